Context: an optimization exercise on an open-source flow, tuned for a short achievable clock period and few clock cycles. The choices shown serve that exercise and are no tape-out recipe.
At most, simulation tests tie the RTL to the original design; equivalence was not proved.
Order is by start time. A run may have started before the one above it ended, and the first run may already hold edits.
Not every run is shown, and edits may drop behaviour that the tests do not exercise.
Function not checked in runs 1 and 7: the RTL went through the layout flow alone.
Power is estimated from default activity; no workload was simulated.

<file path="flow/run.sh">
#!/bin/bash
# synth_recipe.tcl (not shown) runs the flow's synth.tcl, then flattens the netlist and writes it again
# the make line also repeats each setting of config.mk as NAME=value (left out here)
make -C /OpenROAD-flow-scripts/flow DESIGN_CONFIG=/design/flow/config.mk WORK_HOME=/design/flow/orfs CLKGATE_MAP_FILE= SYNTH_SCRIPT=/design/flow/synth_recipe.tcl finish
</file>
<file path="flow/config.mk">
export PLATFORM = sky130hd
export DESIGN_NAME = riscv_single_cycle
export DESIGN_NICKNAME = riscv_single_cycle
export VERILOG_FILES = /design/flow/design.v
export SDC_FILE = /design/flow/constraint.sdc
export NUM_CORES = 4
export LEC_CHECK = 0
export ABC_CLOCK_PERIOD_IN_PS = 5000
export CAP_MARGIN = 20
export CORE_MARGIN = 2
export CORE_UTILIZATION = 40
export PLACE_DENSITY = 0.6
export SETUP_SLACK_MARGIN = 4
export SLEW_MARGIN = 20
export TNS_END_PERCENT = 10
</file>
<file path="flow/constraint.sdc">
create_clock -name core_clock -period 10.0 [get_ports {clk}]
set_input_delay 2.0000 -clock core_clock [delete_from_list [all_inputs] [get_ports {clk}]]
set_output_delay 2.0000 -clock core_clock [all_outputs]
set_load 0.01 [all_outputs]
</file>
<file path="flow/design.v">
module Control_Unit(opcode , Branch, Jump , ImmSrc , ResultSrc , ALUOp , MemWrite , ALUSrc , RegWrite);
input [6:0] opcode;
output reg Branch , Jump , MemWrite , ALUSrc , RegWrite;
output reg [1:0] ImmSrc , ALUOp ,  ResultSrc;
always @(*) begin 
case (opcode)
7'b0110011 : {ALUSrc , ResultSrc , ImmSrc , RegWrite , MemWrite , Branch , ALUOp , Jump} = 11'b0_00_00_1_0_0_10_0;
7'b0000011 : {ALUSrc , ResultSrc , ImmSrc , RegWrite , MemWrite , Branch , ALUOp , Jump} = 11'b1_01_00_1_0_0_00_0;
7'b0100011 : {ALUSrc , ResultSrc , ImmSrc , RegWrite , MemWrite , Branch , ALUOp , Jump} = 11'b1_00_01_0_1_0_00_0;
7'b1100011 : {ALUSrc , ResultSrc , ImmSrc , RegWrite , MemWrite , Branch , ALUOp , Jump} = 11'b0_00_10_0_0_1_01_0;
7'b0010011 : {ALUSrc , ResultSrc , ImmSrc , RegWrite , MemWrite , Branch , ALUOp , Jump} = 11'b1_00_00_1_0_0_10_0;
7'b1101111 : {ALUSrc , ResultSrc , ImmSrc , RegWrite , MemWrite , Branch , ALUOp , Jump} = 11'b0_10_11_1_0_0_00_1;
default    : {ALUSrc , ResultSrc , ImmSrc , RegWrite , MemWrite , Branch , ALUOp , Jump} = 11'b0_00_00_0_0_0_00_0;
endcase
end
endmodule
module ALU_Control(ALUOp , Funct3 , Funct7 , op , Operation);
input [1:0] ALUOp;
input [2:0] Funct3;
input Funct7 , op;
output reg [2:0] Operation;
always @(*) begin
case(ALUOp)
2'b00: Operation = 3'b000;   
2'b01: Operation = 3'b001;   
2'b10: begin                
case(Funct3)
3'b000: Operation = (op && Funct7) ? 3'b001 : 3'b000;  
 3'b010: Operation = 3'b101;  
                3'b110: Operation = 3'b011;  
                3'b111: Operation = 3'b010;  
                default: Operation = 3'b000;
            endcase
        end
        default: Operation = 3'b000;
    endcase
end
endmodule
module CU(Zero , opcode , Funct3 , Funct7 , PCSrc , ResultSrc , MemWrite , ALUSrc , ImmSrc , RegWrite , Operation);
input Zero;
input [6:0] opcode ,Funct7;
input [2:0] Funct3;
output  PCSrc , MemWrite , ALUSrc , RegWrite;
output  [1:0] ImmSrc , ResultSrc;
output  [2:0] Operation;
wire Branch , Jump;
wire [1:0] ALUOp;
Control_Unit c(opcode , Branch , Jump , ImmSrc , ResultSrc , ALUOp , MemWrite , ALUSrc , RegWrite);
ALU_Control  a(ALUOp , Funct3 , Funct7[5] , opcode[5] , Operation);
assign PCSrc = Jump | (Zero & Branch);
endmodule
module registerFile (
    input wire clk,              
    input wire RegWrite,         
    input wire [4:0] RS1,        
    input wire [4:0] RS2,        
    input wire [4:0] RD,         
    input wire [31:0] WriteData,  
    output wire [31:0] ReadData1,  
    output wire [31:0] ReadData2   
);
    reg [31:0] Registers [31:0];  
    assign ReadData1 = (RS1 == 5'd0) ? 32'd0 : Registers[RS1];   
    assign ReadData2 = (RS2 == 5'd0) ? 32'd0 : Registers[RS2];   
    always @(posedge clk) begin
        if (RegWrite) begin
            Registers[RD] <= WriteData;  
        end
    end
endmodule
module alu(a, b, op, res, zero);
input [31:0] a, b; 
input [2:0] op;
output reg zero;
output reg [31:0] res;
always @(*) begin
    case(op)
        3'b000: res = a + b;     
        3'b001: res = a - b;     
        3'b101: res = {31'b0, $signed(a) < $signed(b)};     
        3'b011: res = a | b;     
        3'b010: res = a & b;     
        default: res = 32'b0;
    endcase
    zero = (res == 32'b0) ? 1'b1 : 1'b0;
end
endmodule
module imm_data_gen(instruction , ImmSrc , imm_data);
input [31:0] instruction;
input [1:0] ImmSrc;
output reg [31:0] imm_data;
always @(*) begin
    case(ImmSrc)
        2'b00: imm_data = {{20{instruction[31]}}, instruction[31:20]};
        2'b01: imm_data = {{20{instruction[31]}}, instruction[31:25], instruction[11:7]};
        2'b10: imm_data = {{20{instruction[31]}}, instruction[7], instruction[30:25], instruction[11:8], 1'b0};
        2'b11: imm_data = {{12{instruction[31]}}, instruction[19:12], instruction[20], instruction[30:21], 1'b0};
        default: imm_data = 32'b0; 
    endcase
end
endmodule
module Program_Counter (clk , rst , PC_In , PC_Out);
input clk , rst;
input [31:0] PC_In;
output reg [31:0] PC_Out;
always @(posedge clk) begin
if (rst)
PC_Out <= 0;
else
PC_Out <= PC_In;
end
endmodule 
module adder (a , b , out);
input [31:0] a , b;
output [31:0] out;
assign out = a + b ; 
endmodule
module mux32bit(a,b,c,sel,out);
input [31:0] a,b,c;
input [1:0] sel;
output reg [31:0] out; 
always @(*) begin 
case(sel)
2'b00 : out <= a;
2'b01 : out <= b;
2'b10 : out <= c;
default: out <=32'b0;
endcase
end
endmodule
module mux32bit2(a,b,sel,out);
input [31:0] a,b;
input  sel;
output reg [31:0] out; 
always @(*) begin 
case(sel)
2'b0 : out <= a;
2'b1 : out <= b;
default: out <=32'b0;
endcase
end
endmodule
module riscv_single_cycle (
    input  wire        clk,
    input  wire        rst,
    output wire [31:0] imem_addr,
    input  wire [31:0] imem_rdata,
    output wire [31:0] dmem_addr,
    output wire [31:0] dmem_wdata,
    output wire        dmem_we,
    input  wire [31:0] dmem_rdata
);
    wire [31:0] PC, PCNext, PCPlus4, PCTarget;
    wire [31:0] Instr = imem_rdata;
    wire [31:0] SrcA, RD2, SrcB, ImmExt, ALUResult, Result;
    wire        Zero, PCSrc, MemWrite, ALUSrc, RegWrite;
    wire [1:0]  ImmSrc, ResultSrc;
    wire [2:0]  Operation;
    Program_Counter pc_reg (clk, rst, PCNext, PC);
    adder           pc_inc (PC, 32'd4, PCPlus4);
    adder           pc_br  (PC, ImmExt, PCTarget);
    mux32bit2       pc_mux (PCPlus4, PCTarget, PCSrc, PCNext);
    CU cu (Zero, Instr[6:0], Instr[14:12], Instr[31:25], PCSrc, ResultSrc,
           MemWrite, ALUSrc, ImmSrc, RegWrite, Operation);
    registerFile rf (
        .clk(clk), .RegWrite(RegWrite),
        .RS1(Instr[19:15]), .RS2(Instr[24:20]), .RD(Instr[11:7]),
        .WriteData(Result), .ReadData1(SrcA), .ReadData2(RD2));
    imm_data_gen imm (Instr, ImmSrc, ImmExt);
    mux32bit2    src_mux (RD2, ImmExt, ALUSrc, SrcB);
    alu          alu0 (SrcA, SrcB, Operation, ALUResult, Zero);
    mux32bit     res_mux (ALUResult, dmem_rdata, PCPlus4, ResultSrc, Result);
    assign imem_addr  = PC;
    assign dmem_addr  = ALUResult;
    assign dmem_wdata = RD2;
    assign dmem_we    = MemWrite;
endmodule
</file>
==> results.yml, run 1 <==
timing:
  slew_headroom: 0.2286
  min_period_ps: 8553
  setup_violations: 0
  tightest_slew_ps: 1154
  fin_setup_tns_ps: 0
  fin_crit_sh: 0.8553
  hold_viol_final: 0
  clock_skew_ps: 59.35
  fmax_ghz: 0.1169
  finalMaxSlewViolations: 0
  rsz0062_at_grt: "true"
synth:
  synthArstFlopShare: 0
  ys_types: 96
  avgSynthCellArea_um2: 15.12
  syn_area_um2: 56920
  ys_seq_area_frac: 0.5514
  syn_inst: 3766
  ys.flop_type: "edfxtp_1"
  synth_edf_count: 1024
  yosys_warnings: 8
  synth-seq-cells: 1056
cts:
  ctsHoldBuffers: 0
  clk_pin_slew_ps: 60
  cts_tree: "yes"
  clock_latency_ps: 770
  numCtsBuffers: 111
  cts_sinks: 1056
  root_buffer: "clkbuf_16"
  cts_buffer_depth: 3
  htreeDepth: 3
grt:
  grt_pass1_wl_um: 300700
  antenna_found_initial: 3
  gr-total-overflow: 0
  grt_max_degree: 52
  grt_pass1_vias: 39980
  track_usage: 0.2909
power:
  switching_share: 0.3001
  seqPwrFrac: 0.416
  leakage_nw: 24.62
  power_density_nw_per_um2: 183.4
  power.share.combinational: 0.259
  p_int_mw: 9.166
  ir_worst_vdd_uv: 150.9
  power_frac_clock: 0.326
  p_switching_mw: 3.929
  total_power_mw: 13.10
placement:
  place_hpwl_um: 126400
  io_buffers: 162
  routabilityCongestion: 0.9671
  post_dp_cell_area_um2: 62510
die:
  die_h_um: 381.2
  die_x_um: 381.2
  die-area_um2: 145300
  boundaryPins: 163
  num_rows: 138
  start_util: 0.4025
  core_um2: 141400
worst_setup_path:
  cp-end-kind: "primary output"
  reg2reg_from: "rf.Registers[7][7]"
  critPathMaxFanout: 6
  rr_endpoint: "pc_reg.PC_Out[11]"
  crit_required_ps: 8000
  worstSetupPathType: "in2out"
  startpoint_type: "primary input"
  worstPathArrival_ps: 6550
  reg2reg_setup_slack_ps: 3870
  rr_worst_depth: 25
detailed_routing:
  ant_nets: 0
  viasPerCell: 6.595
  drtIter0Drc: 5818
  wire_per_inst_um: 34.58
  wl_um: 215800
  drc: 0
  vias: 41150
  first_pass_iters: 6
layout:
  areaGrowthSynthToFinish_pct: 25.41
  fin_nets: 4454
  final_layout_size_suffix_gt1_frac: 0.3778
  postLayoutCellArea_um2: 71390
job:
  timing.max_cap.violations: 0
hold_path:
  hold_class: "reg2reg"
  hp-start: "pc_reg.PC_Out[0]"
  min_path_cells: 2
  holdPathEnd: "pc_reg.PC_Out[0]"
run_status:
  status: "finished clean"
cell type report:
class                   instances  area [um^2]
inverters                     144        554.3
repair buffers                630         6935
flip-flops and latches       1056        31390
well taps                    1890         2365
clock inverters                85        905.9
clock buffers                 123         2823
fillers                     11660        70020
multi-input cells            2311        26410
diodes                          1        2.502
cell usage in the layout, fill, tap and decap left out, types with 44 or more instances in the layout:
master / instances
o21ai_0: 62
nor3_1: 64
clkdlybuf4s50_1: 116
mux4_2: 471
o221ai_1: 47
clkbuf_16: 112
buf_4: 330
edfxtp_1: 1024
buf_6: 56
mux2i_1: 204
xnor2_1: 44
nor2_1: 150
mux2_2: 48
buf_12: 44
nand2_1: 96
ha_1: 96
inv_1: 123
o22ai_1: 54
a21oi_1: 127
critical path, cell delays in order:
cell       delay (ps)
buf_16            170
buf_8             140
buf_4             110
mux4_2            490
mux4_2            530
mux2i_4           280
nor3_2             80
a21oi_2           240
ha_4              260
nor2b_4           140
a2111oi_4          90
or4b_4            550
or3_4             440
a21oi_4           160
a41oi_2           110
mux2i_1           200
nand4_1           280
buf_2             250
cell families (layout without fill, tap and decap cells):
kind of cell	Yosys count	after routing	synth area share
adder cells (fa/ha/maj)	134	134	0.02985
AND/OR/NAND/NOR	658	660	0.05805
multiplexers	726	726	0.2323
buffers and inverters	408	982	0.02868
flip-flops	1056	1056	0.5514
AO/OA/AOI/OAI	709	716	0.08816
XOR/XNOR	75	75	0.01154
other	0	1	0
worst max path at each step:
stage                         from             to  slack (ps)  depth (start not counted)
global placement    imem_rdata[20]  dmem_addr[23]         280                         18
global route        imem_rdata[20]  dmem_addr[28]        1370                         26
floorplan           imem_rdata[20]  dmem_addr[17]        2030                         18
detailed placement  imem_rdata[20]  dmem_addr[17]         300                         18
CTS                 imem_rdata[20]  dmem_addr[31]        1480                         18
finish              imem_rdata[20]  dmem_addr[31]        1450                         18
stage by stage:
stage                     std cells  setup WS, ps  hold WS [ps]  utilization
after CTS                      6192          1483         532.0       0.4979
after floorplan                3766          2035         516.6            -
after global routing           6239          1367         557.9       0.5048
after global placement         5776         282.9         502.4       0.4421
after detailed placement       5776         296.4         516.8       0.4421
final                          6240          1447         536.8       0.5048
cells in the mapped netlist (all sizes together) (25+ instances only):
| library cell | number | share of area |
|---|---|---|
| nand2b | 25 | 0.0029 |
| a21o | 42 | 0.0055 |
| ha | 131 | 0.029 |
| mux4 | 471 | 0.19 |
| dfxtp | 32 | 0.011 |
| clkbuf | 162 | 0.011 |
| o22ai | 56 | 0.0062 |
| a21oi | 170 | 0.015 |
| nor3 | 105 | 0.0094 |
| inv | 143 | 0.0094 |
| edfxtp | 1024 | 0.54 |
| a221o | 29 | 0.0051 |
| mux2 | 49 | 0.0097 |
| nor2 | 201 | 0.013 |
| o31ai | 37 | 0.0062 |
| buf | 102 | 0.0085 |
| nand2 | 113 | 0.0075 |
| o221ai | 61 | 0.0096 |
| nor2b | 29 | 0.0032 |
| xnor2 | 47 | 0.0072 |
| xor2 | 28 | 0.0043 |
| nand3 | 40 | 0.0035 |
| o21ai | 121 | 0.011 |
| mux2i | 206 | 0.036 |
| and2 | 33 | 0.0036 |
routing by layer:
metal / wire length [um] / vias up / GRT usage
li1: - / 16450 / -
met1: 82950 / 21450 / 0.3995
met2: 99790 / 2781 / 0.4599
met3: 24600 / 472 / 0.06228
met4: 8459 / 2 / 0.09742
met5: 7 / - / 0
registers in the layout, summed over array words and instances (netlist names):
| register | count |
|---|---|
| pc_reg.PC_Out | 32 |
| rf.Registers | 1024 |
power by group through the flow:
stage	registers (mW)	clock network [mW]	logic, mW
2_1_floorplan	5.55	0	1.51
3_3_place_gp	5.55	0	2.65
3_5_place_dp	5.55	0	2.67
4_1_cts	5.45	4.30	3.15
5_1_grt	5.44	4.47	3.55
6_report	5.44	4.27	3.39
repair_timing:
action                                  in CTS  in global routing
buffers inserted                           173                 43
resized for setup                          566                129
endpoints found under the setup margin    1025               1061
gates cloned                                35                  4
pin swaps                                  149                 96
==> run 2: changes to the inputs <==
==> flow/design.v (replaced) <==
module rv_alu (
    input  wire [31:0] a,
    input  wire [31:0] b,
    input  wire [31:0] pc4,
    input  wire        op_add,
    input  wire        op_sub,
    input  wire        op_slt,
    input  wire        op_or,
    input  wire        op_and,
    input  wire        op_link,
    output wire [31:0] res
);
    wire [31:0] sum  = a + b;
    wire [31:0] diff = a - b;
    wire        lt   = (a[31] ^ b[31]) ? a[31] : diff[31];
    assign res = ({32{op_add}}  & sum)
               | ({32{op_sub}}  & diff)
               | ({31'd0, op_slt & lt})
               | ({32{op_or}}   & (a | b))
               | ({32{op_and}}  & (a & b))
               | ({32{op_link}} & pc4);
endmodule
module riscv_single_cycle (
    input  wire        clk,
    input  wire        rst,
    output wire [31:0] imem_addr,
    input  wire [31:0] imem_rdata,
    output wire [31:0] dmem_addr,
    output wire [31:0] dmem_wdata,
    output wire        dmem_we,
    input  wire [31:0] dmem_rdata
);
    reg [31:0] rf [1:31];
    reg [31:0] pc;
    reg        x_wr, x_ld, x_st, x_br, x_pred;
    reg [4:0]  x_rd;
    reg [31:0] x_a, x_b, x_imm, x_pc4, x_alt;
    reg        x_useimm;
    reg        x_add, x_sub, x_slt, x_or, x_and, x_link;
    reg        x_s1M, x_s1W, x_s2M, x_s2W;
    reg        m_wr, m_ld, m_we;
    reg [4:0]  m_rd;
    reg [31:0] m_res, m_sd;
    reg        w_v;
    reg [4:0]  w_rd;
    reg [31:0] w_val;
    wire [31:0] ins = imem_rdata;
    wire [6:0]  f_op  = ins[6:0];
    wire [2:0]  f_f3  = ins[14:12];
    wire [4:0]  f_rd  = ins[11:7];
    wire [4:0]  f_rs1 = ins[19:15];
    wire [4:0]  f_rs2 = ins[24:20];
    wire f_isR = (f_op == 7'b0110011);
    wire f_isI = (f_op == 7'b0010011);
    wire f_isL = (f_op == 7'b0000011);
    wire f_isS = (f_op == 7'b0100011);
    wire f_isB = (f_op == 7'b1100011);
    wire f_isJ = (f_op == 7'b1101111);
    wire [31:0] immI = {{20{ins[31]}}, ins[31:20]};
    wire [31:0] immS = {{20{ins[31]}}, ins[31:25], ins[11:7]};
    wire [31:0] immB = {{20{ins[31]}}, ins[7], ins[30:25], ins[11:8], 1'b0};
    wire [31:0] immJ = {{12{ins[31]}}, ins[19:12], ins[20], ins[30:21], 1'b0};
    wire [31:0] pc4  = pc + 32'd4;
    wire [31:0] tgtB = pc + immB;
    wire [31:0] tgtJ = pc + immJ;
    wire f_same  = (f_rs1 == f_rs2);
    wire f_b4    = (immB == 32'd4);
    wire f_predB = f_same | ins[31];
    wire f_jump  = f_isJ | (f_isB & f_predB);
    wire [31:0] f_tgt = f_isJ ? tgtJ : tgtB;
    wire f_use1 = f_isR | f_isI | f_isL | f_isS | f_isB;
    wire f_use2 = f_isR | f_isS | f_isB;
    wire f_wr   = (f_isR | f_isI | f_isL | f_isJ) & (f_rd != 5'd0);
    wire [31:0] f_a = (f_rs1 == 5'd0) ? 32'd0 : rf[f_rs1];
    wire [31:0] f_b = (f_rs2 == 5'd0) ? 32'd0 : rf[f_rs2];
    wire f_alu   = f_isR | f_isI;
    wire f_subop = f_alu & (f_f3 == 3'b000) & f_isR & ins[30];
    wire f_sltop = f_alu & (f_f3 == 3'b010);
    wire f_orop  = f_alu & (f_f3 == 3'b110);
    wire f_andop = f_alu & (f_f3 == 3'b111);
    wire f_addop = ~(f_subop | f_sltop | f_orop | f_andop | f_isJ);
    wire [31:0] a  = x_s1M ? m_res : x_s1W ? w_val : x_a;
    wire [31:0] b2 = x_s2M ? m_res : x_s2W ? w_val : x_b;
    wire [31:0] bs = x_useimm ? x_imm : b2;
    wire [31:0] x_res;
    rv_alu alu (.a(a), .b(bs), .pc4(x_pc4),
                .op_add(x_add), .op_sub(x_sub), .op_slt(x_slt),
                .op_or(x_or), .op_and(x_and), .op_link(x_link), .res(x_res));
    wire x_eq       = (a == b2);
    wire x_redirect = x_br & (x_eq ^ x_pred);
    wire stall = x_ld & x_wr & ((f_use1 & (f_rs1 == x_rd)) | (f_use2 & (f_rs2 == x_rd)));
    wire f_go  = ~x_redirect & ~stall;
    wire       wn_v  = m_wr | w_v;
    wire [4:0] wn_rd = m_wr ? m_rd : w_rd;
    wire [31:0] m_wdata = m_ld ? dmem_rdata : m_res;
    assign imem_addr  = pc;
    assign dmem_addr  = m_res;
    assign dmem_wdata = m_sd;
    assign dmem_we    = m_we;
    always @(posedge clk) begin
        if (rst)             pc <= 32'd0;
        else if (x_redirect) pc <= x_alt;
        else if (stall)      pc <= pc;
        else if (f_jump)     pc <= f_tgt;
        else                 pc <= pc4;
        x_wr     <= ~rst & f_go & f_wr;
        x_ld     <= ~rst & f_go & f_isL;
        x_st     <= ~rst & f_go & f_isS;
        x_br     <= ~rst & f_go & f_isB & ~f_same & ~f_b4;
        x_pred   <= ins[31];
        x_rd     <= f_rd;
        x_a      <= f_a;
        x_b      <= f_b;
        x_imm    <= f_isS ? immS : immI;
        x_useimm <= ~f_isR;
        x_pc4    <= pc4;
        x_alt    <= ins[31] ? pc4 : tgtB;
        x_add    <= f_addop;
        x_sub    <= f_subop;
        x_slt    <= f_sltop;
        x_or     <= f_orop;
        x_and    <= f_andop;
        x_link   <= f_isJ;
        x_s1M    <= x_wr & ~x_ld & (x_rd == f_rs1);
        x_s2M    <= x_wr & ~x_ld & (x_rd == f_rs2);
        x_s1W    <= wn_v & (wn_rd == f_rs1);
        x_s2W    <= wn_v & (wn_rd == f_rs2);
        m_wr  <= ~rst & x_wr;
        m_ld  <= x_ld;
        m_we  <= ~rst & x_st;
        m_rd  <= x_rd;
        m_res <= x_res;
        m_sd  <= b2;
        if (m_wr) begin
            rf[m_rd] <= m_wdata;
            w_val    <= m_wdata;
            w_rd     <= m_rd;
        end
        w_v <= ~rst & wn_v;
    end
endmodule
--- a/flow/config.mk
+++ b/flow/config.mk
@@ -6,10 +6,10 @@
 export NUM_CORES = 4
 export LEC_CHECK = 0
-export ABC_CLOCK_PERIOD_IN_PS = 5000
+export ABC_CLOCK_PERIOD_IN_PS = 2500
 export CAP_MARGIN = 20
 export CORE_MARGIN = 2
 export CORE_UTILIZATION = 40
 export PLACE_DENSITY = 0.6
-export SETUP_SLACK_MARGIN = 4
+export SETUP_SLACK_MARGIN = 5
 export SLEW_MARGIN = 20
-export TNS_END_PERCENT = 10
+export TNS_END_PERCENT = 100
==> run 2 against run 1 <==
Sequential power up about 20%. Worst setup slack gained 3600 ps. Sequential share of layout area up 4.8 points. Utilization decreased by 4.8 points. Fmax up 74%. Critical path type is now reg2reg. Largest power group unchanged. Highest routed layer unchanged.
==> results.yml, run 2 <==
worst_setup_path:
  crit_chain: "buf_6 -> mux2_2 -> mux2i_1 -> xor2_1 -> nor4_1 -> nand4_1 -> o211ai_2 -> nand2_2 -> buf_4 -> or3_1 -> a21oi_1"
  cp_num_buf_inv: 2
  startpoint_type: "flop"
  cp-end-kind: "flop"
  critPathMaxStageDelay_ps: 700
  worstSetupPathType: "reg2reg"
  worstPathArrival_ps: 5630
  slowest_stage: "o211ai_2"
  reg2reg_setup_slack_ps: 5070
  critPathTopFamily: "simple AND/OR/NAND/NOR gates"
  critPathMaxFanout: 32
  crit_required_ps: 10710
timing:
  tightest_slew_ps: 1196
  slew_headroom: 0.1962
  setup_violations: 0
  rsz0062_at_grt: "true"
  min_period_ps: 4929
  clock_skew_ps: 46.22
  fin_crit_sh: 0.4929
  hold_viol_final: 0
  fmax_ghz: 0.2029
  finalMaxSlewViolations: 0
  fin_setup_tns_ps: 0
cts:
  cts_sinks: 1293
  ctsHoldBuffers: 0
  cts_tree: "yes"
  cts_buffer_depth: 3
  numCtsBuffers: 142
  htreeDepth: 4
  clk_pin_slew_ps: 60
  clock_latency_ps: 800
  root_buffer: "clkbuf_16"
grt:
  grt_pass1_vias: 41740
  grt_max_degree: 123
  gr-total-overflow: 0
  antenna_found_initial: 16
  track_usage: 0.2568
  grt_pass1_wl_um: 308500
detailed_routing:
  wire_per_inst_um: 31.72
  drc: 0
  met3_length_um: 20430
  wl_met2_um: 99930
  first_pass_iters: 5
  top_layer: "met5"
  viasPerCell: 6.263
  wl_met1_um: 86980
  vias: 42820
  wl_um: 216900
  drtIter0Drc: 5425
  ant_nets: 0
hold_path:
  hold_class: "reg2reg"
die:
  num_rows: 148
  boundaryPins: 163
  die_h_um: 407.4
  start_util: 0.4012
  core_um2: 162200
  die_x_um: 407.4
  die-area_um2: 166000
synth:
  synthSimpleGateAreaFrac: 0.05185
  synth_area_leaders: "edfxtp_1 47%, mux4_2 18%, dfxtp_1 8.3%, mux2i_1 3.1%, ha_1 2.7%"
  synth_top_area_frac: 0.4725
  avgSynthCellArea_um2: 14.65
  synth_most_common_cell: "edfxtp_1"
  synth_xor_area_frac: 0.01776
  synth_compound_area_frac: 0.08253
  synthArstFlopShare: 0
  ys.flop_type: "edfxtp_1"
  synthTopCellsByCount: "1024 x edfxtp_1, 510 x mux4_2, 269 x dfxtp_1"
  ys_types: 80
  ys_seq_area_frac: 0.5552
  synthAdderAreaFrac: 0.02903
  yosysTopAreaCell: "edfxtp_1"
  synth-seq-cells: 1293
  synth_edf_count: 1024
  syn_area_um2: 65080
  syn_inst: 4441
  synth_top_family_by_area: "multiplexers"
  yosys_warnings: 1
  synthMuxAreaShare: 0.2347
power:
  power.share.combinational: 0.152
  ir_worst_vdd_uv: 134.3
  switching_share: 0.2741
  power_density_nw_per_um2: 186.9
  total_power_mw: 13.87
  p_int_mw: 10.07
  power_frac_clock: 0.378
  leakage_nw: 25.10
  seqPwrFrac: 0.469
  p_switching_mw: 3.801
placement:
  io_buffers: 162
  routabilityCongestion: 0.9271
  place_hpwl_um: 134000
  post_dp_cell_area_um2: 69280
layout:
  areaGrowthSynthToFinish_pct: 13.98
  layout_common_cells: "1024 x edfxtp_1, 510 x mux4_2, 262 x dfxtp_1"
  largest_reg_flops: 992
  register_area_um2: 36150
  final_layout_size_suffix_gt1_frac: 0.2326
  fillCellCount: 14200
  postLayoutCellArea_um2: 74180
  multi_input_area_um2: 27510
  regMostFlops: "rf"
  layout_commonest_cell: "edfxtp_1"
  fin_nets: 4755
run_status:
  status: "finished clean"
job:
  timing.max_cap.violations: 0
==> run 2: cell types whose count changed after synthesis, moves of 27 or more <==
| cell | delta |
|---|---|
| a21oi_1 | +52 |
| o21a_1 | +33 |
| o21ai_0 | +33 |
| dfxtp_1 | +237 |
| mux4_2 | +39 |
| buf_2 | -34 |
| xor2_1 | +44 |
| nor2_1 | +44 |
| clkbuf_1 | +52 |
| o22ai_1 | -45 |
| a221oi_1 | +40 |
| mux2_2 | +92 |
| o221ai_1 | -27 |
| nand2_1 | +66 |
==> run 2: layer usage <==
metal	track usage	up-vias
li1	-	17890
met1	0.3508	22260
met2	0.4014	2242
met3	0.05331	421
met4	0.1033	6
met5	0	-
==> run 2: what timing repair did <==
action,in CTS,in global routing
buffers inserted,0,1
pin swaps,0,2
hold endpoints to repair,0,0
gates resized for setup,13,31
endpoints found under the setup margin,24,15
==> run 2: kinds of logic after synthesis <==
group | Yosys count
flip-flops | 1293
multiplexers | 864
AO/OA/AOI/OAI | 804
AND/OR/NAND/NOR | 729
buffers and inverters | 471
adder cells (fa/ha/maj) | 148
XOR/XNOR | 132
==> run 2: worst paths after layout <==
kind                             from      to  depth (start not counted)
worst min-delay path             x_ld    m_ld                          0
worst max register to register  x_s1W  pc[11]                         11
worst max-delay path            x_s1W  pc[11]                         11
worst min register to register   x_ld    m_ld                          0
==> run 2: metrics by stage <==
| stage | utilization | setup WS (ps) | std cells | hold WS (ps) |
|---|---|---|---|---|
| detailed placement | 0.4271 | 4242 | 6571 | 360.6 |
| finish | 0.4573 | 5071 | 6837 | 351.6 |
| global route | 0.4572 | 4983 | 6832 | 366.8 |
| floorplan | - | 5085 | 4441 | 342.6 |
| global placement | 0.4268 | 4299 | 6569 | 358.8 |
| CTS | 0.4563 | 4926 | 6831 | 344.3 |
==> run 2: cell type report <==
class,instances,share of cell area
antenna,5,0.0001687
sequential,1293,0.4873
clock buffer,196,0.05440
clock inverter,64,0.008906
multi-input combinational,2677,0.3708
inverter,167,0.008450
tap,2175,0.03669
timing repair buffer,260,0.03333
==> run 2: power by group through the flow <==
stage	sequential, mW	combinational (mW)	clock [mW]
2_1_floorplan	6.49	1.25	0
3_3_place_gp	6.61	2.06	0
3_5_place_dp	6.61	2.07	0
4_1_cts	6.50	2.08	5.32
5_1_grt	6.51	2.26	5.54
6_report	6.51	2.11	5.25
Testbench counts for the RTL of run 2, summed over its fixed seeds: cycles 53,980.
==> run 3: changes to the inputs <==
--- a/flow/design.v
+++ b/flow/design.v
@@ -80,6 +80,7 @@
     wire f_andop = f_alu & (f_f3 == 3'b111);
     wire f_addop = ~(f_subop | f_sltop | f_orop | f_andop | f_isJ);
-    wire [31:0] a  = x_s1M ? m_res : x_s1W ? w_val : x_a;
-    wire [31:0] b2 = x_s2M ? m_res : x_s2W ? w_val : x_b;
+    wire [31:0] m_fwd = m_ld ? dmem_rdata : m_res;
+    wire [31:0] a  = x_s1M ? m_fwd : x_s1W ? w_val : x_a;
+    wire [31:0] b2 = x_s2M ? m_fwd : x_s2W ? w_val : x_b;
     wire [31:0] bs = x_useimm ? x_imm : b2;
     wire [31:0] x_res;
@@ -89,5 +90,5 @@
     wire x_eq       = (a == b2);
     wire x_redirect = x_br & (x_eq ^ x_pred);
-    wire stall = x_ld & x_wr & ((f_use1 & (f_rs1 == x_rd)) | (f_use2 & (f_rs2 == x_rd)));
+    wire stall = 1'b0;
     wire f_go  = ~x_redirect & ~stall;
     wire       wn_v  = m_wr | w_v;
@@ -122,6 +123,6 @@
         x_and    <= f_andop;
         x_link   <= f_isJ;
-        x_s1M    <= x_wr & ~x_ld & (x_rd == f_rs1);
-        x_s2M    <= x_wr & ~x_ld & (x_rd == f_rs2);
+        x_s1M    <= x_wr & (x_rd == f_rs1);
+        x_s2M    <= x_wr & (x_rd == f_rs2);
         x_s1W    <= wn_v & (wn_rd == f_rs1);
         x_s2W    <= wn_v & (wn_rd == f_rs2);
==> flow/flow/run.sh (new file) <==
#!/bin/bash
set -euo pipefail
MARGIN=6.8
sed -E "s/SETUP_SLACK_MARGIN=[0-9.]+/SETUP_SLACK_MARGIN=${MARGIN}/" standard.sh > standard_tight.sh
grep -q "SETUP_SLACK_MARGIN=${MARGIN}" standard_tight.sh
bash standard_tight.sh > make_flow.log 2>&1
==> flow/standard.sh (new file) <==
#!/bin/bash
# synth_recipe.tcl (not shown) runs the flow's synth.tcl, then flattens the netlist and writes it again
# the make line also repeats each setting of config.mk as NAME=value (left out here)
make -C /OpenROAD-flow-scripts/flow DESIGN_CONFIG=/design/flow/config.mk WORK_HOME=/design/flow/orfs CLKGATE_MAP_FILE= SYNTH_SCRIPT=/design/flow/synth_recipe.tcl "${@:-finish}"
removed: flow/run.sh
==> run 3 against run 2 <==
Via count grew 7.3%. Combinational power grew 44%. Fmax increased by 0.53%. Clock-buffer cell count decreased by 20. Flip-flop and latch count stayed put. Power is 5.7% higher. Critical path type is now in2reg.
==> results.yml, run 3 <==
synth:
  syn_inst: 4489
  ys.flop_type: "edfxtp_1"
  syn_area_um2: 65080
  synthTopCellsByCount: "1024 x edfxtp_1, 506 x mux4_2, 269 x dfxtp_1"
  yosysTopAreaCell: "edfxtp_1"
  synth_edf_count: 1024
  yosys_warnings: 1
  synth-seq-cells: 1293
  ys_seq_area_frac: 0.5553
  synth_top_area_frac: 0.4725
  ys_types: 81
  avgSynthCellArea_um2: 14.50
  synthArstFlopShare: 0
  synth_area_leaders: "edfxtp_1 47%, mux4_2 18%, dfxtp_1 8.3%, mux2i_1 3.2%, ha_1 2.7%"
  synth_most_common_cell: "edfxtp_1"
cts:
  clk_pin_slew_ps: 70
  clock_latency_ps: 820
  numCtsBuffers: 138
  cts_tree: "yes"
  root_buffer: "clkbuf_16"
  cts_buffer_depth: 3
  htreeDepth: 4
  cts_sinks: 1293
detailed_routing:
  vias: 45960
  first_pass_iters: 7
  wire_per_inst_um: 33.24
  ant_nets: 0
  viasPerCell: 6.287
  drtIter0Drc: 6110
  wl_um: 243000
  drc: 0
timing:
  fin_crit_sh: 0.4903
  setup_violations: 0
  hold_viol_final: 0
  finalMaxSlewViolations: 0
  tightest_slew_ps: 1096
  rsz0062_at_grt: "true"
  slew_headroom: 0.2649
  min_period_ps: 4903
  fin_setup_tns_ps: 0
  clock_skew_ps: 35.33
  fmax_ghz: 0.2039
  hold_ws_ps: 324.2
power:
  power_frac_clock: 0.357
  power.share.combinational: 0.206
  power_density_nw_per_um2: 174.7
  ir_worst_vdd_uv: 191.9
  leakage_nw: 29.42
  switching_share: 0.2846
  p_switching_mw: 4.172
  seqPwrFrac: 0.437
  total_power_mw: 14.66
  p_int_mw: 10.49
placement:
  post_dp_cell_area_um2: 70430
  io_buffers: 162
  place_hpwl_um: 131000
  routabilityCongestion: 0.9462
  place_inst: 6606
die:
  start_util: 0.4012
  die-area_um2: 165900
  boundaryPins: 163
  die_x_um: 407.4
  die_h_um: 407.4
  num_rows: 148
  core_um2: 162200
grt:
  grt_pass1_wl_um: 328000
  grt_max_degree: 64
  antenna_found_initial: 9
  grt_pass1_vias: 44380
  track_usage: 0.2754
  gr-total-overflow: 0
layout:
  largest_reg_flops: 992
  layout_commonest_cell: "edfxtp_1"
  fin_cells: 7311
  areaGrowthSynthToFinish_pct: 28.94
  regMostFlops: "rf"
  fin_nets: 5228
  final_layout_size_suffix_gt1_frac: 0.4136
  postLayoutCellArea_um2: 83910
  layout_common_cells: "1024 x edfxtp_1, 506 x mux4_2, 328 x buf_4"
worst_setup_path:
  critPathMaxFanout: 4
  startpoint_type: "primary input"
  cp-end-kind: "flop"
  worstSetupPathType: "in2reg"
  worstPathArrival_ps: 5590
  crit_required_ps: 10690
job:
  timing.max_cap.violations: 0
run_status:
  status: "finished clean"
hold_path:
  hold_class: "reg2reg"
run 3: cell types whose count changed after synthesis, moves of 27 or more:
cell / previous run / this run
o21ai_0: 152 / 184
inv_1: 166 / 194
mux2_2: 141 / 104
xor2_1: 72 / 99
nor2_1: 244 / 217
a21oi_1: 220 / 248
run 3: final cells by class:
class / instances / area, um^2
Fill cell: 13250 / 78310
Sequential cell: 1293 / 36380
Multi-Input combinational cell: 2691 / 30970
Timing Repair Buffer: 693 / 8452
Clock buffer: 176 / 3687
Tap cell: 2175 / 2721
Clock inverter: 79 / 889.6
Inverter: 199 / 794.5
Timing Repair inverter: 2 / 11.26
Antenna cell: 3 / 7.507
run 3: logic make-up after synthesis:
group                      after synthesis  synth area share
adders and majority gates              144           0.02826
AOI/OAI and AO/OA                      850           0.08494
muxes                                  829            0.2277
and+or+nand+nor                        685           0.04901
xor gates and xnor gates               182           0.02449
DFF                                   1293            0.5553
buffers and inverters                  506           0.03034
run 3: critical path, stage by stage:
cell      delay (ps)
buf_6            100
mux2i_4          260
nand2_2          110
o21ai_2           80
o21a_1           220
ha_4             230
or3_4            330
a211oi_2         230
a211oi_2         100
o21a_2           260
o221a_4          270
nor2_4           100
nand3_2           90
a211oi_2         260
nor3_2            80
fa_1             480
o22ai_1           80
a221oi_1         210
o21ai_1           90
run 3: per-layer routing:
metal	wire length, um	GRT usage	vias to the layer above
met5	12	0	-
li1	-	-	18840
met3	22060	0.04953	614
met4	14240	0.1338	2
met1	90600	0.3541	23820
met2	116100	0.4510	2685
run 3: stage by stage:
step                      setup slack, ps  utilization
final                                5097       0.5173
after global routing                 4967       0.5172
after CTS                            5230       0.4940
after detailed placement             3522       0.4342
after global placement               3528       0.4342
after floorplan                      4543            -
run 3: timing repair:
item                                    in CTS  in global routing
pin swaps                                  106                116
cloned                                      43                 44
gates resized for setup                   1106                343
hold buffers                                 0                  0
endpoints found under the setup margin     567                375
setup buffers                              217                138
run 3: path summary, 6_finish.rpt:
path                      start         to  slack [ps]  cells after the start
setup reg to reg           m_ld  m_res[31]        5210                     20
hold / removal             x_ld       m_ld         320                      0
setup / recovery  dmem_rdata[6]  m_res[31]        5100                     19
hold reg to reg            x_ld       m_ld         320                      0
run 3: power by group through the flow:
stage / sequential [mW] / clock [mW] / combinational, mW
final: 6.40 / 5.23 / 3.03
after global placement: 6.50 / 0 / 2.21
after CTS: 6.40 / 5.29 / 2.63
after global routing: 6.41 / 5.49 / 3.16
after detailed placement: 6.50 / 0 / 2.22
after floorplan: 6.46 / 0 / 1.39
Testbench counts for the RTL of run 3, summed over its fixed seeds: cycles 53,178.
==> run 4: changes to the inputs <==
--- a/flow/design.v
+++ b/flow/design.v
@@ -80,7 +80,6 @@
     wire f_andop = f_alu & (f_f3 == 3'b111);
     wire f_addop = ~(f_subop | f_sltop | f_orop | f_andop | f_isJ);
-    wire [31:0] m_fwd = m_ld ? dmem_rdata : m_res;
-    wire [31:0] a  = x_s1M ? m_fwd : x_s1W ? w_val : x_a;
-    wire [31:0] b2 = x_s2M ? m_fwd : x_s2W ? w_val : x_b;
+    wire [31:0] a  = x_s1M ? m_res : x_s1W ? w_val : x_a;
+    wire [31:0] b2 = x_s2M ? m_res : x_s2W ? w_val : x_b;
     wire [31:0] bs = x_useimm ? x_imm : b2;
     wire [31:0] x_res;
@@ -90,5 +89,5 @@
     wire x_eq       = (a == b2);
     wire x_redirect = x_br & (x_eq ^ x_pred);
-    wire stall = 1'b0;
+    wire stall = x_ld & x_wr & ((f_use1 & (f_rs1 == x_rd)) | (f_use2 & (f_rs2 == x_rd)));
     wire f_go  = ~x_redirect & ~stall;
     wire       wn_v  = m_wr | w_v;
@@ -123,6 +122,6 @@
         x_and    <= f_andop;
         x_link   <= f_isJ;
-        x_s1M    <= x_wr & (x_rd == f_rs1);
-        x_s2M    <= x_wr & (x_rd == f_rs2);
+        x_s1M    <= x_wr & ~x_ld & (x_rd == f_rs1);
+        x_s2M    <= x_wr & ~x_ld & (x_rd == f_rs2);
         x_s1W    <= wn_v & (wn_rd == f_rs1);
         x_s2W    <= wn_v & (wn_rd == f_rs2);
==> run 4 against run 3 <==
Still clean. Via count up 1.5%. Final cell count down 1.2%. First-iteration DRC count is 13% higher. Cell area shrank 0.64%.
==> results.yml, run 4 <==
run_status:
  status: "finished clean"
grt:
  grt_max_degree: 59
  grt_pass1_vias: 44930
  gr-total-overflow: 0
  track_usage: 0.2873
  grt_pass1_wl_um: 340100
  antenna_found_initial: 25
synth:
  syn_area_um2: 65080
  synth_most_common_cell: "edfxtp_1"
  ys_seq_area_frac: 0.5552
  synthMuxAreaShare: 0.2347
  synthArstFlopShare: 0
  synthSimpleGateAreaFrac: 0.05185
  syn_inst: 4441
  ys.flop_type: "edfxtp_1"
  synth_xor_area_frac: 0.01776
  synth_compound_area_frac: 0.08253
  synth-seq-cells: 1293
  ys_types: 80
  synth_top_family_by_area: "multiplexers"
  yosysTopAreaCell: "edfxtp_1"
  synth_edf_count: 1024
  synthTopCellsByCount: "1024 x edfxtp_1, 510 x mux4_2, 269 x dfxtp_1"
  yosys_warnings: 1
  avgSynthCellArea_um2: 14.65
  synth_top_area_frac: 0.4725
  synth_area_leaders: "edfxtp_1 47%, mux4_2 18%, dfxtp_1 8.3%, mux2i_1 3.1%, ha_1 2.7%"
  synthAdderAreaFrac: 0.02903
timing:
  setup_violations: 0
  min_period_ps: 4036
  rsz0062_at_grt: "true"
  fmax_ghz: 0.2477
  fin_crit_sh: 0.4036
  finalMaxSlewViolations: 0
  fin_setup_tns_ps: 0
  slew_headroom: 0.1878
  tightest_slew_ps: 1210
  hold_viol_final: 0
  clock_skew_ps: 40.49
die:
  num_rows: 148
  start_util: 0.4012
  die_x_um: 407.4
  core_um2: 162200
  die-area_um2: 166000
  die_h_um: 407.4
  boundaryPins: 163
cts:
  cts_buffer_depth: 3
  cts_sinks: 1293
  htreeDepth: 4
  clock_latency_ps: 810
  root_buffer: "clkbuf_16"
  numCtsBuffers: 143
  cts_tree: "yes"
  clk_pin_slew_ps: 60
detailed_routing:
  viasPerCell: 6.456
  vias: 46640
  wire_per_inst_um: 34.64
  wl_um: 250200
  drc: 0
  drtIter0Drc: 6882
  first_pass_iters: 6
  ant_nets: 0
layout:
  largest_reg_flops: 992
  layout_common_cells: "1024 x edfxtp_1, 510 x mux4_2, 289 x buf_4"
  layout_commonest_cell: "edfxtp_1"
  fin_nets: 5132
  areaGrowthSynthToFinish_pct: 28.11
  final_layout_size_suffix_gt1_frac: 0.4132
  regMostFlops: "rf"
  fin_cells: 7224
worst_setup_path:
  crit_start: "x_s2W"
  endpoint: "m_res[31]"
  crit_chain: "buf_8 -> mux2i_4 -> o21a_1 -> o21a_2 -> ha_4 -> nor2_4 -> a211oi_4 -> o311ai_2 -> buf_4 -> a21oi_4 -> a31oi_4 -> a21o_4 -> nor2_4 -> o21ai_2 -> a221oi_2 -> fa_2 -> o21ai_2 -> nor3_2 -> nand2_1"
  worstSetupPathType: "reg2reg"
  critPathMaxStageDelay_ps: 480
  reg2reg_setup_slack_ps: 5960
  cp-end-kind: "flop"
  critPathMaxFanout: 6
  worstPathArrival_ps: 4770
  crit_required_ps: 10730
  slowest_stage: "fa_2"
  rr_worst_depth: 19
  rr_endpoint: "m_res[31]"
  reg2reg_from: "x_s2W"
  startpoint_type: "flop"
placement:
  place_hpwl_um: 135100
  place_inst: 6565
  io_buffers: 162
  routabilityCongestion: 0.9040
power:
  leakage_nw: 28.95
  ir_worst_vdd_uv: 151.6
  power_density_nw_per_um2: 176.5
hold_path:
  hold_class: "reg2reg"
job:
  timing.max_cap.violations: 0
==> run 4: cell types whose count changed after synthesis, sizes merged, moves of 22 or more <==
cell / delta
xnor2: -23
xor2: -27
nor3: +22
o21ai: -36
inv: -31
nor2: +27
mux2: +42
a21oi: -29
==> run 4: critical path: cells and delay by family (launching register included) <==
family	cells	cell delay (ps)
adders and majority gates	2	810
and+or+nand+nor	4	290
buffers and inverters	2	330
AOI/OAI and AO/OA	10	1910
DFF	1	400
muxes	1	200
==> run 4: logic make-up (layout without fill, tap and decap cells) <==
logic type               Yosys count  count (layout)
adder cells (fa/ha/maj)          148             148
other                              0              13
AO/OA/AOI/OAI                    804             804
XOR/XNOR                         132             132
flip-flops                      1293            1293
AND/OR/NAND/NOR                  729             735
multiplexers                     864             864
buffers and inverters            471            1060
==> run 4: final cells by class <==
type / instances / area, um^2
inverter: 167 / 635.6
antenna: 13 / 32.53
sequential: 1293 / 36420
clock inverter: 72 / 777.0
multi-input combinational: 2683 / 31130
tap: 2175 / 2721
fill: 13260 / 78840
timing repair buffer: 630 / 7742
clock buffer: 191 / 3923
==> run 4: worst min-delay path by stage <==
stage	from	end	slack (ps)	cells past startpoint
6_report	x_ld	m_ld	370	0
3_3_place_gp	x_ld	m_ld	360	0
5_1_grt	x_ld	m_ld	380	0
4_1_cts	x_ld	m_ld	370	0
3_5_place_dp	x_ld	m_ld	350	0
2_1_floorplan	x_ld	m_ld	340	0
==> run 4: where the power goes <==
part,leakage [nW],switching (mW),internal [mW]
registers,11.5,0.209,6.32
clock network,2.29,2.30,3.02
logic,15.2,1.70,1.17
==> run 4: timing repair <==
action	4_1_cts	5_1_grt
setup endpoints to repair	449	240
hold buffers	0	0
hold endpoints to repair	0	0
buffers inserted	238	74
pin swaps	165	181
gates resized for setup	1181	283
gates cloned	48	23
==> run 4: stage by stage <==
stage          area [um^2]  hold WS (ps)  setup WS (ps)    util  power (mW)
6_report             83380         369.9           5964  0.5140       14.72
3_5_place_dp         70370         353.7           4333  0.4338       8.787
5_1_grt              83340         384.7           5858  0.5138       15.11
2_1_floorplan        67620         342.6           5722       -       7.906
3_3_place_gp         70350         362.7           4315  0.4337       8.765
4_1_cts              80860         365.5           5953  0.4985       14.48
==> run 4: layer usage <==
metal	GRT usage	share of wire	vias up
li1	-	-	18710
met1	0.3784	0.37	24100
met2	0.4482	0.46	3116
met3	0.06576	0.12	708
met4	0.1426	0.062	10
met5	0	0.00026	-
Testbench counts for the RTL of run 4, summed over its fixed seeds: cycles 53,980.
==> run 5: changes to the inputs <==
--- a/flow/design.v
+++ b/flow/design.v
@@ -1,2 +1,54 @@
+module rv_xor32 (input wire [31:0] a, input wire [31:0] b, output wire [31:0] y);
+    assign y = a ^ b;
+endmodule
+module rv_xnor32 (input wire [31:0] a, input wire [31:0] b, output wire [31:0] y);
+    assign y = ~(a ^ b);
+endmodule
+module rv_and32 (input wire [31:0] a, input wire [31:0] b, output wire [31:0] y);
+    assign y = a & b;
+endmodule
+module rv_andn32 (input wire [31:0] a, input wire [31:0] b, output wire [31:0] y);
+    assign y = a & ~b;
+endmodule
+module rv_carry (
+    input  wire [31:0] g,
+    input  wire [31:0] p,
+    input  wire        cin,
+    output wire [31:0] c
+);
+    wire [31:0] G [0:5];
+    wire [31:0] P [0:5];
+    assign G[0] = g;
+    assign P[0] = p;
+    genvar k, i;
+    generate
+        for (k = 0; k < 5; k = k + 1) begin : lvl
+            for (i = 0; i < 32; i = i + 1) begin : bt
+                if (i >= (1 << k)) begin : comb
+                    assign G[k+1][i] = G[k][i] | (P[k][i] & G[k][i-(1<<k)]);
+                    assign P[k+1][i] = P[k][i] & P[k][i-(1<<k)];
+                end else begin : pass
+                    assign G[k+1][i] = G[k][i];
+                    assign P[k+1][i] = P[k][i];
+                end
+            end
+        end
+    endgenerate
+    assign c = {G[5][30:0] | (P[5][30:0] & {31{cin}}), cin};
+endmodule
+module rv_add (input wire [31:0] a, input wire [31:0] b, output wire [31:0] s);
+    wire [31:0] p, g, c;
+    rv_xor32 px (.a(a), .b(b), .y(p));
+    rv_and32 gx (.a(a), .b(b), .y(g));
+    rv_carry cx (.g(g), .p(p), .cin(1'b0), .c(c));
+    rv_xor32 sx (.a(p), .b(c), .y(s));
+endmodule
+module rv_sub (input wire [31:0] a, input wire [31:0] b, output wire [31:0] s);
+    wire [31:0] p, g, c;
+    rv_xnor32 px (.a(a), .b(b), .y(p));
+    rv_andn32 gx (.a(a), .b(b), .y(g));
+    rv_carry  cx (.g(g), .p(p), .cin(1'b1), .c(c));
+    rv_xor32  sx (.a(p), .b(c), .y(s));
+endmodule
 module rv_alu (
     input  wire [31:0] a,
@@ -11,7 +63,26 @@
     output wire [31:0] res
 );
-    wire [31:0] sum  = a + b;
-    wire [31:0] diff = a - b;
-    wire        lt   = (a[31] ^ b[31]) ? a[31] : diff[31];
+    wire [31:0] sum, diff;
+    rv_add add_u (.a(a), .b(b), .s(sum));
+    rv_sub sub_u (.a(a), .b(b), .s(diff));
+    rv_alu_out out_u (.a(a), .b(b), .sum(sum), .diff(diff), .pc4(pc4),
+                      .op_add(op_add), .op_sub(op_sub), .op_slt(op_slt),
+                      .op_or(op_or), .op_and(op_and), .op_link(op_link), .res(res));
+endmodule
+module rv_alu_out (
+    input  wire [31:0] a,
+    input  wire [31:0] b,
+    input  wire [31:0] sum,
+    input  wire [31:0] diff,
+    input  wire [31:0] pc4,
+    input  wire        op_add,
+    input  wire        op_sub,
+    input  wire        op_slt,
+    input  wire        op_or,
+    input  wire        op_and,
+    input  wire        op_link,
+    output wire [31:0] res
+);
+    wire lt = (a[31] ^ b[31]) ? a[31] : diff[31];
     assign res = ({32{op_add}}  & sum)
                | ({32{op_sub}}  & diff)
@@ -20,4 +91,18 @@
                | ({32{op_and}}  & (a & b))
                | ({32{op_link}} & pc4);
+endmodule
+module rv_rf_read (
+    input  wire [1023:0] regs,
+    input  wire [4:0]    ra,
+    input  wire          wen,
+    input  wire [4:0]    wa,
+    input  wire [31:0]   wd,
+    output wire [31:0]   rd
+);
+    wire [31:0] r = regs[ra*32 +: 32];
+    assign rd = (ra == 5'd0) ? 32'd0 : (wen & (wa == ra)) ? wd : r;
+endmodule
+module rv_eq32 (input wire [31:0] a, input wire [31:0] b, output wire eq);
+    assign eq = (a == b);
 endmodule
 module riscv_single_cycle (
@@ -32,17 +117,21 @@
 );
     reg [31:0] rf [1:31];
+    wire [1023:0] regs;
+    assign regs[31:0] = 32'd0;
+    genvar gi;
+    generate
+        for (gi = 1; gi < 32; gi = gi + 1) begin : rfw
+            assign regs[gi*32 +: 32] = rf[gi];
+        end
+    endgenerate
     reg [31:0] pc;
     reg        x_wr, x_ld, x_st, x_br, x_pred;
     reg [4:0]  x_rd;
-    reg [31:0] x_a, x_b, x_imm, x_pc4, x_alt;
-    reg        x_useimm;
+    reg [31:0] x_a, x_b, x_bv, x_pc4, x_alt;
     reg        x_add, x_sub, x_slt, x_or, x_and, x_link;
-    reg        x_s1M, x_s1W, x_s2M, x_s2W;
+    reg        x_s1M, x_s2M, x_s2Mv;
     reg        m_wr, m_ld, m_we;
     reg [4:0]  m_rd;
     reg [31:0] m_res, m_sd;
-    reg        w_v;
-    reg [4:0]  w_rd;
-    reg [31:0] w_val;
     wire [31:0] ins = imem_rdata;
     wire [6:0]  f_op  = ins[6:0];
@@ -61,7 +150,8 @@
     wire [31:0] immB = {{20{ins[31]}}, ins[7], ins[30:25], ins[11:8], 1'b0};
     wire [31:0] immJ = {{12{ins[31]}}, ins[19:12], ins[20], ins[30:21], 1'b0};
-    wire [31:0] pc4  = pc + 32'd4;
-    wire [31:0] tgtB = pc + immB;
-    wire [31:0] tgtJ = pc + immJ;
+    wire [31:0] pc4 = pc + 32'd4;
+    wire [31:0] tgtB, tgtJ;
+    rv_add addB (.a(pc), .b(immB), .s(tgtB));
+    rv_add addJ (.a(pc), .b(immJ), .s(tgtJ));
     wire f_same  = (f_rs1 == f_rs2);
     wire f_b4    = (immB == 32'd4);
@@ -72,6 +162,8 @@
     wire f_use2 = f_isR | f_isS | f_isB;
     wire f_wr   = (f_isR | f_isI | f_isL | f_isJ) & (f_rd != 5'd0);
-    wire [31:0] f_a = (f_rs1 == 5'd0) ? 32'd0 : rf[f_rs1];
-    wire [31:0] f_b = (f_rs2 == 5'd0) ? 32'd0 : rf[f_rs2];
+    wire [31:0] m_wdata = m_ld ? dmem_rdata : m_res;
+    wire [31:0] f_a, f_b;
+    rv_rf_read rd1 (.regs(regs), .ra(f_rs1), .wen(m_wr), .wa(m_rd), .wd(m_wdata), .rd(f_a));
+    rv_rf_read rd2 (.regs(regs), .ra(f_rs2), .wen(m_wr), .wa(m_rd), .wd(m_wdata), .rd(f_b));
     wire f_alu   = f_isR | f_isI;
     wire f_subop = f_alu & (f_f3 == 3'b000) & f_isR & ins[30];
@@ -80,18 +172,19 @@
     wire f_andop = f_alu & (f_f3 == 3'b111);
     wire f_addop = ~(f_subop | f_sltop | f_orop | f_andop | f_isJ);
-    wire [31:0] a  = x_s1M ? m_res : x_s1W ? w_val : x_a;
-    wire [31:0] b2 = x_s2M ? m_res : x_s2W ? w_val : x_b;
-    wire [31:0] bs = x_useimm ? x_imm : b2;
+    wire [31:0] a  = x_s1M  ? m_res : x_a;
+    wire [31:0] b2 = x_s2M  ? m_res : x_b;
+    wire [31:0] bs = x_s2Mv ? m_res : x_bv;
     wire [31:0] x_res;
     rv_alu alu (.a(a), .b(bs), .pc4(x_pc4),
                 .op_add(x_add), .op_sub(x_sub), .op_slt(x_slt),
                 .op_or(x_or), .op_and(x_and), .op_link(x_link), .res(x_res));
-    wire x_eq       = (a == b2);
+    wire eq_AB, eq_MB, eq_AM;
+    rv_eq32 e0 (.a(x_a),   .b(x_b), .eq(eq_AB));
+    rv_eq32 e1 (.a(m_res), .b(x_b), .eq(eq_MB));
+    rv_eq32 e2 (.a(x_a), .b(m_res), .eq(eq_AM));
+    wire x_eq = x_s1M ? (x_s2M | eq_MB) : (x_s2M ? eq_AM : eq_AB);
     wire x_redirect = x_br & (x_eq ^ x_pred);
     wire stall = x_ld & x_wr & ((f_use1 & (f_rs1 == x_rd)) | (f_use2 & (f_rs2 == x_rd)));
     wire f_go  = ~x_redirect & ~stall;
-    wire       wn_v  = m_wr | w_v;
-    wire [4:0] wn_rd = m_wr ? m_rd : w_rd;
-    wire [31:0] m_wdata = m_ld ? dmem_rdata : m_res;
     assign imem_addr  = pc;
     assign dmem_addr  = m_res;
@@ -112,6 +205,5 @@
         x_a      <= f_a;
         x_b      <= f_b;
-        x_imm    <= f_isS ? immS : immI;
-        x_useimm <= ~f_isR;
+        x_bv     <= f_isR ? f_b : f_isS ? immS : immI;
         x_pc4    <= pc4;
         x_alt    <= ins[31] ? pc4 : tgtB;
@@ -122,8 +214,7 @@
         x_and    <= f_andop;
         x_link   <= f_isJ;
-        x_s1M    <= x_wr & ~x_ld & (x_rd == f_rs1);
-        x_s2M    <= x_wr & ~x_ld & (x_rd == f_rs2);
-        x_s1W    <= wn_v & (wn_rd == f_rs1);
-        x_s2W    <= wn_v & (wn_rd == f_rs2);
+        x_s1M    <= x_wr & (x_rd == f_rs1);
+        x_s2M    <= x_wr & (x_rd == f_rs2);
+        x_s2Mv   <= x_wr & (x_rd == f_rs2) & f_isR;
         m_wr  <= ~rst & x_wr;
         m_ld  <= x_ld;
@@ -132,10 +223,5 @@
         m_res <= x_res;
         m_sd  <= b2;
-        if (m_wr) begin
-            rf[m_rd] <= m_wdata;
-            w_val    <= m_wdata;
-            w_rd     <= m_rd;
-        end
-        w_v <= ~rst & wn_v;
+        if (m_wr) rf[m_rd] <= m_wdata;
     end
 endmodule
--- a/flow/config.mk
+++ b/flow/config.mk
@@ -13,3 +13,4 @@
 export SETUP_SLACK_MARGIN = 5
 export SLEW_MARGIN = 20
+export SYNTH_HIERARCHICAL = 1
 export TNS_END_PERCENT = 100
==> run 5 against run 4 <==
Still clean. Area after synthesis grew 4.5%. Flip-flop and latch count is 18 lower. Power is 5.3% higher. Sequential share of layout area shrank 4.5 points. Sequential power is essentially flat. Critical path depth fell by 7. Largest cell class is now multi-input gates. Highest routed layer unchanged.
==> results.yml, run 5 <==
detailed_routing:
  vias: 54780
  wl_um: 295000
  drc: 0
  drtIter0Drc: 7424
  first_pass_iters: 7
  ant_nets: 0
  viasPerCell: 6.691
  wire_per_inst_um: 36.02
power:
  power_density_nw_per_um2: 170.0
  ir_worst_vdd_uv: 176.0
  total_power_mw: 15.50
  leakage_nw: 33.15
worst_setup_path:
  critPathMaxFanout: 7
  rr_endpoint: "m_res[27]"
  worstPathArrival_ps: 4370
  rr_worst_depth: 12
  reg2reg_from: "x_s2Mv"
  crit_start: "imem_rdata[20]"
  endpoint: "x_bv[6]"
  crit_required_ps: 10700
  cp-end-kind: "flop"
  worstSetupPathType: "in2reg"
  reg2reg_setup_slack_ps: 6370
  startpoint_type: "primary input"
die:
  boundaryPins: 163
  start_util: 0.4024
  num_rows: 151
  die_h_um: 416.4
  core_um2: 169100
  die-area_um2: 173400
  die_x_um: 416.4
layout:
  fin_nets: 5919
  final_layout_size_suffix_gt1_frac: 0.4075
  fin_cells: 8188
  largest_reg_flops: 992
  fillCellCount: 13560
  areaGrowthSynthToFinish_pct: 33.98
  layout_commonest_cell: "edfxtp_1"
  layout_common_cells: "992 x edfxtp_1, 442 x buf_4, 342 x mux4_2"
  regMostFlops: "rf"
hold_path:
  hold_class: "reg2reg"
  hp-start: "x_ld"
synth:
  avgSynthCellArea_um2: 13.50
  syn_area_um2: 68040
  syn_inst: 5040
  yosys_warnings: 8
grt:
  grt_busiest_layer: "met2"
  met2_usage: 0.5022
  grt_pass1_wl_um: 399100
  antenna_found_initial: 22
  track_usage: 0.3250
  use_met3: 0.08580
  grt_pass1_vias: 52480
  met1_usage: 0.3997
  gr-total-overflow: 0
  grt_max_degree: 48
timing:
  tightest_slew_ps: 1066
  setup_violations: 0
  finalWorstSetupSlack_ps: 6329
  clock_skew_ps: 53.42
  fin_crit_sh: 0.3671
  rsz0062_at_grt: "true"
  slew_headroom: 0.2896
  hold_viol_final: 0
  fmax_ghz: 0.2724
  finalMaxSlewViolations: 0
  fin_setup_tns_ps: 0
  min_period_ps: 3671
job:
  timing.max_cap.violations: 0
cts:
  cts_tree: "yes"
  root_buffer: "clkbuf_16"
  cts_sinks: 1275
  htreeDepth: 4
  clock_latency_ps: 830
  ctsHoldBuffers: 0
  numCtsBuffers: 139
  clk_pin_slew_ps: 60
  cts_buffer_depth: 3
placement:
  routabilityCongestion: 0.9499
  place_inst: 7288
  place_ws_ps: 4371
  io_buffers: 162
  place_hpwl_um: 160700
run_status:
  status: "finished clean"
## run 5: stage by stage
stage                     hold WS (ps)  cell area (um^2)  utilization
after floorplan                  356.0             69610            -
after global placement           364.5             72680       0.4298
after detailed placement         361.6             72680       0.4298
after CTS                        340.8             87620       0.5182
after global routing             346.6             91150       0.5390
final                            340.4             91160       0.5391
## run 5: worst min-delay path by stage
stage | slack, ps | end | depth (start not counted)
3_5_place_dp | 360 | m_ld | 0
6_report | 340 | m_ld | 0
4_1_cts | 340 | m_ld | 0
3_3_place_gp | 360 | m_ld | 0
5_1_grt | 350 | m_ld | 0
2_1_floorplan | 360 | m_ld | 0
## run 5: power by group
part	total, mW	switching [mW]	internal [mW]
Sequential	6.54	0.214	6.33
Combinational	3.66	2.24	1.43
Clock	5.29	2.28	3.01
Total	15.5	4.73	10.8
## run 5: worst max-delay path, stage by stage
cell and delay [ps]:
buf_16 110, buf_12 110, buf_6 90, buf_6 90, buf_12 160, buf_12 140
buf_16 130, mux4_2 560, o21ai_2 170, a211oi_2 90, a311o_1 400, mux2_2 290
## run 5: final cells by class
class	count	area (um^2)	share of cell area
multi-input combinational	3495	36450	0.3998
sequential	1275	35730	0.3919
timing repair buffer	893	11350	0.1245
clock buffer	192	3879	0.04255
tap	2218	2775	0.03044
clock inverter	64	773.2	0.008482
inverter	45	186.4	0.002045
antenna	5	12.51	0.0001373
timing repair inverter	1	7.507	0.00008235
## run 5: timing repair
item                       in CTS  in global routing
setup endpoints to repair     290                266
gates cloned                   81                 26
hold endpoints to repair        0                  0
setup buffers                 407                125
pin swaps                     261                214
resized for setup            1500                399
## run 5: layer usage
layer / vias up / routed length [um] / part of all wire
met4: 30 / 24820 / 0.084
met3: 1148 / 34900 / 0.12
li1: 21770 / - / -
met2: 4093 / 131800 / 0.45
met5: - / 253 / 0.00086
met1: 27750 / 103200 / 0.35
Testbench counts for the RTL of run 5, summed over its fixed seeds: cycles 53,980.
==> run 6: changes to the inputs <==
--- a/flow/design.v
+++ b/flow/design.v
@@ -105,4 +105,15 @@
 module rv_eq32 (input wire [31:0] a, input wire [31:0] b, output wire eq);
     assign eq = (a == b);
+endmodule
+module rv_pcsel (
+    input  wire        sel_b,
+    input  wire        sel_j,
+    input  wire        sel_o,
+    input  wire [31:0] tgt_b,
+    input  wire [31:0] tgt_j,
+    input  wire [31:0] other,
+    output wire [31:0] pc_next
+);
+    assign pc_next = ({32{sel_b}} & tgt_b) | ({32{sel_j}} & tgt_j) | ({32{sel_o}} & other);
 endmodule
 module riscv_single_cycle (
@@ -158,5 +169,4 @@
     wire f_predB = f_same | ins[31];
     wire f_jump  = f_isJ | (f_isB & f_predB);
-    wire [31:0] f_tgt = f_isJ ? tgtJ : tgtB;
     wire f_use1 = f_isR | f_isI | f_isL | f_isS | f_isB;
     wire f_use2 = f_isR | f_isS | f_isB;
@@ -187,4 +197,9 @@
     wire stall = x_ld & x_wr & ((f_use1 & (f_rs1 == x_rd)) | (f_use2 & (f_rs2 == x_rd)));
     wire f_go  = ~x_redirect & ~stall;
+    wire f_take = ~rst & ~x_redirect & ~stall & f_jump;
+    wire [31:0] pc_other = rst ? 32'd0 : x_redirect ? x_alt : stall ? pc : pc4;
+    wire [31:0] pc_next;
+    rv_pcsel pcs (.sel_b(f_take & ~f_isJ), .sel_j(f_take & f_isJ), .sel_o(~f_take),
+                  .tgt_b(tgtB), .tgt_j(tgtJ), .other(pc_other), .pc_next(pc_next));
     assign imem_addr  = pc;
     assign dmem_addr  = m_res;
@@ -192,9 +207,5 @@
     assign dmem_we    = m_we;
     always @(posedge clk) begin
-        if (rst)             pc <= 32'd0;
-        else if (x_redirect) pc <= x_alt;
-        else if (stall)      pc <= pc;
-        else if (f_jump)     pc <= f_tgt;
-        else                 pc <= pc4;
+        pc <= pc_next;
         x_wr     <= ~rst & f_go & f_wr;
         x_ld     <= ~rst & f_go & f_isL;
==> run 6 against run 5 <==
Still clean on timing, DRC and antenna. Clock-buffer cell count fell by 17. Power decreased by 0.21%. First-iteration DRC count increased by 3.0%.
==> results.yml, run 6 <==
run_status:
  status: "finished clean"
timing:
  fin_setup_tns_ps: 0
  fin_crit_sh: 0.3877
  min_period_ps: 3877
  rsz0062_at_grt: "true"
  fmax_ghz: 0.2579
  tightest_slew_ps: 959.7
  slew_headroom: 0.3602
  hold_ws_ps: 363.5
  setup_violations: 0
  clock_skew_ps: 36.54
  hold_viol_final: 0
  finalMaxSlewViolations: 0
placement:
  post_dp_cell_area_um2: 72670
  io_buffers: 162
  routabilityCongestion: 0.9720
  place_hpwl_um: 162700
detailed_routing:
  drtIter0Drc: 7646
  ant_nets: 0
  wl_um: 287600
  drc: 0
  wire_per_inst_um: 35.49
  first_pass_iters: 8
  viasPerCell: 6.641
  vias: 53830
cts:
  cts_sinks: 1275
  cts_tree: "yes"
  clk_pin_slew_ps: 60
  root_buffer: "clkbuf_16"
  numCtsBuffers: 140
  htreeDepth: 4
  clock_latency_ps: 820
  cts_buffer_depth: 3
power:
  power_density_nw_per_um2: 173.0
  ir_worst_vdd_uv: 200.1
  total_power_mw: 15.46
  leakage_nw: 32.70
layout:
  layout_common_cells: "992 x edfxtp_1, 419 x buf_4, 344 x mux4_2"
  areaGrowthSynthToFinish_pct: 31.13
  largest_reg_flops: 992
  fin_nets: 5844
  final_layout_size_suffix_gt1_frac: 0.3857
  postLayoutCellArea_um2: 89390
  regMostFlops: "rf"
  finish.utilization: 0.5280
  layout_commonest_cell: "edfxtp_1"
worst_setup_path:
  critPathMaxStageDelay_ps: 520
  worstPathArrival_ps: 4570
  crit_top_cell: "buf_16"
  worstSetupPathType: "in2reg"
  reg2reg_from: "m_res[1]"
  cp-end-kind: "flop"
  startpoint_type: "primary input"
  reg2reg_setup_slack_ps: 6460
  rr_worst_depth: 18
  critPathMaxFanout: 22
  slowest_stage: "a2111o_1"
  crit_required_ps: 10690
  crit_chain: "buf_16 -> buf_12 -> buf_16 -> and2_1 -> a221o_1 -> a2111o_1 -> o211ai_1 -> nand2_2 -> xor2_1 -> a222oi_1 -> inv_1"
  rr_endpoint: "pc[30]"
job:
  timing.max_cap.violations: 0
hold_path:
  min_path_cells: 0
  hp-start: "x_ld"
  holdPathEnd: "m_ld"
  hold_class: "reg2reg"
die:
  core_um2: 169300
  num_rows: 151
  die_x_um: 416.8
  boundaryPins: 163
  die_h_um: 416.8
  start_util: 0.4027
  die-area_um2: 173700
synth:
  syn_inst: 5026
  avgSynthCellArea_um2: 13.56
  syn_area_um2: 68170
  yosys_warnings: 8
grt:
  track_usage: 0.3194
  met2_usage: 0.4959
  grt_pass1_wl_um: 393900
  grt_pass1_vias: 51520
  gr-total-overflow: 0
  use_met3: 0.07399
  grt_busiest_layer: "met2"
  antenna_found_initial: 12
  grt_max_degree: 52
  met1_usage: 0.4046
==> run 6: area by class of cell <==
cell class,instances,area (um^2)
repair buffers,820,10060
flip-flops and latches,1275,35770
clock inverters,78,889.6
fillers,13810,79890
clock buffers,175,3737
inverters,68,271.5
diodes,1,2.502
multi-input cells,3470,35880
well taps,2218,2775
==> run 6: critical path: cells and delay by family <==
family | cells | cell delay [ps]
buf+inv | 4 | 500
compound gates | 4 | 1530
simple gates | 2 | 340
xor+xnor | 1 | 180
==> run 6: power by group <==
part | switching (mW) | total (mW) | internal (mW)
Sequential | 0.218 | 6.55 | 6.33
Clock | 2.28 | 5.27 | 2.99
Combinational | 2.23 | 3.64 | 1.41
Total | 4.73 | 15.5 | 10.7
==> run 6: worst max-delay path by stage <==
stage / start / endpoint
3_3_place_gp: imem_rdata[20] / x_bv[9]
4_1_cts: imem_rdata[31] / pc[29]
5_1_grt: imem_rdata[31] / pc[31]
3_5_place_dp: imem_rdata[20] / x_bv[9]
6_report: imem_rdata[31] / pc[31]
2_1_floorplan: imem_rdata[31] / pc[24]
==> run 6: metrics by stage <==
step | setup WS (ps) | std cells
floorplan | 5979 | 5097
global placement | 4360 | 7284
detailed placement | 4400 | 7284
CTS | 6304 | 7963
global route | 6087 | 8105
finish | 6123 | 8105
==> run 6: metal layers <==
layer  routed length [um]  part of all wire
met1               104400              0.36
met2               129900              0.45
met3                31570              0.11
met4                21690             0.075
met5                   76           0.00026
==> run 6: what timing repair did <==
item | in CTS | in global routing
setup endpoints to repair | 284 | 277
pin swaps | 233 | 192
hold buffers | 0 | 0
setup buffers | 350 | 127
cloned | 76 | 14
gates resized for setup | 1420 | 317
Testbench counts for the RTL of run 6, summed over its fixed seeds: cycles 53,980.
==> run 7: changes to the inputs <==
==> flow/design.v (replaced) <==
module rv_xorw #(parameter W = 32) (input wire [W-1:0] a, input wire [W-1:0] b, output wire [W-1:0] y);
    assign y = a ^ b;
endmodule
module rv_xnorw #(parameter W = 32) (input wire [W-1:0] a, input wire [W-1:0] b, output wire [W-1:0] y);
    assign y = ~(a ^ b);
endmodule
module rv_andw #(parameter W = 32) (input wire [W-1:0] a, input wire [W-1:0] b, output wire [W-1:0] y);
    assign y = a & b;
endmodule
module rv_andnw #(parameter W = 32) (input wire [W-1:0] a, input wire [W-1:0] b, output wire [W-1:0] y);
    assign y = a & ~b;
endmodule
module rv_carry #(parameter W = 32) (
    input  wire [W-1:0] g,
    input  wire [W-1:0] p,
    input  wire         cin,
    output wire [W-1:0] c,
    output wire         cout
);
    localparam L = $clog2(W);
    wire [W-1:0] G [0:L];
    wire [W-1:0] P [0:L];
    assign G[0] = g;
    assign P[0] = p;
    genvar k, i;
    generate
        for (k = 0; k < L; k = k + 1) begin : lvl
            for (i = 0; i < W; i = i + 1) begin : bt
                if (i >= (1 << k)) begin : comb
                    assign G[k+1][i] = G[k][i] | (P[k][i] & G[k][i-(1<<k)]);
                    assign P[k+1][i] = P[k][i] & P[k][i-(1<<k)];
                end else begin : pass
                    assign G[k+1][i] = G[k][i];
                    assign P[k+1][i] = P[k][i];
                end
            end
        end
    endgenerate
    wire [W-1:0] co = G[L] | (P[L] & {W{cin}});
    assign c    = {co[W-2:0], cin};
    assign cout = co[W-1];
endmodule
module rv_add #(parameter W = 32) (input wire [W-1:0] a, input wire [W-1:0] b,
                                   output wire [W-1:0] s, output wire cout);
    wire [W-1:0] p, g, c;
    rv_xorw  #(W) px (.a(a), .b(b), .y(p));
    rv_andw  #(W) gx (.a(a), .b(b), .y(g));
    rv_carry #(W) cx (.g(g), .p(p), .cin(1'b0), .c(c), .cout(cout));
    rv_xorw  #(W) sx (.a(p), .b(c), .y(s));
endmodule
module rv_sub (input wire [31:0] a, input wire [31:0] b, output wire [31:0] s);
    wire [31:0] p, g, c;
    wire        co;
    rv_xnorw #(32) px (.a(a), .b(b), .y(p));
    rv_andnw #(32) gx (.a(a), .b(b), .y(g));
    rv_carry #(32) cx (.g(g), .p(p), .cin(1'b1), .c(c), .cout(co));
    rv_xorw  #(32) sx (.a(p), .b(c), .y(s));
endmodule
module rv_incdec #(parameter LO = 13) (input wire [31:0] pc,
                                       output wire [31:LO] inc, output wire [31:LO] dec);
    assign inc = pc[31:LO] + 1'b1;
    assign dec = pc[31:LO] - 1'b1;
endmodule
module rv_alu (
    input  wire [31:0] a,
    input  wire [31:0] b,
    input  wire [31:0] pc4,
    input  wire        op_slt,
    input  wire        op_or,
    input  wire        op_and,
    input  wire        op_link,
    output wire [31:0] sum,
    output wire [31:0] diff,
    output wire [31:0] other
);
    wire [31:0] oth;
    wire        co;
    rv_add #(32) add_u (.a(a), .b(b), .s(sum), .cout(co));
    rv_sub       sub_u (.a(a), .b(b), .s(diff));
    rv_alu_misc  mis_u (.a(a), .b(b), .pc4(pc4), .op_or(op_or), .op_and(op_and),
                        .op_link(op_link), .other(oth));
    rv_alu_slt   slt_u (.a31(a[31]), .b31(b[31]), .d31(diff[31]), .op_slt(op_slt),
                        .oth(oth), .other(other));
endmodule
module rv_alu_misc (
    input  wire [31:0] a,
    input  wire [31:0] b,
    input  wire [31:0] pc4,
    input  wire        op_or,
    input  wire        op_and,
    input  wire        op_link,
    output wire [31:0] other
);
    assign other = ({32{op_or}} & (a | b)) | ({32{op_and}} & (a & b)) | ({32{op_link}} & pc4);
endmodule
module rv_alu_slt (
    input  wire        a31,
    input  wire        b31,
    input  wire        d31,
    input  wire        op_slt,
    input  wire [31:0] oth,
    output wire [31:0] other
);
    wire lt = (a31 ^ b31) ? a31 : d31;
    assign other = {oth[31:1], oth[0] | (op_slt & lt)};
endmodule
module rv_fwd4 (
    input  wire        s0, s1, s2, s3,
    input  wire [31:0] d0, d1, d2, d3,
    output wire [31:0] y
);
    assign y = ({32{s0}} & d0) | ({32{s1}} & d1) | ({32{s2}} & d2) | ({32{s3}} & d3);
endmodule
module rv_add20 (input wire [19:0] a, input wire [19:0] b, input wire c, output wire [19:0] s);
    assign s = a + b + c;
endmodule
module rv_rf_mux (
    input  wire [1023:0] regs,
    input  wire [4:0]    ra,
    output wire [31:0]   rd
);
    assign rd = regs[ra*32 +: 32];
endmodule
module rv_ao (input wire s, input wire [31:0] a, input wire [31:0] o, output wire [31:0] y);
    assign y = ({32{s}} & a) | o;
endmodule
module rv_eq32 (input wire [31:0] a, input wire [31:0] b, output wire eq);
    assign eq = (a == b);
endmodule
module rv_pcsel (
    input  wire        sel_b,
    input  wire        sel_j,
    input  wire        sel_h,
    input  wire        sel_o,
    input  wire [31:0] tgt_b,
    input  wire [31:0] tgt_j,
    input  wire [31:0] hold,
    input  wire [31:0] other,
    output wire [31:0] pc_next
);
    assign pc_next = ({32{sel_b}} & tgt_b) | ({32{sel_j}} & tgt_j)
                   | ({32{sel_h}} & hold)  | ({32{sel_o}} & other);
endmodule
module riscv_single_cycle (
    input  wire        clk,
    input  wire        rst,
    output wire [31:0] imem_addr,
    input  wire [31:0] imem_rdata,
    output wire [31:0] dmem_addr,
    output wire [31:0] dmem_wdata,
    output wire        dmem_we,
    input  wire [31:0] dmem_rdata
);
    reg [31:0] rf [1:31];
    wire [1023:0] regs;
    assign regs[31:0] = 32'd0;
    genvar gi;
    generate
        for (gi = 1; gi < 32; gi = gi + 1) begin : rfw
            assign regs[gi*32 +: 32] = rf[gi];
        end
    endgenerate
    reg [31:0] pc;
    reg        fx_t;                 
    wire       fx = fx_t & ~((fx_imm == 20'hFFFFF) & fx_c | (fx_imm == 20'h00000) & ~fx_c);
    reg [19:0] fx_pc, fx_imm;
    reg        fx_c;
    reg        x_wr, x_ld, x_st, x_br, x_pred;
    reg [4:0]  x_rd;
    reg [31:0] x_a, x_b, x_bv, x_pc4;
    reg [11:0] x_lo;                 
    reg        x_c;
    reg [31:12] x_pchi, x_inc;
    reg        x_add, x_sub, x_slt, x_or, x_and, x_link;
    reg        x_1s, x_1d, x_1o, x_1n;
    reg        x_2s, x_2d, x_2o, x_2n;
    reg        x_vs, x_vd, x_vo, x_vn;
    reg        m_wr, m_ld, m_we, m_add, m_sub;
    reg [4:0]  m_rd;
    reg [31:0] m_sum, m_diff, m_oth, m_sd;
    wire [31:0] ins = imem_rdata;
    wire [6:0]  f_op  = ins[6:0];
    wire [2:0]  f_f3  = ins[14:12];
    wire [4:0]  f_rd  = ins[11:7];
    wire [4:0]  f_rs1 = ins[19:15];
    wire [4:0]  f_rs2 = ins[24:20];
    wire f_isR = (f_op == 7'b0110011);
    wire f_isI = (f_op == 7'b0010011);
    wire f_isL = (f_op == 7'b0000011);
    wire f_isS = (f_op == 7'b0100011);
    wire f_isB = (f_op == 7'b1100011);
    wire f_isJ = (f_op == 7'b1101111);
    wire [31:0] immI = {{20{ins[31]}}, ins[31:20]};
    wire [31:0] immS = {{20{ins[31]}}, ins[31:25], ins[11:7]};
    wire [31:0] immB = {{20{ins[31]}}, ins[7], ins[30:25], ins[11:8], 1'b0};
    wire [31:0] immJ = {{12{ins[31]}}, ins[19:12], ins[20], ins[30:21], 1'b0};
    wire [31:0] pc4 = pc + 32'd4;
    wire [11:0] loB, loJ;
    wire        cB, cJ;
    rv_add #(12) addB (.a(pc[11:0]), .b(immB[11:0]), .s(loB), .cout(cB));
    rv_add #(12) addJ (.a(pc[11:0]), .b(immJ[11:0]), .s(loJ), .cout(cJ));
    wire [31:12] incB, decB;
    rv_incdec #(12) idB (.pc(pc), .inc(incB), .dec(decB));
    wire f_same  = (f_rs1 == f_rs2);
    wire f_b4    = (immB == 32'd4);
    wire f_predB = f_same | ins[31];
    wire f_jump  = f_isJ | (f_isB & f_predB);
    wire f_use1 = f_isR | f_isI | f_isL | f_isS | f_isB;
    wire f_use2 = f_isR | f_isS | f_isB;
    wire f_wr   = (f_isR | f_isI | f_isL | f_isJ) & (f_rd != 5'd0);
    wire [31:0] m_val;
    rv_fwd4 mv (.s0(m_add), .s1(m_sub), .s2(1'b1), .s3(1'b0),
                .d0(m_sum), .d1(m_diff), .d2(m_oth), .d3(32'd0), .y(m_val));
    wire [31:0] m_wdata = m_ld ? dmem_rdata : m_val;
    wire [31:0] r1, r2, f_a, f_b, f_bv;
    rv_rf_mux rm1 (.regs(regs), .ra(f_rs1), .rd(r1));
    rv_rf_mux rm2 (.regs(regs), .ra(f_rs2), .rd(r2));
    wire byp1 = m_wr & (m_rd == f_rs1);
    wire byp2 = m_wr & (m_rd == f_rs2);
    rv_ao ao1 (.s(~byp1), .a(r1), .o({32{byp1}} & m_wdata), .y(f_a));
    rv_ao ao2 (.s(~byp2), .a(r2), .o({32{byp2}} & m_wdata), .y(f_b));
    rv_ao ao3 (.s(f_isR & ~byp2), .a(r2),
               .o(({32{f_isR & byp2}} & m_wdata) | ({32{~f_isR}} & (f_isS ? immS : immI))),
               .y(f_bv));
    wire f_alu   = f_isR | f_isI;
    wire f_subop = f_alu & (f_f3 == 3'b000) & f_isR & ins[30];
    wire f_sltop = f_alu & (f_f3 == 3'b010);
    wire f_orop  = f_alu & (f_f3 == 3'b110);
    wire f_andop = f_alu & (f_f3 == 3'b111);
    wire f_addop = ~(f_subop | f_sltop | f_orop | f_andop | f_isJ);
    wire fw1 = x_wr & ~x_ld & (x_rd == f_rs1);
    wire fw2 = x_wr & ~x_ld & (x_rd == f_rs2);
    wire fwv = fw2 & f_isR;
    wire [31:0] a, b2, bs;
    rv_fwd4 fa (.s0(x_1s), .s1(x_1d), .s2(x_1o), .s3(x_1n),
                .d0(m_sum), .d1(m_diff), .d2(m_oth), .d3(x_a), .y(a));
    rv_fwd4 fb (.s0(x_2s), .s1(x_2d), .s2(x_2o), .s3(x_2n),
                .d0(m_sum), .d1(m_diff), .d2(m_oth), .d3(x_b), .y(b2));
    rv_fwd4 fv (.s0(x_vs), .s1(x_vd), .s2(x_vo), .s3(x_vn),
                .d0(m_sum), .d1(m_diff), .d2(m_oth), .d3(x_bv), .y(bs));
    wire [31:0] x_sum, x_diff, x_oth;
    rv_alu alu (.a(a), .b(bs), .pc4(x_pc4),
                .op_slt(x_slt), .op_or(x_or), .op_and(x_and), .op_link(x_link),
                .sum(x_sum), .diff(x_diff), .other(x_oth));
    wire x_eq;
    rv_eq32 eq (.a(a), .b(b2), .eq(x_eq));
    wire x_redirect = x_br & (x_eq ^ x_pred);
    wire [31:0] x_alt = x_pred ? x_pc4 :
                        {x_c ? x_inc : x_pchi, x_lo};    
    wire stall = x_ld & x_wr & ((f_use1 & (f_rs1 == x_rd)) | (f_use2 & (f_rs2 == x_rd)));
    wire f_go  = ~x_redirect & ~fx & ~stall;
    wire f_take = ~rst & f_go & f_jump;
    wire f_hold = ~rst & ~x_redirect & ~fx & stall;
    wire [19:0] fx_hi;
    rv_add20 fxa (.a(fx_pc), .b(fx_imm), .c(fx_c), .s(fx_hi));
    wire [31:0] pc_other = rst ? 32'd0 : x_redirect ? x_alt : fx ? {fx_hi, pc[11:0]} : pc4;
    wire [31:0] pc_next;
    rv_pcsel pcs (.sel_b(f_take & ~f_isJ), .sel_j(f_take & f_isJ), .sel_h(f_hold),
                  .sel_o(~f_take & ~f_hold),
                  .tgt_b({pc[31:12], loB}), .tgt_j({pc[31:12], loJ}), .hold(pc),
                  .other(pc_other), .pc_next(pc_next));
    assign imem_addr  = pc;
    assign dmem_addr  = m_sum;       
    assign dmem_wdata = m_sd;
    assign dmem_we    = m_we;
    always @(posedge clk) begin
        pc     <= pc_next;
        fx_t   <= f_take;
        fx_pc  <= pc[31:12];
        fx_imm <= f_isJ ? immJ[31:12] : immB[31:12];
        fx_c   <= f_isJ ? cJ : cB;
        x_wr     <= ~rst & f_go & f_wr;
        x_ld     <= ~rst & f_go & f_isL;
        x_st     <= ~rst & f_go & f_isS;
        x_br     <= ~rst & f_go & f_isB & ~f_same & ~f_b4;
        x_pred   <= ins[31];
        x_rd     <= f_rd;
        x_a      <= f_a;
        x_b      <= f_b;
        x_bv     <= f_bv;
        x_pc4    <= pc4;
        x_lo     <= loB;
        x_c      <= cB;
        x_pchi   <= pc[31:12];
        x_inc    <= incB;
        x_add    <= f_addop;
        x_sub    <= f_subop;
        x_slt    <= f_sltop;
        x_or     <= f_orop;
        x_and    <= f_andop;
        x_link   <= f_isJ;
        x_1s <= fw1 & x_add;  x_1d <= fw1 & x_sub;  x_1o <= fw1 & ~x_add & ~x_sub;  x_1n <= ~fw1;
        x_2s <= fw2 & x_add;  x_2d <= fw2 & x_sub;  x_2o <= fw2 & ~x_add & ~x_sub;  x_2n <= ~fw2;
        x_vs <= fwv & x_add;  x_vd <= fwv & x_sub;  x_vo <= fwv & ~x_add & ~x_sub;  x_vn <= ~fwv;
        m_wr   <= ~rst & x_wr;
        m_ld   <= x_ld;
        m_we   <= ~rst & x_st;
        m_rd   <= x_rd;
        m_add  <= x_add;
        m_sub  <= x_sub;
        m_sum  <= x_sum;
        m_diff <= x_diff;
        m_oth  <= x_oth;
        m_sd   <= b2;
        if (m_wr) rf[m_rd] <= m_wdata;
    end
endmodule
--- a/flow/config.mk
+++ b/flow/config.mk
@@ -10,4 +10,6 @@
 export CORE_MARGIN = 2
 export CORE_UTILIZATION = 40
+export CTS_CLUSTER_DIAMETER = 60
+export CTS_CLUSTER_SIZE = 30
 export PLACE_DENSITY = 0.6
 export SETUP_SLACK_MARGIN = 5
==> run 7 against run 6 <==
Non-clock buffer count decreased by 167. First-iteration DRC count grew 0.21%. Clock skew rose by 20 ps. Wire length shrank 1.3%. Combinational power down 18%. Power down 2.4%. Sequential power rose by 5.5%. Critical path type is now reg2reg. Via count grew 4.5%. Largest power group unchanged. Synthesized cell count is 19% higher. Sequential share of layout area increased by 3.4 points. Cell area down 2.5%. Still clean on timing, DRC and antenna.
==> results.yml, run 7 <==
cts:
  htreeDepth: 3
  clock_latency_ps: 800
  cts_tree: "yes"
  cts_sinks: 1381
  cts_buffer_depth: 3
  numCtsBuffers: 118
  root_buffer: "clkbuf_16"
  ctsHoldBuffers: 0
  clk_pin_slew_ps: 80
grt:
  grt_pass1_wl_um: 386300
  track_usage: 0.2951
  grt_pass1_vias: 53190
  grt_max_degree: 69
  antenna_found_initial: 13
  gr-total-overflow: 0
die:
  die-area_um2: 180900
  boundaryPins: 163
  num_rows: 154
  core_um2: 176300
  die_h_um: 425.3
  die_x_um: 425.3
  start_util: 0.4026
placement:
  io_buffers: 162
  place_hpwl_um: 147400
  routabilityCongestion: 0.9473
synth:
  syn_inst: 6004
  syn_area_um2: 70990
  avgSynthCellArea_um2: 11.82
  yosys_warnings: 9
layout:
  layout_commonest_cell: "mux2i_1"
  layout_common_cells: "1081 x mux2i_1, 992 x edfxtp_1, 440 x a22oi_1"
  areaGrowthSynthToFinish_pct: 22.82
  final_layout_size_suffix_gt1_frac: 0.2280
  largest_reg_flops: 992
  regMostFlops: "rf"
  fin_nets: 6575
run_status:
  status: "finished clean"
timing:
  rsz0062_at_grt: "true"
  clock_skew_ps: 56.87
  slew_headroom: 0.2598
  tightest_slew_ps: 1106
  min_period_ps: 3537
  fin_crit_sh: 0.3537
  fmax_ghz: 0.2827
  hold_ws_ps: 400.6
  hold_viol_final: 0
  setup_violations: 0
  finalMaxSlewViolations: 0
  fin_setup_tns_ps: 0
detailed_routing:
  ant_nets: 0
  drc: 0
  wire_per_inst_um: 31.78
  drtIter0Drc: 7662
  vias: 56230
  first_pass_iters: 7
  wl_um: 284000
  viasPerCell: 6.292
power:
  p_int_mw: 10.37
  leakage_nw: 34.13
  seqPwrFrac: 0.458
  p_switching_mw: 4.713
  switching_share: 0.3124
  ir_worst_vdd_uv: 155.7
  power_density_nw_per_um2: 173.0
  power_frac_clock: 0.345
  power.share.combinational: 0.197
  total_power_mw: 15.09
worst_setup_path:
  startpoint_type: "flop"
  worstSetupPathType: "reg2reg"
  cp_num_buf_inv: 3
  crit_required_ps: 10660
  slowest_stage: "dfxtp_2"
  critPathMaxStageDelay_ps: 330
  worstPathArrival_ps: 4200
  reg2reg_setup_slack_ps: 6460
  crit_chain: "buf_8 -> a22oi_1 -> nand2_2 -> xor2_4 -> nor4_2 -> nand4_1 -> nor2_4 -> xor2_4 -> nand2_8 -> o211a_4 -> o211ai_4 -> buf_12 -> nor2_4 -> buf_12 -> a22oi_1 -> nand2_1"
  cp-end-kind: "flop"
  critPathTopFamily: "simple AND/OR/NAND/NOR gates"
  critPathMaxFanout: 32
job:
  timing.max_cap.violations: 0
hold_path:
  hold_class: "reg2reg"
[run 7: path summary, 6_finish.rpt]
check / endpoint / depth (start not counted) / start
setup reg to reg: pc[26] / 16 / x_2o
hold / removal: m_ld / 0 / x_ld
setup / recovery: pc[26] / 16 / x_2o
hold reg to reg: m_ld / 0 / x_ld
[run 7: repair_timing]
item | 4_1_cts | 5_1_grt
endpoints found under the setup margin | 439 | 462
resized for setup | 1116 | 265
pin swaps | 91 | 74
setup buffers | 197 | 118
gates cloned | 62 | 18
[run 7: per-stage QoR]
stage                     instances  utilization  cell area, um^2  setup WS [ps]
after floorplan                6116            -            71800           6400
after global placement         8310       0.4240            74760           4193
after detailed placement       8310       0.4240            74760           4160
after CTS                      8794       0.4795            84550           6481
after global routing           8934       0.4945            87180           6450
final                          8937       0.4945            87180           6463
[run 7: cell type report]
class	count	area [um^2]
diodes	6	15.01
clock buffers	130	3072
clock inverters	95	1344
fillers	15350	89120
inverters	104	439.2
multi-input cells	4219	33540
flip-flops and latches	1381	37870
well taps	2340	2928
repair buffers	653	7908
repair inverters	9	67.56
[run 7: routing by layer]
metal,GRT usage,wire (um),up-vias
li1,-,-,23650
met1,0.3963,112200,28190
met2,0.4500,124100,3535
met3,0.05856,29720,842
met4,0.1546,17940,8
met5,0,57,-
[run 7: power by group through the flow]
stage / sequential [mW] / clock (mW) / combinational (mW)
after floorplan: 6.96 / 0 / 1.34
final: 6.91 / 5.21 / 2.97
after detailed placement: 7.05 / 0 / 2.22
after global placement: 7.05 / 0 / 2.20
after CTS: 6.90 / 5.23 / 2.67
after global routing: 6.93 / 5.46 / 3.09
==> run 8: changes to the inputs <==
--- a/flow/design.v
+++ b/flow/design.v
@@ -18,5 +18,5 @@
     output wire         cout
 );
-    localparam L = $clog2(W);
+    localparam L = (W > 16) ? 5 : (W > 8) ? 4 : (W > 4) ? 3 : (W > 2) ? 2 : 1;
     wire [W-1:0] G [0:L];
     wire [W-1:0] P [0:L];
--- a/flow/config.mk
+++ b/flow/config.mk
@@ -10,6 +10,4 @@
 export CORE_MARGIN = 2
 export CORE_UTILIZATION = 40
-export CTS_CLUSTER_DIAMETER = 60
-export CTS_CLUSTER_SIZE = 30
 export PLACE_DENSITY = 0.6
 export SETUP_SLACK_MARGIN = 5
==> run 8 against run 7 <==
Still clean. Clock-buffer cell count grew 85. Utilization is 0.30 points higher. Clock skew down 17 ps. Synthesized cell count unchanged. Flip-flop and latch count did not move. Wire length down 0.38%. Worst setup slack improved by 3.6 ps. Largest power group unchanged.
==> results.yml, run 8 <==
power:
  ir_worst_vdd_uv: 154.4
  leakage_nw: 34.31
  power_density_nw_per_um2: 177.9
  total_power_mw: 15.60
worst_setup_path:
  crit_start: "x_1s"
  endpoint: "pc[26]"
  crit_required_ps: 10690
  worstPathArrival_ps: 4220
  rr_worst_depth: 16
  worstSetupPathType: "reg2reg"
  crit_chain: "buf_12 -> a22oi_2 -> nand2_2 -> xor2_4 -> nor4_2 -> nand4_1 -> nor2_4 -> xor2_4 -> nand2_8 -> o211a_4 -> o211ai_4 -> buf_12 -> nor2_4 -> buf_12 -> a22oi_1 -> nand2_1"
  reg2reg_from: "x_1s"
  startpoint_type: "flop"
  cp-end-kind: "flop"
  reg2reg_setup_slack_ps: 6470
  rr_endpoint: "pc[26]"
  slowest_stage: "dfxtp_4"
  critPathMaxFanout: 16
  critPathMaxStageDelay_ps: 440
  crit_top_cell: "buf_12"
cts:
  cts_buffer_depth: 3
  numCtsBuffers: 152
  root_buffer: "clkbuf_16"
  clock_latency_ps: 820
  cts_sinks: 1381
  cts_tree: "yes"
  htreeDepth: 4
  ctsHoldBuffers: 0
  clk_pin_slew_ps: 60
detailed_routing:
  wl_um: 282900
  drtIter0Drc: 7561
  wire_per_inst_um: 31.59
  viasPerCell: 6.282
  drc: 0
  first_pass_iters: 6
  vias: 56250
  ant_nets: 0
die:
  die-area_um2: 180900
  die_h_um: 425.3
  die_x_um: 425.3
  start_util: 0.4026
  boundaryPins: 163
  num_rows: 154
  core_um2: 176300
timing:
  fmax_ghz: 0.2830
  rsz0062_at_grt: "true"
  setup_violations: 0
  finalMaxSlewViolations: 0
  fin_crit_sh: 0.3533
  min_period_ps: 3533
  fin_setup_tns_ps: 0
  clock_skew_ps: 39.77
  hold_viol_final: 0
  tightest_slew_ps: 1118
  hold_ws_ps: 397.3
  slew_headroom: 0.2518
  finalWorstSetupSlack_ps: 6467
grt:
  grt_pass1_vias: 53620
  grt_max_degree: 69
  track_usage: 0.2974
  grt_pass1_wl_um: 388400
  antenna_found_initial: 8
  gr-total-overflow: 0
job:
  timing.max_cap.violations: 0
layout:
  regMostFlops: "rf"
  largest_reg_flops: 992
  layout_commonest_cell: "mux2i_1"
  final_layout_size_suffix_gt1_frac: 0.2263
  fin_nets: 6575
  layout_common_cells: "1081 x mux2i_1, 992 x edfxtp_1, 441 x a22oi_1"
  postLayoutCellArea_um2: 87710
  fillCellCount: 15320
  areaGrowthSynthToFinish_pct: 23.55
synth:
  avgSynthCellArea_um2: 11.82
  syn_inst: 6004
  yosys_warnings: 9
  syn_area_um2: 70990
placement:
  io_buffers: 162
  place_hpwl_um: 147400
  place_ws_ps: 4160
  routabilityCongestion: 0.9473
  post_dp_cell_area_um2: 74760
hold_path:
  hp-start: "x_rd[2]"
  hold_class: "reg2reg"
run_status:
  status: "finished clean"
[run 8: how the worst min path moves through the flow]
stage	endpoint	slack (ps)	cells after the start
2_1_floorplan	m_ld	360	0
3_3_place_gp	m_ld	380	0
3_5_place_dp	m_ld	380	0
4_1_cts	m_ld	390	0
5_1_grt	m_rd[4]	400	0
6_report	m_rd[2]	400	0
[run 8: report_power, final]
| group | internal [mW] | leakage [nW] | total [mW] | switching [mW] |
|---|---|---|---|---|
| logic | 1.10 | 19.7 | 2.98 | 1.88 |
| clock network | 3.27 | 2.46 | 5.70 | 2.44 |
| registers | 6.71 | 12.1 | 6.92 | 0.206 |
| total | 11.1 | 34.3 | 15.6 | 4.52 |
[run 8: metrics by stage]
step                      std cells    util
after floorplan                6116       -
after global placement         8310  0.4240
after detailed placement       8310  0.4240
after CTS                      8860  0.4849
after global routing           8953  0.4974
final                          8954  0.4975
[run 8: final cells by class]
| type | count | area (um^2) | area share |
|---|---|---|---|
| Clock buffer | 215 | 4285 | 0.04886 |
| Timing Repair inverter | 8 | 55.05 | 0.0006277 |
| Clock inverter | 65 | 716.9 | 0.008174 |
| Inverter | 104 | 435.4 | 0.004965 |
| Antenna cell | 2 | 5.005 | 0.00005706 |
| Timing Repair Buffer | 619 | 7672 | 0.08748 |
| Sequential cell | 1381 | 37870 | 0.4318 |
| Tap cell | 2340 | 2928 | 0.03338 |
| Multi-Input combinational cell | 4220 | 33730 | 0.3846 |
[run 8: worst max-delay path: cells and delay by family (launching register included)]
family	cells	cell delay, ps
flip-flops	1	440
AND/OR/NAND/NOR	7	1050
buffers and inverters	3	550
AO/OA/AOI/OAI	4	720
XOR/XNOR	2	580
[run 8: layer usage]
| metal | vias up | share of wire | GRT usage |
|---|---|---|---|
| li1 | 23670 | - | - |
| met1 | 28250 | 0.39 | 0.4000 |
| met2 | 3544 | 0.44 | 0.4510 |
| met3 | 796 | 0.11 | 0.05849 |
| met4 | 2 | 0.062 | 0.1608 |
| met5 | - | 0.000046 | 0 |
[run 8: what timing repair did]
item                                     CTS  global route
pin swaps                                 94            94
buffers inserted                         210            79
endpoints found under the setup margin   434           486
cloned                                    60            12
resized for setup                       1158           241
Testbench counts for the RTL of run 8, summed over its fixed seeds: cycles 53,980.
==> run 9: changes to the inputs <==
--- a/flow/design.v
+++ b/flow/design.v
@@ -178,5 +178,5 @@
     reg        m_wr, m_ld, m_we, m_add, m_sub;
     reg [4:0]  m_rd;
-    reg [31:0] m_sum, m_diff, m_oth, m_sd;
+    reg [31:0] m_sum, m_diff, m_oth, m_sd, m_addr;
     wire [31:0] ins = imem_rdata;
     wire [6:0]  f_op  = ins[6:0];
@@ -243,6 +243,16 @@
                 .op_slt(x_slt), .op_or(x_or), .op_and(x_and), .op_link(x_link),
                 .sum(x_sum), .diff(x_diff), .other(x_oth));
-    wire x_eq;
-    rv_eq32 eq (.a(a), .b(b2), .eq(x_eq));
+    wire e_ab, e_sb, e_db, e_ob, e_as, e_ad, e_ao;
+    rv_eq32 eq0 (.a(x_a),    .b(x_b),    .eq(e_ab));
+    rv_eq32 eq1 (.a(m_sum),  .b(x_b),    .eq(e_sb));
+    rv_eq32 eq2 (.a(m_diff), .b(x_b),    .eq(e_db));
+    rv_eq32 eq3 (.a(m_oth),  .b(x_b),    .eq(e_ob));
+    rv_eq32 eq4 (.a(x_a),    .b(m_sum),  .eq(e_as));
+    rv_eq32 eq5 (.a(x_a),    .b(m_diff), .eq(e_ad));
+    rv_eq32 eq6 (.a(x_a),    .b(m_oth),  .eq(e_ao));
+    wire x_eq = (~x_1n & ~x_2n)
+              | (x_1n & x_2n & e_ab)
+              | (x_1s & x_2n & e_sb) | (x_1d & x_2n & e_db) | (x_1o & x_2n & e_ob)
+              | (x_1n & x_2s & e_as) | (x_1n & x_2d & e_ad) | (x_1n & x_2o & e_ao);
     wire x_redirect = x_br & (x_eq ^ x_pred);
     wire [31:0] x_alt = x_pred ? x_pc4 :
@@ -261,5 +271,5 @@
                   .other(pc_other), .pc_next(pc_next));
     assign imem_addr  = pc;
-    assign dmem_addr  = m_sum;       
+    assign dmem_addr  = m_addr;      
     assign dmem_wdata = m_sd;
     assign dmem_we    = m_we;
@@ -302,5 +312,6 @@
         m_diff <= x_diff;
         m_oth  <= x_oth;
-        m_sd   <= b2;
+        if (x_ld | x_st) m_addr <= x_sum;    
+        if (x_st) m_sd <= b2;
         if (m_wr) rf[m_rd] <= m_wdata;
     end
==> run 9 against run 8 <==
Critical path type is now reg2out. Wire length grew 10%. Clock skew grew 12 ps. Largest power group unchanged. Clock power grew 3.9%. Sequential share of layout area grew 0.14 points. Worst setup slack gained 90 ps. Still clean on timing, DRC and antenna. Highest routed layer is now met4. Via count grew 6.2%. Critical endpoint is now dmem_addr[0]. Global-route usage grew 1.4 points.
==> results.yml, run 9 <==
layout:
  final_layout_size_suffix_gt1_frac: 0.2230
  largest_reg_flops: 992
  layout_commonest_cell: "mux2i_1"
  regMostFlops: "rf"
  areaGrowthSynthToFinish_pct: 21.46
  layout_common_cells: "1068 x mux2i_1, 1056 x edfxtp_1, 415 x a22oi_1"
  fin_nets: 6847
worst_setup_path:
  cp-end-kind: "primary output"
  critPathMaxStageDelay_ps: 450
  worstPathArrival_ps: 1440
  startpoint_type: "flop"
  cp_num_buf_inv: 1
  critPathTopFamily: "flip-flops"
  crit_required_ps: 8000
  critPathMaxFanout: 1
  reg2reg_setup_slack_ps: 6590
  worstSetupPathType: "reg2out"
  slowest_stage: "edfxtp_1"
  crit_chain: "buf_6"
grt:
  grt_pass1_wl_um: 424700
  grt_pass1_vias: 56460
  gr-total-overflow: 0
  antenna_found_initial: 10
  track_usage: 0.3110
  grt_max_degree: 68
detailed_routing:
  drtIter0Drc: 8521
  viasPerCell: 6.367
  vias: 59730
  drc: 0
  ant_nets: 0
  first_pass_iters: 9
  wire_per_inst_um: 33.32
  wl_um: 312600
synth:
  syn_area_um2: 74720
  avgSynthCellArea_um2: 11.73
  yosys_warnings: 9
  syn_inst: 6373
placement:
  place_ws_ps: 4197
  place_hpwl_um: 167100
  io_buffers: 162
  routabilityCongestion: 0.9931
hold_path:
  hold_class: "reg2reg"
timing:
  setup_violations: 0
  clock_skew_ps: 51.53
  hold_viol_final: 0
  finalMaxSlewViolations: 0
  rsz0062_at_grt: "true"
  tightest_slew_ps: 1235
  fmax_ghz: 0.2904
  fin_setup_tns_ps: 0
  finalWorstSetupSlack_ps: 6557
  fin_crit_sh: 0.3443
  min_period_ps: 3443
  slew_headroom: 0.1739
cts:
  numCtsBuffers: 155
  ctsHoldBuffers: 0
  root_buffer: "clkbuf_16"
  clk_pin_slew_ps: 60
  cts_tree: "yes"
  htreeDepth: 4
  cts_buffer_depth: 3
  clock_latency_ps: 830
  cts_sinks: 1413
die:
  boundaryPins: 163
  die-area_um2: 190300
  core_um2: 185400
  die_h_um: 436.2
  start_util: 0.4030
  num_rows: 158
  die_x_um: 436.2
run_status:
  status: "finished clean"
job:
  timing.max_cap.violations: 0
power:
  power_density_nw_per_um2: 179.3
  leakage_nw: 34.96
  total_power_mw: 16.28
  ir_worst_vdd_uv: 201.1
==> run 9: area by class of cell <==
class | count | area [um^2]
fill | 16310 | 94670
sequential | 1413 | 39320
multi-input combinational | 4539 | 36190
timing repair buffer | 529 | 6291
clock buffer | 222 | 4446
tap | 2480 | 3103
clock inverter | 66 | 810.8
inverter | 104 | 454.2
timing repair inverter | 16 | 120.1
antenna | 11 | 27.53
==> run 9: where the power goes <==
| part | leakage (nW) | switching, mW | internal, mW |
|---|---|---|---|
| sequential | 12.4 | 0.589 | 6.91 |
| clock | 2.58 | 2.51 | 3.41 |
| combinational | 20.0 | 1.87 | 0.989 |
| total | 35.0 | 4.97 | 11.3 |
==> run 9: worst paths after layout <==
path              from            to  cells past startpoint
max          m_addr[0]  dmem_addr[0]                      1
min            x_rd[2]       m_rd[2]                      0
max reg2reg   m_sum[1]        pc[16]                     15
min reg2reg    x_rd[2]       m_rd[2]                      0
==> run 9: timing repair <==
action                                  in CTS  in global routing
endpoints found under the setup margin     597                669
pin swaps                                   62                 87
gates resized for setup                   1062                386
setup buffers                              126                 94
gates cloned                                56                 23
==> run 9: metrics by stage <==
stage | utilization | area (um^2) | cells | hold slack, ps
after floorplan | - | 75530 | 6485 | 359.7
after global placement | 0.4230 | 78440 | 8782 | 372.1
after detailed placement | 0.4230 | 78440 | 8782 | 375.4
after CTS | 0.4751 | 88100 | 9252 | 390.4
after global routing | 0.4894 | 90740 | 9374 | 393.9
final | 0.4894 | 90760 | 9380 | 387.9
==> run 9: per-layer routing <==
layer / GRT usage / wire, um
met5: 0 / 0
met2: 0.4668 / 134800
met3: 0.07231 / 35850
met1: 0.4137 / 121800
met4: 0.1723 / 20100
Testbench counts for the RTL of run 9, summed over its fixed seeds: cycles 53,980.
==> run 10: changes to the inputs <==
==> flow/flow/run.sh (replaced) <==
#!/bin/bash
set -euo pipefail
MARGIN=7.3
sed -E "s/SETUP_SLACK_MARGIN=[0-9.]+/SETUP_SLACK_MARGIN=${MARGIN}/" standard.sh > standard_tight.sh
grep -q "SETUP_SLACK_MARGIN=${MARGIN}" standard_tight.sh
bash standard_tight.sh > make_flow.log 2>&1
==> run 10 against run 9 <==
Via count up 6.6%. Sequential power about the same. Clock-buffer cell count down 15. Non-clock buffer count up 365. Flip-flop and latch count unchanged. Synthesized cell count unchanged.
==> results.yml, run 10 <==
timing:
  slew_headroom: 0.1642
  setup_violations: 0
  finalWorstSetupSlack_ps: 6503
  fmax_ghz: 0.2860
  fin_setup_tns_ps: 0
  fin_crit_sh: 0.3497
  rsz0062_at_grt: "true"
  tightest_slew_ps: 1254
  clock_skew_ps: 44.09
  min_period_ps: 3497
  hold_viol_final: 0
  finalMaxSlewViolations: 0
worst_setup_path:
  endpoint: "pc[3]"
  slowest_stage: "a222oi_1"
  crit_chain: "xor2_1 -> nor4_2 -> nand4_1 -> nor2_1 -> a222oi_1 -> mux2i_2 -> buf_4 -> o21ai_4 -> and2_4 -> bufbuf_16 -> a211oi_2 -> a311oi_1 -> a22oi_2 -> nand2_1"
  reg2reg_from: "m_oth[14]"
  cp-end-kind: "flop"
  rr_endpoint: "pc[3]"
  critPathMaxFanout: 13
  reg2reg_setup_slack_ps: 6500
  startpoint_type: "flop"
  worstPathArrival_ps: 4250
  worstSetupPathType: "reg2reg"
  rr_worst_depth: 14
  crit_required_ps: 10750
  crit_start: "m_oth[14]"
  critPathMaxStageDelay_ps: 590
power:
  switching_share: 0.3105
  seqPwrFrac: 0.437
  total_power_mw: 17.08
  power_density_nw_per_um2: 173.4
  p_switching_mw: 5.303
  p_int_mw: 11.78
  ir_worst_vdd_uv: 187.0
  leakage_nw: 38.49
  power.share.combinational: 0.200
  power_frac_clock: 0.362
cts:
  cts_tree: "yes"
  cts_sinks: 1413
  ctsHoldBuffers: 0
  numCtsBuffers: 158
  root_buffer: "clkbuf_16"
  cts_buffer_depth: 3
  clock_latency_ps: 840
  clk_pin_slew_ps: 60
  htreeDepth: 4
detailed_routing:
  wire_per_inst_um: 35.66
  drtIter0Drc: 9630
  drc: 0
  wl_um: 347300
  viasPerCell: 6.535
  first_pass_iters: 9
  vias: 63650
  ant_nets: 0
die:
  die_h_um: 436.2
  start_util: 0.4030
  num_rows: 158
  die-area_um2: 190300
  boundaryPins: 163
  die_x_um: 436.2
  core_um2: 185400
placement:
  io_buffers: 162
  place_hpwl_um: 170600
  place_ws_ps: 3938
  place_inst: 8790
  routabilityCongestion: 0.9722
grt:
  track_usage: 0.3499
  grt_pass1_vias: 60710
  gr-total-overflow: 0
  grt_pass1_wl_um: 471800
  antenna_found_initial: 15
  grt_max_degree: 65
layout:
  fin_cells: 9740
  regMostFlops: "rf"
  fillCellCount: 15380
  final_layout_size_suffix_gt1_frac: 0.2899
  layout_common_cells: "1056 x edfxtp_1, 1042 x mux2i_1, 428 x a22oi_1"
  largest_reg_flops: 992
  areaGrowthSynthToFinish_pct: 31.83
  layout_commonest_cell: "edfxtp_1"
  fin_nets: 7204
  register_area_um2: 39240
  multi_input_area_um2: 37960
synth:
  yosys_warnings: 9
  avgSynthCellArea_um2: 11.73
  syn_inst: 6373
  syn_area_um2: 74720
hold_path:
  hold_class: "reg2reg"
  min_path_cells: 0
job:
  timing.max_cap.violations: 0
run_status:
  status: "finished clean"
==> run 10: worst min path at each step <==
stage	start	end	slack, ps
floorplan	x_ld	m_ld	360
global placement	x_ld	m_ld	390
detailed placement	x_rd[2]	m_rd[2]	380
CTS	x_rd[2]	m_rd[2]	390
global route	x_rd[1]	m_rd[1]	400
finish	x_rd[4]	m_rd[4]	400
==> run 10: power groups by stage <==
| stage | clock [mW] | sequential [mW] | combinational (mW) |
|---|---|---|---|
| 6_report | 6.19 | 7.47 | 3.42 |
| 5_1_grt | 6.43 | 7.44 | 3.54 |
| 4_1_cts | 6.18 | 7.41 | 3.08 |
| 3_5_place_dp | 0 | 7.50 | 2.31 |
| 3_3_place_gp | 0 | 7.51 | 2.28 |
| 2_1_floorplan | 0 | 7.20 | 1.59 |
==> run 10: through the flow <==
| step | utilization | hold slack (ps) | area (um^2) |
|---|---|---|---|
| after global placement | 0.4253 | 385.3 | 78860 |
| after global routing | 0.5311 | 399.0 | 98490 |
| after floorplan | - | 359.7 | 76000 |
| after CTS | 0.5187 | 391.9 | 96180 |
| final | 0.5312 | 396.7 | 98510 |
| after detailed placement | 0.4258 | 383.3 | 78960 |
==> run 10: area by class of cell <==
cell class / count / area share
antenna: 8 / 0.0002032
clock buffer: 207 / 0.04385
clock inverter: 90 / 0.01217
inverter: 104 / 0.004763
multi-input combinational: 4544 / 0.3853
sequential: 1413 / 0.3983
tap: 2480 / 0.03150
timing repair buffer: 894 / 0.1238
==> run 10: critical path: cells and delay by family, from the launching register on <==
family                 cells  cell delay (ps)
AND/OR/NAND/NOR            5              610
flip-flops                 1              530
buffers and inverters      2              550
XOR/XNOR                   1              270
multiplexers               1              230
AO/OA/AOI/OAI              5             1260
==> run 10: what timing repair did <==
item,in CTS,in global routing
gates resized for setup,1626,330
cloned,136,4
pin swaps,330,180
setup endpoints to repair,1687,903
buffers inserted,413,92
endpoints found under the hold margin,0,0
==> run 10: per-layer routing <==
layer | up-vias | wire length (um) | GRT usage
met5 | - | 264 | 0.004284
met1 | 31710 | 127400 | 0.4447
met2 | 4918 | 142100 | 0.5010
met4 | 20 | 30300 | 0.2393
li1 | 25590 | - | -
met3 | 1413 | 47270 | 0.1172
==> run 11: changes to the inputs <==
--- a/flow/design.v
+++ b/flow/design.v
@@ -49,7 +49,8 @@
     rv_xorw  #(W) sx (.a(p), .b(c), .y(s));
 endmodule
-module rv_sub (input wire [31:0] a, input wire [31:0] b, output wire [31:0] s);
+module rv_sub (input wire [31:0] a, input wire [31:0] b, output wire [31:0] s, output wire c31);
     wire [31:0] p, g, c;
     wire        co;
+    assign c31 = c[31];
     rv_xnorw #(32) px (.a(a), .b(b), .y(p));
     rv_andnw #(32) gx (.a(a), .b(b), .y(g));
@@ -77,8 +78,9 @@
     wire        co;
     rv_add #(32) add_u (.a(a), .b(b), .s(sum), .cout(co));
-    rv_sub       sub_u (.a(a), .b(b), .s(diff));
+    wire         c31;
+    rv_sub       sub_u (.a(a), .b(b), .s(diff), .c31(c31));
     rv_alu_misc  mis_u (.a(a), .b(b), .pc4(pc4), .op_or(op_or), .op_and(op_and),
                         .op_link(op_link), .other(oth));
-    rv_alu_slt   slt_u (.a31(a[31]), .b31(b[31]), .d31(diff[31]), .op_slt(op_slt),
+    rv_alu_slt   slt_u (.a31(a[31]), .b31(b[31]), .c31(c31), .op_slt(op_slt),
                         .oth(oth), .other(other));
 endmodule
@@ -97,10 +99,10 @@
     input  wire        a31,
     input  wire        b31,
-    input  wire        d31,
+    input  wire        c31,
     input  wire        op_slt,
     input  wire [31:0] oth,
     output wire [31:0] other
 );
-    wire lt = (a31 ^ b31) ? a31 : d31;
+    wire lt = (a31 ^ b31) ? a31 : ~c31;
     assign other = {oth[31:1], oth[0] | (op_slt & lt)};
 endmodule
==> flow/flow/run.sh (replaced) <==
#!/bin/bash
set -euo pipefail
MARGIN=6.8
sed -E "s/SETUP_SLACK_MARGIN=[0-9.]+/SETUP_SLACK_MARGIN=${MARGIN}/" standard.sh > standard_tight.sh
grep -q "SETUP_SLACK_MARGIN=${MARGIN}" standard_tight.sh
bash standard_tight.sh > make_flow.log 2>&1
==> run 11 against run 10 <==
Still clean. Area after synthesis unchanged. Final cell count decreased by 3.7%. Global-route usage decreased by 3.6 points. First-iteration DRC count decreased by 12%. Die area unchanged. Synthesized cell count about the same. Hold slack got worse by 1.2 ps. Fmax decreased by 0.50%. Largest power group unchanged.
==> results.yml, run 11 <==
worst_setup_path:
  critPathMaxFanout: 1
  slowest_stage: "edfxtp_1"
  crit_required_ps: 8000
  cp_num_buf_inv: 1
  critPathTopFamily: "flip-flops"
  cp-end-kind: "primary output"
  startpoint_type: "flop"
  worstSetupPathType: "reg2out"
  critPathMaxStageDelay_ps: 490
  worstPathArrival_ps: 1510
  crit_chain: "buf_2"
cts:
  cts_tree: "yes"
  cts_sinks: 1413
  htreeDepth: 4
  clock_latency_ps: 850
  cts_buffer_depth: 3
  clk_pin_slew_ps: 60
  root_buffer: "clkbuf_16"
  numCtsBuffers: 155
detailed_routing:
  wl_um: 317200
  drc: 0
  vias: 59400
  first_pass_iters: 8
  ant_nets: 0
  drtIter0Drc: 8481
  viasPerCell: 6.333
  wire_per_inst_um: 33.82
die:
  core_um2: 185400
  start_util: 0.4030
  num_rows: 158
  die-area_um2: 190300
  boundaryPins: 163
  die_h_um: 436.2
  die_x_um: 436.2
grt:
  track_usage: 0.3140
  grt_pass1_wl_um: 428100
  antenna_found_initial: 12
  grt_pass1_vias: 56180
  grt_max_degree: 65
  gr-total-overflow: 0
layout:
  fin_nets: 6847
  layout_commonest_cell: "mux2i_1"
  final_layout_size_suffix_gt1_frac: 0.2205
  fin_cells: 9379
  largest_reg_flops: 992
  regMostFlops: "rf"
  layout_common_cells: "1066 x mux2i_1, 1056 x edfxtp_1, 438 x a22oi_1"
  postLayoutCellArea_um2: 91010
  areaGrowthSynthToFinish_pct: 21.80
placement:
  place_hpwl_um: 173600
  place_inst: 8791
  place_ws_ps: 4134
  routabilityCongestion: 0.9850
  post_dp_cell_area_um2: 78490
  io_buffers: 162
timing:
  rsz0062_at_grt: "true"
  slew_headroom: 0.2864
  finalMaxSlewViolations: 0
  setup_violations: 0
  finalWorstSetupSlack_ps: 6486
  fin_setup_tns_ps: 0
  min_period_ps: 3514
  hold_viol_final: 0
  fmax_ghz: 0.2845
  clock_skew_ps: 41.23
  fin_crit_sh: 0.3514
  tightest_slew_ps: 1061
hold_path:
  hold_class: "reg2reg"
synth:
  syn_inst: 6372
  syn_area_um2: 74720
  yosys_warnings: 9
  avgSynthCellArea_um2: 11.73
power:
  leakage_nw: 35.21
  power_density_nw_per_um2: 180.3
  ir_worst_vdd_uv: 204.6
job:
  timing.max_cap.violations: 0
run_status:
  status: "finished clean"
==> run 11: routing by layer <==
layer	wire length, um	GRT usage	up-vias
met2	138000	0.4717	3923
met4	18480	0.1565	10
met1	125000	0.4239	29790
li1	-	-	24830
met5	74	0	-
met3	35750	0.07315	847
==> run 11: final cells by class <==
type	count	area, um^2
Antenna cell	7	17.52
Timing Repair inverter	18	125.1
Multi-Input combinational cell	4540	36370
Timing Repair Buffer	527	6387
Sequential cell	1413	39240
Tap cell	2480	3103
Clock buffer	202	4327
Inverter	103	457.9
Clock inverter	89	993.5
Fill cell	16250	94420
==> run 11: path summary, 6_finish.rpt <==
path | startpoint | endpoint | slack (ps) | cells past startpoint
setup reg to reg | x_a[14] | pc[1] | 6600 | 15
setup / recovery | m_sd[30] | dmem_wdata[30] | 6490 | 1
hold / removal | x_rd[2] | m_rd[2] | 400 | 0
hold reg to reg | x_rd[2] | m_rd[2] | 400 | 0
==> run 11: through the flow <==
step | util | power [mW] | hold WS (ps)
after floorplan | - | 8.737 | 359.7
after global placement | 0.4233 | 9.777 | 381.1
after detailed placement | 0.4233 | 9.790 | 387.6
after CTS | 0.4757 | 16.07 | 397.3
after global routing | 0.4908 | 16.80 | 409.1
final | 0.4908 | 16.41 | 395.5
==> run 11: power breakdown <==
part	switching (mW)	internal [mW]
logic	1.92	1.03
registers	0.589	6.89
clock network	2.56	3.42
total	5.07	11.3
==> run 11: timing repair <==
item / CTS / global route
setup buffers: 107 / 98
gates cloned: 60 / 25
pin swaps: 68 / 100
resized for setup: 1160 / 336
setup endpoints to repair: 769 / 497
hold buffers: 0 / 0
Testbench counts for the RTL of run 11, summed over its fixed seeds: cycles 53,980.
==> run 12: changes to the inputs <==
--- a/flow/config.mk
+++ b/flow/config.mk
@@ -9,6 +9,6 @@
 export CAP_MARGIN = 20
 export CORE_MARGIN = 2
-export CORE_UTILIZATION = 40
-export PLACE_DENSITY = 0.6
+export CORE_UTILIZATION = 60
+export PLACE_DENSITY = 0.72
 export SETUP_SLACK_MARGIN = 5
 export SLEW_MARGIN = 20
==> run 12 against run 11 <==
Sequential power about the same. Non-clock buffer count increased by 56. Synthesized cell count unchanged. Via count increased by 4.4%. Clock power decreased by 3.7%. Clock-buffer cell count grew 3. Critical path depth up 14. Flip-flop and latch count stayed put. Global-route usage increased by 13 points. Wire length is 3.9% lower. Largest cell class unchanged.
==> results.yml, run 12 <==
run_status:
  status: "finished clean"
timing:
  finalMaxSlewViolations: 0
  fin_setup_tns_ps: 0
  setup_violations: 0
  fmax_ghz: 0.2646
  min_period_ps: 3779
  tightest_slew_ps: 1189
  fin_crit_sh: 0.3779
  clock_skew_ps: 44.33
  rsz0062_at_grt: "true"
  hold_viol_final: 0
  slew_headroom: 0.2000
worst_setup_path:
  critPathMaxFanout: 9
  crit_chain: "xor2_2 -> nor4_2 -> nand4_1 -> nor2_1 -> a222oi_1 -> mux2i_1 -> buf_4 -> buf_6 -> o21ai_4 -> and2_4 -> buf_16 -> nor3_1 -> a311o_1 -> a22oi_1 -> nand2_1"
  slowest_stage: "a222oi_1"
  startpoint_type: "flop"
  worstSetupPathType: "reg2reg"
  crit_required_ps: 10700
  crit_start: "x_b[11]"
  critPathMaxStageDelay_ps: 760
  worstPathArrival_ps: 4480
  cp-end-kind: "flop"
  reg2reg_from: "x_b[11]"
grt:
  antenna_found_initial: 17
  grt_pass1_wl_um: 407600
  gr-total-overflow: 0
  grt_max_degree: 76
  grt_pass1_vias: 57660
  track_usage: 0.4483
die:
  num_rows: 129
  die_x_um: 356.9
  boundaryPins: 163
  start_util: 0.6044
  die-area_um2: 127400
  core_um2: 123600
  die_h_um: 356.9
detailed_routing:
  first_pass_iters: 9
  wire_per_inst_um: 35.55
  vias: 62040
  viasPerCell: 7.234
  ant_nets: 0
  wl_um: 304900
  drtIter0Drc: 10870
  drc: 0
job:
  timing.max_cap.violations: 0
cts:
  cts_buffer_depth: 3
  clk_pin_slew_ps: 70
  htreeDepth: 4
  cts_sinks: 1413
  root_buffer: "clkbuf_16"
  clock_latency_ps: 830
  cts_tree: "yes"
  ctsHoldBuffers: 0
  numCtsBuffers: 152
power:
  leakage_nw: 35.41
  power_density_nw_per_um2: 178.3
  ir_worst_vdd_uv: 214.1
synth:
  syn_inst: 6372
  avgSynthCellArea_um2: 11.73
  yosys_warnings: 9
  syn_area_um2: 74720
placement:
  place_hpwl_um: 156500
  io_buffers: 162
  routabilityCongestion: 0.9927
  post_dp_cell_area_um2: 77380
hold_path:
  hold_class: "reg2reg"
  hp-start: "x_rd[1]"
layout:
  postLayoutCellArea_um2: 90180
  regMostFlops: "rf"
  areaGrowthSynthToFinish_pct: 20.68
  final_layout_size_suffix_gt1_frac: 0.2183
  largest_reg_flops: 992
  layout_commonest_cell: "mux2i_1"
  fin_nets: 6894
  layout_common_cells: "1071 x mux2i_1, 1056 x edfxtp_1, 425 x a22oi_1"
run 12: area by class of cell:
type / count / area (um^2)
Clock inverter: 71 / 857.1
Inverter: 103 / 431.7
Fill cell: 8249 / 33460
Sequential cell: 1413 / 39230
Timing Repair inverter: 11 / 77.57
Clock buffer: 205 / 4198
Timing Repair Buffer: 583 / 7202
Tap cell: 1637 / 2048
Antenna cell: 13 / 32.53
Multi-Input combinational cell: 4541 / 36100
run 12: power breakdown:
part           internal, mW  switching [mW]
registers              6.90           0.552
logic                  1.02            1.85
clock network          3.33            2.44
total                  11.2            4.84
run 12: path summary, 6_finish.rpt:
kind	slack, ps	cells after the start	endpoint
worst min-delay path	380	0	m_rd[1]
worst max-delay path	6220	15	pc[25]
worst min register to register	380	0	m_rd[1]
worst max register to register	6220	15	pc[25]
run 12: critical path: cells and delay by family (launching register included):
family | cells | cell delay [ps]
buffers and inverters | 3 | 510
and+or+nand+nor | 6 | 770
xor gates and xnor gates | 1 | 160
muxes | 1 | 220
DFF | 1 | 480
AOI/OAI and AO/OA | 4 | 1470
run 12: stage by stage:
| step | power, mW | hold WS, ps | utilization | setup WS, ps | instances |
|---|---|---|---|---|---|
| 2_1_floorplan | 8.737 | 359.7 | - | 6052 | 6484 |
| 3_3_place_gp | 9.662 | 394.3 | 0.6259 | 3976 | 7952 |
| 3_5_place_dp | 9.687 | 389.2 | 0.6259 | 3865 | 7952 |
| 4_1_cts | 15.63 | 393.4 | 0.7037 | 6519 | 8432 |
| 5_1_grt | 16.38 | 393.3 | 0.7291 | 6286 | 8565 |
| 6_report | 16.08 | 383.8 | 0.7294 | 6221 | 8577 |
run 12: what timing repair did:
action                                   CTS  global route
cloned                                    68            30
pin swaps                                 78           143
buffers inserted                         136           102
resized for setup                       1088           340
endpoints found under the setup margin   554           442
run 12: per-layer routing:
layer / wire length, um / GRT usage / vias to the layer above
li1: - / - / 24910
met1: 105300 / 0.5754 / 29900
met2: 125000 / 0.6343 / 5679
met3: 48080 / 0.1478 / 1539
met4: 26410 / 0.3282 / 12
met5: 80 / 0 / -
==> run 13: changes to the inputs <==
--- a/flow/design.v
+++ b/flow/design.v
@@ -144,4 +144,39 @@
                    | ({32{sel_h}} & hold)  | ({32{sel_o}} & other);
 endmodule
+module rv_fctl (
+    input  wire [6:0] op,
+    input  wire [4:0] rs1,
+    input  wire [4:0] rs2,
+    input  wire       sign,
+    input  wire       rst,
+    input  wire       redirect,
+    input  wire       fx,
+    input  wire       x_ldwr,        
+    input  wire [4:0] x_rd,
+    output wire       sel_b,
+    output wire       sel_j,
+    output wire       sel_h,
+    output wire       sel_o,
+    output wire       go,
+    output wire       take
+);
+    wire isR = (op == 7'b0110011);
+    wire isI = (op == 7'b0010011);
+    wire isL = (op == 7'b0000011);
+    wire isS = (op == 7'b0100011);
+    wire isB = (op == 7'b1100011);
+    wire isJ = (op == 7'b1101111);
+    wire use1 = isR | isI | isL | isS | isB;
+    wire use2 = isR | isS | isB;
+    wire stall = x_ldwr & ((use1 & (rs1 == x_rd)) | (use2 & (rs2 == x_rd)));
+    wire free  = ~rst & ~redirect & ~fx;
+    wire jump  = isJ | (isB & ((rs1 == rs2) | sign));
+    assign go    = ~redirect & ~fx & ~stall;
+    assign take  = free & ~stall & jump;
+    assign sel_b = take & ~isJ;
+    assign sel_j = take & isJ;
+    assign sel_h = free & stall;
+    assign sel_o = ~take & ~(free & stall);
+endmodule
 module riscv_single_cycle (
     input  wire        clk,
@@ -181,4 +216,7 @@
     reg [4:0]  m_rd;
     reg [31:0] m_sum, m_diff, m_oth, m_sd, m_addr;
+    reg        w_wr;
+    reg [4:0]  w_rd;
+    reg [31:0] w_data;
     wire [31:0] ins = imem_rdata;
     wire [6:0]  f_op  = ins[6:0];
@@ -206,8 +244,4 @@
     wire f_same  = (f_rs1 == f_rs2);
     wire f_b4    = (immB == 32'd4);
-    wire f_predB = f_same | ins[31];
-    wire f_jump  = f_isJ | (f_isB & f_predB);
-    wire f_use1 = f_isR | f_isI | f_isL | f_isS | f_isB;
-    wire f_use2 = f_isR | f_isS | f_isB;
     wire f_wr   = (f_isR | f_isI | f_isL | f_isJ) & (f_rd != 5'd0);
     wire [31:0] m_val;
@@ -218,10 +252,14 @@
     rv_rf_mux rm1 (.regs(regs), .ra(f_rs1), .rd(r1));
     rv_rf_mux rm2 (.regs(regs), .ra(f_rs2), .rd(r2));
-    wire byp1 = m_wr & (m_rd == f_rs1);
-    wire byp2 = m_wr & (m_rd == f_rs2);
-    rv_ao ao1 (.s(~byp1), .a(r1), .o({32{byp1}} & m_wdata), .y(f_a));
-    rv_ao ao2 (.s(~byp2), .a(r2), .o({32{byp2}} & m_wdata), .y(f_b));
-    rv_ao ao3 (.s(f_isR & ~byp2), .a(r2),
-               .o(({32{f_isR & byp2}} & m_wdata) | ({32{~f_isR}} & (f_isS ? immS : immI))),
+    wire bm1 = m_wr & (m_rd == f_rs1);
+    wire bm2 = m_wr & (m_rd == f_rs2);
+    wire bw1 = ~bm1 & w_wr & (w_rd == f_rs1);
+    wire bw2 = ~bm2 & w_wr & (w_rd == f_rs2);
+    wire [31:0] byv1 = ({32{bm1}} & m_wdata) | ({32{bw1}} & w_data);
+    wire [31:0] byv2 = ({32{bm2}} & m_wdata) | ({32{bw2}} & w_data);
+    rv_ao ao1 (.s(~bm1 & ~bw1), .a(r1), .o(byv1), .y(f_a));
+    rv_ao ao2 (.s(~bm2 & ~bw2), .a(r2), .o(byv2), .y(f_b));
+    rv_ao ao3 (.s(f_isR & ~bm2 & ~bw2), .a(r2),
+               .o(({32{f_isR}} & byv2) | ({32{~f_isR}} & (f_isS ? immS : immI))),
                .y(f_bv));
     wire f_alu   = f_isR | f_isI;
@@ -260,14 +298,14 @@
     wire [31:0] x_alt = x_pred ? x_pc4 :
                         {x_c ? x_inc : x_pchi, x_lo};    
-    wire stall = x_ld & x_wr & ((f_use1 & (f_rs1 == x_rd)) | (f_use2 & (f_rs2 == x_rd)));
-    wire f_go  = ~x_redirect & ~fx & ~stall;
-    wire f_take = ~rst & f_go & f_jump;
-    wire f_hold = ~rst & ~x_redirect & ~fx & stall;
+    wire f_go, f_take, sel_b, sel_j, sel_h, sel_o;
+    rv_fctl fctl (.op(f_op), .rs1(f_rs1), .rs2(f_rs2), .sign(ins[31]), .rst(rst),
+                  .redirect(x_redirect), .fx(fx), .x_ldwr(x_ld & x_wr), .x_rd(x_rd),
+                  .sel_b(sel_b), .sel_j(sel_j), .sel_h(sel_h), .sel_o(sel_o),
+                  .go(f_go), .take(f_take));
     wire [19:0] fx_hi;
     rv_add20 fxa (.a(fx_pc), .b(fx_imm), .c(fx_c), .s(fx_hi));
     wire [31:0] pc_other = rst ? 32'd0 : x_redirect ? x_alt : fx ? {fx_hi, pc[11:0]} : pc4;
     wire [31:0] pc_next;
-    rv_pcsel pcs (.sel_b(f_take & ~f_isJ), .sel_j(f_take & f_isJ), .sel_h(f_hold),
-                  .sel_o(~f_take & ~f_hold),
+    rv_pcsel pcs (.sel_b(sel_b), .sel_j(sel_j), .sel_h(sel_h), .sel_o(sel_o),
                   .tgt_b({pc[31:12], loB}), .tgt_j({pc[31:12], loJ}), .hold(pc),
                   .other(pc_other), .pc_next(pc_next));
@@ -314,7 +352,10 @@
         m_diff <= x_diff;
         m_oth  <= x_oth;
-        if (x_ld | x_st) m_addr <= x_sum;    
-        if (x_st) m_sd <= b2;
-        if (m_wr) rf[m_rd] <= m_wdata;
+        m_addr <= (x_ld | x_st) ? x_sum : 32'd0;    
+        m_sd   <= b2;
+        w_wr   <= ~rst & m_wr;
+        w_rd   <= m_rd;
+        w_data <= m_wdata;
+        if (w_wr) rf[w_rd] <= w_data;
     end
 endmodule
--- a/flow/config.mk
+++ b/flow/config.mk
@@ -9,6 +9,6 @@
 export CAP_MARGIN = 20
 export CORE_MARGIN = 2
-export CORE_UTILIZATION = 60
-export PLACE_DENSITY = 0.72
+export CORE_UTILIZATION = 40
+export PLACE_DENSITY = 0.6
 export SETUP_SLACK_MARGIN = 5
 export SLEW_MARGIN = 20
==> run 13 against run 12 <==
Still clean. Global-route usage down 13 points. Non-clock buffer count rose by 106. Cell area rose by 4.8%. Critical endpoint is now pc[15]. Largest cell class unchanged.
==> results.yml, run 13 <==
worst_setup_path:
  startpoint_type: "flop"
  rr_worst_depth: 18
  reg2reg_from: "x_a[27]"
  reg2reg_setup_slack_ps: 6160
  worstPathArrival_ps: 4590
  critPathMaxFanout: 10
  cp-end-kind: "flop"
  worstSetupPathType: "reg2reg"
  endpoint: "pc[15]"
  crit_start: "x_a[27]"
  crit_required_ps: 10740
  rr_endpoint: "pc[15]"
die:
  boundaryPins: 163
  core_um2: 189600
  num_rows: 160
  die-area_um2: 193800
  die_h_um: 440.2
  start_util: 0.4014
  die_x_um: 440.2
timing:
  finalMaxSlewViolations: 0
  fmax_ghz: 0.2604
  rsz0062_at_grt: "true"
  clock_skew_ps: 28.35
  tightest_slew_ps: 1219
  hold_viol_final: 0
  fin_setup_tns_ps: 0
  min_period_ps: 3840
  fin_crit_sh: 0.3840
  setup_violations: 0
  slew_headroom: 0.1864
layout:
  register_area_um2: 39460
  final_layout_size_suffix_gt1_frac: 0.2386
  multi_input_area_um2: 37740
  fin_nets: 7156
  layout_commonest_cell: "mux2i_1"
  largest_reg_flops: 992
  fillCellCount: 16390
  layout_common_cells: "1095 x mux2i_1, 992 x edfxtp_1, 437 x a22oi_1"
  postLayoutCellArea_um2: 94540
  areaGrowthSynthToFinish_pct: 24.23
  regMostFlops: "rf"
detailed_routing:
  wl_um: 329200
  vias: 61850
  drc: 0
  ant_nets: 0
  wire_per_inst_um: 33.87
  viasPerCell: 6.365
  first_pass_iters: 9
  drtIter0Drc: 8925
placement:
  routabilityCongestion: 0.9450
  io_buffers: 162
  place_hpwl_um: 177900
  post_dp_cell_area_um2: 80040
power:
  ir_worst_vdd_uv: 138.4
  leakage_nw: 37.04
  total_power_mw: 16.72
  power_density_nw_per_um2: 176.8
cts:
  htreeDepth: 4
  cts_sinks: 1451
  cts_buffer_depth: 3
  root_buffer: "clkbuf_16"
  cts_tree: "yes"
  clk_pin_slew_ps: 60
  clock_latency_ps: 820
  numCtsBuffers: 157
grt:
  grt_pass1_vias: 58550
  antenna_found_initial: 10
  gr-total-overflow: 0
  track_usage: 0.3218
  grt_pass1_wl_um: 443300
  grt_max_degree: 64
synth:
  syn_inst: 6559
  yosys_warnings: 9
  syn_area_um2: 76100
  avgSynthCellArea_um2: 11.60
job:
  timing.max_cap.violations: 0
run_status:
  status: "finished clean"
hold_path:
  hold_class: "reg2reg"
[run 13: worst min path at each step]
stage               endpoint  slack, ps  cells after the start    start
detailed placement   w_rd[0]        400                      0  m_rd[0]
finish               w_rd[1]        420                      0  m_rd[1]
global placement     w_rd[0]        410                      0  m_rd[0]
floorplan               m_ld        360                      0     x_ld
global route         w_rd[1]        440                      0  m_rd[1]
CTS                  w_rd[0]        410                      0  m_rd[0]
[run 13: area by class of cell]
type | instances | share of cell area
Inverter | 135 | 0.005360
Clock buffer | 222 | 0.04779
Sequential cell | 1451 | 0.4174
Clock inverter | 69 | 0.007332
Tap cell | 2511 | 0.03323
Timing Repair Buffer | 689 | 0.08949
Antenna cell | 7 | 0.0001853
Multi-Input combinational cell | 4633 | 0.3992
[run 13: routing by layer]
metal / wire [um] / share of wire / vias up / track usage
met5: 94 / 0.00029 / - / 0
li1: - / - / 25740 / -
met1: 131300 / 0.40 / 31080 / 0.4414
met2: 139400 / 0.42 / 4121 / 0.4671
met3: 40340 / 0.12 / 904 / 0.08579
met4: 18040 / 0.055 / 6 / 0.1594
[run 13: timing repair]
action | 4_1_cts | 5_1_grt
endpoints found under the setup margin | 310 | 309
endpoints found under the hold margin | 0 | 0
pin swaps | 144 | 172
buffers inserted | 211 | 144
gates resized for setup | 1222 | 330
hold buffers | 0 | 0
cloned | 60 | 16
[run 13: critical path, stage by stage (launching register included)]
cell      delay [ps]
dfxtp_1          560
xor2_1           140
nor4_1           600
nand4_1          180
nor2_1           190
a22oi_1          100
a21boi_0         260
buf_4            250
nor3_4            90
nor2_4           120
inv_2             50
nor3_4           120
nand4b_1         190
buf_6            190
a211oi_4         160
buf_6            210
buf_12           160
a22oi_1           90
nand2_1           80
[run 13: through the flow]
| stage | hold WS (ps) | util | std cells | setup WS, ps |
|---|---|---|---|---|
| 2_1_floorplan | 360.0 | - | 6671 | 6462 |
| 3_3_place_gp | 414.2 | 0.4221 | 8988 | 4337 |
| 3_5_place_dp | 403.1 | 0.4222 | 8988 | 4279 |
| 4_1_cts | 411.1 | 0.4821 | 9550 | 6266 |
| 5_1_grt | 435.6 | 0.4986 | 9714 | 6017 |
| 6_report | 419.1 | 0.4987 | 9717 | 6160 |
[run 13: power breakdown]
part	leakage [nW]	internal (mW)	switching, mW	total [mW]
logic	21.8	1.14	1.60	2.74
registers	12.7	7.07	0.979	8.05
clock network	2.55	3.34	2.59	5.93
Testbench counts for the RTL of run 13, summed over its fixed seeds: cycles 53,980.
==> run 14: changes to the inputs <==
--- a/flow/design.v
+++ b/flow/design.v
@@ -179,4 +179,18 @@
     assign sel_o = ~take & ~(free & stall);
 endmodule
+module rv_xctl (
+    input  wire x_br,
+    input  wire x_pred,
+    input  wire s1s, s1d, s1o, s1n,
+    input  wire s2s, s2d, s2o, s2n,
+    input  wire e_ab, e_sb, e_db, e_ob, e_as, e_ad, e_ao,
+    output wire redirect
+);
+    wire eq = (~s1n & ~s2n)
+            | (s1n & s2n & e_ab)
+            | (s1s & s2n & e_sb) | (s1d & s2n & e_db) | (s1o & s2n & e_ob)
+            | (s1n & s2s & e_as) | (s1n & s2d & e_ad) | (s1n & s2o & e_ao);
+    assign redirect = x_br & (eq ^ x_pred);
+endmodule
 module riscv_single_cycle (
     input  wire        clk,
@@ -291,9 +305,10 @@
     rv_eq32 eq5 (.a(x_a),    .b(m_diff), .eq(e_ad));
     rv_eq32 eq6 (.a(x_a),    .b(m_oth),  .eq(e_ao));
-    wire x_eq = (~x_1n & ~x_2n)
-              | (x_1n & x_2n & e_ab)
-              | (x_1s & x_2n & e_sb) | (x_1d & x_2n & e_db) | (x_1o & x_2n & e_ob)
-              | (x_1n & x_2s & e_as) | (x_1n & x_2d & e_ad) | (x_1n & x_2o & e_ao);
-    wire x_redirect = x_br & (x_eq ^ x_pred);
+    wire x_redirect;
+    rv_xctl xctl (.x_br(x_br), .x_pred(x_pred),
+                  .s1s(x_1s), .s1d(x_1d), .s1o(x_1o), .s1n(x_1n),
+                  .s2s(x_2s), .s2d(x_2d), .s2o(x_2o), .s2n(x_2n),
+                  .e_ab(e_ab), .e_sb(e_sb), .e_db(e_db), .e_ob(e_ob),
+                  .e_as(e_as), .e_ad(e_ad), .e_ao(e_ao), .redirect(x_redirect));
     wire [31:0] x_alt = x_pred ? x_pc4 :
                         {x_c ? x_inc : x_pchi, x_lo};    
==> run 14 against run 13 <==
Cell area fell by 2.4%. Clock-buffer cell count up 5. First-iteration DRC count up 8.3%. Wire length is 1.2% lower. Register-to-register slack gained 150 ps. Critical path type unchanged. Critical endpoint is now pc[28]. Clock skew is 9.0 ps higher. Sequential share of layout area is 0.89 points higher.
==> results.yml, run 14 <==
cts:
  clock_latency_ps: 830
  cts_tree: "yes"
  htreeDepth: 4
  ctsHoldBuffers: 0
  numCtsBuffers: 155
  root_buffer: "clkbuf_16"
  cts_buffer_depth: 3
  cts_sinks: 1451
  clk_pin_slew_ps: 60
worst_setup_path:
  startpoint_type: "flop"
  worstPathArrival_ps: 4390
  cp-end-kind: "flop"
  critPathMaxFanout: 6
  worstSetupPathType: "reg2reg"
  reg2reg_setup_slack_ps: 6310
  crit_required_ps: 10700
detailed_routing:
  wire_per_inst_um: 34.10
  first_pass_iters: 6
  ant_nets: 0
  drc: 0
  drtIter0Drc: 9667
  wl_um: 325100
  viasPerCell: 6.430
  vias: 61290
die:
  core_um2: 188200
  die_x_um: 439.5
  boundaryPins: 163
  die-area_um2: 193200
  start_util: 0.4031
  die_h_um: 439.5
  num_rows: 159
grt:
  antenna_found_initial: 16
  track_usage: 0.3191
  grt_pass1_vias: 57970
  gr-total-overflow: 0
  grt_max_degree: 69
  grt_pass1_wl_um: 438600
power:
  leakage_nw: 36.48
  power_frac_clock: 0.358
  p_int_mw: 11.44
  p_switching_mw: 4.929
  power_density_nw_per_um2: 177.4
  seqPwrFrac: 0.488
  ir_worst_vdd_uv: 137.0
  switching_share: 0.3011
  power.share.combinational: 0.154
timing:
  rsz0062_at_grt: "true"
  hold_ws_ps: 403.3
  slew_headroom: 0.1359
  fin_setup_tns_ps: 0
  clock_skew_ps: 37.36
  fin_crit_sh: 0.3690
  hold_viol_final: 0
  fmax_ghz: 0.2710
  tightest_slew_ps: 1296
  min_period_ps: 3690
  setup_violations: 0
  finalMaxSlewViolations: 0
layout:
  fin_nets: 6993
  layout_common_cells: "1086 x mux2i_1, 992 x edfxtp_1, 448 x a22oi_1"
  largest_reg_flops: 992
  layout_commonest_cell: "mux2i_1"
  regMostFlops: "rf"
  areaGrowthSynthToFinish_pct: 21.66
  final_layout_size_suffix_gt1_frac: 0.2184
synth:
  yosys_warnings: 9
  syn_inst: 6490
  syn_area_um2: 75870
  avgSynthCellArea_um2: 11.69
placement:
  routabilityCongestion: 0.9737
  place_hpwl_um: 166900
  io_buffers: 162
run_status:
  status: "finished clean"
job:
  timing.max_cap.violations: 0
hold_path:
  hold_class: "reg2reg"
## run 14: cell types whose count changed in the layout (fill, tap and decap cells not counted), sizes merged, moves of 33 or more
cell,before,now
inv,146,110
a31oi,104,71
a21oi,329,294
buf,595,494
and3,13,53
## run 14: final timing paths
path                 from      end  cells after the start
setup / recovery   x_a[5]   pc[28]                     16
hold / removal    m_rd[4]  w_rd[4]                      0
setup reg to reg   x_a[5]   pc[28]                     16
hold reg to reg   m_rd[4]  w_rd[4]                      0
## run 14: layer usage
layer,up-vias,global-route usage,share of wire
li1,25300,-,-
met1,30690,0.4385,0.39
met2,4370,0.4516,0.41
met3,917,0.09216,0.13
met4,14,0.1701,0.063
met5,-,0,0.00049
## run 14: per-stage QoR
stage | cell area [um^2] | std cells | util | setup slack (ps) | power, mW
5_1_grt | 92280 | 9527 | 0.4903 | 6261 | 16.74
3_5_place_dp | 79610 | 8902 | 0.4230 | 4269 | 10.01
6_report | 92290 | 9532 | 0.4904 | 6310 | 16.37
3_3_place_gp | 79590 | 8901 | 0.4229 | 3840 | 9.984
4_1_cts | 90340 | 9444 | 0.4800 | 6473 | 16.11
2_1_floorplan | 76470 | 6602 | - | 6325 | 8.960
## run 14: critical path, cell delays in order (launching register included)
cell      delay [ps]
dfxtp_2          580
xor2_1           120
nor4_1           410
nand4_1          290
nor2_1           160
a22oi_1          110
a21boi_2         170
buf_4            180
nor3_2            50
and3b_4          360
buf_6            150
nor2_2            90
buf_6            170
and3_1           190
a221o_1          290
a22oi_2          160
nand2_1           70
## run 14: power by group through the flow
stage / logic (mW) / registers [mW] / clock network (mW)
after floorplan: 1.37 / 7.59 / 0
after global placement: 1.98 / 8.01 / 0
after global routing: 2.64 / 8.00 / 6.10
after CTS: 2.32 / 7.92 / 5.87
final: 2.52 / 8.00 / 5.85
after detailed placement: 1.99 / 8.02 / 0
## run 14: area by class of cell
| type | count | area [um^2] |
|---|---|---|
| diodes | 9 | 22.52 |
| clock buffers | 227 | 4519 |
| clock inverters | 54 | 546.8 |
| fillers | 16560 | 95900 |
| inverters | 107 | 416.7 |
| multi-input cells | 4607 | 36970 |
| flip-flops and latches | 1451 | 39350 |
| well taps | 2495 | 3122 |
| repair buffers | 582 | 7348 |
## run 14: repair_timing
| item | 4_1_cts | 5_1_grt |
|---|---|---|
| resized for setup | 1133 | 235 |
| setup buffers | 203 | 65 |
| cloned | 58 | 14 |
| pin swaps | 143 | 76 |
| endpoints found under the setup margin | 313 | 276 |
Testbench counts for the RTL of run 14, summed over its fixed seeds: cycles 53,980.
==> run 15: changes to the inputs <==
--- a/flow/design.v
+++ b/flow/design.v
@@ -49,8 +49,7 @@
     rv_xorw  #(W) sx (.a(p), .b(c), .y(s));
 endmodule
-module rv_sub (input wire [31:0] a, input wire [31:0] b, output wire [31:0] s, output wire c31);
+module rv_sub (input wire [31:0] a, input wire [31:0] b, output wire [31:0] s);
     wire [31:0] p, g, c;
     wire        co;
-    assign c31 = c[31];
     rv_xnorw #(32) px (.a(a), .b(b), .y(p));
     rv_andnw #(32) gx (.a(a), .b(b), .y(g));
@@ -78,9 +77,8 @@
     wire        co;
     rv_add #(32) add_u (.a(a), .b(b), .s(sum), .cout(co));
-    wire         c31;
-    rv_sub       sub_u (.a(a), .b(b), .s(diff), .c31(c31));
+    rv_sub       sub_u (.a(a), .b(b), .s(diff));
     rv_alu_misc  mis_u (.a(a), .b(b), .pc4(pc4), .op_or(op_or), .op_and(op_and),
                         .op_link(op_link), .other(oth));
-    rv_alu_slt   slt_u (.a31(a[31]), .b31(b[31]), .c31(c31), .op_slt(op_slt),
+    rv_alu_slt   slt_u (.a31(a[31]), .b31(b[31]), .d31(diff[31]), .op_slt(op_slt),
                         .oth(oth), .other(other));
 endmodule
@@ -99,10 +97,10 @@
     input  wire        a31,
     input  wire        b31,
-    input  wire        c31,
+    input  wire        d31,
     input  wire        op_slt,
     input  wire [31:0] oth,
     output wire [31:0] other
 );
-    wire lt = (a31 ^ b31) ? a31 : ~c31;
+    wire lt = (a31 ^ b31) ? a31 : d31;
     assign other = {oth[31:1], oth[0] | (op_slt & lt)};
 endmodule
@@ -144,52 +142,6 @@
                    | ({32{sel_h}} & hold)  | ({32{sel_o}} & other);
 endmodule
-module rv_fctl (
-    input  wire [6:0] op,
-    input  wire [4:0] rs1,
-    input  wire [4:0] rs2,
-    input  wire       sign,
-    input  wire       rst,
-    input  wire       redirect,
-    input  wire       fx,
-    input  wire       x_ldwr,        
-    input  wire [4:0] x_rd,
-    output wire       sel_b,
-    output wire       sel_j,
-    output wire       sel_h,
-    output wire       sel_o,
-    output wire       go,
-    output wire       take
-);
-    wire isR = (op == 7'b0110011);
-    wire isI = (op == 7'b0010011);
-    wire isL = (op == 7'b0000011);
-    wire isS = (op == 7'b0100011);
-    wire isB = (op == 7'b1100011);
-    wire isJ = (op == 7'b1101111);
-    wire use1 = isR | isI | isL | isS | isB;
-    wire use2 = isR | isS | isB;
-    wire stall = x_ldwr & ((use1 & (rs1 == x_rd)) | (use2 & (rs2 == x_rd)));
-    wire free  = ~rst & ~redirect & ~fx;
-    wire jump  = isJ | (isB & ((rs1 == rs2) | sign));
-    assign go    = ~redirect & ~fx & ~stall;
-    assign take  = free & ~stall & jump;
-    assign sel_b = take & ~isJ;
-    assign sel_j = take & isJ;
-    assign sel_h = free & stall;
-    assign sel_o = ~take & ~(free & stall);
-endmodule
-module rv_xctl (
-    input  wire x_br,
-    input  wire x_pred,
-    input  wire s1s, s1d, s1o, s1n,
-    input  wire s2s, s2d, s2o, s2n,
-    input  wire e_ab, e_sb, e_db, e_ob, e_as, e_ad, e_ao,
-    output wire redirect
-);
-    wire eq = (~s1n & ~s2n)
-            | (s1n & s2n & e_ab)
-            | (s1s & s2n & e_sb) | (s1d & s2n & e_db) | (s1o & s2n & e_ob)
-            | (s1n & s2s & e_as) | (s1n & s2d & e_ad) | (s1n & s2o & e_ao);
-    assign redirect = x_br & (eq ^ x_pred);
+module rv_mux32 (input wire s, input wire [31:0] a, input wire [31:0] b, output wire [31:0] y);
+    assign y = s ? a : b;
 endmodule
 module riscv_single_cycle (
@@ -230,7 +182,4 @@
     reg [4:0]  m_rd;
     reg [31:0] m_sum, m_diff, m_oth, m_sd, m_addr;
-    reg        w_wr;
-    reg [4:0]  w_rd;
-    reg [31:0] w_data;
     wire [31:0] ins = imem_rdata;
     wire [6:0]  f_op  = ins[6:0];
@@ -258,4 +207,8 @@
     wire f_same  = (f_rs1 == f_rs2);
     wire f_b4    = (immB == 32'd4);
+    wire f_predB = f_same | ins[31];
+    wire f_jump  = f_isJ | (f_isB & f_predB);
+    wire f_use1 = f_isR | f_isI | f_isL | f_isS | f_isB;
+    wire f_use2 = f_isR | f_isS | f_isB;
     wire f_wr   = (f_isR | f_isI | f_isL | f_isJ) & (f_rd != 5'd0);
     wire [31:0] m_val;
@@ -266,14 +219,10 @@
     rv_rf_mux rm1 (.regs(regs), .ra(f_rs1), .rd(r1));
     rv_rf_mux rm2 (.regs(regs), .ra(f_rs2), .rd(r2));
-    wire bm1 = m_wr & (m_rd == f_rs1);
-    wire bm2 = m_wr & (m_rd == f_rs2);
-    wire bw1 = ~bm1 & w_wr & (w_rd == f_rs1);
-    wire bw2 = ~bm2 & w_wr & (w_rd == f_rs2);
-    wire [31:0] byv1 = ({32{bm1}} & m_wdata) | ({32{bw1}} & w_data);
-    wire [31:0] byv2 = ({32{bm2}} & m_wdata) | ({32{bw2}} & w_data);
-    rv_ao ao1 (.s(~bm1 & ~bw1), .a(r1), .o(byv1), .y(f_a));
-    rv_ao ao2 (.s(~bm2 & ~bw2), .a(r2), .o(byv2), .y(f_b));
-    rv_ao ao3 (.s(f_isR & ~bm2 & ~bw2), .a(r2),
-               .o(({32{f_isR}} & byv2) | ({32{~f_isR}} & (f_isS ? immS : immI))),
+    wire byp1 = m_wr & (m_rd == f_rs1);
+    wire byp2 = m_wr & (m_rd == f_rs2);
+    rv_ao ao1 (.s(~byp1), .a(r1), .o({32{byp1}} & m_wdata), .y(f_a));
+    rv_ao ao2 (.s(~byp2), .a(r2), .o({32{byp2}} & m_wdata), .y(f_b));
+    rv_ao ao3 (.s(f_isR & ~byp2), .a(r2),
+               .o(({32{f_isR & byp2}} & m_wdata) | ({32{~f_isR}} & (f_isS ? immS : immI))),
                .y(f_bv));
     wire f_alu   = f_isR | f_isI;
@@ -305,24 +254,24 @@
     rv_eq32 eq5 (.a(x_a),    .b(m_diff), .eq(e_ad));
     rv_eq32 eq6 (.a(x_a),    .b(m_oth),  .eq(e_ao));
-    wire x_redirect;
-    rv_xctl xctl (.x_br(x_br), .x_pred(x_pred),
-                  .s1s(x_1s), .s1d(x_1d), .s1o(x_1o), .s1n(x_1n),
-                  .s2s(x_2s), .s2d(x_2d), .s2o(x_2o), .s2n(x_2n),
-                  .e_ab(e_ab), .e_sb(e_sb), .e_db(e_db), .e_ob(e_ob),
-                  .e_as(e_as), .e_ad(e_ad), .e_ao(e_ao), .redirect(x_redirect));
+    wire x_eq = (~x_1n & ~x_2n)
+              | (x_1n & x_2n & e_ab)
+              | (x_1s & x_2n & e_sb) | (x_1d & x_2n & e_db) | (x_1o & x_2n & e_ob)
+              | (x_1n & x_2s & e_as) | (x_1n & x_2d & e_ad) | (x_1n & x_2o & e_ao);
+    wire x_redirect = x_br & (x_eq ^ x_pred);
     wire [31:0] x_alt = x_pred ? x_pc4 :
                         {x_c ? x_inc : x_pchi, x_lo};    
-    wire f_go, f_take, sel_b, sel_j, sel_h, sel_o;
-    rv_fctl fctl (.op(f_op), .rs1(f_rs1), .rs2(f_rs2), .sign(ins[31]), .rst(rst),
-                  .redirect(x_redirect), .fx(fx), .x_ldwr(x_ld & x_wr), .x_rd(x_rd),
-                  .sel_b(sel_b), .sel_j(sel_j), .sel_h(sel_h), .sel_o(sel_o),
-                  .go(f_go), .take(f_take));
+    wire stall = x_ld & x_wr & ((f_use1 & (f_rs1 == x_rd)) | (f_use2 & (f_rs2 == x_rd)));
+    wire f_go  = ~x_redirect & ~fx & ~stall;
+    wire f_take = ~rst & ~fx & ~stall & f_jump;
+    wire f_hold = ~rst & ~fx & stall;
     wire [19:0] fx_hi;
     rv_add20 fxa (.a(fx_pc), .b(fx_imm), .c(fx_c), .s(fx_hi));
-    wire [31:0] pc_other = rst ? 32'd0 : x_redirect ? x_alt : fx ? {fx_hi, pc[11:0]} : pc4;
-    wire [31:0] pc_next;
-    rv_pcsel pcs (.sel_b(sel_b), .sel_j(sel_j), .sel_h(sel_h), .sel_o(sel_o),
+    wire [31:0] pc_other = rst ? 32'd0 : fx ? {fx_hi, pc[11:0]} : pc4;
+    wire [31:0] pc_f, pc_next;
+    rv_pcsel pcs (.sel_b(f_take & ~f_isJ), .sel_j(f_take & f_isJ), .sel_h(f_hold),
+                  .sel_o(~f_take & ~f_hold),
                   .tgt_b({pc[31:12], loB}), .tgt_j({pc[31:12], loJ}), .hold(pc),
-                  .other(pc_other), .pc_next(pc_next));
+                  .other(pc_other), .pc_next(pc_f));
+    rv_mux32 pcr (.s(x_redirect & ~rst), .a(x_alt), .b(pc_f), .y(pc_next));
     assign imem_addr  = pc;
     assign dmem_addr  = m_addr;      
@@ -331,5 +280,5 @@
     always @(posedge clk) begin
         pc     <= pc_next;
-        fx_t   <= f_take;
+        fx_t   <= f_take & ~x_redirect;
         fx_pc  <= pc[31:12];
         fx_imm <= f_isJ ? immJ[31:12] : immB[31:12];
@@ -369,8 +318,5 @@
         m_addr <= (x_ld | x_st) ? x_sum : 32'd0;    
         m_sd   <= b2;
-        w_wr   <= ~rst & m_wr;
-        w_rd   <= m_rd;
-        w_data <= m_wdata;
-        if (w_wr) rf[w_rd] <= w_data;
+        if (m_wr) rf[m_rd] <= m_wdata;
     end
 endmodule
==> run 15 against run 14 <==
Clock power shrank 2%. Hold slack lost 0.69 ps. Sequential share of layout area shrank 0.12 points. Wire length shrank 3.8%. Critical endpoint is now m_addr[31]. Largest cell class unchanged.
==> results.yml, run 15 <==
placement:
  io_buffers: 162
  routabilityCongestion: 0.9823
  place_hpwl_um: 165300
  post_dp_cell_area_um2: 78430
  place_inst: 8804
layout:
  register_area_um2: 38670
  largest_reg_flops: 992
  fin_cells: 9423
  fillCellCount: 16200
  layout_commonest_cell: "mux2i_1"
  multi_input_area_um2: 36600
  final_layout_size_suffix_gt1_frac: 0.2310
  regMostFlops: "rf"
  layout_common_cells: "1059 x mux2i_1, 992 x edfxtp_1, 438 x a22oi_1"
  fin_nets: 6895
  postLayoutCellArea_um2: 90980
  areaGrowthSynthToFinish_pct: 22.05
timing:
  hold_ws_ps: 402.6
  tightest_slew_ps: 1076
  fin_crit_sh: 0.3436
  rsz0062_at_grt: "true"
  clock_skew_ps: 46.56
  fin_setup_tns_ps: 0
  min_period_ps: 3436
  setup_violations: 0
  hold_viol_final: 0
  fmax_ghz: 0.2910
  finalMaxSlewViolations: 0
  slew_headroom: 0.2828
synth:
  avgSynthCellArea_um2: 11.67
  syn_area_um2: 74540
  yosys_warnings: 9
  syn_inst: 6386
hold_path:
  holdPathEnd: "m_ld"
  hp-start: "x_ld"
  hold_class: "reg2reg"
  min_path_cells: 0
worst_setup_path:
  reg2reg_from: "x_vo"
  startpoint_type: "flop"
  worstSetupPathType: "reg2reg"
  slowest_stage: "xor2_2"
  reg2reg_setup_slack_ps: 6560
  crit_top_cell: "xor2_2"
  cp-end-kind: "flop"
  crit_required_ps: 10730
  critPathMaxStageDelay_ps: 450
  crit_chain: "clkbuf_16 -> a22oi_1 -> nand2_2 -> xor2_2 -> nand3_1 -> a21boi_0 -> a211oi_1 -> a21oi_1 -> a31oi_2 -> a21oi_4 -> xor2_2 -> nor2b_1"
  worstPathArrival_ps: 4170
  rr_worst_depth: 12
  rr_endpoint: "m_addr[31]"
  critPathMaxFanout: 16
power:
  power_frac_clock: 0.356
  switching_share: 0.3093
  power_density_nw_per_um2: 177.1
  total_power_mw: 16.12
  seqPwrFrac: 0.461
  p_int_mw: 11.13
  ir_worst_vdd_uv: 210.8
  power.share.combinational: 0.183
  leakage_nw: 35.48
  p_switching_mw: 4.985
die:
  die_h_um: 435.7
  boundaryPins: 163
  die-area_um2: 189800
  die_x_um: 435.7
  num_rows: 158
  start_util: 0.4024
  core_um2: 185200
cts:
  root_buffer: "clkbuf_16"
  htreeDepth: 4
  ctsHoldBuffers: 0
  clock_latency_ps: 850
  cts_tree: "yes"
  cts_sinks: 1413
  cts_buffer_depth: 3
  numCtsBuffers: 153
  clk_pin_slew_ps: 60
detailed_routing:
  first_pass_iters: 8
  vias: 59430
  wire_per_inst_um: 33.19
  viasPerCell: 6.307
  drc: 0
  ant_nets: 0
  wl_um: 312700
  drtIter0Drc: 8635
grt:
  antenna_found_initial: 11
  gr-total-overflow: 0
  grt_max_degree: 93
  track_usage: 0.3101
  grt_pass1_vias: 56190
  grt_pass1_wl_um: 423100
run_status:
  status: "finished clean"
job:
  timing.max_cap.violations: 0
## run 15: changes by cell type in the layout (fill, tap and decap cells not counted), moves of 30 or more
| cell | change |
|---|---|
| nor2_1 | +54 |
| a22o_1 | -32 |
| buf_6 | -32 |
| dfxtp_1 | -53 |
| mux2_4 | +30 |
| and3_1 | -39 |
| clkinvlp_4 | +43 |
## run 15: layout make-up
type,count,share of cell area
flip-flops and latches,1413,0.4251
well taps,2480,0.03411
multi-input cells,4550,0.4023
clock inverters,66,0.008362
inverters,116,0.005570
diodes,7,0.0001925
repair inverters,18,0.001485
repair buffers,554,0.07593
clock buffers,219,0.04694
## run 15: what timing repair did
action | 4_1_cts | 5_1_grt
endpoints found under the hold margin | 0 | 0
gates cloned | 63 | 27
setup endpoints to repair | 752 | 731
resized for setup | 1186 | 295
pin swaps | 79 | 113
buffers inserted | 155 | 82
## run 15: metal layers
metal,vias to the layer above,share of wire,track usage
li1,24780,-,-
met4,4,0.072,0.1939
met1,29800,0.38,0.3993
met5,-,0.000086,0
met2,3918,0.44,0.4752
met3,924,0.11,0.06624
## run 15: power groups by stage
stage | Clock (mW) | Sequential (mW) | Combinational, mW
after floorplan | 0 | 7.17 | 1.56
after global placement | 0 | 7.48 | 2.27
after detailed placement | 0 | 7.47 | 2.29
after CTS | 5.77 | 7.38 | 2.63
after global routing | 6.02 | 7.41 | 3.08
final | 5.74 | 7.43 | 2.95
## run 15: how the worst max path moves through the flow
stage,start,cells after the start,to
floorplan,imem_rdata[9],10,pc[11]
finish,x_vo,12,m_addr[31]
global placement,imem_rdata[22],8,x_b[21]
CTS,x_vd,12,m_addr[31]
global route,x_1s,12,m_addr[31]
detailed placement,imem_rdata[22],8,x_b[21]
## run 15: worst max-delay path: cells and delay by family, from the launching register on
family | cells | cell delay, ps
compound gates | 6 | 1290
xor+xnor | 2 | 770
simple gates | 3 | 650
flops | 1 | 390
buf+inv | 1 | 230
## run 15: through the flow
stage,util,setup WS [ps]
final,0.4912,6564
after CTS,0.4770,6555
after global routing,0.4911,6499
after global placement,0.4234,4339
after detailed placement,0.4234,4184
after floorplan,-,6287
Testbench counts for the RTL of run 15, summed over its fixed seeds: cycles 53,980.
==> run 16: changes to the inputs <==
--- a/flow/design.v
+++ b/flow/design.v
@@ -181,5 +181,5 @@
     reg        m_wr, m_ld, m_we, m_add, m_sub;
     reg [4:0]  m_rd;
-    reg [31:0] m_sum, m_diff, m_oth, m_sd, m_addr;
+    reg [31:0] m_sum, m_diff, m_oth, m_sd;
     wire [31:0] ins = imem_rdata;
     wire [6:0]  f_op  = ins[6:0];
@@ -275,5 +275,5 @@
     rv_mux32 pcr (.s(x_redirect & ~rst), .a(x_alt), .b(pc_f), .y(pc_next));
     assign imem_addr  = pc;
-    assign dmem_addr  = m_addr;      
+    assign dmem_addr  = m_sum;       
     assign dmem_wdata = m_sd;
     assign dmem_we    = m_we;
@@ -316,5 +316,4 @@
         m_diff <= x_diff;
         m_oth  <= x_oth;
-        m_addr <= (x_ld | x_st) ? x_sum : 32'd0;    
         m_sd   <= b2;
         if (m_wr) rf[m_rd] <= m_wdata;
==> run 16 against run 15 <==
Highest routed layer unchanged. Critical endpoint is now dmem_addr[9]. Cell area fell by 2.0%. Clock skew rose by 18 ps. Still clean on timing, DRC and antenna. Critical path type is now reg2out. Sequential share of layout area about the same. Critical path depth decreased by 10. Synthesized cell count down 1.1%. Final cell count decreased by 1.2%. Non-clock buffer count shrank 35. Combinational power rose by 11%.
==> results.yml, run 16 <==
detailed_routing:
  vias: 58740
  wl_um: 308100
  drc: 0
  wire_per_inst_um: 33.09
  drtIter0Drc: 7870
  first_pass_iters: 6
  ant_nets: 0
  viasPerCell: 6.309
placement:
  routabilityCongestion: 0.9779
  place_hpwl_um: 166600
  io_buffers: 162
  place_inst: 8733
die:
  boundaryPins: 163
  die_x_um: 433.2
  die-area_um2: 187700
  num_rows: 157
  core_um2: 183100
  start_util: 0.4025
  die_h_um: 433.2
timing:
  fmax_ghz: 0.2965
  min_period_ps: 3373
  tightest_slew_ps: 1222
  finalMaxSlewViolations: 0
  rsz0062_at_grt: "true"
  setup_violations: 0
  slew_headroom: 0.1853
  fin_crit_sh: 0.3373
  clock_skew_ps: 65.03
  fin_setup_tns_ps: 0
  hold_viol_final: 0
cts:
  root_buffer: "clkbuf_16"
  cts_sinks: 1381
  cts_tree: "yes"
  cts_buffer_depth: 3
  clock_latency_ps: 850
  htreeDepth: 4
  ctsHoldBuffers: 0
  clk_pin_slew_ps: 60
  numCtsBuffers: 156
synth:
  yosys_warnings: 9
  syn_area_um2: 73690
  avgSynthCellArea_um2: 11.66
  syn_inst: 6318
layout:
  largest_reg_flops: 992
  fillCellCount: 16200
  areaGrowthSynthToFinish_pct: 21.00
  register_area_um2: 37940
  fin_cells: 9310
  final_layout_size_suffix_gt1_frac: 0.2120
  layout_common_cells: "1066 x mux2i_1, 992 x edfxtp_1, 468 x a22oi_1"
  layout_commonest_cell: "mux2i_1"
  regMostFlops: "rf"
  multi_input_area_um2: 35980
  fin_nets: 6794
grt:
  antenna_found_initial: 11
  met1_usage: 0.4075
  track_usage: 0.3127
  grt_pass1_wl_um: 418000
  gr-total-overflow: 0
  met2_usage: 0.4765
  grt_busiest_layer: "met2"
  use_met3: 0.07433
  grt_pass1_vias: 55630
  grt_max_degree: 123
power:
  p_switching_mw: 5.017
  leakage_nw: 34.92
  seqPwrFrac: 0.440
  switching_share: 0.3086
  p_int_mw: 11.24
  power_density_nw_per_um2: 182.3
  ir_worst_vdd_uv: 180.0
  power_frac_clock: 0.360
  total_power_mw: 16.26
  power.share.combinational: 0.200
worst_setup_path:
  worstPathArrival_ps: 1370
  cp-end-kind: "primary output"
  critPathMaxFanout: 2
  worstSetupPathType: "reg2out"
  startpoint_type: "flop"
  crit_required_ps: 8000
job:
  timing.max_cap.violations: 0
run_status:
  status: "finished clean"
hold_path:
  hold_class: "reg2reg"
[run 16: repair_timing]
item / 4_1_cts / 5_1_grt
endpoints found under the setup margin: 579 / 498
pin swaps: 74 / 88
gates cloned: 47 / 17
gates resized for setup: 1088 / 273
buffers inserted: 146 / 68
[run 16: critical path: stages (launching register included)]
cell	delay, ps
dfxtp_4	340
buf_8	120
buf_6	110
[run 16: final cells by class]
| type | count | share of cell area |
|---|---|---|
| Timing Repair inverter | 14 | 0.001123 |
| Timing Repair Buffer | 519 | 0.07057 |
| Multi-Input combinational cell | 4517 | 0.4036 |
| Clock buffer | 224 | 0.04993 |
| Sequential cell | 1381 | 0.4255 |
| Inverter | 116 | 0.005515 |
| Tap cell | 2464 | 0.03458 |
| Clock inverter | 63 | 0.008911 |
| Antenna cell | 12 | 0.0003368 |
[run 16: stage by stage]
step | area [um^2] | utilization | setup WS, ps | hold WS [ps]
6_report | 89160 | 0.4870 | 6627 | 411.7
3_3_place_gp | 77650 | 0.4241 | 4487 | 383.1
4_1_cts | 87090 | 0.4757 | 6577 | 394.5
2_1_floorplan | 74870 | - | 6287 | 335.4
5_1_grt | 89140 | 0.4869 | 6587 | 407.8
3_5_place_dp | 77660 | 0.4242 | 4381 | 380.1
[run 16: final timing paths]
path              startpoint            to  slack [ps]  cells past startpoint
hold reg to reg         x_ld          m_ld         410                      0
setup reg to reg    x_bv[23]      m_oth[0]        6700                     12
setup / recovery    m_sum[9]  dmem_addr[9]        6630                      2
hold / removal          x_ld          m_ld         410                      0
[run 16: layer usage]
metal,wire length (um),part of all wire,vias up
li1,-,-,24540
met5,159,0.00052,-
met4,19930,0.065,8
met1,118600,0.39,29600
met3,33840,0.11,901
met2,135500,0.44,3694
[run 16: power by group through the flow]
stage          clock network (mW)  logic [mW]  registers [mW]
4_1_cts                      5.88        2.98            7.13
2_1_floorplan                   0        1.54            7.08
3_5_place_dp                    0        2.47            7.35
6_report                     5.85        3.26            7.15
5_1_grt                      6.12        3.40            7.15
3_3_place_gp                    0        2.45            7.35
Testbench counts for the RTL of run 16, summed over its fixed seeds: cycles 53,980.

-- what the ideal ports hide --
In the flow no input, the clock included, has a driving cell. The finished layouts below were timed again as built, in two steps.
Step 1: set_driving_cell puts a clkbuf_16 on clk and a buf_2 on each other input, an assumption about the parent block.
Step 2 also shifts input and output timing later by t, the mid clock arrival at the registers, as if the neighbouring blocks saw the same clock.
a / b / c = no drivers / after step 1 / after step 2; a / b = the first two.
run	t (ns)	setup WS [ns]	latest minus earliest clock arrival (ns)
run 1	0.815	1.447 / 1.129 / 1.129	0.060 / 0.059
run 2	0.863	5.071 / 5.071 / 4.426	0.056 / 0.055
run 3	0.887	5.097 / 5.152 / 4.265	0.036 / 0.036
run 4	0.877	5.964 / 5.964 / 5.221	0.049 / 0.049
run 5	0.891	6.329 / 5.998 / 5.107	0.060 / 0.060
run 6	0.898	6.123 / 6.124 / 5.226	0.040 / 0.040
run 7	0.861	6.463 / 6.463 / 5.676	0.067 / 0.066
run 8	0.889	6.467 / 6.467 / 5.603	0.040 / 0.041
run 9	0.899	6.557 / 6.464 / 5.597	0.054 / 0.053
run 10	0.903	6.503 / 6.503 / 5.622	0.044 / 0.044
run 11	0.921	6.486 / 6.391 / 5.485	0.049 / 0.049
run 12	0.901	6.221 / 6.221 / 5.609	0.051 / 0.052
run 13	0.903	6.160 / 6.160 / 5.426	0.031 / 0.031
run 14	0.899	6.310 / 6.310 / 5.664	0.047 / 0.047
run 15	0.924	6.564 / 6.471 / 5.546	0.047 / 0.047
run 16	0.906	6.627 / 6.537 / 5.638	0.066 / 0.065
After both steps setup and hold are still met in every run listed. The setup slack of run 5, which loses most, moves by -0.331 ns with the drivers and by -1.222 ns with both steps.
